This design comes from an exercise in tuning for small area and a short achievable clock period on the open sky130 flow, not from production work.
In this exercise RTL edits were held to simulation tests only and were not proved equivalent to the original.
Order is by start time. A run may have started before the one above it ended, and the first run may already hold edits.
Some runs may be left out. An edit can pass the tests and still lose a function that they never use.

$ cat design/flow/design.v
module mux(a,b,s,c);
  input [31:0]a,b;
  input s;
  output [31:0]c;
  assign c=(s==0)?a:b;
endmodule
module mux4(a,b,c,sel,d);
  input [31:0]a,b,c;
  input [1:0]sel;
  output reg [31:0]d;
  always@(*)begin
    case(sel)
      2'b00:d=a;
      2'b01:d=b;
      2'b10:d=c;
      2'b11:d=0;
    endcase
  end
endmodule
module pc_adder(a,b,c);
  input [31:0]a,b;
  output [31:0]c;
assign c=a+b;  
endmodule
module pctarget(input [31:0]PC,ImmExt,
output [31:0]Pctarget1
    );
    assign Pctarget1=PC+ImmExt;
endmodule
module programme_counter(pc_next,rst,clk,pc);
  input [31:0]pc_next;
  input clk,rst;
  output reg [31:0]pc;
  always@(posedge clk)begin
    if(!rst) begin    pc<=32'd0;  end
    else begin      pc<=pc_next;   end
  end
endmodule
module registerfile(a1,a2,a3,we3,clk,rst,rd1,rd2,wd3);
  input [4:0]a1,a2,a3;
  input we3,clk,rst;
  input [31:0]wd3;
  output [31:0]rd1,rd2;
 integer i;
  reg [31:0] registers[31:0];
  always @ (posedge clk)
    begin
        if(!rst) begin 
             for(i=0;i<32;i=i+1) begin  registers[i]=0;  end
         end
      else begin
        if(we3)  registers[a3] <= wd3;
        end
    end
assign rd1 = (!rst) ? 32'd0 : registers[a1];
assign rd2 = (!rst) ? 32'd0 : registers[a2];
endmodule
module extend(in,Immext,immsrc);
  input [31:7]in;
  input [1:0]immsrc;
  output [31:0]Immext;
  assign Immext = (immsrc == 2'b00) ? {{20{in[31]}}, in[31:20]} :
                  (immsrc == 2'b01) ? {{20{in[31]}}, in[31:25], in[11:7]} :
                  (immsrc == 2'b10) ? {{20{in[31]}}, in[7], in[30:25], in[11:8], 1'b0} :
                  (immsrc == 2'b11) ? {{12{in[31]}}, in[19:12], in[20], in[30:21], 1'b0} : 32'hX;
endmodule
module alu(a,b,alucontrol,overflow,carry,negative,zero,result);
  input [31:0]a,b;
  input [2:0]alucontrol;
  output overflow,carry,negative,zero;
  output [31:0]result;
  wire [31:0] a_and_b;
  wire [31:0] a_or_b;
  wire [31:0] not_b;
  wire [31:0] mux1;
  wire [31:0]extend;
  wire [31:0]tempadd;
  wire [31:0]tempmul;
   wire [15:0]tempmul1;
  wire cout;
  assign a_and_b=a&b;
  assign a_or_b=a|b;
  assign not_b=~b;
  assign mux1=(alucontrol[0]==1'b0)?b:not_b;
  assign {cout,tempadd}=a+mux1+alucontrol[0];
assign tempmul= a*b;
  assign extend={31'd0,tempadd[31]};
  assign result=(alucontrol[2:0]==3'b000)?tempadd:
    (alucontrol[2:0]==3'b001)?tempadd:
    (alucontrol[2:0]==3'b010)? a_and_b:
    (alucontrol[2:0]==3'b011)?a_or_b:
    (alucontrol[2:0]==3'd4)?tempmul:
    (alucontrol[2:0]==3'b101)?extend:31'dx;
  assign negative=result[31]; 
  assign zero=&(~result);
  assign overflow=(~(alucontrol[0]^a[31]^b[31]))&(a[31]^tempadd[31])&(~alucontrol[1]);
  assign carry=(~alucontrol[1])&(cout);
endmodule
module alu_decoder(
  input  [6:0]funct7,
  input [2:0] funct3,
  input [1:0] aluop,
  output reg [2:0] alucontrol
);
   always @(*) begin
    if (aluop == 2'b00) begin
      alucontrol <= 3'b000;
    end
    else if (aluop == 2'b01) begin
      alucontrol <= 3'b001;  
    end
    else if (aluop == 2'b10) begin
               if (funct3 == 3'b000) begin
                   if(funct7==7'b0000001)  begin alucontrol<=3'b100;  end  
                   else if(funct7==7'b00000)  begin alucontrol<=3'b000;  end  
                   else if(funct7==7'b0100000)  begin alucontrol<=3'b001;  end  
                   else begin alucontrol<=3'b000; end
                end
                else if (funct3 == 3'b010) begin
                alucontrol <= 3'b101;  
                   end
                else if (funct3 == 3'b110) begin
                 alucontrol <= 3'b011; 
                  end
                else if (funct3 == 3'b111) begin
                 alucontrol <= 3'b010;      
                   end
              else begin
         alucontrol <= 3'b000;
                 end
    end
    else begin   
      alucontrol <= 3'b000;
    end
  end
endmodule
module main_decoder(op,zero,pcsrc,resultsrc,memwrite,alusrc,immsrc,branch,regwrite,aluop);
 input zero;
  input [6:0]op;
  output   pcsrc;
  output reg memwrite,alusrc,regwrite;
  output reg [1:0]resultsrc;
  output reg [1:0]immsrc;  
  output reg [1:0]aluop;
 output reg branch;
  reg jump;
  always@(*)begin
    if(op==7'b0000011) begin  
      regwrite<=1'b1;
      immsrc<=2'b00;
      alusrc<=1'b1;
      memwrite<=1'b0;
      resultsrc<=2'b01;
      branch<=1'b0;
      aluop<=2'b00;
      jump<=1'b0;
    end
    else if(op==7'b0100011)begin  
       regwrite<=1'b0;
      immsrc<=2'b01;
      alusrc<=1'b1;
      memwrite<=1'b1;
      resultsrc<=2'b00;
      branch<=1'b0;
      aluop<=2'b00;
      jump<=1'b0;
    end
    else if(op==7'b0110011)begin  
           regwrite<=1'b1;
      immsrc<=2'b00;
      alusrc<=1'b0;
      memwrite<=1'b0;
      resultsrc<=2'b00;
      branch<=1'b0;
      aluop<=2'b10;
      jump<=1'b0;
    end
    else if(op==7'b1100011)begin   
      regwrite<=1'b0;
      immsrc<=2'b10;
      alusrc<=1'b0;
      memwrite<=1'b0;
      resultsrc<=2'b00;
      branch<=1'b1;
      aluop<=2'b01;
      jump<=1'b0;
    end
    else if(op==7'b0010011) begin  
    regwrite<=1'b1;
      immsrc<=2'b00;
      alusrc<=1'b1;
      memwrite<=1'b0;
      resultsrc<=2'b00;
      branch<=1'b0;
      aluop<=2'b00;
      jump<=1'b0;
     end   
    else if(op==7'b1101111) begin  
    regwrite<=1'b1;
      immsrc<=2'b11;
      alusrc<=1'b1;
      memwrite<=1'b0;
      resultsrc<=2'b10;
      branch<=1'b0;
      aluop<=2'b00;
      jump<=1'b1;
     end   
    else begin
     regwrite<=1'b0;
      immsrc<=2'b00;
      alusrc<=1'b0;
      memwrite<=1'b0;
      resultsrc<=2'b00;
      branch<=1'b0;
      aluop<=2'b00;
      jump<=1'b0;
    end
  end
  assign pcsrc=((zero&branch)|jump);
endmodule
module control_unit_top(op,zero,immsrc,regwrite,alusrc,memwrite,resultsrc,pcsrc,branch,funct3,funct7,alucontrol);
  input [6:0]op,funct7;
    input [2:0]funct3;
  input zero;
    output regwrite,alusrc,memwrite,branch,pcsrc;
  output [1:0]immsrc,resultsrc;
  output [2:0]alucontrol;
  wire [1:0]aluop;
  main_decoder main_decoder1(
    .op(op),
    .zero(zero),
    .pcsrc(pcsrc),
    .resultsrc(resultsrc),
    .memwrite(memwrite),
    .alusrc(alusrc),
    .immsrc(immsrc),
    .branch(branch),
    .regwrite(regwrite),
    .aluop(aluop)
  );
  alu_decoder alu_decoder1(
    .funct7(funct7),
    .funct3(funct3),
    .aluop(aluop),
    .alucontrol(alucontrol)
  );
endmodule
module riscv_single_core(clk,rst,imem_addr,imem_rdata,dmem_addr,dmem_wdata,dmem_we,dmem_re,dmem_rdata,overflow,carry,negative,branch);
  input clk,rst;
  output [31:0]imem_addr;
  input  [31:0]imem_rdata;
  output [31:0]dmem_addr,dmem_wdata;
  output dmem_we,dmem_re;
  input  [31:0]dmem_rdata;
  output  overflow,carry,negative,branch;
  wire [31:0]pctop,rdtop,rd1top,Immexttop,aluresulttop,readdata,pcnext,rd2top,srcb,result,pcplus4,pctar1;
wire [2:0]alucontroltop;
wire regwrite,memwrite,zero,alusrc,pcsrc;
  wire [1:0]immsrc,resultsrc;
  wire [4:0]a1,a2;
  wire [4:0]a3;
  wire [31:7]extendin;
  wire [6:0]op;
  wire [14:12]funct3;
  wire [31:25]funct7;
  assign a1=rdtop[19:15];
  assign a2=rdtop[24:20];
  assign a3=rdtop[11:7];
  assign extendin=rdtop[31:7];
  assign op=rdtop[6:0];
  assign funct3=rdtop[14:12];
  assign funct7=rdtop[31:25];
  assign imem_addr=pctop;
  assign rdtop=imem_rdata;
  assign dmem_addr=aluresulttop;
  assign dmem_wdata=rd2top;
  assign dmem_we=memwrite;
  assign dmem_re=(resultsrc==2'b01);
  assign readdata=dmem_rdata;
  programme_counter programme_counter1(
    .pc_next(pcnext),
    .rst(rst),
    .clk(clk),
    .pc(pctop)
  );
   pc_adder pcadder1(
    .a(pctop),
    .b(32'd4),
    .c(pcplus4)
   );
   mux programmcounter_and_pcsrc(
     .a(pcplus4),
    .b(pctar1),
    .s(pcsrc),
    .c(pcnext)
  );
  registerfile registerfile1(
    .a1(a1),
    .a2(a2),     
    .a3(a3),
    .we3(regwrite),
    .clk(clk),
    .rst(rst),
    .rd1(rd1top),
    .rd2(rd2top),
    .wd3(result)
  );
  extend extend1(
    .in(extendin),
    .immsrc(immsrc),
    .Immext(Immexttop)
  );
  alu alu1(
    .a(rd1top),
    .b(srcb),
    .alucontrol(alucontroltop),
    .overflow(overflow),
    .carry(carry),
    .negative(negative),
    .zero(zero),
    .result(aluresulttop)
  );
    mux mux_registerfile_to_alu(
    .a(rd2top),
    .b(Immexttop),
    .s(alusrc),
    .c(srcb)
  );
  control_unit_top control_unit_top1(
    .op(op),
    .zero(zero),
    .pcsrc(pcsrc),
    .immsrc(immsrc),
    .regwrite(regwrite),
    .alusrc(alusrc),
    .memwrite(memwrite),
    .resultsrc(resultsrc),
    .branch(branch),
    .funct3(funct3),
    .funct7(funct7),
    .alucontrol(alucontroltop)
  );
    mux4 mux_datamemory_to_registerfile(
    .a(aluresulttop),
    .b(readdata),
    .c(pcplus4),
    .sel(resultsrc),
    .d(result)
  );
  pctarget pctarget1(
   .PC(pctop),
   .ImmExt(Immexttop),
   .Pctarget1(pctar1)
  );
  endmodule
$ cat design/flow/run.sh
#!/bin/bash
# synth_recipe.tcl (not shown) runs the flow's synth.tcl, then flattens the netlist and writes it again
# the make line also repeats each setting of config.mk as NAME=value (left out here)
make -C /OpenROAD-flow-scripts/flow DESIGN_CONFIG=/design/flow/config.mk WORK_HOME=/design/flow/orfs CLKGATE_MAP_FILE= SYNTH_SCRIPT=/design/flow/synth_recipe.tcl finish
$ cat design/flow/config.mk
export PLATFORM = sky130hd
export DESIGN_NAME = riscv_single_core
export DESIGN_NICKNAME = riscv_single_core
export VERILOG_FILES = /design/flow/design.v
export SDC_FILE = /design/flow/constraint.sdc
export NUM_CORES = 4
export LEC_CHECK = 0
export CAP_MARGIN = 20
export CORE_MARGIN = 2
export CORE_UTILIZATION = 40
export SLEW_MARGIN = 20
$ cat design/flow/constraint.sdc
create_clock -name core_clock -period 17.0 [get_ports {clk}]
set_input_delay 3.4000 -clock core_clock [delete_from_list [all_inputs] [get_ports {clk}]]
set_output_delay 3.4000 -clock core_clock [all_outputs]
set_load 0.01 [all_outputs]
==> results.txt, run 1 <==
outcome complete, no violations; Filler cells roughly 17000; Critical Path Most Common Cell fa_1; Tcrit/Tclk final 0.984; Ports between 150 and 200; crit path DAT around 13 ns; WL/cell about 34 microns; IO Port Bufs about 170; total core area between 150000 and 200000 sq um; GRT overflow 0; CP bufs+invs 15; full die area 192000 sq um; Reg clk slew, reported paths about 0.060 ns; clk sink count ~1100; top_reg_cell synth edfxtp_1; Avg Cell Area, Syn 11.6 sq um; drt pass-1 iters 6; Max Fclk 0.0598 GHz; Setup crit end kind output pin; fin nets roughly 7400; CP Launch Type input pin; initial antenna violation count 8; CP top delay family adder cells; CP peak stage delay 0.56 ns; Data required, critical path ~14 ns; asr flop ratio synth 0; CTS root buffer clkbuf_16; fin area just under 90000 sq um; crit path max fanout 10; CTS tree done; fraction of layout cells with a size suffix above 1 0.208; clock latency (worst-skew pair) a little under 0.8 ns; clock buffer depth 3; number of global-route vias before repair ~60000; Tmin final approximately 17 ns; Via density roughly 6.3; Synthesis Warnings 5; Die Y about 440 microns; Clock Skews around 0.073 ns; Hold/Removal Path Class reg -> reg; Area after DPL approximately 84000 sq um; Cell Rows approximately 160; Crit Path Category in -> out; gate count of the mapped netlist roughly 6500; Synth Register Bits between 1000 and 1500; reg2reg setup slack 5.16 ns; CTS buffer count between 100 and 150; CP max-delay cell clkdlybuf4s50_1; Initial Util 0.402; mapped cell area 75400 sq um; max_cap viols 0; # setup viols final 0; Area Growth Syn to Fin 16.2%; Util after Layout 0.467; Worst-Margin Slew about 1.1 ns; DRT iter0 DRCs ~8000; Synth cell types between 90 and 100; htree depth 3; WL final approximately 320000 microns; Slew Limit Fails 0; post-DP HPWL around 210000 microns; sequential element share of the synthesized area 0.417; Final Hold Viols 0; Total GRT Usage 0.327; GP Congestion roughly 0.97; antenna viol nets, final 0; drt drc 0; Vias between 50000 and 60000; first-pass GRT wire length approximately 440000 microns; pin count of the biggest net entering global routing 63; CTS Hold Bufs 0; EDFF count, synth between 1000 and 1500; Die W ~440 microns; Rel. slew slack 0.255
state kept, by name (all words and copies together), names as in the netlist:
signal / flops
registerfile1.registers: 1024
programme_counter1.pc: 32
cell usage after synthesis, drive strengths merged, types with 23 or more instances:
library cell | number | share of area
a21o | 38 | 0.0038
a21oi | 159 | 0.011
a221oi | 30 | 0.0036
a22o | 43 | 0.0050
a22oi | 109 | 0.011
and2 | 146 | 0.012
and3 | 25 | 0.0021
buf | 138 | 0.011
clkbuf | 389 | 0.019
dfxtp | 32 | 0.0085
edfxtp | 1024 | 0.41
fa | 410 | 0.11
ha | 186 | 0.031
inv | 529 | 0.026
mux2i | 147 | 0.020
mux4 | 506 | 0.15
nand2 | 489 | 0.024
nand2b | 45 | 0.0037
nand3 | 85 | 0.0056
nor2 | 1181 | 0.059
nor2b | 95 | 0.0079
nor3 | 55 | 0.0037
o21a | 23 | 0.0023
o21ai | 100 | 0.0066
xnor2 | 139 | 0.016
xor2 | 33 | 0.0038
timing repair:
action,CTS,global route
setup buffers,0,9
endpoints found under the setup margin,3,6
cloned,0,1
resized for setup,3,49
cell usage in the layout, fill, tap and decap left out, drive strengths merged, types with 23 or more instances in the layout:
master,n
o21ai,100
nand3,85
a21o,38
o21a,23
dfxtp,32
clkdlybuf4s50,151
mux4,506
clkinv,52
a221oi,30
and2,146
mux2i,147
and3,25
a22oi,109
nor2,1181
ha,186
nand2b,45
a22o,43
inv,529
fa,410
nor3,55
xnor2,139
buf,570
xor2,33
a21oi,159
nand2,489
clkbuf,142
nor2b,95
edfxtp,1024
final timing paths:
check | start | end | cells past startpoint
worst max-delay path | imem_rdata[19] | dmem_addr[31] | 39
worst min-delay path | programme_counter1.pc[0]$_SDFFE_PN0P_ | programme_counter1.pc[0]$_SDFFE_PN0P_ | 2
worst max register to register | registerfile1.registers[23][3]$_SDFFCE_PN0P_ | programme_counter1.pc[29]$_SDFF_PN0_ | 38
worst min register to register | programme_counter1.pc[0]$_SDFFE_PN0P_ | programme_counter1.pc[0]$_SDFFE_PN0P_ | 2
layout make-up:
type | instances | area, sq um | share of cell area
multi-input cells | 4359 | 40700 | 0.465
well taps | 2495 | 3120 | 0.0357
clock buffers | 140 | 2970 | 0.0340
repair buffers | 724 | 6810 | 0.0778
diodes | 5 | 12.5 | 0.000143
inverters | 530 | 1990 | 0.0228
clock inverters | 62 | 541 | 0.00618
flip-flops and latches | 1056 | 31400 | 0.359
worst register-to-register path: cells and delay by family (launching register included):
kind	cells	cell delay, ns
muxes	2	0.71
adders and majority gates	9	3.80
buffers and inverters	10	1.07
AOI/OAI and AO/OA	8	2.78
and+or+nand+nor	9	3.01
DFF	1	0.39
routing by layer:
metal  wire [microns]  global-route usage
met2           145000               0.517
met1           108000               0.396
met5               13                   0
met3            36800              0.0759
met4            26900               0.229
metrics by stage:
| step | hold WS (ns) | worst slack [ns] | instances | TNS, ns |
|---|---|---|---|---|
| after floorplan | 0.517 | 0.800 | 6472 | 0 |
| after global routing | 0.706 | -0.00956 | 9367 | -0.00956 |
| final | 0.706 | 0.265 | 9371 | 0 |
| after CTS | 0.689 | 0.0206 | 9356 | 0 |
| after detailed placement | 0.680 | -0.0460 | 9154 | -0.123 |
| after global placement | 0.671 | -0.157 | 9154 | -0.157 |
cells by family after synthesis:
family	count (synthesis)	synth area share
DFF	1056	0.417
xor gates and xnor gates	179	0.0221
AOI/OAI and AO/OA	687	0.0627
and+or+nand+nor	2216	0.127
adders and majority gates	606	0.141
buffers and inverters	1057	0.0567
muxes	671	0.174
Power of run 1 is not shown: the default activity estimate is doubtful for this run.
==> run 2, diff against run 1 <==
==> design/flow/design.v (replaced) <==
module g_xor2(a, b, y);
  input a, b;
  output y;
  assign y = a ^ b;
endmodule
module g_xnor2(a, b, y);
  input a, b;
  output y;
  assign y = ~(a ^ b);
endmodule
module g_nand2(a, b, y);
  input a, b;
  output y;
  assign y = ~(a & b);
endmodule
module g_nor2(a, b, y);
  input a, b;
  output y;
  assign y = ~(a | b);
endmodule
module g_and2(a, b, y);
  input a, b;
  output y;
  assign y = a & b;
endmodule
module g_nand4(a, b, c, d, y);
  input a, b, c, d;
  output y;
  assign y = ~(a & b & c & d);
endmodule
module g_aoi22(a1, a2, b1, b2, y);
  input a1, a2, b1, b2;
  output y;
  assign y = ~((a1 & a2) | (b1 & b2));
endmodule
module pc_adder(a, c);
  input [31:0] a;
  output [31:0] c;
  assign c = a + 32'd4;
endmodule
module pctarget(PC, instr, is_j, Pctarget1);
  input [31:0] PC, instr;
  input is_j;
  output [31:0] Pctarget1;
  wire [31:0] off = is_j ? {{12{instr[31]}}, instr[19:12], instr[20], instr[30:21], 1'b0} :
                           {{20{instr[31]}}, instr[7], instr[30:25], instr[11:8], 1'b0};
  assign Pctarget1 = PC + off;
endmodule
module programme_counter(pc_next,rst,clk,pc);
  input [31:0]pc_next;
  input clk,rst;
  output reg [31:0]pc;
  always@(posedge clk)begin
    if(!rst) pc<=32'd0;
    else     pc<=pc_next;
  end
endmodule
module registerfile(clk, rst, a1, a2, a3, we3, wd3, rd1, rd2);
  input clk, rst, we3;
  input [4:0] a1, a2, a3;
  input [31:0] wd3;
  output [31:0] rd1, rd2;
  reg [31:0] valid;
  wire [31:0] wen;
  wire [31:0] q [0:31];
  wire [1023:0] qt;    
  genvar i, b;
  generate
    for (i = 0; i < 32; i = i + 1) begin : r
      reg [31:0] d;
      assign wen[i] = we3 & (a3 == i);
      always @(posedge clk)
        if (wen[i]) d <= wd3;
      assign q[i] = d;
      for (b = 0; b < 32; b = b + 1) begin : t
        assign qt[32*b + i] = d[b];
      end
    end
  endgenerate
  always @(posedge clk)
    if (!rst) valid <= 32'd0;
    else      valid <= valid | (wen & {32{rst}});
  wire [31:0] s1, s2;
  generate
    for (i = 0; i < 32; i = i + 1) begin : dec
      assign s1[i] = valid[i] & (a1 == i);
      assign s2[i] = valid[i] & (a2 == i);
    end
    for (b = 0; b < 32; b = b + 1) begin : rd
      rf_rdbit p1(.q(qt[32*b +: 32]), .s(s1), .y(rd1[b]));
      rf_rdbit p2(.q(qt[32*b +: 32]), .s(s2), .y(rd2[b]));
    end
  endgenerate
endmodule
module rf_rdbit(q, s, y);
  input [31:0] q, s;
  output y;
  wire [3:0] m;
  wire [1:0] k;
  rf_rd8 o0(.q(q[7:0]), .s(s[7:0]), .y(m[0]));
  rf_rd8 o1(.q(q[15:8]), .s(s[15:8]), .y(m[1]));
  rf_rd8 o2(.q(q[23:16]), .s(s[23:16]), .y(m[2]));
  rf_rd8 o3(.q(q[31:24]), .s(s[31:24]), .y(m[3]));
  g_nor2 k0(.a(m[0]), .b(m[1]), .y(k[0]));
  g_nor2 k1(.a(m[2]), .b(m[3]), .y(k[1]));
  g_nand2 k2(.a(k[0]), .b(k[1]), .y(y));
endmodule
module rf_rd8(q, s, y);
  input [7:0] q, s;
  output y;
  assign y = |(q & s);
endmodule
module extend(instr, is_s, is_j, imm);
  input [31:0] instr;
  input is_s, is_j;
  output [31:0] imm;
  assign imm = is_j ? {{12{instr[31]}}, instr[19:12], instr[20], instr[30:21], 1'b0} :
               is_s ? {{20{instr[31]}}, instr[31:25], instr[11:7]} :
                      {{20{instr[31]}}, instr[31:20]};
endmodule
module alu(a, b, inv_b, op_mul, op_and, op_or, op_slt, mb, sum, prod, result, overflow, carry, negative);
  input [31:0] a, b, mb;
  input inv_b, op_mul, op_and, op_or, op_slt;
  output [31:0] sum, prod, result;
  output overflow, carry, negative;
  wire cout;
  wire [31:0] bx = inv_b ? ~b : b;
  assign {cout, sum} = a + bx + inv_b;
  mul32lo m(.a(a), .b(mb), .p(prod));
  wire logic_op = op_and | op_or;
  assign result = op_mul ? prod :
                  op_and ? (a & b) :
                  op_or  ? (a | b) :
                  op_slt ? {31'd0, sum[31]} : sum;
  assign negative = op_mul ? prod[31] :
                    op_and ? (a[31] & b[31]) :
                    op_or  ? (a[31] | b[31]) :
                    op_slt ? 1'b0 : sum[31];
  assign overflow = ~logic_op & ~(inv_b ^ a[31] ^ b[31]) & (a[31] ^ sum[31]);
  assign carry = ~logic_op & cout;
endmodule
module mul32lo(a, b, p);
  input [31:0] a, b;
  output [31:0] p;
  wire one0_0, two0_0, neg0_0;
  mul_benc e0_0(.b1(b[1]), .b0(b[0]), .bm(1'b0), .one(one0_0), .two(two0_0), .neg(neg0_0));
  wire one0_1, two0_1, neg0_1;
  mul_benc e0_1(.b1(b[1]), .b0(b[0]), .bm(1'b0), .one(one0_1), .two(two0_1), .neg(neg0_1));
  wire pp1, pp2, pp3, pp4;
  mul_bsel4 u_pp1(.a({a[3], {a[2:0], 1'b0}}), .one(one0_0), .two(two0_0), .neg(neg0_0), .pp({pp4, pp3, pp2, pp1}));
  wire pp5, pp6, pp7, pp8;
  mul_bsel4 u_pp5(.a({a[7], a[6:3]}), .one(one0_0), .two(two0_0), .neg(neg0_0), .pp({pp8, pp7, pp6, pp5}));
  wire pp9, pp10, pp11, pp12;
  mul_bsel4 u_pp9(.a({a[11], a[10:7]}), .one(one0_0), .two(two0_0), .neg(neg0_0), .pp({pp12, pp11, pp10, pp9}));
  wire pp13, pp14, pp15, pp16;
  mul_bsel4 u_pp13(.a({a[15], a[14:11]}), .one(one0_0), .two(two0_0), .neg(neg0_0), .pp({pp16, pp15, pp14, pp13}));
  wire pp17, pp18, pp19, pp20;
  mul_bsel4 u_pp17(.a({a[19], a[18:15]}), .one(one0_1), .two(two0_1), .neg(neg0_1), .pp({pp20, pp19, pp18, pp17}));
  wire pp21, pp22, pp23, pp24;
  mul_bsel4 u_pp21(.a({a[23], a[22:19]}), .one(one0_1), .two(two0_1), .neg(neg0_1), .pp({pp24, pp23, pp22, pp21}));
  wire pp25, pp26, pp27, pp28;
  mul_bsel4 u_pp25(.a({a[27], a[26:23]}), .one(one0_1), .two(two0_1), .neg(neg0_1), .pp({pp28, pp27, pp26, pp25}));
  wire pp29, pp30, pp31, pp32;
  mul_bsel4 u_pp29(.a({a[31], a[30:27]}), .one(one0_1), .two(two0_1), .neg(neg0_1), .pp({pp32, pp31, pp30, pp29}));
  wire one1_0, two1_0, neg1_0;
  mul_benc e1_0(.b1(b[3]), .b0(b[2]), .bm(b[1]), .one(one1_0), .two(two1_0), .neg(neg1_0));
  wire one1_1, two1_1, neg1_1;
  mul_benc e1_1(.b1(b[3]), .b0(b[2]), .bm(b[1]), .one(one1_1), .two(two1_1), .neg(neg1_1));
  wire pp33, pp34, pp35, pp36;
  mul_bsel4 u_pp33(.a({a[3], {a[2:0], 1'b0}}), .one(one1_0), .two(two1_0), .neg(neg1_0), .pp({pp36, pp35, pp34, pp33}));
  wire pp37, pp38, pp39, pp40;
  mul_bsel4 u_pp37(.a({a[7], a[6:3]}), .one(one1_0), .two(two1_0), .neg(neg1_0), .pp({pp40, pp39, pp38, pp37}));
  wire pp41, pp42, pp43, pp44;
  mul_bsel4 u_pp41(.a({a[11], a[10:7]}), .one(one1_0), .two(two1_0), .neg(neg1_0), .pp({pp44, pp43, pp42, pp41}));
  wire pp45, pp46, pp47, pp48;
  mul_bsel4 u_pp45(.a({a[15], a[14:11]}), .one(one1_0), .two(two1_0), .neg(neg1_0), .pp({pp48, pp47, pp46, pp45}));
  wire pp49, pp50, pp51, pp52;
  mul_bsel4 u_pp49(.a({a[19], a[18:15]}), .one(one1_1), .two(two1_1), .neg(neg1_1), .pp({pp52, pp51, pp50, pp49}));
  wire pp53, pp54, pp55, pp56;
  mul_bsel4 u_pp53(.a({a[23], a[22:19]}), .one(one1_1), .two(two1_1), .neg(neg1_1), .pp({pp56, pp55, pp54, pp53}));
  wire pp57, pp58, pp59, pp60;
  mul_bsel4 u_pp57(.a({a[27], a[26:23]}), .one(one1_1), .two(two1_1), .neg(neg1_1), .pp({pp60, pp59, pp58, pp57}));
  wire pp61, pp62;
  mul_bsel2 u_pp61(.a({a[29], a[28:27]}), .one(one1_1), .two(two1_1), .neg(neg1_1), .pp({pp62, pp61}));
  wire one2_0, two2_0, neg2_0;
  mul_benc e2_0(.b1(b[5]), .b0(b[4]), .bm(b[3]), .one(one2_0), .two(two2_0), .neg(neg2_0));
  wire one2_1, two2_1, neg2_1;
  mul_benc e2_1(.b1(b[5]), .b0(b[4]), .bm(b[3]), .one(one2_1), .two(two2_1), .neg(neg2_1));
  wire pp63, pp64, pp65, pp66;
  mul_bsel4 u_pp63(.a({a[3], {a[2:0], 1'b0}}), .one(one2_0), .two(two2_0), .neg(neg2_0), .pp({pp66, pp65, pp64, pp63}));
  wire pp67, pp68, pp69, pp70;
  mul_bsel4 u_pp67(.a({a[7], a[6:3]}), .one(one2_0), .two(two2_0), .neg(neg2_0), .pp({pp70, pp69, pp68, pp67}));
  wire pp71, pp72, pp73, pp74;
  mul_bsel4 u_pp71(.a({a[11], a[10:7]}), .one(one2_0), .two(two2_0), .neg(neg2_0), .pp({pp74, pp73, pp72, pp71}));
  wire pp75, pp76, pp77, pp78;
  mul_bsel4 u_pp75(.a({a[15], a[14:11]}), .one(one2_0), .two(two2_0), .neg(neg2_0), .pp({pp78, pp77, pp76, pp75}));
  wire pp79, pp80, pp81, pp82;
  mul_bsel4 u_pp79(.a({a[19], a[18:15]}), .one(one2_1), .two(two2_1), .neg(neg2_1), .pp({pp82, pp81, pp80, pp79}));
  wire pp83, pp84, pp85, pp86;
  mul_bsel4 u_pp83(.a({a[23], a[22:19]}), .one(one2_1), .two(two2_1), .neg(neg2_1), .pp({pp86, pp85, pp84, pp83}));
  wire pp87, pp88, pp89, pp90;
  mul_bsel4 u_pp87(.a({a[27], a[26:23]}), .one(one2_1), .two(two2_1), .neg(neg2_1), .pp({pp90, pp89, pp88, pp87}));
  wire one3_0, two3_0, neg3_0;
  mul_benc e3_0(.b1(b[7]), .b0(b[6]), .bm(b[5]), .one(one3_0), .two(two3_0), .neg(neg3_0));
  wire one3_1, two3_1, neg3_1;
  mul_benc e3_1(.b1(b[7]), .b0(b[6]), .bm(b[5]), .one(one3_1), .two(two3_1), .neg(neg3_1));
  wire pp91, pp92, pp93, pp94;
  mul_bsel4 u_pp91(.a({a[3], {a[2:0], 1'b0}}), .one(one3_0), .two(two3_0), .neg(neg3_0), .pp({pp94, pp93, pp92, pp91}));
  wire pp95, pp96, pp97, pp98;
  mul_bsel4 u_pp95(.a({a[7], a[6:3]}), .one(one3_0), .two(two3_0), .neg(neg3_0), .pp({pp98, pp97, pp96, pp95}));
  wire pp99, pp100, pp101, pp102;
  mul_bsel4 u_pp99(.a({a[11], a[10:7]}), .one(one3_0), .two(two3_0), .neg(neg3_0), .pp({pp102, pp101, pp100, pp99}));
  wire pp103, pp104, pp105, pp106;
  mul_bsel4 u_pp103(.a({a[15], a[14:11]}), .one(one3_0), .two(two3_0), .neg(neg3_0), .pp({pp106, pp105, pp104, pp103}));
  wire pp107, pp108, pp109, pp110;
  mul_bsel4 u_pp107(.a({a[19], a[18:15]}), .one(one3_1), .two(two3_1), .neg(neg3_1), .pp({pp110, pp109, pp108, pp107}));
  wire pp111, pp112, pp113, pp114;
  mul_bsel4 u_pp111(.a({a[23], a[22:19]}), .one(one3_1), .two(two3_1), .neg(neg3_1), .pp({pp114, pp113, pp112, pp111}));
  wire pp115, pp116;
  mul_bsel2 u_pp115(.a({a[25], a[24:23]}), .one(one3_1), .two(two3_1), .neg(neg3_1), .pp({pp116, pp115}));
  wire one4_0, two4_0, neg4_0;
  mul_benc e4_0(.b1(b[9]), .b0(b[8]), .bm(b[7]), .one(one4_0), .two(two4_0), .neg(neg4_0));
  wire one4_1, two4_1, neg4_1;
  mul_benc e4_1(.b1(b[9]), .b0(b[8]), .bm(b[7]), .one(one4_1), .two(two4_1), .neg(neg4_1));
  wire pp117, pp118, pp119, pp120;
  mul_bsel4 u_pp117(.a({a[3], {a[2:0], 1'b0}}), .one(one4_0), .two(two4_0), .neg(neg4_0), .pp({pp120, pp119, pp118, pp117}));
  wire pp121, pp122, pp123, pp124;
  mul_bsel4 u_pp121(.a({a[7], a[6:3]}), .one(one4_0), .two(two4_0), .neg(neg4_0), .pp({pp124, pp123, pp122, pp121}));
  wire pp125, pp126, pp127, pp128;
  mul_bsel4 u_pp125(.a({a[11], a[10:7]}), .one(one4_0), .two(two4_0), .neg(neg4_0), .pp({pp128, pp127, pp126, pp125}));
  wire pp129, pp130, pp131, pp132;
  mul_bsel4 u_pp129(.a({a[15], a[14:11]}), .one(one4_1), .two(two4_1), .neg(neg4_1), .pp({pp132, pp131, pp130, pp129}));
  wire pp133, pp134, pp135, pp136;
  mul_bsel4 u_pp133(.a({a[19], a[18:15]}), .one(one4_1), .two(two4_1), .neg(neg4_1), .pp({pp136, pp135, pp134, pp133}));
  wire pp137, pp138, pp139, pp140;
  mul_bsel4 u_pp137(.a({a[23], a[22:19]}), .one(one4_1), .two(two4_1), .neg(neg4_1), .pp({pp140, pp139, pp138, pp137}));
  wire one5_0, two5_0, neg5_0;
  mul_benc e5_0(.b1(b[11]), .b0(b[10]), .bm(b[9]), .one(one5_0), .two(two5_0), .neg(neg5_0));
  wire one5_1, two5_1, neg5_1;
  mul_benc e5_1(.b1(b[11]), .b0(b[10]), .bm(b[9]), .one(one5_1), .two(two5_1), .neg(neg5_1));
  wire pp141, pp142, pp143, pp144;
  mul_bsel4 u_pp141(.a({a[3], {a[2:0], 1'b0}}), .one(one5_0), .two(two5_0), .neg(neg5_0), .pp({pp144, pp143, pp142, pp141}));
  wire pp145, pp146, pp147, pp148;
  mul_bsel4 u_pp145(.a({a[7], a[6:3]}), .one(one5_0), .two(two5_0), .neg(neg5_0), .pp({pp148, pp147, pp146, pp145}));
  wire pp149, pp150, pp151, pp152;
  mul_bsel4 u_pp149(.a({a[11], a[10:7]}), .one(one5_0), .two(two5_0), .neg(neg5_0), .pp({pp152, pp151, pp150, pp149}));
  wire pp153, pp154, pp155, pp156;
  mul_bsel4 u_pp153(.a({a[15], a[14:11]}), .one(one5_1), .two(two5_1), .neg(neg5_1), .pp({pp156, pp155, pp154, pp153}));
  wire pp157, pp158, pp159, pp160;
  mul_bsel4 u_pp157(.a({a[19], a[18:15]}), .one(one5_1), .two(two5_1), .neg(neg5_1), .pp({pp160, pp159, pp158, pp157}));
  wire pp161, pp162;
  mul_bsel2 u_pp161(.a({a[21], a[20:19]}), .one(one5_1), .two(two5_1), .neg(neg5_1), .pp({pp162, pp161}));
  wire one6_0, two6_0, neg6_0;
  mul_benc e6_0(.b1(b[13]), .b0(b[12]), .bm(b[11]), .one(one6_0), .two(two6_0), .neg(neg6_0));
  wire one6_1, two6_1, neg6_1;
  mul_benc e6_1(.b1(b[13]), .b0(b[12]), .bm(b[11]), .one(one6_1), .two(two6_1), .neg(neg6_1));
  wire pp163, pp164, pp165, pp166;
  mul_bsel4 u_pp163(.a({a[3], {a[2:0], 1'b0}}), .one(one6_0), .two(two6_0), .neg(neg6_0), .pp({pp166, pp165, pp164, pp163}));
  wire pp167, pp168, pp169, pp170;
  mul_bsel4 u_pp167(.a({a[7], a[6:3]}), .one(one6_0), .two(two6_0), .neg(neg6_0), .pp({pp170, pp169, pp168, pp167}));
  wire pp171, pp172, pp173, pp174;
  mul_bsel4 u_pp171(.a({a[11], a[10:7]}), .one(one6_0), .two(two6_0), .neg(neg6_0), .pp({pp174, pp173, pp172, pp171}));
  wire pp175, pp176, pp177, pp178;
  mul_bsel4 u_pp175(.a({a[15], a[14:11]}), .one(one6_1), .two(two6_1), .neg(neg6_1), .pp({pp178, pp177, pp176, pp175}));
  wire pp179, pp180, pp181, pp182;
  mul_bsel4 u_pp179(.a({a[19], a[18:15]}), .one(one6_1), .two(two6_1), .neg(neg6_1), .pp({pp182, pp181, pp180, pp179}));
  wire one7_0, two7_0, neg7_0;
  mul_benc e7_0(.b1(b[15]), .b0(b[14]), .bm(b[13]), .one(one7_0), .two(two7_0), .neg(neg7_0));
  wire one7_1, two7_1, neg7_1;
  mul_benc e7_1(.b1(b[15]), .b0(b[14]), .bm(b[13]), .one(one7_1), .two(two7_1), .neg(neg7_1));
  wire pp183, pp184, pp185, pp186;
  mul_bsel4 u_pp183(.a({a[3], {a[2:0], 1'b0}}), .one(one7_0), .two(two7_0), .neg(neg7_0), .pp({pp186, pp185, pp184, pp183}));
  wire pp187, pp188, pp189, pp190;
  mul_bsel4 u_pp187(.a({a[7], a[6:3]}), .one(one7_0), .two(two7_0), .neg(neg7_0), .pp({pp190, pp189, pp188, pp187}));
  wire pp191, pp192, pp193, pp194;
  mul_bsel4 u_pp191(.a({a[11], a[10:7]}), .one(one7_0), .two(two7_0), .neg(neg7_0), .pp({pp194, pp193, pp192, pp191}));
  wire pp195, pp196, pp197, pp198;
  mul_bsel4 u_pp195(.a({a[15], a[14:11]}), .one(one7_1), .two(two7_1), .neg(neg7_1), .pp({pp198, pp197, pp196, pp195}));
  wire pp199, pp200;
  mul_bsel2 u_pp199(.a({a[17], a[16:15]}), .one(one7_1), .two(two7_1), .neg(neg7_1), .pp({pp200, pp199}));
  wire one8_0, two8_0, neg8_0;
  mul_benc e8_0(.b1(b[17]), .b0(b[16]), .bm(b[15]), .one(one8_0), .two(two8_0), .neg(neg8_0));
  wire pp201, pp202, pp203, pp204;
  mul_bsel4 u_pp201(.a({a[3], {a[2:0], 1'b0}}), .one(one8_0), .two(two8_0), .neg(neg8_0), .pp({pp204, pp203, pp202, pp201}));
  wire pp205, pp206, pp207, pp208;
  mul_bsel4 u_pp205(.a({a[7], a[6:3]}), .one(one8_0), .two(two8_0), .neg(neg8_0), .pp({pp208, pp207, pp206, pp205}));
  wire pp209, pp210, pp211, pp212;
  mul_bsel4 u_pp209(.a({a[11], a[10:7]}), .one(one8_0), .two(two8_0), .neg(neg8_0), .pp({pp212, pp211, pp210, pp209}));
  wire pp213, pp214, pp215, pp216;
  mul_bsel4 u_pp213(.a({a[15], a[14:11]}), .one(one8_0), .two(two8_0), .neg(neg8_0), .pp({pp216, pp215, pp214, pp213}));
  wire one9_0, two9_0, neg9_0;
  mul_benc e9_0(.b1(b[19]), .b0(b[18]), .bm(b[17]), .one(one9_0), .two(two9_0), .neg(neg9_0));
  wire pp217, pp218, pp219, pp220;
  mul_bsel4 u_pp217(.a({a[3], {a[2:0], 1'b0}}), .one(one9_0), .two(two9_0), .neg(neg9_0), .pp({pp220, pp219, pp218, pp217}));
  wire pp221, pp222, pp223, pp224;
  mul_bsel4 u_pp221(.a({a[7], a[6:3]}), .one(one9_0), .two(two9_0), .neg(neg9_0), .pp({pp224, pp223, pp222, pp221}));
  wire pp225, pp226, pp227, pp228;
  mul_bsel4 u_pp225(.a({a[11], a[10:7]}), .one(one9_0), .two(two9_0), .neg(neg9_0), .pp({pp228, pp227, pp226, pp225}));
  wire pp229, pp230;
  mul_bsel2 u_pp229(.a({a[13], a[12:11]}), .one(one9_0), .two(two9_0), .neg(neg9_0), .pp({pp230, pp229}));
  wire one10_0, two10_0, neg10_0;
  mul_benc e10_0(.b1(b[21]), .b0(b[20]), .bm(b[19]), .one(one10_0), .two(two10_0), .neg(neg10_0));
  wire pp231, pp232, pp233, pp234;
  mul_bsel4 u_pp231(.a({a[3], {a[2:0], 1'b0}}), .one(one10_0), .two(two10_0), .neg(neg10_0), .pp({pp234, pp233, pp232, pp231}));
  wire pp235, pp236, pp237, pp238;
  mul_bsel4 u_pp235(.a({a[7], a[6:3]}), .one(one10_0), .two(two10_0), .neg(neg10_0), .pp({pp238, pp237, pp236, pp235}));
  wire pp239, pp240, pp241, pp242;
  mul_bsel4 u_pp239(.a({a[11], a[10:7]}), .one(one10_0), .two(two10_0), .neg(neg10_0), .pp({pp242, pp241, pp240, pp239}));
  wire one11_0, two11_0, neg11_0;
  mul_benc e11_0(.b1(b[23]), .b0(b[22]), .bm(b[21]), .one(one11_0), .two(two11_0), .neg(neg11_0));
  wire pp243, pp244, pp245, pp246;
  mul_bsel4 u_pp243(.a({a[3], {a[2:0], 1'b0}}), .one(one11_0), .two(two11_0), .neg(neg11_0), .pp({pp246, pp245, pp244, pp243}));
  wire pp247, pp248, pp249, pp250;
  mul_bsel4 u_pp247(.a({a[7], a[6:3]}), .one(one11_0), .two(two11_0), .neg(neg11_0), .pp({pp250, pp249, pp248, pp247}));
  wire pp251, pp252;
  mul_bsel2 u_pp251(.a({a[9], a[8:7]}), .one(one11_0), .two(two11_0), .neg(neg11_0), .pp({pp252, pp251}));
  wire one12_0, two12_0, neg12_0;
  mul_benc e12_0(.b1(b[25]), .b0(b[24]), .bm(b[23]), .one(one12_0), .two(two12_0), .neg(neg12_0));
  wire pp253, pp254, pp255, pp256;
  mul_bsel4 u_pp253(.a({a[3], {a[2:0], 1'b0}}), .one(one12_0), .two(two12_0), .neg(neg12_0), .pp({pp256, pp255, pp254, pp253}));
  wire pp257, pp258, pp259, pp260;
  mul_bsel4 u_pp257(.a({a[7], a[6:3]}), .one(one12_0), .two(two12_0), .neg(neg12_0), .pp({pp260, pp259, pp258, pp257}));
  wire one13_0, two13_0, neg13_0;
  mul_benc e13_0(.b1(b[27]), .b0(b[26]), .bm(b[25]), .one(one13_0), .two(two13_0), .neg(neg13_0));
  wire pp261, pp262, pp263, pp264;
  mul_bsel4 u_pp261(.a({a[3], {a[2:0], 1'b0}}), .one(one13_0), .two(two13_0), .neg(neg13_0), .pp({pp264, pp263, pp262, pp261}));
  wire pp265, pp266;
  mul_bsel2 u_pp265(.a({a[5], a[4:3]}), .one(one13_0), .two(two13_0), .neg(neg13_0), .pp({pp266, pp265}));
  wire one14_0, two14_0, neg14_0;
  mul_benc e14_0(.b1(b[29]), .b0(b[28]), .bm(b[27]), .one(one14_0), .two(two14_0), .neg(neg14_0));
  wire pp267, pp268, pp269, pp270;
  mul_bsel4 u_pp267(.a({a[3], {a[2:0], 1'b0}}), .one(one14_0), .two(two14_0), .neg(neg14_0), .pp({pp270, pp269, pp268, pp267}));
  wire one15_0, two15_0, neg15_0;
  mul_benc e15_0(.b1(b[31]), .b0(b[30]), .bm(b[29]), .one(one15_0), .two(two15_0), .neg(neg15_0));
  wire pp271, pp272;
  mul_bsel2 u_pp271(.a({a[1], {a[0:0], 1'b0}}), .one(one15_0), .two(two15_0), .neg(neg15_0), .pp({pp272, pp271}));
  wire s273, c274;
  mul_ha u_s273(.a(neg1_0), .b(pp3), .s(s273), .co(c274));
  wire s275, c276;
  mul_ha u_s275(.a(pp34), .b(pp4), .s(s275), .co(c276));
  wire s277, c278;
  mul_fac u_s277(.a(neg2_0), .b(pp35), .c(pp5), .s(s277), .co(c278));
  wire s279, c280;
  mul_ha u_s279(.a(pp63), .b(c276), .s(s279), .co(c280));
  wire s281, c282;
  mul_fac u_s281(.a(pp36), .b(pp6), .c(pp64), .s(s281), .co(c282));
  wire s283, c284;
  mul_ha u_s283(.a(c280), .b(c278), .s(s283), .co(c284));
  wire s285, c286;
  mul_fac u_s285(.a(neg3_0), .b(pp37), .c(pp65), .s(s285), .co(c286));
  wire s287, c288;
  mul_fac u_s287(.a(pp7), .b(pp91), .c(c282), .s(s287), .co(c288));
  wire s289, c290;
  mul_ha u_s289(.a(s285), .b(c284), .s(s289), .co(c290));
  wire s291, c292;
  mul_fac u_s291(.a(pp38), .b(pp66), .c(pp8), .s(s291), .co(c292));
  wire s293, c294;
  mul_fac u_s293(.a(pp92), .b(c286), .c(s291), .s(s293), .co(c294));
  wire s295, c296;
  mul_ha u_s295(.a(c290), .b(c288), .s(s295), .co(c296));
  wire s297, c298;
  mul_fac u_s297(.a(neg4_0), .b(pp117), .c(pp39), .s(s297), .co(c298));
  wire s299, c300;
  mul_fac u_s299(.a(pp67), .b(pp9), .c(pp93), .s(s299), .co(c300));
  wire s301, c302;
  mul_fac u_s301(.a(c292), .b(s297), .c(s299), .s(s301), .co(c302));
  wire s303, c304;
  mul_ha u_s303(.a(c294), .b(c296), .s(s303), .co(c304));
  wire s305, c306;
  mul_fac u_s305(.a(pp10), .b(pp118), .c(pp40), .s(s305), .co(c306));
  wire s307, c308;
  mul_fac u_s307(.a(pp68), .b(pp94), .c(c298), .s(s307), .co(c308));
  wire s309, c310;
  mul_fac u_s309(.a(c300), .b(s305), .c(s307), .s(s309), .co(c310));
  wire s311, c312;
  mul_ha u_s311(.a(c302), .b(c304), .s(s311), .co(c312));
  wire s313, c314;
  mul_fac u_s313(.a(neg5_0), .b(pp11), .c(pp119), .s(s313), .co(c314));
  wire s315, c316;
  mul_fac u_s315(.a(pp141), .b(pp41), .c(pp69), .s(s315), .co(c316));
  wire s317, c318;
  mul_fac u_s317(.a(pp95), .b(c306), .c(s313), .s(s317), .co(c318));
  wire s319, c320;
  mul_fac u_s319(.a(s315), .b(c308), .c(s317), .s(s319), .co(c320));
  wire s321, c322;
  mul_ha u_s321(.a(c312), .b(c310), .s(s321), .co(c322));
  wire s323, c324;
  mul_fac u_s323(.a(pp12), .b(pp120), .c(pp142), .s(s323), .co(c324));
  wire s325, c326;
  mul_fac u_s325(.a(pp42), .b(pp70), .c(pp96), .s(s325), .co(c326));
  wire s327, c328;
  mul_fac u_s327(.a(c314), .b(c316), .c(s323), .s(s327), .co(c328));
  wire s329, c330;
  mul_fac u_s329(.a(s325), .b(c318), .c(s327), .s(s329), .co(c330));
  wire s331, c332;
  mul_ha u_s331(.a(c320), .b(c322), .s(s331), .co(c332));
  wire s333, c334;
  mul_fac u_s333(.a(neg6_0), .b(pp121), .c(pp13), .s(s333), .co(c334));
  wire s335, c336;
  mul_fac u_s335(.a(pp143), .b(pp163), .c(pp43), .s(s335), .co(c336));
  wire s337, c338;
  mul_fac u_s337(.a(pp71), .b(pp97), .c(c324), .s(s337), .co(c338));
  wire s339, c340;
  mul_fac u_s339(.a(c326), .b(s333), .c(s335), .s(s339), .co(c340));
  wire s341, c342;
  mul_fac u_s341(.a(c328), .b(s337), .c(s339), .s(s341), .co(c342));
  wire s343, c344;
  mul_ha u_s343(.a(c330), .b(s341), .s(s343), .co(c344));
  wire s345, c346;
  mul_fac u_s345(.a(pp122), .b(pp14), .c(pp144), .s(s345), .co(c346));
  wire s347, c348;
  mul_fac u_s347(.a(pp164), .b(pp44), .c(pp72), .s(s347), .co(c348));
  wire s349, c350;
  mul_fac u_s349(.a(pp98), .b(c334), .c(c336), .s(s349), .co(c350));
  wire s351, c352;
  mul_fac u_s351(.a(s345), .b(s347), .c(c338), .s(s351), .co(c352));
  wire s353, c354;
  mul_fac u_s353(.a(c340), .b(s349), .c(s351), .s(s353), .co(c354));
  wire s355, c356;
  mul_ha u_s355(.a(c342), .b(c344), .s(s355), .co(c356));
  wire s357, c358;
  mul_fa u_s357(.a(neg7_0), .b(pp123), .c(pp145), .s(s357), .co(c358));
  wire s359, c360;
  mul_fa u_s359(.a(pp15), .b(pp165), .c(pp183), .s(s359), .co(c360));
  wire s361, c362;
  mul_fa u_s361(.a(pp45), .b(pp73), .c(pp99), .s(s361), .co(c362));
  wire s363, c364;
  mul_fa u_s363(.a(c346), .b(c348), .c(s357), .s(s363), .co(c364));
  wire s365, c366;
  mul_fa u_s365(.a(s359), .b(s361), .c(c350), .s(s365), .co(c366));
  wire s367, c368;
  mul_fa u_s367(.a(s363), .b(s365), .c(c352), .s(s367), .co(c368));
  wire s369, c370;
  mul_ha u_s369(.a(s367), .b(c354), .s(s369), .co(c370));
  wire s371, c372;
  mul_fa u_s371(.a(pp100), .b(pp124), .c(pp146), .s(s371), .co(c372));
  wire s373, c374;
  mul_fa u_s373(.a(pp16), .b(pp166), .c(pp184), .s(s373), .co(c374));
  wire s375, c376;
  mul_fa u_s375(.a(pp46), .b(pp74), .c(c358), .s(s375), .co(c376));
  wire s377, c378;
  mul_fa u_s377(.a(c360), .b(c362), .c(s371), .s(s377), .co(c378));
  wire s379, c380;
  mul_fa u_s379(.a(s373), .b(s375), .c(c364), .s(s379), .co(c380));
  wire s381, c382;
  mul_fa u_s381(.a(s377), .b(c366), .c(s379), .s(s381), .co(c382));
  wire s383, c384;
  mul_ha u_s383(.a(c368), .b(s381), .s(s383), .co(c384));
  wire s385, c386;
  mul_fa u_s385(.a(neg8_0), .b(pp101), .c(pp125), .s(s385), .co(c386));
  wire s387, c388;
  mul_fa u_s387(.a(pp147), .b(pp167), .c(pp17), .s(s387), .co(c388));
  wire s389, c390;
  mul_fa u_s389(.a(pp185), .b(pp201), .c(pp47), .s(s389), .co(c390));
  wire s391, c392;
  mul_fa u_s391(.a(pp75), .b(c372), .c(c374), .s(s391), .co(c392));
  wire s393, c394;
  mul_fa u_s393(.a(s385), .b(s387), .c(s389), .s(s393), .co(c394));
  wire s395, c396;
  mul_fa u_s395(.a(c376), .b(c378), .c(s391), .s(s395), .co(c396));
  wire s397, c398;
  mul_fa u_s397(.a(s393), .b(c380), .c(s395), .s(s397), .co(c398));
  wire s399, c400;
  mul_ha u_s399(.a(c382), .b(s397), .s(s399), .co(c400));
  wire s401, c402;
  mul_fa u_s401(.a(pp102), .b(pp126), .c(pp148), .s(s401), .co(c402));
  wire s403, c404;
  mul_fa u_s403(.a(pp168), .b(pp18), .c(pp186), .s(s403), .co(c404));
  wire s405, c406;
  mul_fa u_s405(.a(pp202), .b(pp48), .c(pp76), .s(s405), .co(c406));
  wire s407, c408;
  mul_fa u_s407(.a(c386), .b(c388), .c(c390), .s(s407), .co(c408));
  wire s409, c410;
  mul_fa u_s409(.a(s401), .b(s403), .c(s405), .s(s409), .co(c410));
  wire s411, c412;
  mul_fa u_s411(.a(c392), .b(c394), .c(s407), .s(s411), .co(c412));
  wire s413, c414;
  mul_fa u_s413(.a(s409), .b(c396), .c(s411), .s(s413), .co(c414));
  wire s415, c416;
  mul_ha u_s415(.a(c398), .b(c400), .s(s415), .co(c416));
  wire s417, c418;
  mul_fa u_s417(.a(neg9_0), .b(pp103), .c(pp127), .s(s417), .co(c418));
  wire s419, c420;
  mul_fa u_s419(.a(pp149), .b(pp169), .c(pp187), .s(s419), .co(c420));
  wire s421, c422;
  mul_fa u_s421(.a(pp19), .b(pp203), .c(pp217), .s(s421), .co(c422));
  wire s423, c424;
  mul_fa u_s423(.a(pp49), .b(pp77), .c(c402), .s(s423), .co(c424));
  wire s425, c426;
  mul_fa u_s425(.a(c404), .b(c406), .c(s417), .s(s425), .co(c426));
  wire s427, c428;
  mul_fa u_s427(.a(s419), .b(s421), .c(s423), .s(s427), .co(c428));
  wire s429, c430;
  mul_fa u_s429(.a(c408), .b(c410), .c(s425), .s(s429), .co(c430));
  wire s431, c432;
  mul_fa u_s431(.a(s427), .b(c412), .c(s429), .s(s431), .co(c432));
  wire s433, c434;
  mul_ha u_s433(.a(c414), .b(s431), .s(s433), .co(c434));
  wire s435, c436;
  mul_fa u_s435(.a(pp104), .b(pp128), .c(pp150), .s(s435), .co(c436));
  wire s437, c438;
  mul_fa u_s437(.a(pp170), .b(pp188), .c(pp20), .s(s437), .co(c438));
  wire s439, c440;
  mul_fa u_s439(.a(pp204), .b(pp218), .c(pp50), .s(s439), .co(c440));
  wire s441, c442;
  mul_fa u_s441(.a(pp78), .b(c418), .c(c420), .s(s441), .co(c442));
  wire s443, c444;
  mul_fa u_s443(.a(c422), .b(s435), .c(s437), .s(s443), .co(c444));
  wire s445, c446;
  mul_fa u_s445(.a(s439), .b(c424), .c(c426), .s(s445), .co(c446));
  wire s447, c448;
  mul_fa u_s447(.a(c428), .b(s441), .c(s443), .s(s447), .co(c448));
  wire s449, c450;
  mul_fa u_s449(.a(s445), .b(c430), .c(s447), .s(s449), .co(c450));
  wire s451, c452;
  mul_ha u_s451(.a(c432), .b(s449), .s(s451), .co(c452));
  wire s453, c454;
  mul_fa u_s453(.a(neg10_0), .b(pp105), .c(pp129), .s(s453), .co(c454));
  wire s455, c456;
  mul_fa u_s455(.a(pp151), .b(pp171), .c(pp189), .s(s455), .co(c456));
  wire s457, c458;
  mul_fa u_s457(.a(pp205), .b(pp21), .c(pp219), .s(s457), .co(c458));
  wire s459, c460;
  mul_fa u_s459(.a(pp231), .b(pp51), .c(pp79), .s(s459), .co(c460));
  wire s461, c462;
  mul_fa u_s461(.a(c436), .b(c438), .c(c440), .s(s461), .co(c462));
  wire s463, c464;
  mul_fa u_s463(.a(s453), .b(s455), .c(s457), .s(s463), .co(c464));
  wire s465, c466;
  mul_fa u_s465(.a(s459), .b(c442), .c(c444), .s(s465), .co(c466));
  wire s467, c468;
  mul_fa u_s467(.a(s461), .b(s463), .c(c446), .s(s467), .co(c468));
  wire s469, c470;
  mul_fa u_s469(.a(c448), .b(s465), .c(s467), .s(s469), .co(c470));
  wire s471, c472;
  mul_ha u_s471(.a(c450), .b(s469), .s(s471), .co(c472));
  wire s473, c474;
  mul_fa u_s473(.a(pp106), .b(pp130), .c(pp152), .s(s473), .co(c474));
  wire s475, c476;
  mul_fa u_s475(.a(pp172), .b(pp190), .c(pp206), .s(s475), .co(c476));
  wire s477, c478;
  mul_fa u_s477(.a(pp22), .b(pp220), .c(pp232), .s(s477), .co(c478));
  wire s479, c480;
  mul_fa u_s479(.a(pp52), .b(pp80), .c(c454), .s(s479), .co(c480));
  wire s481, c482;
  mul_fa u_s481(.a(c456), .b(c458), .c(c460), .s(s481), .co(c482));
  wire s483, c484;
  mul_fa u_s483(.a(s473), .b(s475), .c(s477), .s(s483), .co(c484));
  wire s485, c486;
  mul_fa u_s485(.a(s479), .b(c462), .c(c464), .s(s485), .co(c486));
  wire s487, c488;
  mul_fa u_s487(.a(s481), .b(s483), .c(c466), .s(s487), .co(c488));
  wire s489, c490;
  mul_fa u_s489(.a(s485), .b(c468), .c(s487), .s(s489), .co(c490));
  wire s491, c492;
  mul_ha u_s491(.a(c470), .b(s489), .s(s491), .co(c492));
  wire s493, c494;
  mul_fa u_s493(.a(neg11_0), .b(pp107), .c(pp131), .s(s493), .co(c494));
  wire s495, c496;
  mul_fa u_s495(.a(pp153), .b(pp173), .c(pp191), .s(s495), .co(c496));
  wire s497, c498;
  mul_fa u_s497(.a(pp207), .b(pp221), .c(pp23), .s(s497), .co(c498));
  wire s499, c500;
  mul_fa u_s499(.a(pp233), .b(pp243), .c(pp53), .s(s499), .co(c500));
  wire s501, c502;
  mul_fa u_s501(.a(pp81), .b(c474), .c(c476), .s(s501), .co(c502));
  wire s503, c504;
  mul_fa u_s503(.a(c478), .b(s493), .c(s495), .s(s503), .co(c504));
  wire s505, c506;
  mul_fa u_s505(.a(s497), .b(s499), .c(c480), .s(s505), .co(c506));
  wire s507, c508;
  mul_fa u_s507(.a(c482), .b(c484), .c(s501), .s(s507), .co(c508));
  wire s509, c510;
  mul_fa u_s509(.a(s503), .b(s505), .c(c486), .s(s509), .co(c510));
  wire s511, c512;
  mul_fa u_s511(.a(s507), .b(c488), .c(s509), .s(s511), .co(c512));
  wire s513, c514;
  mul_ha u_s513(.a(c490), .b(c492), .s(s513), .co(c514));
  wire s515, c516;
  mul_fa u_s515(.a(pp108), .b(pp132), .c(pp154), .s(s515), .co(c516));
  wire s517, c518;
  mul_fa u_s517(.a(pp174), .b(pp192), .c(pp208), .s(s517), .co(c518));
  wire s519, c520;
  mul_fa u_s519(.a(pp222), .b(pp234), .c(pp24), .s(s519), .co(c520));
  wire s521, c522;
  mul_fa u_s521(.a(pp244), .b(pp54), .c(pp82), .s(s521), .co(c522));
  wire s523, c524;
  mul_fa u_s523(.a(c494), .b(c496), .c(c498), .s(s523), .co(c524));
  wire s525, c526;
  mul_fa u_s525(.a(c500), .b(s515), .c(s517), .s(s525), .co(c526));
  wire s527, c528;
  mul_fa u_s527(.a(s519), .b(s521), .c(c502), .s(s527), .co(c528));
  wire s529, c530;
  mul_fa u_s529(.a(c504), .b(c506), .c(s523), .s(s529), .co(c530));
  wire s531, c532;
  mul_fa u_s531(.a(s525), .b(s527), .c(c508), .s(s531), .co(c532));
  wire s533, c534;
  mul_fa u_s533(.a(s529), .b(c510), .c(s531), .s(s533), .co(c534));
  wire s535, c536;
  mul_ha u_s535(.a(c512), .b(s533), .s(s535), .co(c536));
  wire s537, c538;
  mul_fa u_s537(.a(neg12_0), .b(pp109), .c(pp133), .s(s537), .co(c538));
  wire s539, c540;
  mul_fa u_s539(.a(pp155), .b(pp175), .c(pp193), .s(s539), .co(c540));
  wire s541, c542;
  mul_fa u_s541(.a(pp209), .b(pp223), .c(pp235), .s(s541), .co(c542));
  wire s543, c544;
  mul_fa u_s543(.a(pp245), .b(pp25), .c(pp253), .s(s543), .co(c544));
  wire s545, c546;
  mul_fa u_s545(.a(pp55), .b(pp83), .c(c516), .s(s545), .co(c546));
  wire s547, c548;
  mul_fa u_s547(.a(c518), .b(c520), .c(c522), .s(s547), .co(c548));
  wire s549, c550;
  mul_fa u_s549(.a(s537), .b(s539), .c(s541), .s(s549), .co(c550));
  wire s551, c552;
  mul_fa u_s551(.a(s543), .b(s545), .c(c524), .s(s551), .co(c552));
  wire s553, c554;
  mul_fa u_s553(.a(c526), .b(s547), .c(s549), .s(s553), .co(c554));
  wire s555, c556;
  mul_fa u_s555(.a(c528), .b(s551), .c(c530), .s(s555), .co(c556));
  wire s557, c558;
  mul_fa u_s557(.a(s553), .b(c532), .c(s555), .s(s557), .co(c558));
  wire s559, c560;
  mul_ha u_s559(.a(c534), .b(s557), .s(s559), .co(c560));
  wire s561, c562;
  mul_fa u_s561(.a(pp110), .b(pp134), .c(pp156), .s(s561), .co(c562));
  wire s563, c564;
  mul_fa u_s563(.a(pp176), .b(pp194), .c(pp210), .s(s563), .co(c564));
  wire s565, c566;
  mul_fa u_s565(.a(pp224), .b(pp236), .c(pp246), .s(s565), .co(c566));
  wire s567, c568;
  mul_fa u_s567(.a(pp254), .b(pp26), .c(pp56), .s(s567), .co(c568));
  wire s569, c570;
  mul_fa u_s569(.a(pp84), .b(c538), .c(c540), .s(s569), .co(c570));
  wire s571, c572;
  mul_fa u_s571(.a(c542), .b(c544), .c(s561), .s(s571), .co(c572));
  wire s573, c574;
  mul_fa u_s573(.a(s563), .b(s565), .c(s567), .s(s573), .co(c574));
  wire s575, c576;
  mul_fa u_s575(.a(c546), .b(c548), .c(c550), .s(s575), .co(c576));
  wire s577, c578;
  mul_fa u_s577(.a(s569), .b(s571), .c(s573), .s(s577), .co(c578));
  wire s579, c580;
  mul_fa u_s579(.a(c552), .b(c554), .c(s575), .s(s579), .co(c580));
  wire s581, c582;
  mul_fa u_s581(.a(s577), .b(c556), .c(s579), .s(s581), .co(c582));
  wire s583, c584;
  mul_ha u_s583(.a(c558), .b(s581), .s(s583), .co(c584));
  wire s585, c586;
  mul_fa u_s585(.a(neg13_0), .b(pp111), .c(pp135), .s(s585), .co(c586));
  wire s587, c588;
  mul_fa u_s587(.a(pp157), .b(pp177), .c(pp195), .s(s587), .co(c588));
  wire s589, c590;
  mul_fa u_s589(.a(pp211), .b(pp225), .c(pp237), .s(s589), .co(c590));
  wire s591, c592;
  mul_fa u_s591(.a(pp247), .b(pp255), .c(pp261), .s(s591), .co(c592));
  wire s593, c594;
  mul_fa u_s593(.a(pp27), .b(pp57), .c(pp85), .s(s593), .co(c594));
  wire s595, c596;
  mul_fa u_s595(.a(c562), .b(c564), .c(c566), .s(s595), .co(c596));
  wire s597, c598;
  mul_fa u_s597(.a(c568), .b(s585), .c(s587), .s(s597), .co(c598));
  wire s599, c600;
  mul_fa u_s599(.a(s589), .b(s591), .c(s593), .s(s599), .co(c600));
  wire s601, c602;
  mul_fa u_s601(.a(c570), .b(c572), .c(c574), .s(s601), .co(c602));
  wire s603, c604;
  mul_fa u_s603(.a(s595), .b(s597), .c(s599), .s(s603), .co(c604));
  wire s605, c606;
  mul_fa u_s605(.a(c576), .b(c578), .c(s601), .s(s605), .co(c606));
  wire s607, c608;
  mul_fa u_s607(.a(s603), .b(c580), .c(s605), .s(s607), .co(c608));
  wire s609, c610;
  mul_ha u_s609(.a(c582), .b(c584), .s(s609), .co(c610));
  wire s611, c612;
  mul_fa u_s611(.a(pp112), .b(pp136), .c(pp158), .s(s611), .co(c612));
  wire s613, c614;
  mul_fa u_s613(.a(pp178), .b(pp196), .c(pp212), .s(s613), .co(c614));
  wire s615, c616;
  mul_fa u_s615(.a(pp226), .b(pp238), .c(pp248), .s(s615), .co(c616));
  wire s617, c618;
  mul_fa u_s617(.a(pp256), .b(pp262), .c(pp28), .s(s617), .co(c618));
  wire s619, c620;
  mul_fa u_s619(.a(pp58), .b(pp86), .c(c586), .s(s619), .co(c620));
  wire s621, c622;
  mul_fa u_s621(.a(c588), .b(c590), .c(c592), .s(s621), .co(c622));
  wire s623, c624;
  mul_fa u_s623(.a(c594), .b(s611), .c(s613), .s(s623), .co(c624));
  wire s625, c626;
  mul_fa u_s625(.a(s615), .b(s617), .c(s619), .s(s625), .co(c626));
  wire s627, c628;
  mul_fa u_s627(.a(c596), .b(c598), .c(c600), .s(s627), .co(c628));
  wire s629, c630;
  mul_fa u_s629(.a(s621), .b(s623), .c(s625), .s(s629), .co(c630));
  wire s631, c632;
  mul_fa u_s631(.a(c602), .b(c604), .c(s627), .s(s631), .co(c632));
  wire s633, c634;
  mul_fa u_s633(.a(s629), .b(c606), .c(s631), .s(s633), .co(c634));
  wire s635, c636;
  mul_ha u_s635(.a(c608), .b(s633), .s(s635), .co(c636));
  wire s637, c638;
  mul_fa u_s637(.a(neg14_0), .b(pp113), .c(pp137), .s(s637), .co(c638));
  wire s639, c640;
  mul_fa u_s639(.a(pp159), .b(pp179), .c(pp197), .s(s639), .co(c640));
  wire s641, c642;
  mul_fa u_s641(.a(pp213), .b(pp227), .c(pp239), .s(s641), .co(c642));
  wire s643, c644;
  mul_fa u_s643(.a(pp249), .b(pp257), .c(pp263), .s(s643), .co(c644));
  wire s645, c646;
  mul_fa u_s645(.a(pp267), .b(pp29), .c(pp59), .s(s645), .co(c646));
  wire s647, c648;
  mul_fa u_s647(.a(pp87), .b(c612), .c(c614), .s(s647), .co(c648));
  wire s649, c650;
  mul_fa u_s649(.a(c616), .b(c618), .c(s637), .s(s649), .co(c650));
  wire s651, c652;
  mul_fa u_s651(.a(s639), .b(s641), .c(s643), .s(s651), .co(c652));
  wire s653, c654;
  mul_fa u_s653(.a(s645), .b(c620), .c(c622), .s(s653), .co(c654));
  wire s655, c656;
  mul_fa u_s655(.a(c624), .b(c626), .c(s647), .s(s655), .co(c656));
  wire s657, c658;
  mul_fa u_s657(.a(s649), .b(s651), .c(s653), .s(s657), .co(c658));
  wire s659, c660;
  mul_fa u_s659(.a(c628), .b(c630), .c(s655), .s(s659), .co(c660));
  wire s661, c662;
  mul_fa u_s661(.a(s657), .b(c632), .c(s659), .s(s661), .co(c662));
  wire s663, c664;
  mul_ha u_s663(.a(c634), .b(s661), .s(s663), .co(c664));
  wire s665, c666;
  mul_fa u_s665(.a(pp114), .b(pp138), .c(pp160), .s(s665), .co(c666));
  wire s667, c668;
  mul_fa u_s667(.a(pp180), .b(pp198), .c(pp214), .s(s667), .co(c668));
  wire s669, c670;
  mul_fa u_s669(.a(pp228), .b(pp240), .c(pp250), .s(s669), .co(c670));
  wire s671, c672;
  mul_fa u_s671(.a(pp258), .b(pp264), .c(pp268), .s(s671), .co(c672));
  wire s673, c674;
  mul_fa u_s673(.a(pp30), .b(pp60), .c(pp88), .s(s673), .co(c674));
  wire s675, c676;
  mul_fa u_s675(.a(c638), .b(c640), .c(c642), .s(s675), .co(c676));
  wire s677, c678;
  mul_fa u_s677(.a(c644), .b(c646), .c(s665), .s(s677), .co(c678));
  wire s679, c680;
  mul_fa u_s679(.a(s667), .b(s669), .c(s671), .s(s679), .co(c680));
  wire s681, c682;
  mul_fa u_s681(.a(s673), .b(c648), .c(c650), .s(s681), .co(c682));
  wire s683, c684;
  mul_fa u_s683(.a(c652), .b(s675), .c(s677), .s(s683), .co(c684));
  wire s685, c686;
  mul_fa u_s685(.a(s679), .b(c654), .c(c656), .s(s685), .co(c686));
  wire s687, c688;
  mul_fa u_s687(.a(s681), .b(c658), .c(s683), .s(s687), .co(c688));
  wire s689, c690;
  mul_fa u_s689(.a(s685), .b(c660), .c(s687), .s(s689), .co(c690));
  wire s691, c692;
  mul_ha u_s691(.a(c662), .b(s689), .s(s691), .co(c692));
  wire s693, c694;
  mul_fa u_s693(.a(neg15_0), .b(pp115), .c(pp139), .s(s693), .co(c694));
  wire s695, c696;
  mul_fa u_s695(.a(pp161), .b(pp181), .c(pp199), .s(s695), .co(c696));
  wire s697, c698;
  mul_fa u_s697(.a(pp215), .b(pp229), .c(pp241), .s(s697), .co(c698));
  wire s699, c700;
  mul_fa u_s699(.a(pp251), .b(pp259), .c(pp265), .s(s699), .co(c700));
  wire s701, c702;
  mul_fa u_s701(.a(pp269), .b(pp271), .c(pp31), .s(s701), .co(c702));
  wire s703, c704;
  mul_fa u_s703(.a(pp61), .b(pp89), .c(c666), .s(s703), .co(c704));
  wire s705, c706;
  mul_fa u_s705(.a(c668), .b(c670), .c(c672), .s(s705), .co(c706));
  wire s707, c708;
  mul_fa u_s707(.a(c674), .b(s693), .c(s695), .s(s707), .co(c708));
  wire s709, c710;
  mul_fa u_s709(.a(s697), .b(s699), .c(s701), .s(s709), .co(c710));
  wire s711, c712;
  mul_fa u_s711(.a(s703), .b(c676), .c(c678), .s(s711), .co(c712));
  wire s713, c714;
  mul_fa u_s713(.a(c680), .b(s705), .c(s707), .s(s713), .co(c714));
  wire s715, c716;
  mul_fa u_s715(.a(s709), .b(c682), .c(c684), .s(s715), .co(c716));
  wire s717, c718;
  mul_fa u_s717(.a(s711), .b(s713), .c(c686), .s(s717), .co(c718));
  wire s719, c720;
  mul_fa u_s719(.a(s715), .b(c688), .c(s717), .s(s719), .co(c720));
  wire s721, c722;
  mul_ha u_s721(.a(c690), .b(s719), .s(s721), .co(c722));
  wire s723, c724;
  mul_fa u_s723(.a(pp116), .b(pp140), .c(pp162), .s(s723), .co(c724));
  wire s725, c726;
  mul_fa u_s725(.a(pp182), .b(pp200), .c(pp216), .s(s725), .co(c726));
  wire s727, c728;
  mul_fa u_s727(.a(pp230), .b(pp242), .c(pp252), .s(s727), .co(c728));
  wire s729, c730;
  mul_fa u_s729(.a(pp260), .b(pp266), .c(pp270), .s(s729), .co(c730));
  wire s731, c732;
  mul_fa u_s731(.a(pp272), .b(pp32), .c(pp62), .s(s731), .co(c732));
  wire s733, c734;
  mul_fa u_s733(.a(pp90), .b(c694), .c(c696), .s(s733), .co(c734));
  wire s735, c736;
  mul_fa u_s735(.a(c698), .b(c700), .c(c702), .s(s735), .co(c736));
  wire s737, c738;
  mul_fa u_s737(.a(s723), .b(s725), .c(s727), .s(s737), .co(c738));
  wire s739, c740;
  mul_fa u_s739(.a(s729), .b(s731), .c(c704), .s(s739), .co(c740));
  wire s741, c742;
  mul_fa u_s741(.a(c706), .b(c708), .c(c710), .s(s741), .co(c742));
  wire s743, c744;
  mul_fa u_s743(.a(s733), .b(s735), .c(s737), .s(s743), .co(c744));
  wire s745, c746;
  mul_fa u_s745(.a(s739), .b(c712), .c(c714), .s(s745), .co(c746));
  wire s747, c748;
  mul_fa u_s747(.a(s741), .b(s743), .c(c716), .s(s747), .co(c748));
  wire s749, c750;
  mul_fa u_s749(.a(s745), .b(c718), .c(s747), .s(s749), .co(c750));
  wire s751, c752;
  mul_ha u_s751(.a(c720), .b(s749), .s(s751), .co(c752));
  wire [31:0] r0 = {c722, c692, c664, c636, c610, s607, c560, c536, c514, s511, c472, c452, c434, c416, s413, c384, c370, c356, s353, c332, s329, s319, s309, s301, s293, s287, s281, s277, c274, pp33, pp2, pp1};
  wire [31:0] r1 = {s751, s721, s691, s663, s635, s609, s583, s559, s535, s513, s491, s471, s451, s433, s415, s399, s383, s369, s355, s343, s331, s321, s311, s303, s295, s289, s283, s279, s275, s273, 1'b0, neg0_0};
  add32 fin(.a(r0), .b(r1), .s(p));
endmodule
module mul_benc(b1, b0, bm, one, two, neg);
  input b1, b0, bm;
  output one, two, neg;
  assign one = b0 ^ bm;
  assign two = (b1 & ~b0 & ~bm) | (~b1 & b0 & bm);
  assign neg = b1;
endmodule
module mul_bsel4(a, one, two, neg, pp);
  input [4:0] a;
  input one, two, neg;
  output [3:0] pp;
  assign pp = ((a[4:1] & {4{one}}) | (a[3:0] & {4{two}})) ^ {4{neg}};
endmodule
module mul_bsel2(a, one, two, neg, pp);
  input [2:0] a;
  input one, two, neg;
  output [1:0] pp;
  assign pp = ((a[2:1] & {2{one}}) | (a[1:0] & {2{two}})) ^ {2{neg}};
endmodule
module mul_fa(a, b, c, s, co);
  input a, b, c;
  output s, co;
  wire t, n1, n2;
  g_xor2 x0(.a(a), .b(b), .y(t));
  g_xor2 x1(.a(t), .b(c), .y(s));
  g_nand2 a0(.a(a), .b(b), .y(n1));
  g_nand2 a1(.a(t), .b(c), .y(n2));
  g_nand2 a2(.a(n1), .b(n2), .y(co));
endmodule
module mul_fac(a, b, c, s, co);
  input a, b, c;
  output s, co;
  assign s = a ^ b ^ c;
  assign co = (a & b) | (a & c) | (b & c);
endmodule
module mul_ha(a, b, s, co);
  input a, b;
  output s, co;
  g_xor2 x0(.a(a), .b(b), .y(s));
  g_and2 a0(.a(a), .b(b), .y(co));
endmodule
module add32(a, b, s);
  input [31:0] a, b;
  output [31:0] s;
  assign s = a + b;
endmodule
module control_unit_top(instr, is_r, is_l, is_s, is_b, is_j, alusrc, regwrite,
                        op_mul, op_and, op_or, op_slt, inv_b);
  input [31:0] instr;
  output is_r, is_l, is_s, is_b, is_j, alusrc, regwrite;
  output op_mul, op_and, op_or, op_slt, inv_b;
  wire [6:0] op = instr[6:0];
  wire [2:0] f3 = instr[14:12];
  wire [6:0] f7 = instr[31:25];
  assign is_r = op == 7'b0110011;
  wire   is_i = op == 7'b0010011;
  assign is_l = op == 7'b0000011;
  assign is_s = op == 7'b0100011;
  assign is_b = op == 7'b1100011;
  assign is_j = op == 7'b1101111;
  assign alusrc = is_l | is_s | is_i | is_j;
  assign regwrite = is_r | is_i | is_l | is_j;
  wire r0 = is_r & (f3 == 3'b000);
  assign op_mul = r0 & (f7 == 7'b0000001);
  wire op_sub = (r0 & (f7 == 7'b0100000)) | is_b;
  assign op_slt = is_r & (f3 == 3'b010);
  assign op_or  = is_r & (f3 == 3'b110);
  assign op_and = is_r & (f3 == 3'b111);
  assign inv_b = op_sub | op_slt;
endmodule
module riscv_single_core(clk,rst,imem_addr,imem_rdata,dmem_addr,dmem_wdata,dmem_we,dmem_re,dmem_rdata,overflow,carry,negative,branch);
  input clk,rst;
  output [31:0]imem_addr;
  input  [31:0]imem_rdata;
  output [31:0]dmem_addr,dmem_wdata;
  output dmem_we,dmem_re;
  input  [31:0]dmem_rdata;
  output  overflow,carry,negative,branch;
  wire [31:0] instr = imem_rdata;
  wire [31:0] pc;
  wire [31:0] rd1, rd2, imm, srcb, sum, prod, pcplus4, pctarget;
  wire is_r, is_l, is_s, is_b, is_j, alusrc, regwrite;
  wire op_mul, op_and, op_or, op_slt, inv_b;
  wire [31:0] result, wd;
  control_unit_top ctrl(
    .instr(instr), .is_r(is_r), .is_l(is_l), .is_s(is_s), .is_b(is_b), .is_j(is_j),
    .alusrc(alusrc), .regwrite(regwrite),
    .op_mul(op_mul), .op_and(op_and), .op_or(op_or), .op_slt(op_slt), .inv_b(inv_b));
  extend ext(.instr(instr), .is_s(is_s), .is_j(is_j), .imm(imm));
  registerfile rf(
    .clk(clk), .rst(rst),
    .a1(instr[19:15]), .a2(instr[24:20]), .a3(instr[11:7]),
    .we3(regwrite), .wd3(wd), .rd1(rd1), .rd2(rd2));
  assign srcb = alusrc ? imm : rd2;
  alu alu1(
    .a(rd1), .b(srcb), .inv_b(inv_b), .op_mul(op_mul), .op_and(op_and), .op_or(op_or), .op_slt(op_slt),
    .mb(rd2), .sum(sum), .prod(prod), .result(result),
    .overflow(overflow), .carry(carry), .negative(negative));
  assign wd = is_l ? dmem_rdata : is_j ? pcplus4 : result;
  wire pcsrc = (is_b & (rd1 == rd2)) | is_j;
  pc_adder pcadd(.a(pc), .c(pcplus4));
  pctarget pct(.PC(pc), .instr(instr), .is_j(is_j), .Pctarget1(pctarget));
  programme_counter pcreg(.clk(clk), .rst(rst), .pc_next(pcsrc ? pctarget : pcplus4), .pc(pc));
  assign imem_addr = pc;
  assign dmem_addr = sum;
  assign dmem_wdata = rd2;
  assign dmem_we = is_s;
  assign dmem_re = is_l;
  assign branch = is_b;
endmodule
==> design/flow/flow/run.sh (new file) <==
#!/bin/bash
set -euo pipefail
bash standard.sh MATCH_CELL_FOOTPRINT=0 "BUFFER_PORTS_ARGS=-buffer_cell sky130_fd_sc_hd__buf_4" finish > standard_flow.log 2>&1
==> design/flow/standard.sh (new file) <==
#!/bin/bash
# synth_recipe.tcl (not shown) runs the flow's synth.tcl, then flattens the netlist and writes it again
# the make line also repeats each setting of config.mk as NAME=value (left out here)
make -C /OpenROAD-flow-scripts/flow DESIGN_CONFIG=/design/flow/config.mk WORK_HOME=/design/flow/orfs CLKGATE_MAP_FILE= SYNTH_SCRIPT=/design/flow/synth_recipe.tcl "${@:-finish}"
--- a/design/flow/config.mk
+++ b/design/flow/config.mk
@@ -8,4 +8,6 @@
 export CAP_MARGIN = 20
 export CORE_MARGIN = 2
-export CORE_UTILIZATION = 40
+export CORE_UTILIZATION = 50
+export SETUP_SLACK_MARGIN = 4
 export SLEW_MARGIN = 20
+export SYNTH_HIERARCHICAL = 1
removed: design/flow/run.sh
==> run 2 against run 1 <==
  * Still clean
  * Routed wire length decreased by 2.8%
  * Non-clock buffer count decreased by 23
  * Die area decreased by 30%
  * Synthesized cell count decreased by 9.0%
  * Critical endpoint is now negative
  * Highest routed layer unchanged
==> results.txt, run 2 <==
total core area 130000 sq um (was 187000 sq um); Reg clk slew, reported paths 0.06 ns (about the same); Hold/Removal Path Class reg -> reg (unchanged); # setup viols final 0 (unchanged); WL final 308000 microns (was 317000 microns); Initial Util 0.505 (was 0.402); CP max-delay cell nand4_1 (was clkdlybuf4s50_1); Vias 60163 (was 58971); Tmin final 14.39 ns (was 16.73 ns); most frequent cells in the layout a22oi_1 (1205), edfxtp_1 (1024), nand2_1 (742) (was nor2_1 (1171), edfxtp_1 (1024), inv_1 (524)); Ports 168 (unchanged); number of global-route vias before repair 55506 (was 58713); commonest non-fill, non-tap cell in the layout a22oi_1 (was nor2_1); Avg Cell Area, Syn 11.2 sq um (was 11.6 sq um); Filler cells 10539 (was 17089); full die area 134000 sq um (was 192000 sq um); initial antenna violation count 21 (was 8); Register Area 32000 sq um (was 31400 sq um); worst reg2reg path depth 37 (was 38); Worst-Margin Slew 1.29 ns (was 1.11 ns); Clock Skews 0.0580 ns (was 0.0726 ns); clock latency (worst-skew pair) 0.78 ns (was 0.77 ns); Crit Path Category in -> out (unchanged); CP peak stage delay 0.73 ns (was 0.56 ns); CTS root buffer clkbuf_16 (unchanged); footprint of the multi-input gates 35700 sq um (was 40700 sq um); GRT overflow 0 (unchanged); Sum Neg Setup Slack 0 ns (unchanged); Rel. slew slack 0.136 (was 0.255); Die W 366 microns (was 438 microns); hold slack 0.532 ns (was 0.706 ns); clk sink count 1088 (was 1056); Synthesis Warnings 8 (was 5); htree depth 3 (unchanged); top flop regs rf.r.d x1024, pcreg.pc x32, rf.valid x32 (was registerfile1.registers x1024, programme_counter1.pc x32); Largest register FFs 1024 (unchanged); clock buffer depth 3 (unchanged); drt drc 0 (unchanged); WL/cell 36.6 microns (was 33.8 microns); Cell Rows 132 (was 159); max_cap viols 0 (unchanged); CTS buffer count 108 (was 113); fraction of layout cells with a size suffix above 1 0.234 (was 0.208); Setup crit end kind output pin (unchanged); outcome complete, no violations (unchanged); CTS tree done (unchanged); antenna viol nets, final 0 (unchanged); IO Port Bufs 167 (unchanged); Critical Path Most Common Cell xor2_1 (was fa_1); fin nets 6767 (was 7446); Max Fclk 0.0695 GHz (was 0.0598 GHz); Via density 7.15 (was 6.29); hold path cells 2 (unchanged); crit path max fanout 6 (was 10); gate count of the mapped netlist 5887 (was 6472); RSZ-0062 raised after global routing true; Final Hold Viols 0 (unchanged); Tcrit/Tclk final 0.847 (was 0.984); Total GRT Usage 0.444 (was 0.327); Data required, critical path 13.60 ns (about the same); Die Y 366 microns (was 438 microns); Slew Limit Fails 0 (unchanged); CP Launch Type input pin (unchanged); first-pass GRT wire length 424000 microns (was 443000 microns); drt pass-1 iters 9 (was 6); pin count of the biggest net entering global routing 73 (was 63); DRT iter0 DRCs 10438 (was 8113); Area Growth Syn to Fin 21.4% (was 16.2%); mapped cell area 65700 sq um (was 75400 sq um); CTS Hold Bufs 0 (unchanged); post-DP HPWL 189000 microns (was 211000 microns); GP Congestion 1.02 (was 0.974); crit path DAT 10.99 ns (was 13.33 ns); largest register by flop count rf.r.d (was registerfile1.registers)
-- run 2: final cells by class --
cell class | instances | area share
Timing Repair Buffer | 701 | 0.0766
Tap cell | 1742 | 0.0274
Inverter | 33 | 0.00155
Antenna cell | 15 | 0.000471
Clock buffer | 137 | 0.0363
Sequential cell | 1088 | 0.402
Multi-Input combinational cell | 4640 | 0.447
Clock inverter | 60 | 0.00834
-- run 2: worst paths after layout --
check	startpoint	to	slack, ns
worst max-delay path	imem_rdata[22]	negative	2.61
worst min-delay path	rf.valid[16]$_SDFF_PN0_	rf.valid[16]$_SDFF_PN0_	0.53
worst max register to register	rf.valid[1]$_SDFF_PN0_	rf.r[23].d[30]$_DFFE_PP_	7.11
worst min register to register	rf.valid[16]$_SDFF_PN0_	rf.valid[16]$_SDFF_PN0_	0.53
-- run 2: per-stage QoR --
step                cells  cell area [sq um]  setup slack (ns)  utilization
finish               8416              79700              2.61        0.613
global route         8403              79700              2.50        0.613
CTS                  8367              78800              3.17        0.606
detailed placement   7848              70400              1.21        0.542
global placement     7847              70400              1.13        0.542
floorplan            5910              65900              4.01            -
-- run 2: critical path: cells and delay by family --
family | cells | cell delay [ns]
simple gates | 8 | 2.26
compound gates | 9 | 1.67
buf+inv | 7 | 0.95
xor+xnor | 10 | 2.37
fa+ha+maj | 1 | 0.29
-- run 2: routing by layer --
| metal | GRT usage | vias up | share of wire |
|---|---|---|---|
| li1 | - | 24491 | - |
| met1 | 0.548 | 29343 | 0.35 |
| met2 | 0.637 | 4996 | 0.41 |
| met3 | 0.167 | 1319 | 0.15 |
| met4 | 0.315 | 14 | 0.092 |
| met5 | 0.00641 | - | 0.00032 |
-- run 2: repair_timing --
item                       CTS  global route
setup endpoints to repair   43             2
gates resized for setup    464            91
pin swaps                  188            66
gates cloned                45             0
buffers inserted           277            31
Power of run 2 is not shown: the default activity estimate is doubtful for this run.
==> run 3, diff against run 2 <==
--- a/design/flow/design.v
+++ b/design/flow/design.v
@@ -119,20 +119,17 @@
                       {{20{instr[31]}}, instr[31:20]};
 endmodule
-module alu(a, b, inv_b, op_mul, op_and, op_or, op_slt, mb, sum, prod, result, overflow, carry, negative);
-  input [31:0] a, b, mb;
-  input inv_b, op_mul, op_and, op_or, op_slt;
-  output [31:0] sum, prod, result;
+module alu(a, b, inv_b, op_and, op_or, op_slt, sum, result, overflow, carry, negative);
+  input [31:0] a, b;
+  input inv_b, op_and, op_or, op_slt;
+  output [31:0] sum, result;
   output overflow, carry, negative;
   wire cout;
   wire [31:0] bx = inv_b ? ~b : b;
   assign {cout, sum} = a + bx + inv_b;
-  mul32lo m(.a(a), .b(mb), .p(prod));
   wire logic_op = op_and | op_or;
-  assign result = op_mul ? prod :
-                  op_and ? (a & b) :
+  assign result = op_and ? (a & b) :
                   op_or  ? (a | b) :
                   op_slt ? {31'd0, sum[31]} : sum;
-  assign negative = op_mul ? prod[31] :
-                    op_and ? (a[31] & b[31]) :
+  assign negative = op_and ? (a[31] & b[31]) :
                     op_or  ? (a[31] | b[31]) :
                     op_slt ? 1'b0 : sum[31];
@@ -140,4 +137,12 @@
   assign carry = ~logic_op & cout;
 endmodule
+module late_mux(s, sn, late, early, y);
+  input s, sn, late, early;
+  output y;
+  wire n1, n2;
+  g_nand2 a0(.a(s), .b(late), .y(n1));
+  g_nand2 a1(.a(sn), .b(early), .y(n2));
+  g_nand2 a2(.a(n1), .b(n2), .y(y));
+endmodule
 module mul32lo(a, b, p);
   input [31:0] a, b;
@@ -902,5 +907,5 @@
   wire is_r, is_l, is_s, is_b, is_j, alusrc, regwrite;
   wire op_mul, op_and, op_or, op_slt, inv_b;
-  wire [31:0] result, wd;
+  wire [31:0] wd;
   control_unit_top ctrl(
     .instr(instr), .is_r(is_r), .is_l(is_l), .is_s(is_s), .is_b(is_b), .is_j(is_j),
@@ -913,9 +918,20 @@
     .we3(regwrite), .wd3(wd), .rd1(rd1), .rd2(rd2));
   assign srcb = alusrc ? imm : rd2;
+  wire [31:0] res_other, wd_other;
+  wire neg_other;
   alu alu1(
-    .a(rd1), .b(srcb), .inv_b(inv_b), .op_mul(op_mul), .op_and(op_and), .op_or(op_or), .op_slt(op_slt),
-    .mb(rd2), .sum(sum), .prod(prod), .result(result),
-    .overflow(overflow), .carry(carry), .negative(negative));
-  assign wd = is_l ? dmem_rdata : is_j ? pcplus4 : result;
+    .a(rd1), .b(srcb), .inv_b(inv_b), .op_and(op_and), .op_or(op_or), .op_slt(op_slt),
+    .sum(sum), .result(res_other),
+    .overflow(overflow), .carry(carry), .negative(neg_other));
+  mul32lo mul(.a(rd1), .b(rd2), .p(prod));
+  assign wd_other = is_l ? dmem_rdata : is_j ? pcplus4 : res_other;
+  wire op_mul_n = ~op_mul;
+  genvar gi;
+  generate
+    for (gi = 0; gi < 32; gi = gi + 1) begin : wsel
+      late_mux m(.s(op_mul), .sn(op_mul_n), .late(prod[gi]), .early(wd_other[gi]), .y(wd[gi]));
+    end
+  endgenerate
+  late_mux nsel(.s(op_mul), .sn(op_mul_n), .late(prod[31]), .early(neg_other), .y(negative));
   wire pcsrc = (is_b & (rd1 == rd2)) | is_j;
   pc_adder pcadd(.a(pc), .c(pcplus4));
--- a/design/flow/config.mk
+++ b/design/flow/config.mk
@@ -8,5 +8,5 @@
 export CAP_MARGIN = 20
 export CORE_MARGIN = 2
-export CORE_UTILIZATION = 50
+export CORE_UTILIZATION = 60
 export SETUP_SLACK_MARGIN = 4
 export SLEW_MARGIN = 20
==> run 3 against run 2 <==
  * Cell area up 2.5%
  * Register-to-register slack better by 1.1 ns
  * Maximum frequency grew 5.6%
  * Highest routed layer unchanged
==> results.txt, run 3 <==
outcome complete, no violations (unchanged); number of global-route vias before repair 56332 (was 55506); Synthesis Warnings 8 (unchanged); clock latency (worst-skew pair) 0.77 ns (was 0.78 ns); full die area 113000 sq um (was 134000 sq um); clock buffer depth 3 (unchanged); RSZ-0062 raised after global routing true (unchanged); fraction of layout cells with a size suffix above 1 0.267 (was 0.234); pin count of the biggest net entering global routing 73 (unchanged); IO Port Bufs 167 (unchanged); first-pass GRT wire length 401000 microns (was 424000 microns); Via density 7.46 (was 7.15); Largest register FFs 1024 (unchanged); Avg Cell Area, Syn 11.0 sq um (was 11.2 sq um); CTS buffer count 109 (was 108); Slew Limit Fails 0 (unchanged); max_cap viols 0 (unchanged); CP bufs+invs 7 (unchanged); clk sink count 1088 (unchanged); Crit Path Category in -> out (unchanged); Setup crit end kind output pin (unchanged); largest register by flop count rf.r.d (unchanged); Hold/Removal Path Class reg -> reg (unchanged); CP Launch Type input pin (unchanged); Ports 168 (unchanged); DRT iter0 DRCs 11599 (was 10438); Sum Neg Setup Slack 0 ns (unchanged); drt drc 0 (unchanged); Worst-Margin Slew 1.18 ns (was 1.29 ns); mapped cell area 66000 sq um (was 65700 sq um); Rel. slew slack 0.204 (was 0.136); Clock Skews 0.101 ns (was 0.0580 ns); post-DP HPWL 179000 microns (was 189000 microns); Reg clk slew, reported paths 0.06 ns (about the same); total core area 109000 sq um (was 130000 sq um); CP top delay family simple AND/OR/NAND/NOR gates (was XOR/XNOR gates); commonest non-fill, non-tap cell in the layout a22oi_1 (unchanged); Register Area 32000 sq um (unchanged); gate count of the mapped netlist 5985 (was 5887); CTS root buffer clkbuf_16 (unchanged); footprint of the multi-input gates 37400 sq um (was 35700 sq um); drt pass-1 iters 13 (was 9); Data required, critical path 13.60 ns (about the same); Final Hold Viols 0 (unchanged); # setup viols final 0 (unchanged); Area Growth Syn to Fin 23.8% (was 21.4%); fin nets 6939 (was 6767); Filler cells 7163 (was 10539); WL/cell 35.4 microns (was 36.6 microns); antenna viol nets, final 0 (unchanged); CP max-delay cell nand4_1 (unchanged); crit path DAT 10.23 ns (was 10.99 ns); Die Y 336 microns (was 366 microns); Vias 61617 (was 60163); GP Congestion 1.01 (was 1.02); Tmin final 13.63 ns (was 14.39 ns); crit path max fanout 11 (was 6); Die W 336 microns (was 366 microns); Total GRT Usage 0.497 (was 0.444); Max Fclk 0.0734 GHz (was 0.0695 GHz); WL final 293000 microns (was 308000 microns); most frequent cells in the layout a22oi_1 (1179), edfxtp_1 (1024), nand2_1 (774) (was a22oi_1 (1205), edfxtp_1 (1024), nand2_1 (742)); htree depth 3 (unchanged); CP peak stage delay 0.38 ns (was 0.73 ns); CTS tree done (unchanged); Critical Path Most Common Cell nand2_1 (was xor2_1); Tcrit/Tclk final 0.802 (was 0.847); GRT overflow 0 (unchanged); top flop regs rf.r.d x1024, pcreg.pc x32, rf.valid x32 (unchanged); Initial Util 0.606 (was 0.505); initial antenna violation count 17 (was 21); Cell Rows 121 (was 132)
==> run 3: changes by cell type in the layout (fill, tap and decap cells not counted), sizes merged, moves of 14 or more <==
| cell | previous run | this run |
|---|---|---|
| a21oi | 120 | 134 |
| o22ai | 36 | 53 |
| nand2 | 813 | 880 |
| o21a | 27 | 11 |
| o21ai | 130 | 110 |
| buf | 700 | 761 |
| nor2 | 216 | 243 |
| inv | 34 | 65 |
==> run 3: worst min-delay path, delay by kind of cell, from the launching register on <==
kind / cells / cell delay [ns]
flip-flops: 1 / 0.35
AO/OA/AOI/OAI: 1 / 0.06
AND/OR/NAND/NOR: 1 / 0.07
==> run 3: through the flow <==
step	instances	instance area [sq um]	util	hold slack, ns	setup WS, ns
after floorplan	6008	66200	-	0.433	4.11
after global placement	7578	69700	0.640	0.451	1.66
after detailed placement	7579	69800	0.640	0.454	1.51
after CTS	8148	79200	0.727	0.510	3.82
after global routing	8247	81700	0.749	0.566	3.17
final	8256	81700	0.750	0.536	3.37
==> run 3: path summary, 6_finish.rpt <==
| check | start | to | slack (ns) | cells after the start |
|---|---|---|---|---|
| max | imem_rdata[24] | negative | 3.37 | 40 |
| min | rf.valid[11]$_SDFF_PN0_ | rf.valid[11]$_SDFF_PN0_ | 0.54 | 2 |
| max reg2reg | rf.valid[21]$_SDFF_PN0_ | rf.r[25].d[27]$_DFFE_PP_ | 8.22 | 37 |
| min reg2reg | rf.valid[11]$_SDFF_PN0_ | rf.valid[11]$_SDFF_PN0_ | 0.54 | 2 |
==> run 3: layer usage <==
| metal | global-route usage | wire (microns) | part of all wire |
|---|---|---|---|
| met2 | 0.686 | 116000 | 0.40 |
| met3 | 0.238 | 52000 | 0.18 |
| met5 | 0.0226 | 506 | 0.0017 |
| met4 | 0.332 | 26900 | 0.092 |
| met1 | 0.614 | 97500 | 0.33 |
==> run 3: what timing repair did <==
item | in CTS | in global routing
setup buffers | 319 | 91
resized for setup | 574 | 275
hold buffers | 0 | 0
gates cloned | 52 | 5
setup endpoints to repair | 15 | 2
pin swaps | 252 | 214
==> run 3: cell type report <==
cell class                 count  area share
sequential                  1088       0.392
inverter                      63     0.00289
multi-input combinational   4716       0.458
timing repair buffer         766      0.0814
clock inverter                67     0.00971
antenna                       11    0.000337
clock buffer                 131      0.0344
tap                         1414      0.0217
Power of run 3 is not shown: the default activity estimate is doubtful for this run.
==> run 4, diff against run 3 <==
--- a/design/flow/design.v
+++ b/design/flow/design.v
@@ -119,22 +119,36 @@
                       {{20{instr[31]}}, instr[31:20]};
 endmodule
-module alu(a, b, inv_b, op_and, op_or, op_slt, sum, result, overflow, carry, negative);
-  input [31:0] a, b;
-  input inv_b, op_and, op_or, op_slt;
+module alu(a, rd2, imm, alusrc, alusrc_n, inv_b, op_and, op_or, op_slt, sum, result, overflow, carry, negative);
+  input [31:0] a, rd2, imm;
+  input alusrc, alusrc_n, inv_b, op_and, op_or, op_slt;
   output [31:0] sum, result;
   output overflow, carry, negative;
+  wire [31:0] r2x = rd2 ^ {32{inv_b}};
+  wire [31:0] bx;
+  genvar i;
+  generate
+    for (i = 0; i < 32; i = i + 1) begin : bsel
+      late_mux m(.s(alusrc_n), .sn(alusrc), .late(r2x[i]), .early(imm[i]), .y(bx[i]));
+    end
+  endgenerate
   wire cout;
-  wire [31:0] bx = inv_b ? ~b : b;
-  assign {cout, sum} = a + bx + inv_b;
+  addc32 ad(.a(a), .b(bx), .cin(inv_b), .s(sum), .cout(cout));
   wire logic_op = op_and | op_or;
-  assign result = op_and ? (a & b) :
-                  op_or  ? (a | b) :
+  assign result = op_and ? (a & rd2) :
+                  op_or  ? (a | rd2) :
                   op_slt ? {31'd0, sum[31]} : sum;
-  assign negative = op_and ? (a[31] & b[31]) :
-                    op_or  ? (a[31] | b[31]) :
+  assign negative = op_and ? (a[31] & rd2[31]) :
+                    op_or  ? (a[31] | rd2[31]) :
                     op_slt ? 1'b0 : sum[31];
-  assign overflow = ~logic_op & ~(inv_b ^ a[31] ^ b[31]) & (a[31] ^ sum[31]);
+  assign overflow = ~logic_op & ~(a[31] ^ bx[31]) & (a[31] ^ sum[31]);
   assign carry = ~logic_op & cout;
 endmodule
+module addc32(a, b, cin, s, cout);
+  input [31:0] a, b;
+  input cin;
+  output [31:0] s;
+  output cout;
+  assign {cout, s} = a + b + cin;
+endmodule
 module late_mux(s, sn, late, early, y);
   input s, sn, late, early;
@@ -904,5 +918,5 @@
   wire [31:0] instr = imem_rdata;
   wire [31:0] pc;
-  wire [31:0] rd1, rd2, imm, srcb, sum, prod, pcplus4, pctarget;
+  wire [31:0] rd1, rd2, imm, sum, prod, pcplus4, pctarget;
   wire is_r, is_l, is_s, is_b, is_j, alusrc, regwrite;
   wire op_mul, op_and, op_or, op_slt, inv_b;
@@ -917,9 +931,9 @@
     .a1(instr[19:15]), .a2(instr[24:20]), .a3(instr[11:7]),
     .we3(regwrite), .wd3(wd), .rd1(rd1), .rd2(rd2));
-  assign srcb = alusrc ? imm : rd2;
   wire [31:0] res_other, wd_other;
   wire neg_other;
   alu alu1(
-    .a(rd1), .b(srcb), .inv_b(inv_b), .op_and(op_and), .op_or(op_or), .op_slt(op_slt),
+    .a(rd1), .rd2(rd2), .imm(imm), .alusrc(alusrc), .alusrc_n(~alusrc), .inv_b(inv_b),
+    .op_and(op_and), .op_or(op_or), .op_slt(op_slt),
     .sum(sum), .result(res_other),
     .overflow(overflow), .carry(carry), .negative(neg_other));
==> run 4 against run 3 <==
  * Maximum frequency grew 0.33%
  * Final cell count grew 1.8%
  * Highest routed layer unchanged
  * Via count grew 0.64%
  * Synthesized cell count is essentially flat
  * Cell area grew 0.53%
  * Clock-buffer cell count shrank 8
  * Synthesized area grew 0.30%
  * Non-clock buffer count grew 90
  * Worst hold slack lost 0.047 ns
  * Critical path type unchanged
  * Critical endpoint unchanged
  * Utilization grew 0.30 points
  * Clock skew shrank 0.011 ns
==> results.txt, run 4 <==
clock buffer depth 3 (unchanged); Cell Rows 121 (unchanged); Final Hold Viols 0 (unchanged); GRT overflow 0 (unchanged); fraction of layout cells with a size suffix above 1 0.266 (was 0.267); crit path DAT 10.18 ns (was 10.23 ns); full die area 113000 sq um (about the same); Min-Delay Endpoint rf.valid[1]$_SDFF_PN0_ (was rf.valid[11]$_SDFF_PN0_); CP peak stage delay 0.38 ns (about the same); fin nets 7025 (was 6939); first-pass GRT wire length 408000 microns (was 401000 microns); Synthesis Warnings 8 (unchanged); Sum Neg Setup Slack 0 ns (unchanged); CP Launch Type input pin (unchanged); clk sink count 1088 (unchanged); largest register by flop count rf.r.d (unchanged); drt drc 0 (unchanged); RSZ-0062 raised after global routing true (unchanged); DRT iter0 DRCs 11174 (was 11599); max_cap viols 0 (unchanged); mapped cell area 66200 sq um (was 66000 sq um); outcome complete, no violations (unchanged); Worst-Margin Slew 1.22 ns (was 1.18 ns); Crit Path Category in -> out (unchanged); Die Y 336 microns (about the same); reg2reg end rf.r[22].d[26]$_DFFE_PP_ (was rf.r[25].d[27]$_DFFE_PP_); Tcrit/Tclk final 0.799 (was 0.802); GP Congestion 1.02 (was 1.01); Clock Skews 0.0903 ns (was 0.101 ns); initial antenna violation count 15 (was 17); Vias 62009 (was 61617); clock latency (worst-skew pair) 0.73 ns (was 0.77 ns); reg2reg setup slack 8.35 ns (was 8.22 ns); post-DP HPWL 177000 microns (was 179000 microns); Slew Limit Fails 0 (unchanged); CTS buffer count 106 (was 109); hold path cells 2 (unchanged); top flop regs rf.r.d x1024, pcreg.pc x32, rf.valid x32 (unchanged); number of global-route vias before repair 58590 (was 56332); CP max-delay cell and3_2 (was nand4_1); # setup viols final 0 (unchanged); WL/cell 34.5 microns (was 35.4 microns); Avg Cell Area, Syn 11.1 sq um (was 11.0 sq um); post-placement setup slack 1.78 ns (was 1.51 ns); worst reg2reg path depth 24 (was 37); Tmin final 13.58 ns (was 13.63 ns); Initial Util 0.607 (was 0.606); Area Growth Syn to Fin 24.0% (was 23.8%); Hold/Removal Path Class reg -> reg (unchanged); Rel. slew slack 0.183 (was 0.204); Die W 336 microns (about the same); CP top delay family XOR/XNOR gates (was simple AND/OR/NAND/NOR gates); IO Port Bufs 167 (unchanged); CTS root buffer clkbuf_16 (unchanged); total core area 109000 sq um (about the same); crit path max fanout 12 (was 11); commonest non-fill, non-tap cell in the layout a22oi_1 (unchanged); antenna viol nets, final 0 (unchanged); Util after Layout 0.752 (was 0.750); Ports 168 (unchanged); Reg clk slew, reported paths 0.06 ns (about the same); Hold Crit Start rf.valid[1]$_SDFF_PN0_ (was rf.valid[11]$_SDFF_PN0_); Largest register FFs 1024 (unchanged); hold slack 0.489 ns (was 0.536 ns); drt pass-1 iters 9 (was 13); Total GRT Usage 0.502 (was 0.497); CP bufs+invs 6 (was 7); most frequent cells in the layout a22oi_1 (1174), edfxtp_1 (1024), nand2_1 (868) (was a22oi_1 (1179), edfxtp_1 (1024), nand2_1 (774)); r2r startpoint rf.valid[29]$_SDFF_PN0_ (was rf.valid[21]$_SDFF_PN0_); Via density 7.38 (was 7.46); Max Fclk 0.0736 GHz (was 0.0734 GHz); pin count of the biggest net entering global routing 73 (unchanged); WL final 290000 microns (was 293000 microns); htree depth 3 (unchanged); setup slack after layout 3.42 ns (was 3.37 ns); Setup crit end kind output pin (unchanged); Data required, critical path 13.60 ns (about the same); Critical Path Most Common Cell xor2_1 (was nand2_1); gate count of the mapped netlist 5983 (was 5985); CTS tree done (unchanged)
[run 4: what timing repair did]
action | CTS | global route
hold endpoints to repair | 0 | 0
gates resized for setup | 691 | 81
gates cloned | 43 | 0
setup endpoints to repair | 2 | 1
buffers inserted | 420 | 42
pin swaps | 358 | 91
hold buffers | 0 | 0
[run 4: metrics by stage]
stage / instances / area, sq um
floorplan: 6006 / 66400
global placement: 7692 / 70400
detailed placement: 7695 / 70400
CTS: 8356 / 81300
global route: 8399 / 82100
finish: 8406 / 82100
[run 4: worst min-delay path, cell delays in order (launching register included)]
cell and delay, ns:
dfxtp_1 0.32, nand2_1 0.08, o21ai_2 0.05
[run 4: area by class of cell]
type / instances / area, sq um
Timing Repair Buffer: 856 / 7520
Sequential cell: 1088 / 32000
Clock inverter: 75 / 978
Inverter: 32 / 120
Clock buffer: 123 / 2740
Fill cell: 7200 / 27000
Tap cell: 1476 / 1850
Antenna cell: 8 / 20.0
Multi-Input combinational cell: 4748 / 36900
[run 4: worst max path at each step]
stage | to | slack (ns) | from | cells past startpoint
6_report | negative | 3.42 | imem_rdata[23] | 33
5_1_grt | negative | 3.29 | imem_rdata[22] | 35
4_1_cts | negative | 3.97 | imem_rdata[22] | 36
3_5_place_dp | negative | 1.78 | imem_rdata[20] | 31
3_3_place_gp | negative | 1.88 | imem_rdata[20] | 32
2_1_floorplan | negative | 4.09 | imem_rdata[22] | 31
[run 4: metal layers]
metal,GRT usage,wire length [microns],vias up
met5,0,79,-
li1,-,-,24971
met3,0.189,47700,1583
met1,0.612,93800,29735
met2,0.729,120000,5710
met4,0.366,28300,10
Power of run 4 is not shown: the default activity estimate is doubtful for this run.
==> run 5, diff against run 4 <==
--- a/design/flow/config.mk
+++ b/design/flow/config.mk
@@ -9,5 +9,5 @@
 export CORE_MARGIN = 2
 export CORE_UTILIZATION = 60
-export SETUP_SLACK_MARGIN = 4
+export SETUP_SLACK_MARGIN = 3
 export SLEW_MARGIN = 20
 export SYNTH_HIERARCHICAL = 1
==> run 5 against run 4 <==
  * Still clean on timing, DRC and antenna
  * Non-clock buffer count decreased by 287
  * Cell area decreased by 5.2%
  * Clock-buffer cell count increased by 6
  * Critical path type unchanged
==> results.txt, run 5 <==
CP Launch Type input pin (unchanged); Die W 336 microns (unchanged); fraction of layout cells with a size suffix above 1 0.206 (was 0.266); mapped cell area 66200 sq um (unchanged); GRT overflow 0 (unchanged); htree depth 3 (unchanged); WL final 274000 microns (was 290000 microns); post-placement setup slack 1.56 ns (was 1.78 ns); Largest register FFs 1024 (unchanged); reg2reg end rf.r[19].d[22]$_DFFE_PP_ (was rf.r[22].d[26]$_DFFE_PP_); CTS Hold Bufs 0 (unchanged); clock latency (worst-skew pair) 0.76 ns (was 0.73 ns); Area after DPL 70400 sq um (about the same); Area Growth Syn to Fin 17.6% (was 24.0%); Final Hold Viols 0 (unchanged); clock buffer depth 3 (unchanged); most frequent cells in the layout a22oi_1 (1211), edfxtp_1 (1024), nand2_1 (883) (was a22oi_1 (1174), edfxtp_1 (1024), nand2_1 (868)); grt met1 use 0.611 (was 0.612); Ports 168 (unchanged); initial antenna violation count 15 (unchanged); Total GRT Usage 0.467 (was 0.502); Die Y 336 microns (unchanged); crit path max fanout 32 (was 12); Setup crit end kind output pin (unchanged); r2r startpoint rf.valid[26]$_SDFF_PN0_ (was rf.valid[29]$_SDFF_PN0_); Via density 7.23 (was 7.38); Sum Neg Setup Slack 0 ns (unchanged); commonest non-fill, non-tap cell in the layout a22oi_1 (unchanged); Cell Rows 121 (unchanged); Synthesis Warnings 8 (unchanged); # setup viols final 0 (unchanged); gate count of the mapped netlist 5983 (unchanged); max_cap viols 0 (unchanged); busiest metal layer after global routing met2 (unchanged); CTS buffer count 107 (was 106); Avg Cell Area, Syn 11.1 sq um (unchanged); met3 Usage GRT 0.200 (was 0.189); drt pass-1 iters 7 (was 9); Rel. slew slack 0.215 (was 0.183); Slew Limit Fails 0 (unchanged); first-pass GRT wire length 377000 microns (was 408000 microns); outcome complete, no violations (unchanged); WL/cell 33.9 microns (was 34.5 microns); M2 GR Usage 0.639 (was 0.729); worst reg2reg path depth 24 (unchanged); hold path cells 2 (unchanged); Tmin final 13.98 ns (was 13.58 ns); Hold Crit Start rf.valid[19]$_SDFF_PN0_ (was rf.valid[1]$_SDFF_PN0_); Vias 58435 (was 62009); total core area 109000 sq um (unchanged); Register Area 32000 sq um (unchanged); Crit Path Category in -> out (unchanged); fin nets 6705 (was 7025); post-DP HPWL 186000 microns (was 177000 microns); clk sink count 1088 (unchanged); top flop regs rf.r.d x1024, pcreg.pc x32, rf.valid x32 (unchanged); Max Fclk 0.0715 GHz (was 0.0736 GHz); fin area 77900 sq um (was 82100 sq um); antenna viol nets, final 0 (unchanged); setup slack after layout 3.02 ns (was 3.42 ns); largest register by flop count rf.r.d (unchanged); DRT iter0 DRCs 9954 (was 11174); Filler cells 7850 (was 7200); crit path DAT 10.58 ns (was 10.18 ns); GP Congestion 1.08 (was 1.02); number of global-route vias before repair 53088 (was 58590); Clock Skews 0.117 ns (was 0.0903 ns); footprint of the multi-input gates 35600 sq um (was 36900 sq um); Reg clk slew, reported paths 0.06 ns (about the same); Data required, critical path 13.60 ns (about the same); drt drc 0 (unchanged); reg2reg setup slack 8.17 ns (was 8.35 ns); CTS tree done (unchanged); Hold/Removal Path Class reg -> reg (unchanged); Worst-Margin Slew 1.17 ns (was 1.22 ns); full die area 113000 sq um (unchanged); IO Port Bufs 167 (unchanged); CTS root buffer clkbuf_16 (unchanged); Tcrit/Tclk final 0.822 (was 0.799); Initial Util 0.607 (unchanged); Min-Delay Endpoint rf.valid[19]$_SDFF_PN0_ (was rf.valid[1]$_SDFF_PN0_); RSZ-0062 raised after global routing false (was true); pin count of the biggest net entering global routing 65 (was 73)
==> run 5: layout make-up <==
type	instances	share of cell area
Sequential cell	1088	0.411
Multi-Input combinational cell	4714	0.457
Antenna cell	7	0.000225
Clock inverter	68	0.00908
Timing Repair Buffer	569	0.0618
Inverter	32	0.00154
Clock buffer	129	0.0355
Tap cell	1476	0.0237
==> run 5: stage by stage <==
step | hold slack (ns) | cells | utilization
after floorplan | 0.434 | 6006 | -
after CTS | 0.474 | 7927 | 0.688
final | 0.488 | 8083 | 0.713
after global placement | 0.447 | 7683 | 0.644
after global routing | 0.503 | 8076 | 0.713
after detailed placement | 0.455 | 7685 | 0.644
==> run 5: worst max-delay path: stages <==
cell       delay [ns]
buf_4            0.16
and2_2           0.28
and3_1           0.20
buf_6            0.23
a22oi_1          0.21
nand4_1          0.39
nor2_1           0.58
nand2_4          0.38
buf_4            0.42
a22oi_1          0.31
xnor2_1          0.19
fa_1             0.47
fa_1             0.52
fa_1             0.46
and2_1           0.19
xor2_1           0.16
ha_1             0.41
nand2_1          0.10
a21oi_1          0.31
o21ai_0          0.16
a21oi_2          0.13
buf_4            0.17
o2111ai_1        0.13
o211ai_1         0.12
buf_4            0.18
nand2_1          0.06
nand2_1          0.09
buf_4            0.12
==> run 5: repair_timing <==
action,4_1_cts,5_1_grt
gates cloned,1,7
buffers inserted,44,142
resized for setup,235,284
pin swaps,27,162
endpoints found under the setup margin,1,1
==> run 5: worst max-delay path by stage <==
| stage | end | cells past startpoint | startpoint | slack [ns] |
|---|---|---|---|---|
| floorplan | negative | 32 | imem_rdata[22] | 3.74 |
| global placement | negative | 33 | imem_rdata[20] | 1.67 |
| detailed placement | negative | 33 | imem_rdata[20] | 1.56 |
| CTS | negative | 30 | imem_rdata[20] | 3.00 |
| global route | negative | 36 | imem_rdata[20] | 2.92 |
| finish | negative | 28 | imem_rdata[15] | 3.02 |
==> run 5: per-layer routing <==
layer	share of wire	routed length, microns	vias up
met2	0.40	109000	4959
li1	-	-	24305
met1	0.35	94800	28193
met3	0.18	48700	960
met4	0.077	21000	18
met5	0.0012	339	-
Power of run 5 is not shown: the default activity estimate is doubtful for this run.
==> run 6, diff against run 5 <==
==> design/flow/flow/run.sh (replaced) <==
#!/bin/bash
set -euo pipefail
bash standard.sh MATCH_CELL_FOOTPRINT=0 "BUFFER_PORTS_ARGS=-buffer_cell sky130_fd_sc_hd__buf_2" finish > standard_flow.log 2>&1
--- a/design/flow/config.mk
+++ b/design/flow/config.mk
@@ -8,5 +8,5 @@
 export CAP_MARGIN = 20
 export CORE_MARGIN = 2
-export CORE_UTILIZATION = 60
+export CORE_UTILIZATION = 55
 export SETUP_SLACK_MARGIN = 3
 export SLEW_MARGIN = 20
==> run 6 against run 5 <==
  * Critical path depth is 6 higher
  * Non-clock buffer count is 3 lower
  * Cell area is 0.22% lower
  * Largest cell class unchanged
  * Synthesized area stayed put
  * Worst hold slack worse by 0.011 ns
  * Clock skew is 0.026 ns lower
  * Critical path type unchanged
==> results.txt, run 6 <==
CP peak stage delay 0.67 ns (was 0.58 ns); number of global-route vias before repair 52388 (was 53088); GRT overflow 0 (unchanged); Tcrit/Tclk final 0.824 (was 0.822); Vias 56931 (was 58435); first-pass GRT wire length 375000 microns (was 377000 microns); Filler cells 9475 (was 7850); Ports 168 (unchanged); crit path DAT 10.61 ns (was 10.58 ns); CTS tree done (unchanged); Sum Neg Setup Slack 0 ns (unchanged); Final Hold Viols 0 (unchanged); IO Port Bufs 167 (unchanged); Synthesis Warnings 8 (unchanged); Hold/Removal Path Class reg -> reg (unchanged); Data required, critical path 13.60 ns (about the same); outcome complete, no violations (unchanged); full die area 123000 sq um (was 113000 sq um); commonest non-fill, non-tap cell in the layout a22oi_1 (unchanged); Cell Rows 127 (was 121); fraction of layout cells with a size suffix above 1 0.209 (was 0.206); max_cap viols 0 (unchanged); initial antenna violation count 16 (was 15); clock buffer depth 3 (unchanged); gate count of the mapped netlist 5983 (unchanged); CP max-delay cell and3_1 (was nor2_1); Max Fclk 0.0714 GHz (was 0.0715 GHz); Rel. slew slack 0.182 (was 0.215); RSZ-0062 raised after global routing false (unchanged); drt pass-1 iters 9 (was 7); largest register by flop count rf.r.d (unchanged); most frequent cells in the layout a22oi_1 (1210), edfxtp_1 (1024), nand2_1 (884) (was a22oi_1 (1211), edfxtp_1 (1024), nand2_1 (883)); DRT iter0 DRCs 7930 (was 9954); Worst-Margin Slew 1.22 ns (was 1.17 ns); CP Launch Type input pin (unchanged); # setup viols final 0 (unchanged); Initial Util 0.553 (was 0.607); pin count of the biggest net entering global routing 73 (was 65); Slew Limit Fails 0 (unchanged); Avg Cell Area, Syn 11.1 sq um (unchanged); GP Congestion 1.05 (was 1.08); crit path max fanout 16 (was 32); Die W 351 microns (was 336 microns); mapped cell area 66200 sq um (unchanged); post-DP HPWL 183000 microns (was 186000 microns); WL/cell 33.2 microns (was 33.9 microns); CTS root buffer clkbuf_16 (unchanged); antenna viol nets, final 0 (unchanged); CTS buffer count 111 (was 107); Via density 6.93 (was 7.23); clk sink count 1088 (unchanged); Crit Path Category in -> out (unchanged); WL final 272000 microns (was 274000 microns); Tmin final 14.01 ns (was 13.98 ns); Die Y 351 microns (was 336 microns); htree depth 3 (unchanged); Largest register FFs 1024 (unchanged); drt drc 0 (unchanged); top flop regs rf.r.d x1024, pcreg.pc x32, rf.valid x32 (unchanged); reg2reg setup slack 8.20 ns (was 8.17 ns); Reg clk slew, reported paths 0.06 ns (about the same); Clock Skews 0.0912 ns (was 0.117 ns); total core area 120000 sq um (was 109000 sq um); Area Growth Syn to Fin 17.3% (was 17.6%); clock latency (worst-skew pair) 0.78 ns (was 0.76 ns); fin nets 6703 (was 6705); Total GRT Usage 0.426 (was 0.467); Setup crit end kind output pin (unchanged)
## run 6: cell count changes in the layout (fill, tap and decap cells not counted), sizes merged
cell and delta:
buf -5, and3 +1, diode -1, nand2 -5
clkbuf +12, o22ai +1, clkinv -8, inv +2
clkinvlp -1, bufinv +1
## run 6: timing repair
action                                  in CTS  in global routing
buffers inserted                            40                108
resized for setup                          246                285
pin swaps                                   36                159
cloned                                       0                  5
hold buffers                                 0                  0
endpoints found under the setup margin       1                  1
## run 6: cell type report
type / instances / area [sq um] / share of cell area
multi-input cells: 4711 / 35600 / 0.459
repair buffers: 566 / 4290 / 0.0553
clock inverters: 62 / 703 / 0.00905
diodes: 6 / 15.0 / 0.000193
clock buffers: 139 / 2880 / 0.0371
well taps: 1612 / 2020 / 0.0260
inverters: 32 / 120 / 0.00155
flip-flops and latches: 1088 / 32000 / 0.412
## run 6: worst paths after layout
kind	to	startpoint	depth (start not counted)
worst min register to register	rf.valid[11]$_SDFF_PN0_	rf.valid[11]$_SDFF_PN0_	2
worst max register to register	rf.r[1].d[26]$_DFFE_PP_	rf.valid[16]$_SDFF_PN0_	26
worst min-delay path	rf.valid[11]$_SDFF_PN0_	rf.valid[11]$_SDFF_PN0_	2
worst max-delay path	negative	imem_rdata[15]	34
## run 6: critical path: cells and delay by family
| kind | cells | cell delay [ns] |
|---|---|---|
| AO/OA/AOI/OAI | 6 | 0.98 |
| XOR/XNOR | 10 | 2.43 |
| adder cells (fa/ha/maj) | 1 | 0.26 |
| buffers and inverters | 5 | 1.36 |
| AND/OR/NAND/NOR | 12 | 2.10 |
## run 6: routing by layer
layer  part of all wire  vias up  routed length [microns]  global-route usage
met5            0.00025        -                       69                   0
met4              0.085       10                    23100               0.305
met3               0.14      789                    39200               0.141
met2               0.41     4045                   112000               0.602
met1               0.36    27852                    98000               0.550
li1                   -    24235                        -                   -
## run 6: metrics by stage
| step | instance area, sq um | hold WS [ns] | util | setup WS, ns | instances |
|---|---|---|---|---|---|
| after floorplan | 66300 | 0.434 | - | 3.74 | 6006 |
| after global placement | 70400 | 0.446 | 0.588 | 0.953 | 7855 |
| after detailed placement | 70400 | 0.453 | 0.588 | 0.929 | 7856 |
| after CTS | 75200 | 0.475 | 0.629 | 3.00 | 8097 |
| after global routing | 77700 | 0.502 | 0.649 | 2.82 | 8212 |
| final | 77700 | 0.478 | 0.649 | 2.99 | 8216 |
Power of run 6 is not shown: the default activity estimate is doubtful for this run.
==> run 7, diff against run 6 <==
--- a/design/flow/design.v
+++ b/design/flow/design.v
@@ -948,4 +948,10 @@
   endgenerate
   late_mux nsel(.s(op_mul), .sn(op_mul_n), .late(prod[31]), .early(neg_other), .y(negative));
+  wire [31:0] aluresult;
+  generate
+    for (gi = 0; gi < 32; gi = gi + 1) begin : asel
+      late_mux m(.s(op_mul), .sn(op_mul_n), .late(prod[gi]), .early(res_other[gi]), .y(aluresult[gi]));
+    end
+  endgenerate
   wire pcsrc = (is_b & (rd1 == rd2)) | is_j;
   pc_adder pcadd(.a(pc), .c(pcplus4));
@@ -953,5 +959,5 @@
   programme_counter pcreg(.clk(clk), .rst(rst), .pc_next(pcsrc ? pctarget : pcplus4), .pc(pc));
   assign imem_addr = pc;
-  assign dmem_addr = sum;
+  assign dmem_addr = aluresult;
   assign dmem_wdata = rd2;
   assign dmem_we = is_s;
==> design/flow/flow/run.sh (replaced) <==
#!/bin/bash
set -euo pipefail
bash standard.sh MATCH_CELL_FOOTPRINT=0 "BUFFER_PORTS_ARGS=-buffer_cell sky130_fd_sc_hd__buf_4" finish > standard_flow.log 2>&1
--- a/design/flow/config.mk
+++ b/design/flow/config.mk
@@ -8,5 +8,5 @@
 export CAP_MARGIN = 20
 export CORE_MARGIN = 2
-export CORE_UTILIZATION = 55
+export CORE_UTILIZATION = 60
 export SETUP_SLACK_MARGIN = 3
 export SLEW_MARGIN = 20
==> run 7 against run 6 <==
  * Setup slack lost 0.25 ns
  * Sequential share of layout area shrank 1.7 points
  * Still clean
  * Synthesized area up 0.54%
  * Global-route usage grew 3.3 points
  * Register-to-register slack improved by 0.35 ns
  * Sequential cell count unchanged
  * Non-clock buffer count is 165 higher
  * Clock-buffer cell count decreased by 18
  * Routed wire length rose by 1.2%
==> results.txt, run 7 <==
CP Launch Type input pin (unchanged); drt pass-1 iters 7 (was 9); pin count of the biggest net entering global routing 73 (unchanged); Reg clk slew, reported paths 0.06 ns (about the same); IO Port Bufs 167 (unchanged); Hold/Removal Path Class reg -> reg (unchanged); Area Growth Syn to Fin 21.8% (was 17.3%); Via density 7.17 (was 6.93); CP peak stage delay 0.43 ns (was 0.67 ns); CTS root buffer clkbuf_16 (unchanged); drt drc 0 (unchanged); GRT overflow 0 (unchanged); Tcrit/Tclk final 0.839 (was 0.824); fin nets 6964 (was 6703); Initial Util 0.603 (was 0.553); Slew Limit Fails 0 (unchanged); WL final 276000 microns (was 272000 microns); Worst-Margin Slew 1.18 ns (was 1.22 ns); # setup viols final 0 (unchanged); Largest register FFs 1024 (unchanged); CTS buffer count 106 (was 111); number of global-route vias before repair 54236 (was 52388); footprint of the multi-input gates 37300 sq um (was 35600 sq um); largest register by flop count rf.r.d (unchanged); CP max-delay cell a221oi_1 (was and3_1); Crit Path Category in -> out (unchanged); Clock Skews 0.0810 ns (was 0.0912 ns); Register Area 32000 sq um (unchanged); Die W 337 microns (was 351 microns); most frequent cells in the layout a22oi_1 (1178), edfxtp_1 (1024), nand2_1 (953) (was a22oi_1 (1210), edfxtp_1 (1024), nand2_1 (884)); top flop regs rf.r.d x1024, pcreg.pc x32, rf.valid x32 (unchanged); RSZ-0062 raised after global routing true (was false); Rel. slew slack 0.215 (was 0.182); mapped cell area 66600 sq um (was 66200 sq um); antenna viol nets, final 0 (unchanged); Max Fclk 0.0701 GHz (was 0.0714 GHz); Filler cells 7511 (was 9475); clock buffer depth 3 (unchanged); post-DP HPWL 179000 microns (was 183000 microns); Cell Rows 122 (was 127); htree depth 3 (unchanged); crit path max fanout 8 (was 16); outcome complete, no violations (unchanged); clock latency (worst-skew pair) 0.74 ns (was 0.78 ns); fraction of layout cells with a size suffix above 1 0.251 (was 0.209); max_cap viols 0 (unchanged); GP Congestion 1.01 (was 1.05); Synthesis Warnings 8 (unchanged); Tmin final 14.26 ns (was 14.01 ns); initial antenna violation count 10 (was 16); clk sink count 1088 (unchanged); Sum Neg Setup Slack 0 ns (unchanged); first-pass GRT wire length 377000 microns (was 375000 microns); CTS Hold Bufs 0 (unchanged); Final Hold Viols 0 (unchanged); total core area 110000 sq um (was 120000 sq um); Critical Path Most Common Cell buf_4; Setup crit end kind output pin (unchanged); Data required, critical path 13.60 ns (about the same); Die Y 337 microns (was 351 microns); CTS tree done (unchanged); Total GRT Usage 0.460 (was 0.426); DRT iter0 DRCs 9645 (was 7930); Avg Cell Area, Syn 11.0 sq um (was 11.1 sq um); Ports 168 (unchanged); crit path DAT 10.86 ns (was 10.61 ns); commonest non-fill, non-tap cell in the layout a22oi_1 (unchanged); full die area 114000 sq um (was 123000 sq um); WL/cell 33.0 microns (was 33.2 microns); gate count of the mapped netlist 6079 (was 5983); Vias 59887 (was 56931)
-- run 7: cell types whose count changed in the layout (fill, tap and decap cells not counted), moves of 18 or more --
cell and delta:
buf_4 +284, buf_2 -159, nand2_1 +69, xor2_1 -42
xor2_2 +35, a22oi_1 -32, a22oi_2 +32, xnor2_1 -26
xnor2_2 +25, nand2_2 +23, buf_6 +18
-- run 7: final timing paths --
check,startpoint,endpoint,slack (ns),cells past startpoint
max,imem_rdata[21],dmem_addr[26],2.74,35
min,rf.valid[11]$_SDFF_PN0_,rf.valid[11]$_SDFF_PN0_,0.47,2
max reg2reg,rf.valid[19]$_SDFF_PN0_,rf.r[10].d[26]$_DFFE_PP_,8.55,32
min reg2reg,rf.valid[11]$_SDFF_PN0_,rf.valid[11]$_SDFF_PN0_,0.47,2
-- run 7: timing repair --
item	4_1_cts	5_1_grt
setup endpoints to repair	24	21
gates resized for setup	381	414
pin swaps	136	226
buffers inserted	148	181
gates cloned	4	11
-- run 7: routing by layer --
layer  vias to the layer above  share of wire  track usage
li1                      24851              -            -
met1                     28875           0.34        0.586
met2                      4980           0.41        0.653
met3                      1167           0.16        0.154
met4                        14          0.096        0.336
met5                         -        0.00079     0.000851
-- run 7: worst max-delay path, delay by kind of cell --
kind / cells / cell delay [ns]
and+or+nand+nor: 11 / 2.17
adders and majority gates: 1 / 0.25
AOI/OAI and AO/OA: 8 / 2.03
xor gates and xnor gates: 8 / 1.90
buffers and inverters: 7 / 1.06
-- run 7: final cells by class --
cell class / count / share of cell area
Antenna cell: 3 / 0.0000926
Multi-Input combinational cell: 4812 / 0.459
Clock inverter: 73 / 0.00963
Clock buffer: 121 / 0.0334
Timing Repair Buffer: 731 / 0.0782
Inverter: 32 / 0.00148
Sequential cell: 1088 / 0.395
Tap cell: 1488 / 0.0230
-- run 7: per-stage QoR --
stage          instances  cell area (sq um)  utilization  hold slack (ns)  setup WS [ns]
4_1_cts             8150              77200        0.700            0.468           3.00
2_1_floorplan       6102              66700            -            0.434           3.42
6_report            8348              81100        0.735            0.471           2.74
5_1_grt             8346              81100        0.735            0.494           2.50
3_3_place_gp        7798              70700        0.641            0.446           1.21
3_5_place_dp        7804              70900        0.642            0.452           1.16
Power of run 7 is not shown: the default activity estimate is doubtful for this run.
==> run 8, diff against run 7 <==
--- a/design/flow/design.v
+++ b/design/flow/design.v
@@ -948,10 +948,4 @@
   endgenerate
   late_mux nsel(.s(op_mul), .sn(op_mul_n), .late(prod[31]), .early(neg_other), .y(negative));
-  wire [31:0] aluresult;
-  generate
-    for (gi = 0; gi < 32; gi = gi + 1) begin : asel
-      late_mux m(.s(op_mul), .sn(op_mul_n), .late(prod[gi]), .early(res_other[gi]), .y(aluresult[gi]));
-    end
-  endgenerate
   wire pcsrc = (is_b & (rd1 == rd2)) | is_j;
   pc_adder pcadd(.a(pc), .c(pcplus4));
@@ -959,5 +953,5 @@
   programme_counter pcreg(.clk(clk), .rst(rst), .pc_next(pcsrc ? pctarget : pcplus4), .pc(pc));
   assign imem_addr = pc;
-  assign dmem_addr = aluresult;
+  assign dmem_addr = sum;
   assign dmem_wdata = rd2;
   assign dmem_we = is_s;
--- a/design/flow/config.mk
+++ b/design/flow/config.mk
@@ -9,5 +9,5 @@
 export CORE_MARGIN = 2
 export CORE_UTILIZATION = 60
-export SETUP_SLACK_MARGIN = 3
+export SETUP_SLACK_MARGIN = 3.5
 export SLEW_MARGIN = 20
 export SYNTH_HIERARCHICAL = 1
==> run 8 against run 7 <==
  * Still clean on timing, DRC and antenna
  * Cell area is 0.21% higher
  * Clock skew grew 0.034 ns
  * Worst hold slack improved by 0.017 ns
==> results.txt, run 8 <==
Worst-Margin Slew 1.25 ns (was 1.18 ns); CTS buffer count 107 (was 106); Largest register FFs 1024 (unchanged); number of global-route vias before repair 54326 (was 54236); Slew Limit Fails 0 (unchanged); total core area 109000 sq um (was 110000 sq um); IO Port Bufs 167 (unchanged); CTS tree done (unchanged); worst reg2reg path depth 28 (was 32); Die Y 336 microns (was 337 microns); mapped cell area 66200 sq um (was 66600 sq um); Die W 336 microns (was 337 microns); outcome complete, no violations (unchanged); top flop regs rf.r.d x1024, pcreg.pc x32, rf.valid x32 (unchanged); full die area 113000 sq um (was 114000 sq um); crit path DAT 10.43 ns (was 10.86 ns); Critical Path Most Common Cell nand2_1 (was buf_4); Final Hold Viols 0 (unchanged); Synthesis Warnings 8 (unchanged); commonest non-fill, non-tap cell in the layout a22oi_1 (unchanged); drt pass-1 iters 9 (was 7); CP Launch Type input pin (unchanged); antenna viol nets, final 0 (unchanged); Cell Rows 121 (was 122); post-DP HPWL 186000 microns (was 179000 microns); Area Growth Syn to Fin 22.8% (was 21.8%); CP peak stage delay 0.41 ns (was 0.43 ns); Total GRT Usage 0.475 (was 0.460); pin count of the biggest net entering global routing 65 (was 73); Initial Util 0.607 (was 0.603); Rel. slew slack 0.166 (was 0.215); initial antenna violation count 13 (was 10); Vias 60187 (was 59887); Area after DPL 70400 sq um (was 70900 sq um); WL final 285000 microns (was 276000 microns); Filler cells 7299 (was 7511); max_cap viols 0 (unchanged); Min-Delay Endpoint rf.valid[18]$_SDFF_PN0_ (was rf.valid[11]$_SDFF_PN0_); Tcrit/Tclk final 0.814 (was 0.839); fraction of layout cells with a size suffix above 1 0.262 (was 0.251); Max Fclk 0.0723 GHz (was 0.0701 GHz); CTS root buffer clkbuf_16 (unchanged); clock buffer depth 3 (unchanged); GP Congestion 1.08 (was 1.01); r2r startpoint rf.valid[22]$_SDFF_PN0_ (was rf.valid[19]$_SDFF_PN0_); fin nets 6912 (was 6964); DRT iter0 DRCs 10622 (was 9645); Setup crit end kind output pin (unchanged); Hold/Removal Path Class reg -> reg (unchanged); Sum Neg Setup Slack 0 ns (unchanged); GRT overflow 0 (unchanged); reg2reg end rf.r[23].d[22]$_DFFE_PP_ (was rf.r[10].d[26]$_DFFE_PP_); worst setup path start imem_rdata[24] (was imem_rdata[21]); clock latency (worst-skew pair) 0.76 ns (was 0.74 ns); reg2reg setup slack 8.14 ns (was 8.55 ns); Data required, critical path 13.60 ns (about the same); fin area 81300 sq um (was 81100 sq um); RSZ-0062 raised after global routing true (unchanged); htree depth 3 (unchanged); Ports 168 (unchanged); drt drc 0 (unchanged); Util after Layout 0.745 (was 0.735); clk sink count 1088 (unchanged); gate count of the mapped netlist 5983 (was 6079); Crit Path Category in -> out (unchanged); Hold Crit Start rf.valid[18]$_SDFF_PN0_ (was rf.valid[11]$_SDFF_PN0_); Reg clk slew, reported paths 0.06 ns (about the same); crit path max fanout 32 (was 8); Via density 7.26 (was 7.17); # setup viols final 0 (unchanged); most frequent cells in the layout a22oi_1 (1187), edfxtp_1 (1024), nand2_1 (854) (was a22oi_1 (1178), edfxtp_1 (1024), nand2_1 (953)); hold slack 0.489 ns (was 0.471 ns); hold path cells 2 (unchanged); WL/cell 34.3 microns (was 33.0 microns); first-pass GRT wire length 384000 microns (was 377000 microns); Avg Cell Area, Syn 11.1 sq um (was 11.0 sq um); Clock Skews 0.115 ns (was 0.0810 ns); Tmin final 13.83 ns (was 14.26 ns); CP max-delay cell nor2_2 (was a221oi_1); largest register by flop count rf.r.d (unchanged)
-- run 8: cell count changes in the layout (fill, tap and decap cells not counted), moves of 7 or more --
cell      delta
nand2_1     -99
buf_4       +33
nor2_1      -18
xor2_1      -15
nor2_2      +12
xor2_2      +11
nand2b_1    -10
nand2b_4    +10
a22oi_1      +9
a22oi_2      -9
nand2_8      +8
clkbuf_1     +7
ha_4         -7
-- run 8: metal layers --
metal / track usage / wire length (microns)
met1: 0.609 / 95600
met2: 0.653 / 113000
met3: 0.220 / 51600
met4: 0.287 / 23800
met5: 0 / 261
-- run 8: worst max path at each step --
| stage | to | depth (start not counted) |
|---|---|---|
| after floorplan | negative | 32 |
| after global placement | negative | 33 |
| after detailed placement | negative | 33 |
| after CTS | negative | 40 |
| after global routing | negative | 34 |
| final | negative | 35 |
-- run 8: per-stage QoR --
stage,std cells,setup slack (ns)
floorplan,6006,3.74
global placement,7683,1.67
detailed placement,7685,1.56
CTS,8062,3.51
global route,8283,3.07
finish,8290,3.17
-- run 8: final cells by class --
cell class              instances  area (sq um)  area share
multi-input cells            4719         37100       0.457
flip-flops and latches       1088         32000       0.394
repair buffers                771          6670      0.0821
clock buffers                 129          2760      0.0340
well taps                    1476          1850      0.0227
clock inverters                68           707     0.00870
inverters                      32           120     0.00148
diodes                          7          17.5    0.000216
-- run 8: critical path: cells and delay by family --
family                     cells  cell delay (ns)
and+or+nand+nor               14             2.22
AOI/OAI and AO/OA              7             1.65
xor gates and xnor gates       6             1.54
buffers and inverters          7             1.30
adders and majority gates      1             0.26
-- run 8: repair_timing --
action / in CTS / in global routing
hold buffers: 0 / 0
resized for setup: 453 / 396
buffers inserted: 175 / 208
setup endpoints to repair: 2 / 1
pin swaps: 146 / 263
cloned: 5 / 13
Power of run 8 is not shown: the default activity estimate is doubtful for this run.
==> run 9, diff against run 8 <==
==> design/flow/flow/run.sh (replaced) <==
#!/bin/bash
set -euo pipefail
bash standard.sh MATCH_CELL_FOOTPRINT=0 "BUFFER_PORTS_ARGS=-buffer_cell sky130_fd_sc_hd__buf_2" finish > standard_flow.log 2>&1
--- a/design/flow/config.mk
+++ b/design/flow/config.mk
@@ -9,5 +9,6 @@
 export CORE_MARGIN = 2
 export CORE_UTILIZATION = 60
-export SETUP_SLACK_MARGIN = 3.5
+export CTS_BUF_LIST = sky130_fd_sc_hd__clkbuf_8
+export SETUP_SLACK_MARGIN = 3
 export SLEW_MARGIN = 20
 export SYNTH_HIERARCHICAL = 1
==> run 9 against run 8 <==
  * Non-clock buffer count down 226
  * Maximum frequency down 1.1%
  * Synthesized area unchanged
  * Still clean
  * Largest cell class unchanged
  * Register-to-register slack worse by 0.27 ns
  * Clock skew down 0.058 ns
==> results.txt, run 9 <==
Via density 7.16 (was 7.26); initial antenna violation count 20 (was 13); mapped cell area 66200 sq um (unchanged); Final Hold Viols 0 (unchanged); Die Y 336 microns (unchanged); Largest register FFs 1024 (unchanged); fraction of layout cells with a size suffix above 1 0.207 (was 0.262); Initial Util 0.607 (unchanged); Tcrit/Tclk final 0.823 (was 0.814); htree depth 4 (was 3); full die area 113000 sq um (unchanged); drt pass-1 iters 10 (was 9); Hold/Removal Path Class reg -> reg (unchanged); Clock Skews 0.0570 ns (was 0.115 ns); Vias 58531 (was 60187); Die W 336 microns (unchanged); IO Port Bufs 167 (unchanged); Tmin final 13.99 ns (was 13.83 ns); post-placement setup slack 1.52 ns (was 1.56 ns); Crit Path Category in -> out (unchanged); Worst-Margin Slew 1.23 ns (was 1.25 ns); drt drc 0 (unchanged); max_cap viols 0 (unchanged); DRT iter0 DRCs 8781 (was 10622); clk sink count 1088 (unchanged); fin nets 6745 (was 6912); Max Fclk 0.0715 GHz (was 0.0723 GHz); Reg clk slew, reported paths 0.06 ns (about the same); WL final 276000 microns (was 285000 microns); CTS Hold Bufs 0 (unchanged); WL/cell 33.8 microns (was 34.3 microns); Avg Cell Area, Syn 11.1 sq um (unchanged); largest register by flop count rf.r.d (unchanged); CP Launch Type input pin (unchanged); Ports 168 (unchanged); most frequent cells in the layout a22oi_1 (1204), edfxtp_1 (1024), nand2_1 (893) (was a22oi_1 (1187), edfxtp_1 (1024), nand2_1 (854)); first-pass GRT wire length 377000 microns (was 384000 microns); Sum Neg Setup Slack 0 ns (unchanged); Slew Limit Fails 0 (unchanged); outcome complete, no violations (unchanged); RSZ-0062 raised after global routing false (was true); antenna viol nets, final 0 (unchanged); post-DP HPWL 184000 microns (was 186000 microns); CP max-delay cell fa_1 (was nor2_2); Setup crit end kind output pin (unchanged); Area Growth Syn to Fin 16.1% (was 22.8%); crit path DAT 10.59 ns (was 10.43 ns); Cell Rows 121 (unchanged); # setup viols final 0 (unchanged); CTS root buffer clkbuf_8 (was clkbuf_16); gate count of the mapped netlist 5983 (unchanged); setup slack after layout 3.01 ns (was 3.17 ns); CTS tree done (unchanged); clock buffer depth 3 (unchanged); total core area 109000 sq um (unchanged); GRT overflow 0 (unchanged); CP peak stage delay 0.47 ns (was 0.41 ns); GP Congestion 1.05 (was 1.08); Rel. slew slack 0.179 (was 0.166); worst setup path start imem_rdata[24] (unchanged); CTS buffer count 171 (was 107); Total GRT Usage 0.470 (was 0.475); crit path max fanout 10 (was 32); commonest non-fill, non-tap cell in the layout a22oi_1 (unchanged); pin count of the biggest net entering global routing 65 (unchanged); Data required, critical path 13.60 ns (about the same); Synthesis Warnings 8 (unchanged); clock latency (worst-skew pair) 0.90 ns (was 0.76 ns); Hold Crit Start rf.valid[25]$_SDFF_PN0_ (was rf.valid[18]$_SDFF_PN0_); r2r startpoint rf.valid[0]$_SDFF_PN0_ (was rf.valid[22]$_SDFF_PN0_); number of global-route vias before repair 53223 (was 54326); top flop regs rf.r.d x1024, pcreg.pc x32, rf.valid x32 (unchanged)
[run 9: cell type report]
| class | count | area [sq um] |
|---|---|---|
| antenna | 11 | 27.5 |
| clock inverter | 133 | 790 |
| fill | 8066 | 32300 |
| multi-input combinational | 4714 | 35600 |
| tap | 1476 | 1850 |
| timing repair buffer | 545 | 4090 |
| sequential | 1088 | 32000 |
| clock buffer | 171 | 2350 |
| inverter | 32 | 120 |
[run 9: critical path: cells and delay by family]
family / cells / cell delay, ns
xor+xnor: 1 / 0.24
compound gates: 9 / 1.86
simple gates: 12 / 2.60
buf+inv: 6 / 1.14
fa+ha+maj: 3 / 1.27
[run 9: final timing paths]
check,to,slack [ns],cells after the start
setup / recovery,negative,3.01,31
hold / removal,rf.valid[25]$_SDFF_PN0_,0.49,2
hold reg to reg,rf.valid[25]$_SDFF_PN0_,0.49,2
setup reg to reg,rf.r[18].d[30]$_DFFE_PP_,7.87,27
[run 9: through the flow]
step | hold slack [ns] | area (sq um) | utilization | instances
3_3_place_gp | 0.451 | 69900 | 0.640 | 7686
4_1_cts | 0.475 | 74300 | 0.681 | 8030
6_report | 0.490 | 76800 | 0.704 | 8170
2_1_floorplan | 0.434 | 66300 | - | 6006
5_1_grt | 0.510 | 76800 | 0.704 | 8161
3_5_place_dp | 0.455 | 69900 | 0.640 | 7687
[run 9: layer usage]
metal	routed length (microns)	GRT usage
met1	93800	0.593
met4	22100	0.300
met3	49600	0.223
met5	169	0.00553
met2	110000	0.642
[run 9: timing repair]
action,CTS,global route
pin swaps,28,157
endpoints found under the setup margin,2,1
resized for setup,244,267
gates cloned,3,4
buffers inserted,36,123
Power of run 9 is not shown: the default activity estimate is doubtful for this run.
==> run 10, diff against run 9 <==
--- a/design/flow/design.v
+++ b/design/flow/design.v
@@ -948,4 +948,10 @@
   endgenerate
   late_mux nsel(.s(op_mul), .sn(op_mul_n), .late(prod[31]), .early(neg_other), .y(negative));
+  wire [31:0] aluresult;
+  generate
+    for (gi = 0; gi < 32; gi = gi + 1) begin : asel
+      late_mux m(.s(op_mul), .sn(op_mul_n), .late(prod[gi]), .early(res_other[gi]), .y(aluresult[gi]));
+    end
+  endgenerate
   wire pcsrc = (is_b & (rd1 == rd2)) | is_j;
   pc_adder pcadd(.a(pc), .c(pcplus4));
@@ -953,5 +959,5 @@
   programme_counter pcreg(.clk(clk), .rst(rst), .pc_next(pcsrc ? pctarget : pcplus4), .pc(pc));
   assign imem_addr = pc;
-  assign dmem_addr = sum;
+  assign dmem_addr = aluresult;
   assign dmem_wdata = rd2;
   assign dmem_we = is_s;
==> run 10 against run 9 <==
  * Register-to-register slack improved by 0.51 ns
  * Critical path depth is 5 lower
  * Critical endpoint is now dmem_addr[30]
  * Sequential share of layout area shrank 1.9 points
  * Critical path type unchanged
  * Utilization up 2.5 points
  * Via count is 2.3% higher
  * Clock skew is 0.056 ns higher
  * Highest routed layer unchanged
==> results.txt, run 10 <==
max_cap viols 0 (unchanged); gate count of the mapped netlist 6079 (was 5983); largest register by flop count rf.r.d (unchanged); Final Hold Viols 0 (unchanged); Area Growth Syn to Fin 20.8% (was 16.1%); Tcrit/Tclk final 0.835 (was 0.823); Sum Neg Setup Slack 0 ns (unchanged); CTS root buffer clkbuf_8 (unchanged); # setup viols final 0 (unchanged); Reg clk slew, reported paths 0.06 ns (about the same); GRT overflow 0 (unchanged); full die area 114000 sq um (was 113000 sq um); Worst-Margin Slew 1.23 ns (about the same); Slew Limit Fails 0 (unchanged); commonest non-fill, non-tap cell in the layout a22oi_1 (unchanged); Filler cells 7922 (was 8066); Total GRT Usage 0.451 (was 0.470); RSZ-0062 raised after global routing true (was false); worst setup path start imem_rdata[22] (was imem_rdata[24]); Tmin final 14.19 ns (was 13.99 ns); crit path DAT 10.79 ns (was 10.59 ns); clk sink count 1088 (unchanged); Data required, critical path 13.60 ns (about the same); Largest register FFs 1024 (unchanged); outcome complete, no violations (unchanged); Rel. slew slack 0.178 (was 0.179); fraction of layout cells with a size suffix above 1 0.251 (was 0.207); Hold/Removal Path Class reg -> reg (unchanged); GP Congestion 0.993 (was 1.05); CP Launch Type input pin (unchanged); crit path max fanout 8 (was 10); Die Y 337 microns (was 336 microns); Ports 168 (unchanged); Synthesis Warnings 8 (unchanged); IO Port Bufs 167 (unchanged); htree depth 4 (unchanged); fin nets 7039 (was 6745); Clock Skews 0.113 ns (was 0.0570 ns); drt drc 0 (unchanged); drt pass-1 iters 12 (was 10); clock buffer depth 3 (unchanged); initial antenna violation count 10 (was 20); CP max-delay cell nor2_1 (was fa_1); Via density 7.06 (was 7.16); top flop regs rf.r.d x1024, pcreg.pc x32, rf.valid x32 (unchanged); CTS buffer count 175 (was 171); CP bufs+invs 4 (was 6); Setup crit end kind output pin (unchanged); Avg Cell Area, Syn 11.0 sq um (was 11.1 sq um); Vias 59905 (was 58531); Initial Util 0.603 (was 0.607); most frequent cells in the layout a22oi_1 (1181), edfxtp_1 (1024), nand2_1 (954) (was a22oi_1 (1204), edfxtp_1 (1024), nand2_1 (893)); CP top delay family XOR/XNOR gates (was simple AND/OR/NAND/NOR gates); number of global-route vias before repair 53884 (was 53223); Max Fclk 0.0705 GHz (was 0.0715 GHz); CP peak stage delay 0.83 ns (was 0.47 ns); total core area 110000 sq um (was 109000 sq um); r2r startpoint rf.valid[20]$_SDFF_PN0_ (was rf.valid[0]$_SDFF_PN0_); Die W 337 microns (was 336 microns); WL final 272000 microns (was 276000 microns); clock latency (worst-skew pair) 0.94 ns (was 0.90 ns); antenna viol nets, final 0 (unchanged); DRT iter0 DRCs 9897 (was 8781); reg2reg setup slack 8.38 ns (was 7.87 ns); Cell Rows 122 (was 121); WL/cell 32.1 microns (was 33.8 microns); mapped cell area 66600 sq um (was 66200 sq um); Hold Crit Start rf.valid[10]$_SDFF_PN0_ (was rf.valid[25]$_SDFF_PN0_); Crit Path Category in -> out (unchanged); CTS Hold Bufs 0 (unchanged); Critical Path Most Common Cell xor2_1; pin count of the biggest net entering global routing 73 (was 65); CTS tree done (unchanged); post-DP HPWL 177000 microns (was 184000 microns); first-pass GRT wire length 369000 microns (was 377000 microns)
-- run 10: timing repair --
item	4_1_cts	5_1_grt
gates cloned	7	17
endpoints found under the setup margin	23	19
gates resized for setup	356	425
setup buffers	97	225
pin swaps	91	285
-- run 10: worst reg2reg max path: cells and delay by family (launching register included) --
| family | cells | cell delay [ns] |
|---|---|---|
| multiplexers | 1 | 0.28 |
| buffers and inverters | 2 | 0.36 |
| XOR/XNOR | 10 | 3.07 |
| AO/OA/AOI/OAI | 2 | 0.25 |
| AND/OR/NAND/NOR | 7 | 3.35 |
| flip-flops | 1 | 0.40 |
| adder cells (fa/ha/maj) | 1 | 0.27 |
-- run 10: worst paths after layout --
path	to	cells past startpoint
worst min-delay path	rf.valid[10]$_SDFF_PN0_	2
worst min register to register	rf.valid[10]$_SDFF_PN0_	2
worst max-delay path	dmem_addr[30]	26
worst max register to register	rf.r[13].d[30]$_DFFE_PP_	23
-- run 10: stage by stage --
| stage | setup slack (ns) | hold WS, ns | cells | utilization | cell area [sq um] |
|---|---|---|---|---|---|
| final | 2.81 | 0.487 | 8482 | 0.729 | 80400 |
| after global routing | 2.71 | 0.511 | 8480 | 0.729 | 80400 |
| after CTS | 3.00 | 0.479 | 8235 | 0.689 | 76100 |
| after detailed placement | 1.22 | 0.455 | 7810 | 0.638 | 70400 |
| after global placement | 1.40 | 0.446 | 7806 | 0.637 | 70300 |
| after floorplan | 3.42 | 0.434 | 6102 | - | 66700 |
-- run 10: routing by layer --
| layer | share of wire | global-route usage | up-vias |
|---|---|---|---|
| li1 | - | - | 25049 |
| met1 | 0.34 | 0.571 | 28867 |
| met3 | 0.16 | 0.164 | 1032 |
| met5 | 0.00039 | 0.000426 | - |
| met2 | 0.42 | 0.648 | 4947 |
| met4 | 0.081 | 0.303 | 10 |
-- run 10: layout make-up --
class                   instances  area [sq um]  share of cell area
multi-input cells            4823         37100               0.461
flip-flops and latches       1088         32000               0.398
repair buffers                726          5980              0.0743
clock buffers                 178          2450              0.0305
well taps                    1488          1860              0.0231
clock inverters               143           886              0.0110
inverters                      32           120             0.00149
diodes                          4          10.0            0.000124
Power of run 10 is not shown: the default activity estimate is doubtful for this run.

## port drivers added, routing unchanged
No port has a modelled driver above. Below, the same layouts with a new extraction and two added sets of constraints. Step 1, drivers: a clkbuf_16 drives clk and a buf_2 each remaining input, both assumed. Step 2 adds t to the input delays and takes it off the output delays; t is the mean of the earliest and latest rising clock arrival at the registers after step 1. Input paths then give back, and output paths get back, about the clock's delay inside the block. a / b / c = ideal ports / drivers / drivers and shift; a / b = the first two.
| run | shift t [ns] | slack for setup (ns) | worst hold slack (ns) | worst setup path after step 2 | worst data-port slew with drivers (ns) |
|---|---|---|---|---|---|
| run 1 | 0.816 | 0.265 / 0.221 / 0.221 | 0.706 / 0.706 / 0.706 | input to output | 0.12 |
| run 2 | 0.833 | 2.605 / 2.435 / 2.435 | 0.532 / 0.532 / 0.532 | input to output | 0.24 |
| run 3 | 0.796 | 3.371 / 3.249 / 3.249 | 0.536 / 0.536 / 0.536 | input to output | 0.13 |
| run 4 | 0.753 | 3.416 / 3.275 / 3.275 | 0.489 / 0.489 / 0.489 | input to output | 0.17 |
| run 5 | 0.778 | 3.019 / 2.869 / 2.869 | 0.488 / 0.488 / 0.488 | input to output | 0.19 |
| run 6 | 0.812 | 2.994 / 2.968 / 2.968 | 0.478 / 0.478 / 0.478 | input to output | 0.22 |
| run 7 | 0.778 | 2.743 / 2.650 / 2.650 | 0.471 / 0.471 / 0.471 | input to output | 0.13 |
| run 8 | 0.782 | 3.168 / 3.056 / 3.056 | 0.489 / 0.489 / 0.489 | input to output | 0.19 |
| run 9 | 0.947 | 3.011 / 2.965 / 2.965 | 0.490 / 0.490 / 0.490 | input to output | 0.19 |
| run 10 | 0.952 | 2.810 / 2.664 / 2.664 | 0.487 / 0.487 / 0.487 | input to output | 0.17 |
After both steps setup and hold are still met in every run listed. The setup slack of run 2, which loses most, moves by -0.170 ns with the drivers and by -0.170 ns with both steps.
